What follows belongs to an exercise in optimizing a design on an open flow for a short achievable clock period and few clock cycles per item; a production flow would make more cautious choices.
RTL that was checked went through simulation tests only; none was proved equivalent to the original.
Order is by start time. A run may have started before the one above it ended, and the first run may already hold edits.
Some runs may be left out. An edit can pass the tests and still lose a function that they never use.
No functional check of the RTL was part of runs 2 to 9.

==> design/flow/design.v <==
typedef enum bit [1:0] {
    pcmux_pc_plus4  = 2'b00
    ,pcmux_alu_out  = 2'b01
    ,pcmux_alu_mod2 = 2'b10
} pcmux_sel_t;
typedef enum bit {
    marmux_pc_out = 1'b0
    ,marmux_alu_out = 1'b1
} marmux_sel_t;
typedef enum bit {
    cmpmux_rs2_out = 1'b0
    ,cmpmux_i_imm = 1'b1
} cmpmux_sel_t;
typedef enum bit {
    alumux_rs1_out = 1'b0
    ,alumux_pc_out = 1'b1
} alumux1_sel_t;
typedef enum bit [2:0] {
    alumux_i_imm    = 3'b000
    ,alumux_u_imm   = 3'b001
    ,alumux_b_imm   = 3'b010
    ,alumux_s_imm   = 3'b011
    ,alumux_j_imm   = 3'b100
    ,alumux_rs2_out = 3'b101
} alumux2_sel_t;
typedef enum bit [3:0] {
    regfilemux_alu_out   = 4'b0000
    ,regfilemux_br_en    = 4'b0001
    ,regfilemux_u_imm    = 4'b0010
    ,regfilemux_lw       = 4'b0011
    ,regfilemux_pc_plus4 = 4'b0100
    ,regfilemux_lb        = 4'b0101
    ,regfilemux_lbu       = 4'b0110   
    ,regfilemux_lh        = 4'b0111
    ,regfilemux_lhu       = 4'b1000   
} regfilemux_sel_t;
typedef logic [31:0] rv32i_word;
typedef logic [4:0] rv32i_reg;
typedef logic [3:0] rv32i_mem_wmask;
typedef enum bit [6:0] {
    op_lui   = 7'b0110111,  
    op_auipc = 7'b0010111,  
    op_jal   = 7'b1101111,  
    op_jalr  = 7'b1100111,  
    op_br    = 7'b1100011,  
    op_load  = 7'b0000011,  
    op_store = 7'b0100011,  
    op_imm   = 7'b0010011,  
    op_reg   = 7'b0110011,  
    op_csr   = 7'b1110011   
} rv32i_opcode;
typedef enum bit [2:0] {
    beq  = 3'b000,
    bne  = 3'b001,
    blt  = 3'b100,
    bge  = 3'b101,
    bltu = 3'b110,
    bgeu = 3'b111
} branch_funct3_t;
typedef enum bit [2:0] {
    lb  = 3'b000,
    lh  = 3'b001,
    lw  = 3'b010,
    lbu = 3'b100,
    lhu = 3'b101
} load_funct3_t;
typedef enum bit [2:0] {
    sb = 3'b000,
    sh = 3'b001,
    sw = 3'b010
} store_funct3_t;
typedef enum bit [2:0] {
    add  = 3'b000,  
    sll  = 3'b001,
    slt  = 3'b010,
    sltu = 3'b011,
    axor = 3'b100,
    sr   = 3'b101,  
    aor  = 3'b110,
    aand = 3'b111
} arith_funct3_t;
typedef enum bit [2:0] {
    alu_add = 3'b000,
    alu_sll = 3'b001,
    alu_sra = 3'b010,
    alu_sub = 3'b011,
    alu_xor = 3'b100,
    alu_srl = 3'b101,
    alu_or  = 3'b110,
    alu_and = 3'b111
} alu_ops;
typedef struct packed {
    rv32i_opcode opcode;
    logic [2:0] funct3;
    logic [6:0] funct7;
    alu_ops aluop;
    branch_funct3_t cmpop;
    logic alumux1_sel;
    logic [2:0] alumux2_sel;
    logic cmpmux_sel;
    logic mem_read;
    logic mem_write;
    logic load_pc;
    logic [1:0] pcmux_sel;
    logic load_regfile;
    logic [3:0] regfilemux_sel;
} rv32i_control_word;
module EX_MEM_buffer(
	input clk, 
	input rst, 
	input load,
	input logic [31:0] pc_i, 
	input rv32i_word alu_out_i,
	input logic br_en_i, 
	input logic [31:0] rs1_out_i, 
	input logic [31:0] rs2_out_i, 
	input logic [31:0] i_imm_i, 
	input logic [31:0] u_imm_i, 
	input logic [31:0] b_imm_i, 
	input logic [31:0] s_imm_i,
	input logic [31:0] j_imm_i,
	input logic [4:0] rd_i, 
	input logic [4:0] rs1_i,
	input logic [4:0] rs2_i,
	input logic [31:0] cmpmux_out_i,
	output logic [31:0] pc_o, 
	output rv32i_word alu_out_o,
	output logic br_en_o,
	output logic [31:0] rs1_out_o, 
	output logic [31:0] rs2_out_o, 
	output logic [31:0] i_imm_o, 
	output logic [31:0] u_imm_o, 
	output logic [31:0] b_imm_o, 
	output logic [31:0] s_imm_o,
	output logic [31:0] j_imm_o,
	output rv32i_reg rd_o,
	output logic [4:0] rs1_o,
	output logic [4:0] rs2_o,
	output logic [31:0] cmpmux_out_o
);
logic [31:0] pc; 
rv32i_word alu_out;
logic br_en;
logic [31:0] rs1_out; 
logic [31:0] rs2_out; 
logic [31:0] i_imm;
logic [31:0] u_imm;
logic [31:0] b_imm;
logic [31:0] s_imm;
logic [31:0] j_imm;
logic [4:0] rd;
logic [4:0] rs1;
logic [4:0] rs2;
logic [31:0] cmpmux_out;
always_ff @(posedge clk) begin 
	if(rst) begin
		pc <= 0; 
		alu_out <= 0; 
		br_en <= 0; 
		rs1_out <= 0;  
		rs2_out <= 0;  
		i_imm <= 0; 
		u_imm <= 0;  
		b_imm <= 0;  
		s_imm <= 0; 
		j_imm <= 0; 
		rd <= 0; 
		rs1 <= 0;
		rs2 <= 0;
		cmpmux_out <= 0;
	end else if(load) begin
		pc <= pc_i; 
		alu_out <= alu_out_i; 
		br_en <= br_en_i;
		rs1_out <= rs1_out_i;  
		rs2_out <= rs2_out_i;  
		i_imm <= i_imm_i; 
		u_imm <= u_imm_i;  
		b_imm <= b_imm_i;  
		s_imm <= s_imm_i; 
		j_imm <= j_imm_i; 
		rd <= rd_i; 
		rs1 <= rs1_i;
		rs2 <= rs2_i;
		cmpmux_out <= cmpmux_out_i;
	end 
end
always_comb begin 
	pc_o = pc; 
	alu_out_o = alu_out; 
	br_en_o = br_en;
	rs1_out_o = rs1_out;  
	rs2_out_o = rs2_out;  
	i_imm_o = i_imm; 
	u_imm_o = u_imm;  
	b_imm_o = b_imm;  
	s_imm_o = s_imm; 
	j_imm_o = j_imm; 
	rd_o = rd;
	rs1_o = rs1;
	rs2_o = rs2;
	cmpmux_out_o = cmpmux_out;
end
endmodule
module ID_EX_buffer(
	input clk, 
	input rst, 
	input logic flush,
	input load,
	input logic [31:0] pc_i, 
	input logic [31:0] old_pc_plus4_i,
	input logic [31:0] rs1_out_i, 
	input logic [31:0] rs2_out_i, 
	input logic [31:0] i_imm_i, 
	input logic [31:0] u_imm_i, 
	input logic [31:0] b_imm_i, 
	input logic [31:0] s_imm_i,
	input logic [31:0] j_imm_i,
	input logic [4:0] rd_i,
	input logic [4:0] rs1_i,
	input logic [4:0] rs2_i,
	output logic [31:0] pc_o, 
	output logic [31:0] old_pc_plus4_o,
	output logic [31:0] rs1_out_o, 
	output logic [31:0] rs2_out_o, 
	output logic [31:0] i_imm_o, 
	output logic [31:0] u_imm_o, 
	output logic [31:0] b_imm_o, 
	output logic [31:0] s_imm_o,
	output logic [31:0] j_imm_o,
	output rv32i_reg rd_o,
	output logic [4:0] rs1_o,
	output logic [4:0] rs2_o
);
logic [31:0] pc;
logic [31:0] rs1_out; 
logic [31:0] rs2_out; 
logic [31:0] i_imm; 
logic [31:0] u_imm; 
logic [31:0] b_imm;
logic [31:0] s_imm;
logic [31:0] j_imm;
logic [4:0] rd;
logic [4:0] rs1;
logic [4:0] rs2;
logic [31:0] old_pc_plus4; 
always_ff @(posedge clk) begin 
	if(rst) begin
		pc_o <= 32'h00000000; 
		rs1_out_o <= 0;  
		rs2_out_o <= 0;  
		i_imm_o <= 0; 
		u_imm_o <= 0;  
		b_imm_o <= 0;  
		s_imm_o <= 0; 
		j_imm_o <= 0; 
		rd_o <= 0; 
		rs1_o <= 0;
		rs2_o <= 0;
		old_pc_plus4_o <= 0; 
	end else if(load) begin
		pc_o <= pc; 
		rs1_out_o <= rs1_out;  
		rs2_out_o <= rs2_out;  
		i_imm_o <= i_imm; 
		u_imm_o <= u_imm;  
		b_imm_o <= b_imm;  
		s_imm_o <= s_imm; 
		j_imm_o <= j_imm; 
		rd_o <= rd; 
		rs1_o <= rs1;
		rs2_o <= rs2;
		old_pc_plus4_o <= old_pc_plus4;
	end 
end
always_comb begin 
	pc = pc_i; 
	rs1_out = rs1_out_i;  
	rs2_out = rs2_out_i;  
	i_imm = i_imm_i; 
	u_imm = u_imm_i;  
	b_imm = b_imm_i;  
	s_imm = s_imm_i; 
	j_imm = j_imm_i; 
	rd = rd_i;
	rs1 = rs1_i;
	rs2 = rs2_i;
	old_pc_plus4 = old_pc_plus4_i;
	if(flush) begin
		pc = 32'h00000000; 
		rs1_out = 0;  
		rs2_out = 0;  
		i_imm = 0; 
		u_imm = 0;  
		b_imm = 0;  
		s_imm = 0; 
		j_imm = 0; 
		rd = 0; 
		rs1 = 0;
		rs2 = 0;
		old_pc_plus4 = 0;
	end
end
endmodule
module IF_ID_buffer(
	input clk, 
	input rst, 
	input logic flush,
	input logic load,
	input logic [31:0] pc_i, 
	input logic [31:0] old_pc_plus4_i, 
	input rv32i_opcode opcode_i, 
	input logic [2:0] funct3_i, 
	input logic [6:0] funct7_i,
	input rv32i_reg rs1_i, 
	input rv32i_reg rs2_i, 
	input logic [31:0] i_imm_i, 
	input logic [31:0] u_imm_i, 
	input logic [31:0] b_imm_i, 
	input logic [31:0] s_imm_i,
	input logic [31:0] j_imm_i,
	input logic [4:0] rd_i, 
	output logic [31:0] pc_o, 
	output logic [31:0] old_pc_plus4_o,
	output rv32i_opcode opcode_o, 
	output logic [2:0] funct3_o, 
	output logic [6:0] funct7_o,
	output rv32i_reg rs1_o, 
	output rv32i_reg rs2_o, 
	output logic [31:0] i_imm_o, 
	output logic [31:0] u_imm_o, 
	output logic [31:0] b_imm_o, 
	output logic [31:0] s_imm_o,
	output logic [31:0] j_imm_o,
	output rv32i_reg rd_o
);
logic [31:0] pc;
rv32i_opcode opcode;
logic [2:0] funct3;
logic [6:0] funct7;
rv32i_reg rs1; 
rv32i_reg rs2;
logic [31:0] i_imm; 
logic [31:0] u_imm;
logic [31:0] b_imm;
logic [31:0] s_imm;
logic [31:0] j_imm;
logic [4:0] rd;
logic [31:0] old_pc_plus4;
always_ff @(posedge clk) begin 
	if(rst) begin
		pc_o <= 32'h00000000;
		opcode_o <= rv32i_opcode'(0);
		funct3_o <= 0;
		funct7_o <= 0;
		rs1_o <= 0;  
		rs2_o <= 0;  
		i_imm_o <= 0; 
		u_imm_o <= 0;  
		b_imm_o <= 0;  
		s_imm_o <= 0; 
		j_imm_o <= 0; 
		rd_o <= 0; 
		old_pc_plus4_o <= 0; 
	end else if(load) begin
		pc_o <= pc; 
		opcode_o <= opcode;
		funct3_o <= funct3;
		funct7_o <= funct7;
		rs1_o <= rs1;  
		rs2_o <= rs2;  
		old_pc_plus4_o <= old_pc_plus4; 
		i_imm_o <= i_imm; 
		u_imm_o <= u_imm;  
		b_imm_o <= b_imm;  
		s_imm_o <= s_imm; 
		j_imm_o <= j_imm; 
		rd_o <= rd; 
	end 
end
always_comb begin 
	pc = pc_i; 
	old_pc_plus4 = old_pc_plus4_i;
	opcode = opcode_i;
	funct3 = funct3_i;
	funct7 = funct7_i;
	rs1 = rs1_i;  
	rs2 = rs2_i;  
	i_imm = i_imm_i; 
	u_imm = u_imm_i;  
	b_imm = b_imm_i;  
	s_imm = s_imm_i; 
	j_imm = j_imm_i; 
	rd = rd_i;
	if(flush) begin
		pc = 32'h00000000;
		opcode = rv32i_opcode'(0);
		funct3 = 0;
		funct7 = 0;
		rs1 = 0;  
		rs2 = 0;  
		i_imm = 0; 
		u_imm = 0;  
		b_imm = 0;  
		s_imm = 0; 
		j_imm = 0; 
		rd = 0;
		old_pc_plus4 = 0;
	end
end
endmodule
module MEM_WB_buffer(
	input clk, 
	input rst, 
	input load,
	input logic [31:0] pc_i, 
	input rv32i_word alu_out_i,
	input logic br_en_i, 
	input logic [31:0] rs1_out_i, 
	input logic [31:0] rs2_out_i, 
	input logic [31:0] i_imm_i, 
	input logic [31:0] u_imm_i, 
	input logic [31:0] b_imm_i, 
	input logic [31:0] s_imm_i,
	input logic [31:0] j_imm_i,
	input logic [4:0] rd_i, 
	input logic [4:0] rs1_i,
	input logic [4:0] rs2_i,
	input rv32i_word read_data_i,
	input logic [31:0] cmpmux_out_i,
	output logic [31:0] pc_o, 
	output rv32i_word alu_out_o,
	output logic br_en_o,
	output logic [31:0] rs1_out_o, 
	output logic [31:0] rs2_out_o, 
	output logic [31:0] i_imm_o, 
	output logic [31:0] u_imm_o, 
	output logic [31:0] b_imm_o, 
	output logic [31:0] s_imm_o,
	output logic [31:0] j_imm_o,
	output rv32i_reg rd_o,
	output rv32i_word read_data_o,
	output logic [4:0] rs1_o,
	output logic [4:0] rs2_o,
	output logic [31:0] cmpmux_out_o
);
logic [31:0] pc; 
rv32i_word alu_out;
logic br_en;
logic [31:0] rs1_out;
logic [31:0] rs2_out;
logic [31:0] i_imm;
logic [31:0] u_imm; 
logic [31:0] b_imm; 
logic [31:0] s_imm;
logic [31:0] j_imm;
logic [4:0] rd;
logic [4:0] rs1;
logic [4:0] rs2;
rv32i_word read_data;
logic [31:0] cmpmux_out;
always_ff @(posedge clk) begin 
	if(rst) begin
		pc <= 0; 
		alu_out <= 0; 
		br_en <= 0; 
		rs1_out <= 0;  
		rs2_out <= 0;  
		i_imm <= 0; 
		u_imm <= 0;  
		b_imm <= 0;  
		s_imm <= 0; 
		j_imm <= 0; 
		rd <= 0; 
		rs1 <= 0;
		rs2 <= 0;
		read_data <= 0;
		cmpmux_out <= 0;
	end else if(load) begin
		pc <= pc_i; 
		alu_out <= alu_out_i; 
		br_en <= br_en_i;
		rs1_out <= rs1_out_i;  
		rs2_out <= rs2_out_i;  
		i_imm <= i_imm_i; 
		u_imm <= u_imm_i;  
		b_imm <= b_imm_i;  
		s_imm <= s_imm_i; 
		j_imm <= j_imm_i; 
		rd <= rd_i; 
		rs1 <= rs1_i;
		rs2 <= rs2_i;
		read_data <= read_data_i;
		cmpmux_out <= cmpmux_out_i;
	end 
end
always_comb begin 
	pc_o = pc; 
	alu_out_o = alu_out; 
	br_en_o = br_en;
	rs1_out_o = rs1_out;  
	rs2_out_o = rs2_out;  
	i_imm_o = i_imm; 
	u_imm_o = u_imm;  
	b_imm_o = b_imm;  
	s_imm_o = s_imm; 
	j_imm_o = j_imm; 
	rd_o = rd;
	rs1_o = rs1;
	rs2_o = rs2;
	read_data_o = read_data;
	cmpmux_out_o = cmpmux_out;
end
endmodule
module alu
(
    input alu_ops aluop,
    input [31:0] a, b,
    output logic [31:0] f
);
always_comb
begin
    unique case (aluop)
        alu_add:  f = a + b;
        alu_sll:  f = a << b[4:0];
        alu_sra:  f = $signed(a) >>> b[4:0];
        alu_sub:  f = a - b;
        alu_xor:  f = a ^ b;
        alu_srl:  f = a >> b[4:0];
        alu_or:   f = a | b;
        alu_and:  f = a & b;
    endcase
end
endmodule
module cmp
(
    input branch_funct3_t cmpop,
    input rv32i_word a, 
	 input rv32i_word b,
    output logic br_en
);
logic [32:0] a_unsigned;
logic [32:0] b_unsigned;
assign a_unsigned = {1'b0,a};
assign b_unsigned = {1'b0,b};
logic signed [31:0] signed_a;
logic signed [31:0] signed_b;
assign signed_a = a;
assign signed_b = b;
always_comb
begin
	 br_en = 1'b0;
    unique case (cmpop)
        beq:  
		  begin
			if(a==b)
				br_en = 1'b1;
		  end
        bne:  
		  begin
			if(a!=b)
				br_en = 1'b1;
		  end
        blt:
		  begin
			if(signed_a < signed_b)
				br_en = 1'b1;
		  end
        bge:
		  begin
			if(signed_a >= signed_b)
				br_en = 1'b1;
		  end
        bltu:  
		  begin
			if(a_unsigned<b_unsigned)
				br_en = 1'b1;
		  end
        bgeu:  
		  begin
			if(a_unsigned>=b_unsigned)
				br_en = 1'b1;
		  end
    endcase
end
endmodule
module control_rom
(
    input rv32i_opcode opcode,
	input logic [6:0] funct7,
    input logic [2:0] funct3,
    output rv32i_control_word ctrl
);
rv32i_opcode opcode_funct7;
arith_funct3_t arith_funct3;
branch_funct3_t branch_funct3;
load_funct3_t load_funct3;
store_funct3_t store_funct3;
alu_ops alu_funct3;
assign opcode_funct7 = rv32i_opcode'(funct7);
assign arith_funct3 = arith_funct3_t'(funct3);
assign branch_funct3 = branch_funct3_t'(funct3);
assign load_funct3 = load_funct3_t'(funct3);
assign store_funct3 = store_funct3_t'(funct3);
assign alu_funct3 = alu_ops'(funct3);
function void loadPC(logic [1:0] sel);
    ctrl.load_pc = 1'b1;
    ctrl.pcmux_sel = sel;
endfunction
function void loadRegfile(logic [3:0] sel);
	ctrl.load_regfile = 1'b1;
	ctrl.regfilemux_sel = sel;
endfunction
function void setALU(logic sel1,
                     logic [2:0] sel2,
                     logic setop, 
                     alu_ops op);
    ctrl.alumux1_sel = sel1;
    ctrl.alumux2_sel = sel2;
    if (setop)
        ctrl.aluop = op;
endfunction
function automatic void setCMP(logic sel, branch_funct3_t op);
	ctrl.cmpmux_sel = sel;
	ctrl.cmpop = op;
endfunction
always_comb
begin
    ctrl.opcode = opcode;
    ctrl.funct3 = funct3;
    ctrl.funct7 = funct7;
    ctrl.aluop = alu_funct3;
    ctrl.cmpop = branch_funct3;
    ctrl.alumux1_sel = alumux_rs1_out;
    ctrl.alumux2_sel = alumux_i_imm;
    ctrl.cmpmux_sel = cmpmux_rs2_out;
    ctrl.mem_read = 1'b0;
    ctrl.mem_write = 1'b0;
    ctrl.load_pc = 1'b0;
    ctrl.pcmux_sel = pcmux_pc_plus4;
    ctrl.load_regfile = 1'b0;
    ctrl.regfilemux_sel = regfilemux_alu_out;
    case(opcode)
        op_auipc: begin
            loadPC(pcmux_pc_plus4);
            setALU(alumux_pc_out, alumux_u_imm, 1'b1, alu_add);
			loadRegfile(regfilemux_alu_out);
        end
        op_lui: begin
            loadPC(pcmux_pc_plus4);
			loadRegfile(regfilemux_u_imm);
        end
        op_br: begin
            loadPC(pcmux_pc_plus4);  
			setALU(alumux_pc_out, alumux_b_imm, 1'b1, alu_add);
        end
        op_imm: begin
            loadPC(pcmux_pc_plus4);
			unique case (arith_funct3)
				add:
				begin
					setALU(alumux_rs1_out, alumux_i_imm, 1'b1, alu_funct3);
					loadRegfile(regfilemux_alu_out);
				end
				sll:
				begin
					setALU(alumux_rs1_out, alumux_i_imm, 1'b1, alu_funct3);
					loadRegfile(regfilemux_alu_out);
				end
				slt:
				begin
					loadRegfile(regfilemux_br_en);
					setCMP(cmpmux_i_imm, blt);
				end
				sltu:
				begin
					loadRegfile(regfilemux_br_en);
					setCMP(cmpmux_i_imm, bltu);
				end
				axor:
				begin
					setALU(alumux_rs1_out, alumux_i_imm, 1'b1, alu_funct3);
					loadRegfile(regfilemux_alu_out);
				end
				sr:
				begin
					loadRegfile(regfilemux_alu_out);
					if(opcode_funct7 == 7'b0)
						setALU(alumux_rs1_out, alumux_i_imm, 1'b1, alu_srl);
					else
						setALU(alumux_rs1_out, alumux_i_imm, 1'b1, alu_sra);
				end
				aor:
				begin
					setALU(alumux_rs1_out, alumux_i_imm, 1'b1, alu_funct3);
					loadRegfile(regfilemux_alu_out);
				end
				aand:
				begin
					setALU(alumux_rs1_out, alumux_i_imm, 1'b1, alu_funct3);
					loadRegfile(regfilemux_alu_out);
				end
			endcase
        end
        op_load: begin
            loadPC(pcmux_pc_plus4);
            setALU(alumux_rs1_out, alumux_i_imm, 1'b1, alu_add);
            ctrl.mem_read = 1'b1;
            unique case (load_funct3)
				lb  : loadRegfile(regfilemux_lb);
				lh  : loadRegfile(regfilemux_lh);
				lw  : loadRegfile(regfilemux_lw);
				lbu : loadRegfile(regfilemux_lbu);
				lhu : loadRegfile(regfilemux_lhu);
			endcase
        end
        op_store: begin
			loadPC(pcmux_pc_plus4);
            setALU(alumux_rs1_out, alumux_s_imm, 1'b1, alu_add);
            ctrl.mem_write = 1'b1;
        end
        op_reg: begin
            loadPC(pcmux_pc_plus4);
			unique case (arith_funct3)
				add:
				begin
					if(opcode_funct7 == 7'b0)
						setALU(alumux_rs1_out, alumux_rs2_out, 1'b1, alu_add);
					else
						setALU(alumux_rs1_out, alumux_rs2_out, 1'b1, alu_sub);
					loadRegfile(regfilemux_alu_out);
				end
				sll:
				begin
					setALU(alumux_rs1_out, alumux_rs2_out, 1'b1, alu_funct3);
					loadRegfile(regfilemux_alu_out);
				end
				slt:
				begin
					loadRegfile(regfilemux_br_en);
					setCMP(cmpmux_rs2_out, blt);
				end
				sltu:
				begin
					loadRegfile(regfilemux_br_en);
					setCMP(cmpmux_rs2_out, bltu);
				end
				axor:
				begin
					setALU(alumux_rs1_out, alumux_rs2_out, 1'b1, alu_funct3);
					loadRegfile(regfilemux_alu_out);
				end
				sr:
				begin
					loadRegfile(regfilemux_alu_out);
					if(opcode_funct7 == 7'b0)
						setALU(alumux_rs1_out, alumux_rs2_out, 1'b1, alu_srl);
					else
						setALU(alumux_rs1_out, alumux_rs2_out, 1'b1, alu_sra);
				end
				aor:
				begin
					setALU(alumux_rs1_out, alumux_rs2_out, 1'b1, alu_funct3);
					loadRegfile(regfilemux_alu_out);
				end
				aand:
				begin
					setALU(alumux_rs1_out, alumux_rs2_out, 1'b1, alu_funct3);
					loadRegfile(regfilemux_alu_out);
				end
			endcase
        end
        op_jal: begin
            loadRegfile(regfilemux_pc_plus4);
			setALU(alumux_pc_out, alumux_j_imm, 1'b1, alu_add);
			loadPC(pcmux_alu_out);
        end
        op_jalr: begin
            loadRegfile(regfilemux_pc_plus4);
			setALU(alumux_rs1_out, alumux_i_imm, 1'b1, alu_add);
			loadPC(pcmux_alu_mod2);
        end
        default: begin
            ctrl = 0;    
        end
    endcase
end
endmodule
module control_word_reg(
    input clk,
    input rst,
    input load,
    input sel,
    input rv32i_control_word in,
    output rv32i_control_word out
);
rv32i_control_word data;
rv32i_control_word data_in;
always_ff @(posedge clk)
begin
    if (rst)
    begin
        data <= 0;
    end
    else if (load)
    begin
        data <= data_in;
    end
    else
    begin
        data <= data;
    end
end
always_comb
begin
    unique case(sel)
        1'b0:   data_in = in;
        1'b1:   data_in = 0;
    endcase
	 out = data;
end
endmodule
module cpu_datapath(
    input clk,
    input rst,
    input [31:0] instruction,
	input i_mem_resp,
	input d_mem_resp,
	input [31:0] d_rdata,
	output rv32i_word pc,
	output logic i_read,
	output logic d_mem_read,
	output logic d_mem_write,
	output rv32i_word d_mem_address,
	output rv32i_word d_wdata,
	output rv32i_mem_wmask d_wmask
);
logic load_IF_ID;
logic flush_IF_ID;
logic [31:0] if_pc;
logic [31:0] if_old_pc_plus4;
logic [2:0] if_funct3;
logic [6:0] if_funct7;
rv32i_opcode if_opcode;
rv32i_reg if_rs1, if_rs2; 
logic [31:0] if_i_imm, if_u_imm, if_b_imm, if_s_imm, if_j_imm;
rv32i_reg if_rd;
logic flush_ID_EX;
logic [31:0] id_pc;
logic [31:0] id_old_pc_plus4;
logic [2:0] id_funct3;
logic [6:0] id_funct7;
rv32i_opcode id_opcode;
rv32i_reg id_rs1, id_rs2; 
logic [31:0] id_i_imm, id_u_imm, id_b_imm, id_s_imm, id_j_imm;
rv32i_reg id_rd;
logic [31:0] id_rs1_out, id_rs2_out;
rv32i_control_word ctrl_word_out;
logic load_ID_EX;
logic [31:0] ex_pc;
logic [31:0] ex_old_pc_plus4;
logic [31:0] ex_i_imm, ex_u_imm, ex_b_imm, ex_s_imm, ex_j_imm;
rv32i_reg ex_rd;
rv32i_word ex_cmpmux_out;
logic[31:0] ex_rs1_out, ex_rs2_out;
rv32i_reg ex_rs1, ex_rs2; 
logic ex_br_en;
rv32i_word ex_alu_out;
rv32i_control_word ex_ctrl_word;
logic ex_ctrl_mux_sel;
logic [1:0] forwardA, forwardB;
logic hazard_load_pc_out;
logic load_EX_ctrl;
logic load_EX_MEM;
rv32i_word forwardA_out;
rv32i_word forwardB_out;
logic [31:0] mem_pc;
logic [31:0] mem_i_imm, mem_u_imm, mem_b_imm, mem_s_imm, mem_j_imm;
rv32i_reg mem_rd;
rv32i_word mem_cmpmux_out;
logic[31:0] mem_rs1_out, mem_rs2_out;
rv32i_reg mem_rs1, mem_rs2; 
logic mem_br_en;
rv32i_word mem_alu_out;
rv32i_word mem_read_data;
rv32i_control_word mem_ctrl_word;
logic mem_ctrl_mux_sel;
logic load_MEM_ctrl;
logic load_MEM_WB;
logic [31:0] wb_pc;
logic [31:0] wb_i_imm, wb_u_imm, wb_b_imm, wb_s_imm, wb_j_imm;
rv32i_reg wb_rd;
rv32i_word wb_cmpmux_out;
logic[31:0] wb_rs1_out, wb_rs2_out;
rv32i_reg wb_rs1, wb_rs2; 
logic wb_br_en;
rv32i_word wb_alu_out;
rv32i_word regfilemux_out;
rv32i_word wb_read_data;
rv32i_control_word wb_ctrl_word;
logic wb_ctrl_mux_sel;
logic load_WB_ctrl;
logic br_out;
rv32i_word pc_target;
assign br_out = 1'b0;
assign pc_target = '0;
assign mem_read_data = d_rdata;  
assign pc = if_pc;
assign i_read = 1'b1;  
IF_ID_buffer IF_ID(
    .*,
	.flush(flush_IF_ID),
	.load(load_IF_ID),
	.pc_i(if_pc), 
	.old_pc_plus4_i(if_old_pc_plus4),
    .opcode_i(if_opcode), 
	.funct3_i(if_funct3), 
	.funct7_i(if_funct7),
    .rs1_i(if_rs1), 
	.rs2_i(if_rs2), 
	.i_imm_i(if_i_imm), 
	.u_imm_i(if_u_imm), 
	.b_imm_i(if_b_imm), 
	.s_imm_i(if_s_imm),
	.j_imm_i(if_j_imm),
	.rd_i(if_rd), 
	.pc_o(id_pc), 
	.old_pc_plus4_o(id_old_pc_plus4),
  	.opcode_o(id_opcode), 
	.funct3_o(id_funct3), 
	.funct7_o(id_funct7),
	.rs1_o(id_rs1), 
	.rs2_o(id_rs2), 
	.i_imm_o(id_i_imm), 
	.u_imm_o(id_u_imm), 
	.b_imm_o(id_b_imm), 
	.s_imm_o(id_s_imm),
	.j_imm_o(id_j_imm),
	.rd_o(id_rd)
);
ID_EX_buffer ID_EX(
    .*,
	.flush(flush_ID_EX),
	.load(load_ID_EX),
    .pc_i(id_pc),
	 .old_pc_plus4_i(id_old_pc_plus4),
	.rs1_out_i(id_rs1_out), 
	.rs2_out_i(id_rs2_out),
	.rs1_i(id_rs1),
	.rs2_i(id_rs2),
	.i_imm_i(id_i_imm), 
	.u_imm_i(id_u_imm), 
	.b_imm_i(id_b_imm), 
	.s_imm_i(id_s_imm),
	.j_imm_i(id_j_imm),
	.rd_i(id_rd),
   .pc_o(ex_pc), 
	.old_pc_plus4_o(ex_old_pc_plus4),	
	.rs1_out_o(ex_rs1_out), 
	.rs2_out_o(ex_rs2_out), 
	.rs1_o(ex_rs1),
	.rs2_o(ex_rs2),
	.i_imm_o(ex_i_imm), 
	.u_imm_o(ex_u_imm), 
	.b_imm_o(ex_b_imm), 
	.s_imm_o(ex_s_imm),
	.j_imm_o(ex_j_imm),
	.rd_o(ex_rd)
);
EX_MEM_buffer EX_MEM(
    .*,
	.load(load_EX_MEM),
    .pc_i(ex_pc), 
	.alu_out_i(ex_alu_out),
    .br_en_i(ex_br_en), 
	.rs1_out_i(forwardA_out), 
	.rs2_out_i(forwardB_out), 
	.rs1_i(ex_rs1),
	.rs2_i(ex_rs2),
	.i_imm_i(ex_i_imm), 
	.u_imm_i(ex_u_imm), 
	.b_imm_i(ex_b_imm), 
	.s_imm_i(ex_s_imm),
	.j_imm_i(ex_j_imm),
	.rd_i(ex_rd), 
	.cmpmux_out_i(ex_cmpmux_out),
    .pc_o(mem_pc), 
	.alu_out_o(mem_alu_out),
	.br_en_o(mem_br_en),
	.rs1_out_o(mem_rs1_out), 
	.rs2_out_o(mem_rs2_out), 
	.rs1_o(mem_rs1),
	.rs2_o(mem_rs2),
	.i_imm_o(mem_i_imm), 
	.u_imm_o(mem_u_imm), 
	.b_imm_o(mem_b_imm), 
	.s_imm_o(mem_s_imm),
	.j_imm_o(mem_j_imm),
	.rd_o(mem_rd),
	.cmpmux_out_o(mem_cmpmux_out)
);
MEM_WB_buffer MEM_WB(
	.*,
	.load(load_MEM_WB),
	.pc_i(mem_pc), 
	.alu_out_i(mem_alu_out),
	.br_en_i(mem_br_en), 
	.rs1_out_i(mem_rs1_out), 
	.rs2_out_i(mem_rs2_out), 
	.rs1_i(mem_rs1),
	.rs2_i(mem_rs2),
	.i_imm_i(mem_i_imm), 
	.u_imm_i(mem_u_imm), 
	.b_imm_i(mem_b_imm), 
	.s_imm_i(mem_s_imm),
	.j_imm_i(mem_j_imm),
	.rd_i(mem_rd),
	.cmpmux_out_i(mem_cmpmux_out),
	.read_data_i(mem_read_data),
	.pc_o(wb_pc), 
	.alu_out_o(wb_alu_out),
	.br_en_o(wb_br_en),
	.rs1_out_o(wb_rs1_out), 
	.rs2_out_o(wb_rs2_out), 
	.rs1_o(wb_rs1),
	.rs2_o(wb_rs2),
	.i_imm_o(wb_i_imm), 
	.u_imm_o(wb_u_imm), 
	.b_imm_o(wb_b_imm), 
	.s_imm_o(wb_s_imm),
	.j_imm_o(wb_j_imm),
	.rd_o(wb_rd),
	.cmpmux_out_o(wb_cmpmux_out),
	.read_data_o(wb_read_data)
);
fetch_stage IF(
    .*,
	.flush(flush_IF_ID),
	.instruction(instruction),
	.alu_out(ex_alu_out),
	.ex_opcode(ex_ctrl_word.opcode),
	.br_en(ex_br_en),
	.ex_old_pc_plus4(ex_old_pc_plus4),
	.br_out(br_out),
	.pcmux_sel(ex_ctrl_word.pcmux_sel), 
	.load_pc(hazard_load_pc_out),
	.pc_i(ex_pc),
	.pc_target(pc_target),
    .pc(if_pc),
	.opcode(if_opcode), 
	.old_pc_plus4(if_old_pc_plus4),
	.funct3(if_funct3), 
	.funct7(if_funct7),
	.rs1(if_rs1),
	.rs2(if_rs2),
	.i_imm(if_i_imm),
	.u_imm(if_u_imm),
	.b_imm(if_b_imm),
	.s_imm(if_s_imm),
	.j_imm(if_j_imm),
	.rd(if_rd)
);
decode_stage ID(
    .*,
    .funct3(id_funct3),
    .funct7(id_funct7),
    .opcode(id_opcode),
    .regfilemux_out(regfilemux_out),
    .load_regfile(wb_ctrl_word.load_regfile),
    .rs1(id_rs1),
    .rs2(id_rs2),
    .rd(wb_rd),
    .rs1_out(id_rs1_out),
    .rs2_out(id_rs2_out),
    .ctrl(ctrl_word_out)
);
execute_stage EX(
	.ex_alu_out(mem_alu_out),
	.regfilemux_out(regfilemux_out),
    .i_imm(ex_i_imm),
    .u_imm(ex_u_imm),
    .b_imm(ex_b_imm),
    .s_imm(ex_s_imm),
    .j_imm(ex_j_imm),
    .rs1_out(ex_rs1_out),
    .rs2_out(ex_rs2_out),
	.mem_rs1_out(mem_rs1_out),
	.wb_rs1_out(wb_rs1_out),
	.mem_cmpmux_out(mem_cmpmux_out),
	.wb_cmpmux_out(wb_cmpmux_out),
    .pc(ex_pc),
    .alumux1_sel(ex_ctrl_word.alumux1_sel),
    .alumux2_sel(ex_ctrl_word.alumux2_sel),
    .cmpmux_sel(ex_ctrl_word.cmpmux_sel),
    .cmpop(ex_ctrl_word.cmpop),
    .aluop(ex_ctrl_word.aluop),
	.forwardA(forwardA),
	.forwardB(forwardB),
    .br_en(ex_br_en),
    .alu_out(ex_alu_out),
	.cmpmux_out(ex_cmpmux_out),
	.forwardA_out,
	.forwardB_out
);
mem_stage MEM(
    .ALU_out(mem_alu_out),
    .rs2_out(mem_rs2_out),
    .mem_read_i(mem_ctrl_word.mem_read),
    .mem_write_i(mem_ctrl_word.mem_write),
    .funct3(mem_ctrl_word.funct3),
    .opcode(mem_ctrl_word.opcode),
    .mem_read(d_mem_read),
    .mem_write(d_mem_write),
    .mem_address(d_mem_address),
    .write_data(d_wdata),
    .mem_byte_enable(d_wmask)
);
wb_stage WB(
    .read_data(wb_read_data),
    .alu_out(wb_alu_out),
    .pc(wb_pc),
    .br_en(wb_br_en),
    .u_imm(wb_u_imm),
    .regfilemux_sel(wb_ctrl_word.regfilemux_sel),
    .regfilemux_out(regfilemux_out)
);
control_word_reg EX_ctrl(
	.*,
	.sel(ex_ctrl_mux_sel),
	.load(load_EX_ctrl),
	.in(ctrl_word_out),
	.out(ex_ctrl_word)
);
control_word_reg MEM_ctrl(
	.*,
	.sel(mem_ctrl_mux_sel),
	.load(load_MEM_ctrl),			 
    .in(ex_ctrl_word),
    .out(mem_ctrl_word)
);
control_word_reg WB_ctrl(
	.*,
	.sel(wb_ctrl_mux_sel),
	.load(load_WB_ctrl),			 
    .in(mem_ctrl_word),
    .out(wb_ctrl_word)
);
hazard hazard(
	.clk(clk),
	.rst(rst),
	.br_en(ex_br_en),
	.br_out(br_out),
	.decode_opcode(ctrl_word_out.opcode),
	.ex_ctrl_opcode(ex_ctrl_word.opcode),
	.ex_ctrl_funct3(ex_ctrl_word.funct3),
	.mem_ctrl_dwrite(mem_ctrl_word.mem_write),
	.mem_ctrl_dread(mem_ctrl_word.mem_read),
	.data_mem_resp(d_mem_resp),
	.inst_mem_resp(i_mem_resp),
	.load_pc_i(1'b1),
	.if_id_rs1(id_rs1),
	.if_id_rs2(id_rs2),
	.id_ex_rd(ex_rd),
	.flush_IF_ID(flush_IF_ID),
	.flush_ID_EX(flush_ID_EX),
	.load_IF_ID(load_IF_ID),
	.load_ID_EX,
	.load_EX_MEM,
	.load_MEM_WB,
	.load_EX_ctrl,
	.load_MEM_ctrl,
	.load_WB_ctrl,
	.load_pc_o(hazard_load_pc_out),
	.ex_ctrl_mux_sel(ex_ctrl_mux_sel),
	.mem_ctrl_mux_sel(mem_ctrl_mux_sel),
	.wb_ctrl_mux_sel(wb_ctrl_mux_sel)
);
forwarding forwarding(
	.clk(clk),
	.rst(rst),
	.ex_mem_rd(mem_rd), 
	.id_ex_rs1(ex_rs1),
	.id_ex_rs2(ex_rs2),
	.mem_wb_rd(wb_rd),
	.id_ex_rd(ex_rd),
	.ex_ctrl_opcode(ex_ctrl_word.opcode),
	.ex_mem_write(mem_ctrl_word.load_regfile),
	.mem_wb_write(wb_ctrl_word.load_regfile),
	.forwardA(forwardA), 
	.forwardB(forwardB)
); 
endmodule
module decode_stage(
    input clk,
    input rst,
    input logic [2:0] funct3,
    input logic [6:0] funct7,
    input rv32i_opcode opcode,
    input [31:0] regfilemux_out,
    input load_regfile,
    input [4:0] rs1,
    input [4:0] rs2,
    input [4:0] rd,
    output rv32i_word rs1_out,
    output rv32i_word rs2_out,
    output rv32i_control_word ctrl
);
logic load_regfile_in;
always_comb begin
    if (rd == 0)
        load_regfile_in = 0;
    else
        load_regfile_in = load_regfile;
	if (rd == 0)
		load_regfile_in = 0;
	else
		load_regfile_in = load_regfile;
end
regfile regile(
    .*,
    .load(load_regfile_in),
    .in(regfilemux_out),
    .src_a(rs1),
    .src_b(rs2),
    .dest(rd),
    .reg_a(rs1_out),
    .reg_b(rs2_out)
);
control_rom control_rom(
    .*
);
endmodule
module execute_stage(
	input rv32i_word ex_alu_out,
	input rv32i_word regfilemux_out,
    input [31:0] i_imm,
    input [31:0] u_imm,
    input [31:0] b_imm,
    input [31:0] s_imm,
    input [31:0] j_imm,
    input [31:0] rs1_out,
    input [31:0] rs2_out,
    input [31:0] pc,
    input logic alumux1_sel,
    input logic [2:0] alumux2_sel,
    input logic cmpmux_sel,
    input branch_funct3_t cmpop,
    input alu_ops aluop,
	input logic [1:0] forwardA,
	input logic [1:0] forwardB,
	 input [31:0] mem_rs1_out,
	 input [31:0] wb_rs1_out,
	 input [31:0] mem_cmpmux_out,
	 input [31:0] wb_cmpmux_out,
    output logic br_en,
    output rv32i_word alu_out,
	 output rv32i_word cmpmux_out,
	 output rv32i_word forwardA_out,
	 output rv32i_word forwardB_out
);
rv32i_word alumux1_out;
rv32i_word alumux2_out;
rv32i_word cmp_forwardA_out;
rv32i_word cmp_forwardB_out;
branch_funct3_t cmpop_in;
always_comb begin
	unique case (cmpop)
		beq: cmpop_in = cmpop;
		bne: cmpop_in = cmpop;
		blt: cmpop_in = cmpop;
		bge: cmpop_in = cmpop;
		bltu: cmpop_in = cmpop;
		bgeu: cmpop_in = cmpop;
		default: cmpop_in = beq;
    endcase
end
alu ALU(
	.aluop,
	.a(alumux1_out),
	.b(alumux2_out),
	.f(alu_out)
);
cmp CMP(
	.cmpop(cmpop_in),
	.a(cmp_forwardA_out),
	.b(cmpmux_out),
	.br_en
);
always_comb begin : MUXES
	unique case(forwardA)
		2'b00: cmp_forwardA_out = rs1_out;
		2'b01: cmp_forwardA_out = regfilemux_out;
		2'b10: cmp_forwardA_out = ex_alu_out;
		default: cmp_forwardA_out = rs1_out;
	endcase
	unique case(forwardA)
		2'b00: forwardA_out = rs1_out;
		2'b01: forwardA_out = regfilemux_out;
		2'b10: forwardA_out = ex_alu_out;
		default: forwardA_out = rs1_out;
	endcase
	unique case(forwardB)
		2'b00: forwardB_out = rs2_out;
		2'b01: forwardB_out = regfilemux_out;
		2'b10: forwardB_out = ex_alu_out;
		default: forwardB_out = rs2_out;
	endcase
    unique case (cmpmux_sel)
		cmpmux_rs2_out: cmpmux_out = forwardB_out;
		cmpmux_i_imm: cmpmux_out = i_imm;
		default: cmpmux_out = forwardB_out;
	endcase
	unique case (alumux1_sel)
		alumux_rs1_out: alumux1_out = forwardA_out;
		alumux_pc_out: alumux1_out = pc;
		default: alumux1_out = forwardA_out;
	endcase
	unique case (alumux2_sel)
		alumux_i_imm: alumux2_out = i_imm;
		alumux_u_imm: alumux2_out = u_imm;
		alumux_b_imm: alumux2_out = b_imm;
		alumux_s_imm: alumux2_out = s_imm;
		alumux_j_imm: alumux2_out = j_imm;
		alumux_rs2_out: alumux2_out = forwardB_out;
		default: alumux2_out = i_imm;
	endcase
end
endmodule
module fetch_stage(
	input clk, 
	input rst,
	input logic flush,
	input rv32i_word instruction,
	input rv32i_word alu_out, 
	input rv32i_opcode ex_opcode,
	input logic br_en,
	input [31:0] pc_i,
	input [31:0] ex_old_pc_plus4,
	input logic br_out,
	input logic [1:0] pcmux_sel, 
	input logic load_pc,
	input rv32i_word pc_target,
	output logic [31:0] pc,
	output logic [31:0] old_pc_plus4,
	output rv32i_opcode opcode, 
	output logic [2:0] funct3, 
	output logic [6:0] funct7,
	output rv32i_reg rs1,
	output rv32i_reg rs2,
	output logic [31:0] i_imm,
	output logic [31:0] u_imm,
	output logic [31:0] b_imm,
	output logic [31:0] s_imm,
	output logic [31:0] j_imm,
	output rv32i_reg rd
); 
logic [31:0] pc_temp;
logic [1:0] branch_mux_out;
logic [31:0] pc_plus4_in;
rv32i_word pcmux_out;
logic [1:0] br_temp; 
assign br_temp = {1'b0, br_en};
assign old_pc_plus4 = pc + 4;
pc_register PC(
	.clk(clk),
	.rst(rst),
	.load(load_pc),
	.in(pcmux_out),
	.out(pc)
); 
always_comb begin: MUXES 
	unique case(ex_opcode == op_br)
		1'b0: branch_mux_out = pcmux_sel; 
		1'b1: branch_mux_out = br_temp; 
		default: branch_mux_out = pcmux_sel; 
	endcase
	unique case(branch_mux_out)
		pcmux_pc_plus4: pcmux_out = pc + 4;
		pcmux_alu_out: pcmux_out = alu_out; 
		pcmux_alu_mod2: pcmux_out = {alu_out[31:1],1'b0};
		default: pcmux_out = pc + 4;  
	endcase 
end
assign opcode = rv32i_opcode'(instruction[6:0]);
assign funct3 = instruction[14:12];
assign funct7 = instruction[31:25];
assign rs1 = instruction[19:15];
assign rs2 = instruction[24:20];
assign i_imm = {{21{instruction[31]}}, instruction[30:20]};
assign u_imm = {instruction[31:12], 12'b000000000000};
assign b_imm = {{20{instruction[31]}}, instruction[7], instruction[30:25], instruction[11:8], 1'b0};
assign s_imm = {{21{instruction[31]}}, instruction[30:25], instruction[11:7]};
assign j_imm = {{12{instruction[31]}}, instruction[19:12], instruction[20], instruction[30:21], 1'b0};
assign rd = instruction[11:7];
endmodule
module forwarding(
	input clk,
	input rst,
	input rv32i_reg ex_mem_rd, 
	input rv32i_reg id_ex_rs1,
	input rv32i_reg id_ex_rs2,
	input rv32i_reg mem_wb_rd,
	input rv32i_reg id_ex_rd,
	input rv32i_opcode ex_ctrl_opcode,
	input logic ex_mem_write,
	input logic mem_wb_write,
	output logic [1:0] forwardA, 
	output logic [1:0] forwardB
); 
logic uses_rs1;
logic uses_rs2;
logic ex_hazard_A;
logic ex_hazard_B;
logic mem_hazard_A;
logic mem_hazard_B;
always_comb begin
	uses_rs1 = (ex_ctrl_opcode != op_lui)&(ex_ctrl_opcode != op_auipc)&(ex_ctrl_opcode != op_jal);
	uses_rs2 = (ex_ctrl_opcode == op_reg)|(ex_ctrl_opcode == op_br)|(ex_ctrl_opcode == op_store);
	ex_hazard_A = ex_mem_write & (ex_mem_rd != 0) & (ex_mem_rd == id_ex_rs1) & uses_rs1;
	mem_hazard_A = mem_wb_write & (mem_wb_rd != 0) & (mem_wb_rd == id_ex_rs1) & uses_rs1;
	ex_hazard_B = ex_mem_write & (ex_mem_rd != 0) & (ex_mem_rd == id_ex_rs2) & uses_rs2;
	mem_hazard_B = mem_wb_write & (mem_wb_rd != 0) & (mem_wb_rd == id_ex_rs2) & uses_rs2;
	if(ex_hazard_A)
		forwardA = 2'b10;
	else if(mem_hazard_A)
		forwardA = 2'b01; 
	else
		forwardA = 2'b00; 
	if(ex_hazard_B)
		forwardB = 2'b10; 
	else if(mem_hazard_B)
		forwardB = 2'b01; 
	else
		forwardB = 2'b00;
end
endmodule
module hazard(
	input clk,
	input rst,
	input br_en,
	input rv32i_opcode decode_opcode,
	input rv32i_opcode ex_ctrl_opcode,
	input [2:0] ex_ctrl_funct3,
	input logic mem_ctrl_dwrite,
	input logic mem_ctrl_dread,
	input logic data_mem_resp, 
	input logic inst_mem_resp,
	input logic load_pc_i,
	input [4:0] if_id_rs1,
   input [4:0] if_id_rs2,
   input [4:0] id_ex_rd,
	input br_out,
	output logic flush_IF_ID,
	output logic flush_ID_EX,
	output logic load_IF_ID,
	output logic load_ID_EX,
	output logic load_EX_MEM,
	output logic load_MEM_WB,
	output logic load_EX_ctrl,
	output logic load_MEM_ctrl,
	output logic load_WB_ctrl,
	output logic load_pc_o,
	output logic ex_ctrl_mux_sel,
	output logic mem_ctrl_mux_sel,
	output logic wb_ctrl_mux_sel
);
logic load_conflict;
logic rs1_conflict;
logic rs2_conflict;
logic all_conflict;
arith_funct3_t arith_funct3;
function void set_defaults ();
	flush_IF_ID = 1'b0;
	flush_ID_EX = 1'b0;
	load_IF_ID = 1'b1;
	load_ID_EX = 1'b1;
	load_EX_MEM = 1'b1;
	load_MEM_WB = 1'b1;
	load_EX_ctrl = 1'b1;
	load_MEM_ctrl = 1'b1;
	load_WB_ctrl = 1'b1;
	load_pc_o = load_pc_i;
	ex_ctrl_mux_sel = 1'b0;
	mem_ctrl_mux_sel = 1'b0;
	wb_ctrl_mux_sel = 1'b0;
endfunction
always_comb begin
	set_defaults();
	arith_funct3 = arith_funct3_t'(ex_ctrl_funct3);
	rs1_conflict = ((if_id_rs1 == id_ex_rd)&(if_id_rs1 != 0)&(decode_opcode != op_lui)&(decode_opcode != op_auipc)&(decode_opcode != op_jal));
	rs2_conflict = ((if_id_rs2 == id_ex_rd)&((decode_opcode == op_reg)|(decode_opcode == op_br)|(decode_opcode == op_store))&(if_id_rs2 != 0));
	load_conflict = ((ex_ctrl_opcode == op_load)|(ex_ctrl_opcode == op_lui)|(arith_funct3 == slt)|(arith_funct3 == sltu))&(rs1_conflict|rs2_conflict);
	if(br_en & (ex_ctrl_opcode == op_br))
	begin 
		flush_IF_ID = 1'b1;
		flush_ID_EX = 1'b1;
		ex_ctrl_mux_sel = 1'b1;
	end
	if((ex_ctrl_opcode == op_jal) | (ex_ctrl_opcode == op_jalr))
	begin
		flush_IF_ID = 1'b1;
		flush_ID_EX = 1'b1;
		ex_ctrl_mux_sel = 1'b1;
	end
	if(load_conflict)
	begin
		if(!flush_IF_ID) begin
			load_IF_ID = 1'b0; 
			load_pc_o = 1'b0; 
		end
		ex_ctrl_mux_sel = 1'b1;
	end
	if((mem_ctrl_dwrite | mem_ctrl_dread) & !data_mem_resp)
	begin
		if(!flush_IF_ID) begin
			load_IF_ID = 1'b0;
			load_pc_o = 1'b0;
		end	
		load_ID_EX = 1'b0;
		load_EX_MEM = 1'b0;
		load_MEM_WB = 1'b0;
		load_EX_ctrl = 1'b0;
		load_MEM_ctrl = 1'b0;
		load_WB_ctrl = 1'b0;
	end
	if(!inst_mem_resp) begin
		if(!flush_IF_ID) begin
			load_IF_ID = 1'b0; 
			load_pc_o = 1'b0; 
		end
		ex_ctrl_mux_sel = 1'b1; 
	end
	all_conflict = (mem_ctrl_dwrite | mem_ctrl_dread) & !data_mem_resp & !inst_mem_resp & flush_IF_ID;
end
endmodule
module mem_stage(
    input [31:0] ALU_out,
    input [31:0] rs2_out,
    input mem_read_i,
    input mem_write_i,
    input [2:0] funct3,
    input rv32i_opcode opcode,
    output logic mem_read,
    output logic mem_write,
    output rv32i_word mem_address,
    output rv32i_word write_data,
    output logic [3:0] mem_byte_enable
);
logic [1:0] address_offset;
store_funct3_t store_funct3;
assign store_funct3 = store_funct3_t'(funct3);
always_comb begin
	 address_offset = ALU_out[1:0];
    mem_address = {ALU_out[31:2], 2'b0};
    mem_read = mem_read_i;
    mem_write = mem_write_i;
    write_data = rs2_out;
    mem_byte_enable = 4'b1111;
    unique case (store_funct3)
        sw: mem_byte_enable = 4'b1111;
        sh: begin
            if(address_offset == 2'b10) begin
                mem_byte_enable = 4'b1100;
                write_data = (rs2_out & 32'h0000FFFF) << 16;
            end
            else begin
                mem_byte_enable = 4'b0011;
                write_data = rs2_out & 32'h0000FFFF;
            end
        end
        sb: begin
            mem_byte_enable = (4'b0001) << address_offset;
            unique case(address_offset)
                2'b00: begin
                    write_data = rs2_out & 32'h000000FF;
                end
                2'b01: begin
                    write_data = (rs2_out & 32'h000000FF) << 8;
                end
                2'b10: begin
                    write_data = (rs2_out & 32'h000000FF) << 16;
                end
                2'b11: begin
                    write_data = (rs2_out & 32'h000000FF) << 24;
                end
					 default: begin
					 end
            endcase
        end 
		  default: begin
		  end
    endcase
end
endmodule
module pc_register #(parameter width = 32)
(
    input clk,
    input rst,
    input load,
    input [width-1:0] in,
    output logic [width-1:0] out
);
logic [width-1:0] data;
always_ff @(posedge clk)
begin
    if (rst)
    begin
        data <= 32'h00000060;
    end
    else if (load)
    begin
        data <= in;
    end
    else
    begin
        data <= data;
    end
end
always_comb
begin
    out = data;
end
endmodule
module regfile
(
    input clk,
    input rst,
    input load,
    input [31:0] in,
    input [4:0] src_a, src_b, dest,
    output logic [31:0] reg_a, reg_b
);
logic [31:0] data [32];
always_ff @(posedge clk)
begin
    if (rst)
    begin
        for (int i=0; i<32; i=i+1) begin
            data[i] <= '0;
        end
    end
    else if (load && dest)
    begin
        data[dest] <= in;
    end
end
always_comb
begin
    reg_a = src_a ? data[src_a] : 0;
    reg_b = src_b ? data[src_b] : 0;
	 if (load && dest) begin
		if(src_a == dest)
			reg_a = in;
		if(src_b == dest)
			reg_b = in;
	 end
end
endmodule
module wb_stage(
    input [31:0] read_data,
    input [31:0] alu_out,
    input [31:0] pc,
    input br_en,
    input [31:0] u_imm,
    input logic [3:0] regfilemux_sel,
    output rv32i_word regfilemux_out
);
logic [1:0] address_offset;
rv32i_word lb_out;
rv32i_word lbu_out;
rv32i_word lh_out;
rv32i_word lhu_out;
always_comb begin
    address_offset = alu_out[1:0];
    if(address_offset == 2'b10) begin
		lhu_out = (read_data & 32'hFFFF0000) >> 16;
		lh_out = {{16{read_data[31]}}, read_data[31:16]};
	end
	else begin
		lhu_out = read_data & 32'h0000FFFF;
		lh_out = {{16{read_data[15]}}, read_data[15:0]};
	end
	unique case(address_offset)
		2'b00: begin
			lbu_out = read_data & 32'h000000FF;
			lb_out = {{24{read_data[7]}}, read_data[7:0]};
		end
		2'b01: begin
			lbu_out = (read_data & 32'h0000FF00) >> 8;
			lb_out = {{24{read_data[15]}}, read_data[15:8]};
		end
		2'b10: begin
			lbu_out = (read_data & 32'h00FF0000) >> 16;
			lb_out = {{24{read_data[23]}}, read_data[23:16]};
		end
		2'b11: begin
			lbu_out = (read_data & 32'hFF000000) >> 24;
			lb_out = {{24{read_data[31]}}, read_data[31:24]};
		end
		default: begin
			lbu_out = '0;
			lb_out = '0;
		end
	endcase
    unique case (regfilemux_sel)
		regfilemux_alu_out: regfilemux_out = alu_out;
		regfilemux_br_en: regfilemux_out = {31'b0, br_en};
		regfilemux_u_imm: regfilemux_out = u_imm;
		regfilemux_lw: regfilemux_out = read_data;
		regfilemux_pc_plus4: regfilemux_out = pc + 4;
		regfilemux_lb: regfilemux_out = lb_out;
		regfilemux_lbu: regfilemux_out = lbu_out;
		regfilemux_lh: regfilemux_out = lh_out;
		regfilemux_lhu: regfilemux_out = lhu_out;
		default: regfilemux_out = alu_out;
	endcase
end
endmodule
==> design/flow/run.sh <==
#!/bin/bash
# synth_recipe.tcl (not shown) runs the flow's synth.tcl, then flattens the netlist and writes it again
# the make line also repeats each setting of config.mk as NAME=value (left out here)
make -C /OpenROAD-flow-scripts/flow DESIGN_CONFIG=/design/flow/config.mk WORK_HOME=/design/flow/orfs CLKGATE_MAP_FILE= SYNTH_SCRIPT=/design/flow/synth_recipe.tcl finish
==> design/flow/constraint.sdc <==
create_clock -name core_clock -period 10.0 [get_ports {clk}]
set_input_delay 2.0000 -clock core_clock [delete_from_list [all_inputs] [get_ports {clk}]]
set_output_delay 2.0000 -clock core_clock [all_outputs]
set_load 0.01 [all_outputs]
==> design/flow/config.mk <==
export PLATFORM = sky130hd
export DESIGN_NAME = cpu_datapath
export DESIGN_NICKNAME = cpu_datapath
export VERILOG_FILES = /design/flow/design.v
export SDC_FILE = /design/flow/constraint.sdc
export NUM_CORES = 4
export LEC_CHECK = 0
export CAP_MARGIN = 20
export CORE_MARGIN = 2
export CORE_UTILIZATION = 40
export PLACE_DENSITY = 0.6
export SLEW_MARGIN = 20
==> results of run 1 <==
layout by cell type (no fill, tap or decap), types with 25 or more instances in the layout:
cell and n:
o211ai_1 38, nor2_1 1329, nand2_2 65, conb_1 35, clkbuf_16 171, a31oi_1 36
a22oi_1 36, a21o_1 34, clkbuf_1 33, mux2i_1 283, xor2_1 30, xnor2_1 74
clkinv_2 25, a22o_1 143, nor3_1 89, o22ai_1 108, a211oi_1 57, o21ai_0 190
a221oi_1 29, nand3_1 79, nor4_1 26, dfxtp_1 505, or3_1 29, nand4_1 38
nand2_1 833, mux4_2 648, ha_1 133, nand2b_1 27, a21oi_1 502, and2_1 26
and3_1 26, nor2b_1 27, edfxtp_1 1024, o21a_1 48, clkinv_1 35, clkdlybuf4s50_1 166
inv_1 127, buf_4 268
worst reg2reg max path, stage by stage, from the launching register on:
cell and delay [ns]:
dfxtp_1 0.96, nor4_2 0.22, nor2_4 0.56, o21ai_0 0.36
a211oi_1 0.90, o21ai_1 0.50, a221oi_4 0.50, buf_12 0.27
ha_1 0.26, and3_1 0.24, inv_1 0.09, o21ai_0 0.23
xnor2_1 0.10, ha_1 0.40, and3_1 0.25, o2111ai_1 0.13
a21oi_1 0.87, o21ai_0 0.22, buf_4 0.18, and2_1 0.15
nand2_1 0.11, xnor2_1 0.13, o221ai_1 0.28, a21oi_1 0.20
o21ai_0 0.36, o21ai_0 0.31, a21oi_1 0.09
layer usage:
metal / global-route usage, % / vias to the layer above
li1: - / 28608
met1: 40.0 / 34320
met2: 55.5 / 4105
met3: 6.66 / 1074
met4: 29.0 / 6
met5: 0 / -
cells by family after synthesis:
logic type,after synthesis
buf+inv,878
fa+ha+maj,134
mux,946
other cells,2
flops,1540
xor+xnor,104
compound gates,1446
simple gates,2692
area by class of cell:
cell class / instances / area (sq um) / area share (%)
tap: 2821 / 3530 / 3.66
antenna: 6 / 15.0 / 0.0156
multi-input combinational: 5357 / 41700 / 43.2
clock inverter: 103 / 1130 / 1.18
inverter: 135 / 507 / 0.526
timing repair buffer: 446 / 3920 / 4.06
sequential: 1540 / 41100 / 42.7
clock buffer: 212 / 4510 / 4.68
metrics by stage:
stage	hold WS [ns]	instance area [sq um]
after floorplan	0.427	85700
after global placement	0.440	90700
after detailed placement	0.443	90700
after CTS	0.447	96400
after global routing	0.461	96400
final	0.444	96400
how the worst max path moves through the flow:
stage / from / to / slack (ns) / depth (start not counted)
6_report: WB_ctrl.data[0] / IF.PC.data[23] / 1.03 / 26
5_1_grt: WB_ctrl.data[0] / IF.PC.data[19] / 0.75 / 25
4_1_cts: WB_ctrl.data[0] / EX_MEM.alu_out[19] / 1.33 / 24
3_5_place_dp: WB_ctrl.data[0] / EX_MEM.alu_out[19] / 1.36 / 24
3_3_place_gp: WB_ctrl.data[0] / IF.PC.data[23] / 1.05 / 27
2_1_floorplan: EX_MEM.rd[1] / IF.PC.data[9] / 3.75 / 29
sequential cells by signal, indices dropped and copies added (netlist names), 10 cells and up, named ones only:
name and cells:
ID.regile.data 1024, EX_MEM.alu_out 32, EX_MEM.pc 32, EX_MEM.rs2_out 32
ID_EX.pc_o 32, ID_EX.rs1_out_o 32, ID_EX.rs2_out_o 32, IF.PC.data 32
IF_ID.pc_o 32, MEM_WB.alu_out 32, MEM_WB.pc 32, MEM_WB.read_data 32
EX_ctrl.data 30, EX_MEM.u_imm 20, MEM_WB.u_imm 20, MEM_ctrl.data 10
==> out/metrics.csv, run 1 <==
stage;metric;value;unit
floorplan;die area;218000;sq um
drt;drt first pass iters;6;
layout;fill count;19663;
setup_path;Buffers & Inverters on Critical Path;3;
drt;met2 wire len;178;mm
drt;max layer used;met5;
setup_path;delay-heaviest family, CP;compound AO/OA/AOI/OAI gates;
timing;Final Max Slew Viols;0;
synthesis;mux contribution to synthesized area;20.6;%
timing;Max Freq;111;MHz
synthesis;Synth top cells by count;nor2_1, edfxtp_1, nand2_1;
synthesis;Syn Area/Cell;11.1;sq um
grt;initial antenna violation count;12;
clock_network;root buf cell;clkbuf_16;
run_status;run status;complete, no violations;
drt;WL met3;34.0;mm
timing;final worst path period need;8.97;ns
timing;Fin. Hold Viols;0;
synthesis;Post-Synthesis Cells;7742;
worst_hold_path;worst min path class;flop to flop;
setup_path;reg2reg path depth;26;
placed_design;Placed Cells;10299;
setup_path;Reg2Reg Setup Slack;1.03;ns
synthesis;largest family of logic cells by synthesized area;multiplexers;
setup_path;Critical Path Source Type;flop;
clock_network;Resized cells post-CTS;0;
worst_hold_path;worst hold path depth;2;
floorplan;row count;169;
run;Max-Cap Viols;0;
clock_network;CTS tree;done;
floorplan;initial core utilization;40.3;%
synthesis;Synth Area in Simple Gates;13.1;%
placed_design;HPWL after detailed placement;259;mm
drt;1st-iter DRT viols;8798;
grt;first-pass GRT wire length;528;mm
setup_path;Critical Path End Type;flop;
drt;antenna-violating nets left;0;
placed_design;Setup WS pre-CTS;1.36;ns
setup_path;Worst EP arrival;9.69;ns
clock_network;post-CTS setup repair buffer count;0;
clock_network;maximum root-to-sink buffer count;3;
floorplan;I/O Pins;171;
setup_path;reg2reg end;IF.PC.data[23];
drt;detailed-route via count;68113;
setup_path;CP most frequent cell;o21ai_0;
worst_hold_path;Hold Crit Start;EX_MEM.pc[31];
clock_network;clock latency on the worst-skew pair;0.88;ns
clock_network;Num CTS Buffers;171;
layout;nets;7853;
drt;total wire length;381;mm
setup_path;kind of critical path;flop to flop;
synthesis;leading area contributor after synthesis;edfxtp_1;
synthesis;Netlist cell types;101;
floorplan;total core area;212000;sq um
timing;Finish-stage setup viols;0;
drt;Via-to-Cell Ratio;6.41;
clock_network;Num Clock Sinks;1540;
layout;Final Util;45.4;%
timing;Least-Margin Pin Slew;1.19;ns
synthesis;ranking of synthesized cells by area;edfxtp_1, mux4_2, dfxtp_1;
synthesis;EDFF count, synth;1024;
synthesis;top-area cell type share of the netlist area;35.9;%
synthesis;adder-cell area share of the yosys netlist;1.97;%
clock_network;H-tree depth;4;
setup_path;Reg-to-Reg Start;WB_ctrl.data[0];
synthesis;Synth Register Bits;1540;
worst_hold_path;hold endpoint;MEM_WB.pc[31];
grt;largest net degree at the start of global routing;189;
setup_path;Slowest cell on crit path;dfxtp_1;
timing;normalized max-slew margin;18.6;%
drt;# DRC;0;
layout;layout cells sized above 1;17.4;%
synthesis;post-synthesis sequential area ratio;48.0;%
timing;RSZ-0062 raised after global routing;false;
timing;Final TNS setup;0;ns
synthesis;Synth Area in XOR/XNOR;1.06;%
timing;Final WS setup;1.03;ns
drt;M1 WL;131;mm
drt;WL per Instance;35.9;um
synthesis;Post-Synthesis Cell Area;85600;sq um
setup_path;delay of the slowest cell on the worst path;0.96;ns
grt;total track usage;34.6;%
floorplan;die width;466;um
timing;final period utilization;89.7;%
clock_network;Clk pin slew, worst setup/hold paths;0.06;ns
placed_design;PortBufs;167;
synthesis;Synth Area in Compound Gates;11.2;%
placed_design;gp weighted congestion;1.05;
setup_path;critical path fanouts, max;27;
synthesis;top_reg_cell synth;edfxtp_1;
grt;GR Overflow Total;0;
layout;area grow syn2layout;12.7;%
layout;Final Non-Filler Cells;10620;
clock_network;hold_buf cts;0;
grt;number of global-route vias before repair;66979;
timing;Final Skew;0.0600;ns
setup_path;CP required;10.72;ns
synthesis;asr flop ratio synth;0;%
synthesis;Synthesis Warnings;17;
floorplan;height of the chip;466;um
synthesis;most frequent cell after synthesis;nor2_1;
Testbench counts, summed over its fixed seeds: cycles 22,901, instrs 13,749.
Power of run 1 is not shown: the default activity estimate is doubtful for this run.
==> inputs of run 2 (changes only) <==
==> design/flow/design.v (replaced) <==
module cpu_datapath(
    input clk,
    input rst,
    input [31:0] instruction,
    input i_mem_resp,
    input d_mem_resp,
    input [31:0] d_rdata,
    output logic [31:0] pc,
    output logic i_read,
    output logic d_mem_read,
    output logic d_mem_write,
    output logic [31:0] d_mem_address,
    output logic [31:0] d_wdata,
    output logic [3:0] d_wmask
);
localparam logic [6:0] OP_LUI   = 7'b0110111;
localparam logic [6:0] OP_AUIPC = 7'b0010111;
localparam logic [6:0] OP_JAL   = 7'b1101111;
localparam logic [6:0] OP_JALR  = 7'b1100111;
localparam logic [6:0] OP_BR    = 7'b1100011;
localparam logic [6:0] OP_LOAD  = 7'b0000011;
localparam logic [6:0] OP_STORE = 7'b0100011;
localparam logic [6:0] OP_IMM   = 7'b0010011;
localparam logic [6:0] OP_REG   = 7'b0110011;
assign i_read = 1'b1;
logic [31:0] f_pc;
logic        d_valid;
logic [31:0] d_instr;
logic [31:0] d_pc;
logic        e_valid;
logic [31:0] e_rs1v, e_rs2v, e_imm, e_pre, e_fix;
logic        e_fa_m, e_fa_w, e_fb_m, e_fb_w;
logic        e_b_imm;
logic        e_op_add, e_op_sub, e_op_sll, e_op_slt, e_op_sltu, e_op_xor;
logic        e_op_sr, e_op_or, e_op_and, e_op_pre, e_sra;
logic        e_br, e_pred, e_jalr, e_load, e_store, e_wen;
logic        e_c_eq, e_c_lts, e_c_ltu, e_c_inv;
logic [2:0]  e_f3;
logic [4:0]  e_rd;
logic        m_read, m_write, m_wen;
logic [31:0] m_res, m_wdata;
logic [3:0]  m_wmask;
logic [2:0]  m_f3;
logic [4:0]  m_rd;
logic        w_wen;
logic [4:0]  w_rd;
logic [31:0] w_res;
logic [31:0] rf [1:31];
assign pc = f_pc;
assign d_mem_read = m_read;
assign d_mem_write = m_write;
assign d_mem_address = {m_res[31:2], 2'b00};
assign d_wdata = m_wdata;
assign d_wmask = m_wmask;
logic [6:0] d_op;
logic [2:0] d_f3;
logic [4:0] d_rs1, d_rs2, d_rd;
logic d_lui, d_auipc, d_jal, d_jalr, d_brn, d_load, d_store, d_opimm, d_opreg;
logic d_use1, d_use2, d_wen;
logic [31:0] i_imm, s_imm, b_imm, u_imm, j_imm, d_imm, d_tadd, d_target, d_pc4;
logic d_pred, d_redirect, stall_d;
logic [31:0] rf1, rf2, d_rs1v, d_rs2v;
assign d_op  = d_instr[6:0];
assign d_f3  = d_instr[14:12];
assign d_rs1 = d_instr[19:15];
assign d_rs2 = d_instr[24:20];
assign d_rd  = d_instr[11:7];
assign d_lui   = d_op == OP_LUI;
assign d_auipc = d_op == OP_AUIPC;
assign d_jal   = d_op == OP_JAL;
assign d_jalr  = d_op == OP_JALR;
assign d_brn   = d_op == OP_BR;
assign d_load  = d_op == OP_LOAD;
assign d_store = d_op == OP_STORE;
assign d_opimm = d_op == OP_IMM;
assign d_opreg = d_op == OP_REG;
assign d_use1 = d_jalr | d_brn | d_load | d_store | d_opimm | d_opreg;
assign d_use2 = d_brn | d_store | d_opreg;
assign d_wen  = (d_lui | d_auipc | d_jal | d_jalr | d_load | d_opimm | d_opreg) & (d_rd != 5'd0);
assign i_imm = {{21{d_instr[31]}}, d_instr[30:20]};
assign s_imm = {{21{d_instr[31]}}, d_instr[30:25], d_instr[11:7]};
assign b_imm = {{20{d_instr[31]}}, d_instr[7], d_instr[30:25], d_instr[11:8], 1'b0};
assign u_imm = {d_instr[31:12], 12'b0};
assign j_imm = {{12{d_instr[31]}}, d_instr[19:12], d_instr[20], d_instr[30:21], 1'b0};
assign d_imm  = d_store ? s_imm : (d_lui | d_auipc) ? u_imm : i_imm;
assign d_tadd = d_jal ? j_imm : d_brn ? b_imm : u_imm;
assign d_target = d_pc + d_tadd;
assign d_pc4 = d_pc + 32'd4;
assign d_pred = d_brn & d_instr[31];
assign d_redirect = d_valid & (d_jal | d_pred);
assign rf1 = (d_rs1 == 5'd0) ? 32'd0 : rf[d_rs1];
assign rf2 = (d_rs2 == 5'd0) ? 32'd0 : rf[d_rs2];
assign d_rs1v = (w_wen && w_rd == d_rs1) ? w_res : rf1;
assign d_rs2v = (w_wen && w_rd == d_rs2) ? w_res : rf2;
assign stall_d = d_valid & e_load & e_wen &
                 ((d_use1 & (e_rd == d_rs1)) | (d_use2 & (e_rd == d_rs2)));
logic [31:0] fa, fb, ab, sum, sll_r, sr_r, res;
logic eq, ltu, lts, taken, e_redirect;
logic [31:0] e_target;
assign fa = e_fa_m ? m_res : e_fa_w ? w_res : e_rs1v;
assign fb = e_fb_m ? m_res : e_fb_w ? w_res : e_rs2v;
assign ab = e_b_imm ? e_imm : fb;
assign sum = e_op_sub ? (fa - ab) : (fa + ab);
assign sll_r = fa << ab[4:0];
assign sr_r = 32'($signed({e_sra & fa[31], fa}) >>> ab[4:0]);
assign eq = fa == ab;
assign ltu = fa < ab;
assign lts = (fa[31] ^ ab[31]) ? fa[31] : ltu;
assign res = ({32{e_op_add | e_op_sub}} & sum)
           | ({32{e_op_sll}} & sll_r)
           | ({32{e_op_sr}} & sr_r)
           | ({32{e_op_slt}} & {31'd0, lts})
           | ({32{e_op_sltu}} & {31'd0, ltu})
           | ({32{e_op_xor}} & (fa ^ ab))
           | ({32{e_op_or}} & (fa | ab))
           | ({32{e_op_and}} & (fa & ab))
           | ({32{e_op_pre}} & e_pre);
assign taken = ((e_c_eq & eq) | (e_c_lts & lts) | (e_c_ltu & ltu)) ^ e_c_inv;
assign e_redirect = (e_br & (taken ^ e_pred)) | e_jalr;
assign e_target = e_jalr ? {sum[31:1], 1'b0} : e_fix;
logic [31:0] st_data;
logic [3:0] st_mask;
always_comb begin
    case (e_f3[1:0])
        2'b00: begin
            st_data = {4{fb[7:0]}};
            st_mask = 4'b0001 << sum[1:0];
        end
        2'b01: begin
            st_data = {2{fb[15:0]}};
            st_mask = sum[1] ? 4'b1100 : 4'b0011;
        end
        default: begin
            st_data = fb;
            st_mask = 4'b1111;
        end
    endcase
end
logic freeze;
assign freeze = (m_read | m_write) & ~d_mem_resp;
logic [7:0] ld_b;
logic [15:0] ld_h;
logic [31:0] ld_v;
always_comb begin
    case (m_res[1:0])
        2'b00: ld_b = d_rdata[7:0];
        2'b01: ld_b = d_rdata[15:8];
        2'b10: ld_b = d_rdata[23:16];
        default: ld_b = d_rdata[31:24];
    endcase
    ld_h = m_res[1] ? d_rdata[31:16] : d_rdata[15:0];
    case (m_f3)
        3'b000: ld_v = {{24{ld_b[7]}}, ld_b};
        3'b001: ld_v = {{16{ld_h[15]}}, ld_h};
        3'b100: ld_v = {24'd0, ld_b};
        3'b101: ld_v = {16'd0, ld_h};
        default: ld_v = d_rdata;
    endcase
end
always_ff @(posedge clk) begin
    if (rst)
        f_pc <= 32'h00000060;
    else if (!freeze) begin
        if (e_redirect)
            f_pc <= e_target;
        else if (!stall_d) begin
            if (d_redirect)
                f_pc <= d_target;
            else if (i_mem_resp)
                f_pc <= f_pc + 32'd4;
        end
    end
end
always_ff @(posedge clk) begin
    if (rst)
        d_valid <= 1'b0;
    else if (!freeze) begin
        if (e_redirect)
            d_valid <= 1'b0;
        else if (!stall_d)
            d_valid <= i_mem_resp & ~d_redirect;
    end
end
always_ff @(posedge clk) begin
    if (!freeze && !stall_d) begin
        d_instr <= instruction;
        d_pc <= f_pc;
    end
end
logic d_go;
assign d_go = d_valid & ~stall_d & ~e_redirect;
always_ff @(posedge clk) begin
    if (rst) begin
        e_valid <= 1'b0;
        e_br <= 1'b0;
        e_jalr <= 1'b0;
        e_load <= 1'b0;
        e_store <= 1'b0;
        e_wen <= 1'b0;
    end else if (!freeze) begin
        e_valid <= d_go;
        e_br <= d_go & d_brn;
        e_jalr <= d_go & d_jalr;
        e_load <= d_go & d_load;
        e_store <= d_go & d_store;
        e_wen <= d_go & d_wen;
    end
end
always_ff @(posedge clk) begin
    if (!freeze) begin
        e_rd <= d_rd;
        e_f3 <= d_f3;
        e_rs1v <= d_rs1v;
        e_rs2v <= d_rs2v;
        e_imm <= d_imm;
        e_pre <= d_lui ? u_imm : d_auipc ? d_target : d_pc4;
        e_fix <= d_pred ? d_pc4 : d_target;
        e_pred <= d_pred;
        e_fa_m <= e_wen & (e_rd == d_rs1);
        e_fa_w <= m_wen & (m_rd == d_rs1);
        e_fb_m <= e_wen & (e_rd == d_rs2);
        e_fb_w <= m_wen & (m_rd == d_rs2);
        e_b_imm <= ~(d_opreg | d_brn);
        e_op_add  <= (d_load | d_store) |
                     ((d_opimm | d_opreg) & d_f3 == 3'b000 & ~(d_opreg & d_instr[30]));
        e_op_sub  <= d_opreg & d_f3 == 3'b000 & d_instr[30];
        e_op_sll  <= (d_opimm | d_opreg) & d_f3 == 3'b001;
        e_op_slt  <= (d_opimm | d_opreg) & d_f3 == 3'b010;
        e_op_sltu <= (d_opimm | d_opreg) & d_f3 == 3'b011;
        e_op_xor  <= (d_opimm | d_opreg) & d_f3 == 3'b100;
        e_op_sr   <= (d_opimm | d_opreg) & d_f3 == 3'b101;
        e_op_or   <= (d_opimm | d_opreg) & d_f3 == 3'b110;
        e_op_and  <= (d_opimm | d_opreg) & d_f3 == 3'b111;
        e_op_pre  <= d_lui | d_auipc | d_jal | d_jalr;
        e_sra     <= d_instr[30];
        e_c_eq  <= d_f3[2:1] == 2'b00;
        e_c_lts <= d_f3[2:1] == 2'b10;
        e_c_ltu <= d_f3[2:1] == 2'b11;
        e_c_inv <= d_f3[0];
    end
end
always_ff @(posedge clk) begin
    if (rst) begin
        m_read <= 1'b0;
        m_write <= 1'b0;
        m_wen <= 1'b0;
    end else if (!freeze) begin
        m_read <= e_load;
        m_write <= e_store;
        m_wen <= e_wen;
    end
end
always_ff @(posedge clk) begin
    if (!freeze) begin
        m_res <= res;
        m_wdata <= st_data;
        m_wmask <= st_mask;
        m_f3 <= e_f3;
        m_rd <= e_rd;
    end
end
always_ff @(posedge clk) begin
    if (rst)
        w_wen <= 1'b0;
    else if (!freeze)
        w_wen <= m_wen;
end
always_ff @(posedge clk) begin
    if (!freeze) begin
        w_rd <= m_rd;
        w_res <= m_read ? ld_v : m_res;
    end
end
always_ff @(posedge clk) begin
    if (w_wen)
        rf[w_rd] <= w_res;
end
endmodule
==> out/metrics.csv, run 2 <==
stage;metric;value;unit
run_status;run status;complete, no violations;
synthesis;Netlist cell types;96;
synthesis;asr flop ratio synth;0;%
synthesis;top_reg_cell synth;edfxtp_1;
grt;initial antenna violation count;10;
drt;drt first pass iters;6;
placed_design;gp weighted congestion;0.983;
run;Max-Cap Viols;0;
timing;normalized max-slew margin;28.0;%
layout;nets;5749;
drt;antenna-violating nets left;0;
layout;layout cells sized above 1;19.1;%
setup_path;worst setup path endpoint;m_res[31];
timing;Fin. Hold Viols;0;
setup_path;critical path fanouts, max;41;
grt;total track usage;27.9;%
setup_path;kind of critical path;flop to flop;
timing;Final TNS setup;0;ns
placed_design;PortBufs;167;
layout;commonest non-fill, non-tap cell in the layout;edfxtp_1;
timing;Least-Margin Pin Slew;1.07;ns
timing;Final Skew;0.0597;ns
clock_network;Resized cells post-CTS;0;
synthesis;Post-Synthesis Cells;5493;
timing;RSZ-0062 raised after global routing;false;
synthesis;top-area cell type share of the netlist area;53.8;%
drt;total wire length;274;mm
layout;largest register by flop count;rf;
floorplan;I/O Pins;171;
drt;detailed-route via count;51828;
clock_network;Num CTS Buffers;157;
grt;largest net degree at the start of global routing;138;
clock_network;CTS tree;done;
setup_path;Critical Path End Type;flop;
clock_network;H-tree depth;4;
synthesis;ranking of synthesized cells by area;edfxtp_1, mux4_2, mux2i_1;
grt;first-pass GRT wire length;382;mm
drt;WL per Instance;33.5;um
timing;Max Freq;152;MHz
setup_path;worst setup path startpoint;e_fb_w;
layout;Largest register FFs;992;
timing;Final Max Slew Viols;0;
drt;# DRC;0;
synthesis;Post-Synthesis Cell Area;75800;sq um
timing;final worst path period need;6.58;ns
synthesis;Synth Register Bits;1409;
clock_network;clock latency on the worst-skew pair;0.84;ns
floorplan;die area;193000;sq um
setup_path;Critical Path Source Type;flop;
clock_network;Num Clock Sinks;1409;
clock_network;maximum root-to-sink buffer count;3;
synthesis;EDFF count, synth;1357;
floorplan;total core area;188000;sq um
timing;Finish-stage setup viols;0;
layout;fill count;16476;
setup_path;Reg2Reg Setup Slack;3.42;ns
drt;Via-to-Cell Ratio;6.33;
synthesis;Synthesis Warnings;1;
setup_path;reg2reg path depth;19;
synthesis;post-synthesis sequential area ratio;55.2;%
worst_hold_path;worst min path class;flop to flop;
grt;GR Overflow Total;0;
floorplan;height of the chip;439;um
synthesis;Synth top cells by count;edfxtp_1, mux4_2, nand2_1;
setup_path;CP required;10.62;ns
floorplan;initial core utilization;40.3;%
layout;Final Util;45.6;%
clock_network;post-CTS setup repair buffer count;0;
layout;area grow syn2layout;13.2;%
synthesis;leading area contributor after synthesis;edfxtp_1;
clock_network;Clk pin slew, worst setup/hold paths;0.06;ns
clock_network;hold_buf cts;0;
setup_path;Worst EP arrival;7.19;ns
grt;number of global-route vias before repair;50231;
layout;most frequent cells in the layout;edfxtp_1, mux4_2, nand2_1;
clock_network;root buf cell;clkbuf_16;
setup_path;Reg-to-Reg Start;e_fb_w;
timing;final period utilization;65.8;%
setup_path;reg2reg end;m_res[31];
drt;1st-iter DRT viols;6814;
placed_design;HPWL after detailed placement;178;mm
floorplan;die width;439;um
synthesis;most frequent cell after synthesis;edfxtp_1;
synthesis;Syn Area/Cell;13.8;sq um
floorplan;row count;159;
## run 2: cell types whose count changed in the layout (fill, tap and decap cells not counted), sizes merged, moves of 127 or more
cell and delta:
a21oi -184, a22o -127, dfxtp -464, edfxtp +333, nand2 -478, nor2 -920
## run 2: stage by stage
step           hold slack [ns]  area (sq um)  setup slack (ns)  std cells
3_3_place_gp             0.404         80300              3.57       7870
6_report                 0.423         85800              3.42       8183
3_5_place_dp             0.411         80300              3.55       7873
2_1_floorplan            0.400         75800              1.78       5494
4_1_cts                  0.425         85600              3.52       8165
5_1_grt                  0.442         85800              3.18       8177
## run 2: worst max-delay path, cell delays in order (launching register included)
cell and delay (ns):
edfxtp_1 0.52, buf_4 0.50, mux2i_1 0.24, nor2_1 0.05, a21oi_1 0.68, o21a_1 0.39
buf_4 0.51, inv_1 0.13, ha_1 0.27, nor2_1 0.15, o211ai_1 0.16, o211ai_1 0.20
nand3_1 0.28, o211ai_1 0.44, nand2_1 0.19, a21o_1 0.23, a2111oi_1 0.87, o41a_1 0.34
o21ai_1 0.09, o311ai_1 0.11
## run 2: cell families (layout without fill, tap and decap cells)
| family | Yosys count | count (layout) | synth area share, % |
|---|---|---|---|
| flops | 1409 | 1409 | 55.2 |
| xor+xnor | 139 | 139 | 1.61 |
| simple gates | 1155 | 1155 | 6.67 |
| compound gates | 1162 | 1162 | 9.86 |
| buf+inv | 590 | 778 | 3.19 |
| other cells | 2 | 9 | 0.00991 |
| fa+ha+maj | 132 | 132 | 2.21 |
| mux | 904 | 904 | 21.3 |
## run 2: cell type report
| type | instances | area, sq um | area share (%) |
|---|---|---|---|
| sequential | 1409 | 41800 | 48.7 |
| multi-input combinational | 3495 | 31800 | 37.1 |
| clock buffer | 194 | 4120 | 4.80 |
| timing repair buffer | 339 | 3150 | 3.67 |
| tap | 2495 | 3120 | 3.64 |
| clock inverter | 98 | 1160 | 1.35 |
| inverter | 147 | 568 | 0.662 |
| antenna | 6 | 15.0 | 0.0175 |
## run 2: how the worst min path moves through the flow
stage	startpoint	to	slack (ns)	cells after the start
after global routing	e_f3[2]	m_f3[2]	0.44	0
after global placement	e_f3[2]	m_f3[2]	0.40	0
after CTS	e_f3[2]	m_f3[2]	0.42	0
after floorplan	e_f3[2]	m_f3[2]	0.40	0
final	e_f3[2]	m_f3[2]	0.42	0
after detailed placement	e_f3[2]	m_f3[2]	0.41	0
## run 2: layer usage
layer	GRT usage (%)	part of all wire (%)	vias to the layer above
met5	0	0.0055	-
met3	5.19	9.0	674
li1	-	-	21748
met2	44.6	47	2814
met1	35.7	37	26590
met4	16.3	6.7	2
Power of run 2 is not shown: the default activity estimate is doubtful for this run.
==> inputs of run 3 (changes only) <==
--- a/design/flow/design.v
+++ b/design/flow/design.v
@@ -27,6 +27,11 @@
 logic        d_valid;
 logic [31:0] d_instr;
 logic [31:0] d_pc;
+logic        d_redir_done;
+logic [1:0]  fb_n;
+logic [31:0] fb_i0, fb_i1, fb_p0, fb_p1;
+logic [2:0]  fb_b0, fb_b1;       
+logic [2:0]  d_bp;
 logic        e_valid;
 logic [31:0] e_rs1v, e_rs2v, e_imm, e_pre, e_fix;
 logic        e_fa_m, e_fa_w, e_fb_m, e_fb_w;
@@ -34,6 +39,9 @@
 logic        e_op_add, e_op_sub, e_op_sll, e_op_slt, e_op_sltu, e_op_xor;
 logic        e_op_sr, e_op_or, e_op_and, e_op_pre, e_sra;
 logic        e_br, e_pred, e_jalr, e_load, e_store, e_wen;
+logic        e_isbr, e_isjal;
+logic [2:0]  e_bp;
+logic [31:0] e_pc, e_btgt;
 logic        e_c_eq, e_c_lts, e_c_ltu, e_c_inv;
 logic [2:0]  e_f3;
 logic [4:0]  e_rd;
@@ -86,8 +94,13 @@
 assign d_tadd = d_jal ? j_imm : d_brn ? b_imm : u_imm;
 assign d_target = d_pc + d_tadd;
 assign d_pc4 = d_pc + 32'd4;
-assign d_pred = d_brn & d_instr[31];
-assign d_redirect = d_valid & (d_jal | d_pred);
+logic d_fpt, d_bad;
+logic [31:0] d_rtarget;
+assign d_fpt = d_bp[2] & d_bp[1];            
+assign d_pred = d_jal | (d_brn & (d_bp[2] ? d_bp[1] : d_instr[31]));
+assign d_bad = d_fpt & ~(d_jal | d_brn);
+assign d_redirect = d_valid & ((d_pred & ~d_fpt) | d_bad);
+assign d_rtarget = d_bad ? d_pc4 : d_target;
 assign rf1 = (d_rs1 == 5'd0) ? 32'd0 : rf[d_rs1];
 assign rf2 = (d_rs2 == 5'd0) ? 32'd0 : rf[d_rs2];
 assign d_rs1v = (w_wen && w_rd == d_rs1) ? w_res : rf1;
@@ -157,34 +170,120 @@
         default: ld_v = d_rdata;
     endcase
 end
+localparam int BB = 2;
+localparam int NB = 1 << BB;
+logic [NB-1:0] btb_v;
+logic [29-BB:0] btb_tag [NB];
+logic [29:0] btb_tgt [NB];
+logic [1:0] btb_ctr [NB];
+logic [BB-1:0] f_idx;
+logic f_hit, f_bpt;
+logic [1:0] f_ctr;
+logic [31:0] f_next;
+assign f_idx = f_pc[BB+1:2];
+assign f_hit = btb_v[f_idx] & (btb_tag[f_idx] == f_pc[31:BB+2]);
+assign f_ctr = btb_ctr[f_idx];
+assign f_bpt = f_hit & f_ctr[1];
+assign f_next = f_bpt ? {btb_tgt[f_idx], 2'b00} : f_pc + 32'd4;
+logic u_we;
+logic [BB-1:0] u_idx;
+logic [29-BB:0] u_tag;
+logic [29:0] u_tgt;
+logic [1:0] u_ctr;
+logic e_tk;
+assign e_tk = e_isjal | taken;
+always_ff @(posedge clk) begin
+    if (rst)
+        u_we <= 1'b0;
+    else
+        u_we <= ~freeze & (e_isjal | (e_isbr & (taken | e_bp[2])));
+    u_idx <= e_pc[BB+1:2];
+    u_tag <= e_pc[31:BB+2];
+    u_tgt <= e_btgt[31:2];
+    if (!e_bp[2])
+        u_ctr <= 2'b10;
+    else if (e_tk)
+        u_ctr <= (e_bp[1:0] == 2'b11) ? 2'b11 : e_bp[1:0] + 2'd1;
+    else
+        u_ctr <= (e_bp[1:0] == 2'b00) ? 2'b00 : e_bp[1:0] - 2'd1;
+end
+always_ff @(posedge clk) begin
+    if (rst)
+        btb_v <= '0;
+    else if (u_we)
+        btb_v[u_idx] <= 1'b1;
+end
+always_ff @(posedge clk) begin
+    if (u_we) begin
+        btb_tag[u_idx] <= u_tag;
+        btb_tgt[u_idx] <= u_tgt;
+        btb_ctr[u_idx] <= u_ctr;
+    end
+end
+logic fetched, d_take, d_redir_go;
+assign fetched = i_mem_resp & ~fb_n[1] & ~e_redirect & ~d_redir_go;
+assign d_take = ~freeze & ~stall_d;
+assign d_redir_go = d_redirect & ~d_redir_done & ~e_redirect;
 always_ff @(posedge clk) begin
     if (rst)
         f_pc <= 32'h00000060;
-    else if (!freeze) begin
-        if (e_redirect)
-            f_pc <= e_target;
-        else if (!stall_d) begin
-            if (d_redirect)
-                f_pc <= d_target;
-            else if (i_mem_resp)
-                f_pc <= f_pc + 32'd4;
+    else if (e_redirect)
+        f_pc <= e_target;
+    else if (d_redir_go)
+        f_pc <= d_rtarget;
+    else if (fetched)
+        f_pc <= f_next;
+end
+always_ff @(posedge clk) begin
+    if (rst || e_redirect || d_redir_go)
+        fb_n <= 2'd0;
+    else if (d_take && fb_n != 2'd0)
+        fb_n <= fb_n - 2'd1 + {1'b0, fetched};
+    else if (fetched && !d_take)
+        fb_n <= fb_n + 2'd1;
+end
+always_ff @(posedge clk) begin
+    if (d_take) begin
+        if (fb_n == 2'd2) begin
+            fb_i0 <= fb_i1;
+            fb_p0 <= fb_p1;
+            fb_b0 <= fb_b1;
+        end
+        if (fb_n == 2'd1) begin
+            fb_i0 <= instruction;
+            fb_p0 <= f_pc;
+            fb_b0 <= {f_hit, f_ctr};
+        end
+    end else begin
+        if (fb_n == 2'd0) begin
+            fb_i0 <= instruction;
+            fb_p0 <= f_pc;
+            fb_b0 <= {f_hit, f_ctr};
+        end
+        if (fb_n == 2'd1) begin
+            fb_i1 <= instruction;
+            fb_p1 <= f_pc;
+            fb_b1 <= {f_hit, f_ctr};
         end
     end
 end
 always_ff @(posedge clk) begin
-    if (rst)
+    if (rst || e_redirect)
         d_valid <= 1'b0;
-    else if (!freeze) begin
-        if (e_redirect)
-            d_valid <= 1'b0;
-        else if (!stall_d)
-            d_valid <= i_mem_resp & ~d_redirect;
-    end
+    else if (d_take)
+        d_valid <= ((fb_n != 2'd0) | fetched) & ~d_redir_go;
+end
+always_ff @(posedge clk) begin
+    if (rst || d_take)
+        d_redir_done <= 1'b0;
+    else if (d_redir_go)
+        d_redir_done <= 1'b1;
 end
 always_ff @(posedge clk) begin
-    if (!freeze && !stall_d) begin
-        d_instr <= instruction;
-        d_pc <= f_pc;
+    if (d_take) begin
+        d_instr <= (fb_n != 2'd0) ? fb_i0 : instruction;
+        d_pc <= (fb_n != 2'd0) ? fb_p0 : f_pc;
+        d_bp <= (fb_n != 2'd0) ? fb_b0 : {f_hit, f_ctr};
     end
 end
 logic d_go;
@@ -192,13 +291,20 @@
 always_ff @(posedge clk) begin
     if (rst) begin
         e_valid <= 1'b0;
+        e_isbr <= 1'b0;
+        e_isjal <= 1'b0;
         e_br <= 1'b0;
         e_jalr <= 1'b0;
         e_load <= 1'b0;
         e_store <= 1'b0;
         e_wen <= 1'b0;
-    end else if (!freeze) begin
+    end else if (freeze) begin
+        e_br <= e_br & ~e_redirect;
+        e_jalr <= e_jalr & ~e_redirect;
+    end else begin
         e_valid <= d_go;
+        e_isbr <= d_go & d_brn;
+        e_isjal <= d_go & d_jal;
         e_br <= d_go & d_brn;
         e_jalr <= d_go & d_jalr;
         e_load <= d_go & d_load;
@@ -216,6 +322,9 @@
         e_pre <= d_lui ? u_imm : d_auipc ? d_target : d_pc4;
         e_fix <= d_pred ? d_pc4 : d_target;
         e_pred <= d_pred;
+        e_bp <= d_bp;
+        e_pc <= d_pc;
+        e_btgt <= d_target;
         e_fa_m <= e_wen & (e_rd == d_rs1);
         e_fa_w <= m_wen & (m_rd == d_rs1);
         e_fb_m <= e_wen & (e_rd == d_rs2);
--- a/design/flow/config.mk
+++ b/design/flow/config.mk
@@ -7,6 +7,7 @@
 export LEC_CHECK = 0
 export CAP_MARGIN = 20
 export CORE_MARGIN = 2
-export CORE_UTILIZATION = 40
-export PLACE_DENSITY = 0.6
+export CORE_UTILIZATION = 55
+export PLACE_DENSITY = 0.65
+export SETUP_SLACK_MARGIN = 5
 export SLEW_MARGIN = 20
==> out/metrics.csv, run 3 <==
stage;metric;value;unit
floorplan;row count;152;
timing;Max Freq;199;MHz
timing;Final WS setup;4.98;ns
floorplan;total core area;172000;sq um
clock_network;maximum root-to-sink buffer count;3;
drt;total wire length;323;mm
synthesis;EDFF count, synth;1797;
timing;Least-Margin Pin Slew;1.17;ns
layout;Largest register FFs;992;
synthesis;Post-Synthesis Cell Area;95000;sq um
floorplan;die width;420;um
synthesis;largest family of logic cells by synthesized area;multiplexers;
placed_design;gp weighted congestion;0.988;
synthesis;leading area contributor after synthesis;edfxtp_1;
placed_design;PortBufs;167;
floorplan;die area;176000;sq um
clock_network;H-tree depth;4;
layout;layout cells sized above 1;21.9;%
timing;final period utilization;50.2;%
synthesis;Synth top cells by count;edfxtp_1, mux4_2, nand2_1;
setup_path;CP required;10.57;ns
drt;# DRC;0;
placed_design;HPWL after detailed placement;212;mm
timing;Finish-stage setup viols;0;
synthesis;Synth Area in Simple Gates;5.64;%
synthesis;adder-cell area share of the yosys netlist;1.84;%
grt;total track usage;36.5;%
drt;detailed-route via count;61755;
drt;antenna-violating nets left;0;
timing;final worst path period need;5.02;ns
floorplan;I/O Pins;171;
timing;normalized max-slew margin;20.4;%
setup_path;Critical Path Source Type;flop;
timing;Final Skew;0.0494;ns
synthesis;top_reg_cell synth;edfxtp_1;
layout;largest register by flop count;rf;
layout;most frequent cells in the layout;edfxtp_1, mux4_2, nand2_1;
setup_path;Reg2Reg Setup Slack;4.98;ns
synthesis;Synth Area in Compound Gates;8.30;%
timing;Final Max Slew Viols;0;
grt;largest net degree at the start of global routing;132;
synthesis;asr flop ratio synth;0;%
clock_network;root buf cell;clkbuf_16;
worst_hold_path;worst min path class;flop to flop;
clock_network;hold_buf cts;0;
timing;Min Hold Slack;0.316;ns
floorplan;initial core utilization;55.4;%
synthesis;Post-Synthesis Cells;6467;
timing;Fin. Hold Viols;0;
clock_network;Num CTS Buffers;192;
clock_network;Clk pin slew, worst setup/hold paths;0.06;ns
layout;area grow syn2layout;12.7;%
synthesis;Synth Area in XOR/XNOR;1.60;%
setup_path;kind of critical path;flop to flop;
placed_design;Setup WS pre-CTS;3.71;ns
grt;number of global-route vias before repair;59567;
clock_network;CTS tree;done;
synthesis;Syn Area/Cell;14.7;sq um
synthesis;mux contribution to synthesized area;20.3;%
synthesis;Netlist cell types;100;
grt;first-pass GRT wire length;451;mm
synthesis;Synthesis Warnings;1;
drt;WL per Instance;35.6;um
synthesis;ranking of synthesized cells by area;edfxtp_1, mux4_2, mux2i_1;
floorplan;height of the chip;420;um
clock_network;clock latency on the worst-skew pair;0.86;ns
setup_path;Worst EP arrival;5.59;ns
layout;commonest non-fill, non-tap cell in the layout;edfxtp_1;
layout;top flop regs;rf (992), btb_tgt (120), btb_tag (112);
synthesis;post-synthesis sequential area ratio;59.5;%
synthesis;top-area cell type share of the netlist area;56.8;%
synthesis;Synth Register Bits;1923;
run;Max-Cap Viols;0;
grt;GR Overflow Total;0;
drt;1st-iter DRT viols;8001;
timing;RSZ-0062 raised after global routing;true;
drt;drt first pass iters;6;
run_status;run status;complete, no violations;
grt;initial antenna violation count;10;
setup_path;Critical Path End Type;flop;
synthesis;most frequent cell after synthesis;edfxtp_1;
clock_network;Num Clock Sinks;1923;
setup_path;critical path fanouts, max;45;
timing;Final TNS setup;0;ns
placed_design;Placed Cells;8620;
layout;Final Non-Filler Cells;9065;
drt;Via-to-Cell Ratio;6.81;
layout;nets;6791;
run 3: cell types whose count changed after synthesis, sizes merged, moves of 21 or more:
| cell | change |
|---|---|
| nand2 | +27 |
| dfxtp | +74 |
| mux4 | +51 |
| mux2 | +130 |
| edfxtp | +440 |
| mux2i | +52 |
| a21oi | -21 |
| xnor2 | +26 |
| clkbuf | +71 |
run 3: per-layer routing:
| metal | wire length, um | track usage (%) | vias to the layer above | part of all wire (%) |
|---|---|---|---|---|
| li1 | - | - | 25777 | - |
| met1 | 120000 | 47.8 | 31734 | 37 |
| met2 | 155000 | 59.2 | 3485 | 48 |
| met3 | 27100 | 6.33 | 753 | 8.4 |
| met4 | 19600 | 18.6 | 6 | 6.1 |
| met5 | 40 | 0 | - | 0.012 |
run 3: repair_timing:
item | CTS | global route
hold endpoints to repair | 0 | 0
endpoints found under the setup margin | 87 | 80
resized for setup | 45 | 52
buffers inserted | 42 | 34
gates cloned | 2 | 0
pin swaps | 9 | 11
run 3: area by class of cell:
| class | instances | area [sq um] |
|---|---|---|
| inverters | 160 | 604 |
| diodes | 5 | 12.5 |
| repair buffers | 432 | 4010 |
| well taps | 2310 | 2890 |
| fillers | 12778 | 64500 |
| clock buffers | 251 | 5230 |
| flip-flops and latches | 1923 | 56500 |
| clock inverters | 106 | 1250 |
| multi-input cells | 3878 | 36500 |
run 3: path summary, 6_finish.rpt:
kind,cells past startpoint,end,startpoint
worst max-delay path,17,m_res[29],e_fb_w
worst min-delay path,0,u_tgt[0],e_btgt[2]
worst max register to register,17,m_res[29],e_fb_w
worst min register to register,0,u_tgt[0],e_btgt[2]
run 3: cells by family after synthesis:
group,count (synthesis)
other,2
flip-flops,1923
adder cells (fa/ha/maj),138
AND/OR/NAND/NOR,1208
buffers and inverters,668
XOR/XNOR,171
AO/OA/AOI/OAI,1220
multiplexers,1137
run 3: through the flow:
stage / cell area [sq um] / util, %
floorplan: 95100 / -
global placement: 99300 / 57.9
detailed placement: 99300 / 57.9
CTS: 106000 / 62.1
global route: 107000 / 62.4
finish: 107000 / 62.4
run 3: worst max-delay path, stage by stage (launching register included):
cell and delay [ns]:
edfxtp_1 0.43, buf_12 0.20, mux2_2 0.39, mux2i_4 0.23, o21a_2 0.23, inv_2 0.05
buf_6 0.22, ha_1 0.30, or2_2 0.27, o211ai_1 0.25, nand4_1 0.22, a41oi_2 0.36
o21ai_2 0.16, a221o_2 0.46, a311oi_2 0.32, o21ai_0 0.13, nor3b_1 0.18, a211o_1 0.26
Power of run 3 is not shown: the default activity estimate is doubtful for this run.
==> inputs of run 4 (changes only) <==
==> design/flow/flow/run.sh (new file) <==
#!/bin/bash
# Standard layout, with repair_timing aiming well past the clock period
# (setup margin 6.5 ns); the clock and constraints are unchanged.
set -euo pipefail
bash standard.sh SETUP_SLACK_MARGIN=6.5 finish > standard_flow.log 2>&1
==> design/flow/standard.sh (new file) <==
#!/bin/bash
# synth_recipe.tcl (not shown) runs the flow's synth.tcl, then flattens the netlist and writes it again
# the make line also repeats each setting of config.mk as NAME=value (left out here)
make -C /OpenROAD-flow-scripts/flow DESIGN_CONFIG=/design/flow/config.mk WORK_HOME=/design/flow/orfs CLKGATE_MAP_FILE= SYNTH_SCRIPT=/design/flow/synth_recipe.tcl "${@:-finish}"
--- a/design/flow/config.mk
+++ b/design/flow/config.mk
@@ -9,5 +9,5 @@
 export CORE_MARGIN = 2
 export CORE_UTILIZATION = 55
 export PLACE_DENSITY = 0.65
-export SETUP_SLACK_MARGIN = 5
 export SLEW_MARGIN = 20
+export TNS_END_PERCENT = 20
removed: design/flow/run.sh
==> out/metrics.csv, run 4 <==
stage;metric;value;unit
drt;drt first pass iters;7;
synthesis;post-synthesis sequential area ratio;59.5;%
floorplan;die width;420;um
clock_network;root buf cell;clkbuf_16;
synthesis;Netlist cell types;100;
synthesis;EDFF count, synth;1797;
drt;antenna-violating nets left;0;
setup_path;Reg-to-Reg Start;e_fb_w;
timing;Final WS setup;5.49;ns
setup_path;Worst EP arrival;5.05;ns
timing;Max Freq;222;MHz
setup_path;Critical Path Source Type;flop;
synthesis;ranking of synthesized cells by area;edfxtp_1, mux4_2, mux2i_1;
worst_hold_path;Hold Crit Start;e_btgt[5];
floorplan;row count;152;
layout;Largest register FFs;992;
timing;Final TNS setup;0;ns
run;Max-Cap Viols;0;
layout;commonest non-fill, non-tap cell in the layout;edfxtp_1;
setup_path;CP cell instances;buf_4 > buf_6 > mux2_4 > mux2i_4 > o21a_4 > buf_12 > inv_16 > ha_4 > or2_4 > o211ai_1 > nand4_1 > a41oi_2 > o21ai_2 > a221o_1 > buf_4 > a211oi_2 > a21oi_2 > xnor2_1 > o221ai_1;
synthesis;Syn Area/Cell;14.7;sq um
clock_network;Clk pin slew, worst setup/hold paths;0.07;ns
clock_network;Num CTS Buffers;194;
timing;normalized max-slew margin;22.5;%
setup_path;Reg2Reg Setup Slack;5.49;ns
timing;Finish-stage setup viols;0;
synthesis;Synthesis Warnings;1;
clock_network;clock latency on the worst-skew pair;0.89;ns
layout;largest register by flop count;rf;
worst_hold_path;hold endpoint;u_tgt[3];
synthesis;top_reg_cell synth;edfxtp_1;
layout;nets;7117;
drt;Via-to-Cell Ratio;6.85;
clock_network;CTS tree;done;
synthesis;Synth Area in Compound Gates;8.30;%
timing;final period utilization;45.1;%
grt;total track usage;36.8;%
placed_design;Setup WS pre-CTS;3.37;ns
drt;total wire length;331;mm
timing;final worst path period need;4.51;ns
placed_design;PortBufs;167;
placed_design;HPWL after detailed placement;199;mm
drt;detailed-route via count;64418;
layout;Final Util;66.3;%
synthesis;largest family of logic cells by synthesized area;multiplexers;
clock_network;hold_buf cts;0;
synthesis;Synth Area in XOR/XNOR;1.60;%
drt;# DRC;0;
placed_design;gp weighted congestion;1.02;
timing;Least-Margin Pin Slew;1.16;ns
setup_path;critical path fanouts, max;4;
synthesis;Post-Synthesis Cell Area;95000;sq um
grt;GR Overflow Total;0;
setup_path;reg2reg path depth;19;
setup_path;kind of critical path;flop to flop;
run_status;run status;complete, no violations;
drt;WL per Instance;35.2;um
setup_path;CP most frequent cell;buf_4;
synthesis;Synth Area in Simple Gates;5.64;%
floorplan;initial core utilization;55.4;%
layout;area grow syn2layout;19.6;%
setup_path;reg2reg end;m_res[25];
synthesis;top-area cell type share of the netlist area;56.8;%
drt;1st-iter DRT viols;9399;
synthesis;Synth Register Bits;1923;
floorplan;die area;176000;sq um
synthesis;mux contribution to synthesized area;20.3;%
setup_path;CP required;10.54;ns
synthesis;Post-Synthesis Cells;6467;
layout;fill count;12104;
setup_path;Critical Path End Type;flop;
clock_network;Num Clock Sinks;1923;
worst_hold_path;worst min path class;flop to flop;
layout;top flop regs;rf (992), btb_tgt (120), btb_tag (112);
timing;Fin. Hold Viols;0;
setup_path;Slowest cell on crit path;edfxtp_1;
synthesis;asr flop ratio synth;0;%
grt;initial antenna violation count;17;
layout;most frequent cells in the layout;edfxtp_1, mux4_2, nand2_1;
timing;Final Skew;0.0607;ns
clock_network;H-tree depth;4;
floorplan;total core area;172000;sq um
setup_path;delay of the slowest cell on the worst path;0.44;ns
synthesis;most frequent cell after synthesis;edfxtp_1;
synthesis;adder-cell area share of the yosys netlist;1.84;%
synthesis;Synth top cells by count;edfxtp_1, mux4_2, nand2_1;
synthesis;leading area contributor after synthesis;edfxtp_1;
grt;largest net degree at the start of global routing;114;
floorplan;height of the chip;420;um
timing;Final Max Slew Viols;0;
grt;first-pass GRT wire length;455;mm
worst_hold_path;worst hold path depth;0;
grt;number of global-route vias before repair;61682;
floorplan;I/O Pins;171;
clock_network;maximum root-to-sink buffer count;3;
layout;layout cells sized above 1;31.9;%
timing;RSZ-0062 raised after global routing;true;
==> run 4: metrics by stage <==
step / area, sq um / hold WS, ns / cells
3_5_place_dp: 99300 / 0.327 / 8617
4_1_cts: 111000 / 0.302 / 9241
3_3_place_gp: 99300 / 0.324 / 8617
5_1_grt: 114000 / 0.331 / 9394
2_1_floorplan: 95000 / 0.323 / 6468
6_report: 114000 / 0.314 / 9400
==> run 4: worst max-delay path by stage <==
stage / from / end / slack, ns / cells after the start
global placement: w_res[1] / flop / 3.57 / 16
global route: e_fb_w / fb_n[1] / 5.43 / 20
CTS: f_pc[21] / pc[21] / 5.61 / 1
floorplan: d_mem_resp / e_b_imm / 1.91 / 3
detailed placement: w_res[1] / f_pc[11] / 3.37 / 16
finish: e_fb_w / m_res[25] / 5.49 / 19
==> run 4: kinds of logic (layout without fill, tap and decap cells) <==
logic type      count (synthesis)  in the layout
flops                        1923           1923
compound gates               1220           1222
simple gates                 1208           1208
mux                          1137           1137
buf+inv                       668           1279
xor+xnor                      171            171
fa+ha+maj                     138            138
other cells                     2             12
==> run 4: cell type report <==
| type | instances | area, sq um | area share (%) |
|---|---|---|---|
| timing repair buffer | 752 | 7730 | 6.80 |
| timing repair inverter | 3 | 26.3 | 0.0231 |
| multi-input combinational | 3879 | 39300 | 34.6 |
| clock inverter | 117 | 1160 | 1.02 |
| tap | 2310 | 2890 | 2.54 |
| clock buffer | 247 | 5270 | 4.64 |
| antenna | 9 | 22.5 | 0.0198 |
| inverter | 160 | 648 | 0.570 |
| sequential | 1923 | 56600 | 49.8 |
==> run 4: what timing repair did <==
action,CTS,global route
pin swaps,192,85
gates resized for setup,711,294
setup endpoints to repair,747,649
setup buffers,233,142
cloned,27,7
==> run 4: worst max-delay path: cells and delay by family, from the launching register on <==
family          cells  cell delay (ns)
compound gates      8             1.81
xor+xnor            1             0.18
fa+ha+maj           1             0.15
buf+inv             5             0.64
flops               1             0.44
mux                 2             0.51
simple gates        2             0.44
==> run 4: per-layer routing <==
| metal | up-vias | wire [um] | GRT usage [%] |
|---|---|---|---|
| li1 | 26428 | - | - |
| met1 | 32941 | 119000 | 47.5 |
| met2 | 4065 | 154000 | 57.1 |
| met3 | 974 | 33600 | 8.09 |
| met4 | 10 | 24600 | 22.7 |
| met5 | - | 66 | 0 |
Power of run 4 is not shown: the default activity estimate is doubtful for this run.
==> inputs of run 5 (changes only) <==
==> design/flow/design.v (replaced) <==
module cpu_datapath(
    input clk,
    input rst,
    input [31:0] instruction,
    input i_mem_resp,
    input d_mem_resp,
    input [31:0] d_rdata,
    output logic [31:0] pc,
    output logic i_read,
    output logic d_mem_read,
    output logic d_mem_write,
    output logic [31:0] d_mem_address,
    output logic [31:0] d_wdata,
    output logic [3:0] d_wmask
);
localparam logic [6:0] OP_LUI   = 7'b0110111;
localparam logic [6:0] OP_AUIPC = 7'b0010111;
localparam logic [6:0] OP_JAL   = 7'b1101111;
localparam logic [6:0] OP_JALR  = 7'b1100111;
localparam logic [6:0] OP_BR    = 7'b1100011;
localparam logic [6:0] OP_LOAD  = 7'b0000011;
localparam logic [6:0] OP_STORE = 7'b0100011;
localparam logic [6:0] OP_IMM   = 7'b0010011;
localparam logic [6:0] OP_REG   = 7'b0110011;
localparam int BB  = 3;            
localparam int NB  = 1 << BB;
localparam int FBN = 2;            
assign i_read = 1'b1;
logic [31:0] f_pc;
logic [2:0]  fb_n;
logic [66:0] fbq [FBN];            
logic        d_valid;
logic [31:0] d_instr;
logic [31:0] d_pc;
logic [2:0]  d_bp;
logic        d_redir_done;
logic        e_valid;
logic [31:0] e_rs1v, e_rs2v, e_imm, e_pre, e_fix, e_pc, e_btgt;
logic        e_fa_m, e_fa_w, e_fb_m, e_fb_w;
logic        e_b_imm, e_sub;
logic        e_op_add, e_op_slt, e_op_sltu, e_op_xor, e_op_or, e_op_and, e_op_pre;
logic        e_sh, e_sra, e_sl;
logic        e_br, e_pred, e_jalr, e_load, e_store, e_wen;
logic        e_isbr, e_isjal;
logic        e_c_eq, e_c_lts, e_c_ltu, e_c_inv;
logic [2:0]  e_bp;
logic [2:0]  e_f3;
logic [4:0]  e_rd;
logic        m_read, m_write, m_wen, m_sh, m_sra, m_sl;
logic [31:0] m_res, m_wdata, m_sa;
logic [4:0]  m_samt;
logic [3:0]  m_wmask;
logic [2:0]  m_f3;
logic [4:0]  m_rd;
logic        x_redir;             
logic [31:0] x_tgt;
logic        w_wen;
logic [4:0]  w_rd;
logic [31:0] w_res;
logic [31:0] rf [1:31];
assign pc = f_pc;
assign d_mem_read = m_read;
assign d_mem_write = m_write;
assign d_mem_address = {m_res[31:2], 2'b00};
assign d_wdata = m_wdata;
assign d_wmask = m_wmask;
logic freeze;
assign freeze = (m_read | m_write) & ~d_mem_resp;
logic [6:0] d_op;
logic [2:0] d_f3;
logic [4:0] d_rs1, d_rs2, d_rd;
logic d_lui, d_auipc, d_jal, d_jalr, d_brn, d_load, d_store, d_opimm, d_opreg, d_alu;
logic d_use1, d_use2, d_wen, d_shift;
logic [31:0] i_imm, s_imm, b_imm, u_imm, j_imm, d_imm, d_tadd, d_target, d_pc4, d_jtgt;
logic d_fpt, d_bad, d_pred, d_jfast, d_redirect, stall_d;
logic [31:0] d_rtarget;
logic [31:0] rf1, rf2, d_rs1v, d_rs2v;
assign d_op  = d_instr[6:0];
assign d_f3  = d_instr[14:12];
assign d_rs1 = d_instr[19:15];
assign d_rs2 = d_instr[24:20];
assign d_rd  = d_instr[11:7];
assign d_lui   = d_op == OP_LUI;
assign d_auipc = d_op == OP_AUIPC;
assign d_jal   = d_op == OP_JAL;
assign d_jalr  = d_op == OP_JALR;
assign d_brn   = d_op == OP_BR;
assign d_load  = d_op == OP_LOAD;
assign d_store = d_op == OP_STORE;
assign d_opimm = d_op == OP_IMM;
assign d_opreg = d_op == OP_REG;
assign d_alu   = d_opimm | d_opreg;
assign d_shift = d_alu & (d_f3[1:0] == 2'b01);
assign d_use1 = d_jalr | d_brn | d_load | d_store | d_opimm | d_opreg;
assign d_use2 = d_brn | d_store | d_opreg;
assign d_wen  = (d_lui | d_auipc | d_jal | d_jalr | d_load | d_opimm | d_opreg) & (d_rd != 5'd0);
assign i_imm = {{21{d_instr[31]}}, d_instr[30:20]};
assign s_imm = {{21{d_instr[31]}}, d_instr[30:25], d_instr[11:7]};
assign b_imm = {{20{d_instr[31]}}, d_instr[7], d_instr[30:25], d_instr[11:8], 1'b0};
assign u_imm = {d_instr[31:12], 12'b0};
assign j_imm = {{12{d_instr[31]}}, d_instr[19:12], d_instr[20], d_instr[30:21], 1'b0};
assign d_imm  = d_store ? s_imm : (d_lui | d_auipc) ? u_imm : i_imm;
assign d_tadd = d_jal ? j_imm : d_brn ? b_imm : u_imm;
assign d_target = d_pc + d_tadd;
assign d_pc4 = d_pc + 32'd4;
assign d_jfast = d_jalr & e_op_pre & e_wen & (e_rd == d_rs1);
assign d_jtgt = e_pre + i_imm;
assign d_fpt = d_bp[2] & d_bp[1];            
assign d_pred = d_jal | (d_brn & (d_bp[2] ? d_bp[1] : d_instr[31]));
assign d_bad = d_fpt & ~(d_jal | d_brn);
assign d_redirect = d_valid & ((d_pred & ~d_fpt) | d_bad | d_jfast);
assign d_rtarget = d_bad ? d_pc4 : d_jfast ? {d_jtgt[31:1], 1'b0} : d_target;
assign rf1 = (d_rs1 == 5'd0) ? 32'd0 : rf[d_rs1];
assign rf2 = (d_rs2 == 5'd0) ? 32'd0 : rf[d_rs2];
assign d_rs1v = (w_wen && w_rd == d_rs1) ? w_res : rf1;
assign d_rs2v = (w_wen && w_rd == d_rs2) ? w_res : rf2;
assign stall_d = d_valid & (e_load | e_sh) & e_wen &
                 ((d_use1 & (e_rd == d_rs1)) | (d_use2 & (e_rd == d_rs2)));
logic [31:0] fa, fb, ab, bx, sum, res;
logic eq, ltu, lts, cout, taken, e_mis;
assign fa = e_fa_m ? m_res : e_fa_w ? w_res : e_rs1v;
assign fb = e_fb_m ? m_res : e_fb_w ? w_res : e_rs2v;
assign ab = e_b_imm ? e_imm : fb;
assign bx = ab ^ {32{e_sub}};
logic [5:0][31:0] kg, kp;
always_comb begin
    kp[0] = fa ^ bx;
    kg[0] = fa & bx;
    kg[0][0] = kg[0][0] | (kp[0][0] & e_sub);
    for (int l = 0; l < 5; l++) begin
        for (int i = 0; i < 32; i++) begin
            if (i >= (1 << l)) begin
                kg[l+1][i] = kg[l][i] | (kp[l][i] & kg[l][i - (1 << l)]);
                kp[l+1][i] = kp[l][i] & kp[l][i - (1 << l)];
            end else begin
                kg[l+1][i] = kg[l][i];
                kp[l+1][i] = kp[l][i];
            end
        end
    end
end
assign sum = kp[0] ^ {kg[5][30:0], e_sub};
assign cout = kg[5][31];
assign eq = fa == ab;
assign ltu = ~cout;
assign lts = (fa[31] ^ ab[31]) ? fa[31] : ltu;
assign res = ({32{e_op_add}} & sum)
           | ({32{e_op_slt}} & {31'd0, lts})
           | ({32{e_op_sltu}} & {31'd0, ltu})
           | ({32{e_op_xor}} & (fa ^ ab))
           | ({32{e_op_or}} & (fa | ab))
           | ({32{e_op_and}} & (fa & ab))
           | ({32{e_op_pre}} & e_pre);
assign taken = ((e_c_eq & eq) | (e_c_lts & lts) | (e_c_ltu & ltu)) ^ e_c_inv;
assign e_mis = ((e_br & (taken ^ e_pred)) | e_jalr) & ~x_redir;
logic [31:0] st_data;
logic [3:0] st_mask;
always_comb begin
    case (e_f3[1:0])
        2'b00: begin
            st_data = {4{fb[7:0]}};
            st_mask = 4'b0001 << sum[1:0];
        end
        2'b01: begin
            st_data = {2{fb[15:0]}};
            st_mask = sum[1] ? 4'b1100 : 4'b0011;
        end
        default: begin
            st_data = fb;
            st_mask = 4'b1111;
        end
    endcase
end
logic [7:0] ld_b;
logic [15:0] ld_h;
logic [31:0] ld_v, sh_v;
always_comb begin
    case (m_res[1:0])
        2'b00: ld_b = d_rdata[7:0];
        2'b01: ld_b = d_rdata[15:8];
        2'b10: ld_b = d_rdata[23:16];
        default: ld_b = d_rdata[31:24];
    endcase
    ld_h = m_res[1] ? d_rdata[31:16] : d_rdata[15:0];
    case (m_f3)
        3'b000: ld_v = {{24{ld_b[7]}}, ld_b};
        3'b001: ld_v = {{16{ld_h[15]}}, ld_h};
        3'b100: ld_v = {24'd0, ld_b};
        3'b101: ld_v = {16'd0, ld_h};
        default: ld_v = d_rdata;
    endcase
end
assign sh_v = m_sl ? (m_sa << m_samt) : 32'($signed({m_sra & m_sa[31], m_sa}) >>> m_samt);
logic [NB-1:0] btb_v;
logic [29-BB:0] btb_tag [NB];
logic [29:0] btb_tgt [NB];
logic [1:0] btb_ctr [NB];
logic [BB-1:0] f_idx;
logic f_hit, f_bpt;
logic [1:0] f_ctr;
logic [31:0] f_next;
assign f_idx = f_pc[BB+1:2];
assign f_hit = btb_v[f_idx] & (btb_tag[f_idx] == f_pc[31:BB+2]);
assign f_ctr = btb_ctr[f_idx];
assign f_bpt = f_hit & f_ctr[1];
assign f_next = f_bpt ? {btb_tgt[f_idx], 2'b00} : f_pc + 32'd4;
logic u_we;
logic [BB-1:0] u_idx;
logic [29-BB:0] u_tag;
logic [29:0] u_tgt;
logic [1:0] u_ctr;
always_ff @(posedge clk) begin
    if (rst)
        u_we <= 1'b0;
    else
        u_we <= ~freeze & ~x_redir & (e_isjal | (e_isbr & (taken | e_bp[2])));
    u_idx <= e_pc[BB+1:2];
    u_tag <= e_pc[31:BB+2];
    u_tgt <= e_btgt[31:2];
    if (!e_bp[2])
        u_ctr <= 2'b10;
    else if (e_isjal | taken)
        u_ctr <= (e_bp[1:0] == 2'b11) ? 2'b11 : e_bp[1:0] + 2'd1;
    else
        u_ctr <= (e_bp[1:0] == 2'b00) ? 2'b00 : e_bp[1:0] - 2'd1;
end
always_ff @(posedge clk) begin
    if (rst)
        btb_v <= '0;
    else if (u_we)
        btb_v[u_idx] <= 1'b1;
end
always_ff @(posedge clk) begin
    if (u_we) begin
        btb_tag[u_idx] <= u_tag;
        btb_tgt[u_idx] <= u_tgt;
        btb_ctr[u_idx] <= u_ctr;
    end
end
logic fetched, d_take, d_redir_go;
logic [66:0] f_ent;
assign d_take = ~freeze & ~stall_d;
assign d_redir_go = d_redirect & ~d_redir_done & ~x_redir;
assign fetched = i_mem_resp & (fb_n != 3'(FBN)) & ~x_redir & ~d_redir_go;
assign f_ent = {f_hit, f_ctr, f_pc, instruction};
always_ff @(posedge clk) begin
    if (rst)
        f_pc <= 32'h00000060;
    else if (x_redir)
        f_pc <= x_tgt;
    else if (d_redir_go)
        f_pc <= d_rtarget;
    else if (fetched)
        f_pc <= f_next;
end
always_ff @(posedge clk) begin
    if (rst || x_redir || d_redir_go)
        fb_n <= 3'd0;
    else if (d_take && fb_n != 3'd0)
        fb_n <= fb_n - 3'd1 + {2'b0, fetched};
    else if (fetched && !d_take)
        fb_n <= fb_n + 3'd1;
end
always_ff @(posedge clk) begin
    for (int i = 0; i < FBN; i++) begin
        if (d_take) begin
            if (i == int'(fb_n) - 1)
                fbq[i] <= f_ent;
            else if (i + 1 < FBN)
                fbq[i] <= fbq[(i + 1) % FBN];
        end else if (i == int'(fb_n))
            fbq[i] <= f_ent;
    end
end
always_ff @(posedge clk) begin
    if (rst || x_redir)
        d_valid <= 1'b0;
    else if (d_take)
        d_valid <= ((fb_n != 3'd0) | fetched) & ~d_redir_go;
end
always_ff @(posedge clk) begin
    if (rst || d_take)
        d_redir_done <= 1'b0;
    else if (d_redir_go)
        d_redir_done <= 1'b1;
end
always_ff @(posedge clk) begin
    if (d_take)
        {d_bp, d_pc, d_instr} <= (fb_n != 3'd0) ? fbq[0] : f_ent;
end
logic d_go;
assign d_go = d_valid & ~stall_d & ~x_redir;
always_ff @(posedge clk) begin
    if (rst) begin
        e_valid <= 1'b0;
        e_isbr <= 1'b0;
        e_isjal <= 1'b0;
        e_br <= 1'b0;
        e_jalr <= 1'b0;
        e_load <= 1'b0;
        e_store <= 1'b0;
        e_wen <= 1'b0;
        e_sh <= 1'b0;
    end else if (x_redir) begin
        e_valid <= 1'b0;
        e_isbr <= 1'b0;
        e_isjal <= 1'b0;
        e_br <= 1'b0;
        e_jalr <= 1'b0;
        e_load <= 1'b0;
        e_store <= 1'b0;
        e_wen <= 1'b0;
        e_sh <= 1'b0;
    end else if (!freeze) begin
        e_valid <= d_go;
        e_isbr <= d_go & d_brn;
        e_isjal <= d_go & d_jal;
        e_br <= d_go & d_brn;
        e_jalr <= d_go & d_jalr & ~d_jfast & ~d_redir_done;
        e_load <= d_go & d_load;
        e_store <= d_go & d_store;
        e_wen <= d_go & d_wen;
        e_sh <= d_go & d_shift;
    end
end
always_ff @(posedge clk) begin
    if (!freeze) begin
        e_rd <= d_rd;
        e_f3 <= d_f3;
        e_rs1v <= d_rs1v;
        e_rs2v <= d_rs2v;
        e_imm <= d_imm;
        e_pre <= d_lui ? u_imm : d_auipc ? d_target : d_pc4;
        e_fix <= d_pred ? d_pc4 : d_target;
        e_pred <= d_pred;
        e_bp <= d_bp;
        e_pc <= d_pc;
        e_btgt <= d_target;
        e_fa_m <= e_wen & (e_rd == d_rs1);
        e_fa_w <= m_wen & (m_rd == d_rs1);
        e_fb_m <= e_wen & (e_rd == d_rs2);
        e_fb_w <= m_wen & (m_rd == d_rs2);
        e_b_imm <= ~(d_opreg | d_brn);
        e_sub <= d_brn | (d_alu & (d_f3[2:1] == 2'b01)) |
                 (d_opreg & d_f3 == 3'b000 & d_instr[30]);
        e_op_add  <= d_load | d_store | (d_alu & d_f3 == 3'b000);
        e_op_slt  <= d_alu & d_f3 == 3'b010;
        e_op_sltu <= d_alu & d_f3 == 3'b011;
        e_op_xor  <= d_alu & d_f3 == 3'b100;
        e_op_or   <= d_alu & d_f3 == 3'b110;
        e_op_and  <= d_alu & d_f3 == 3'b111;
        e_op_pre  <= d_lui | d_auipc | d_jal | d_jalr;
        e_sra     <= d_instr[30];
        e_sl      <= ~d_f3[2];
        e_c_eq  <= d_f3[2:1] == 2'b00;
        e_c_lts <= d_f3[2:1] == 2'b10;
        e_c_ltu <= d_f3[2:1] == 2'b11;
        e_c_inv <= d_f3[0];
    end
end
always_ff @(posedge clk) begin
    if (rst) begin
        x_redir <= 1'b0;
    end else begin
        x_redir <= e_mis & ~freeze;
    end
    x_tgt <= e_jalr ? {sum[31:1], 1'b0} : e_fix;
end
always_ff @(posedge clk) begin
    if (rst) begin
        m_read <= 1'b0;
        m_write <= 1'b0;
        m_wen <= 1'b0;
        m_sh <= 1'b0;
    end else if (!freeze) begin
        m_read <= e_load & ~x_redir;
        m_write <= e_store & ~x_redir;
        m_wen <= e_wen & ~x_redir;
        m_sh <= e_sh;
    end
end
always_ff @(posedge clk) begin
    if (!freeze) begin
        m_res <= res;
        m_wdata <= st_data;
        m_wmask <= st_mask;
        m_f3 <= e_f3;
        m_rd <= e_rd;
        m_sa <= fa;
        m_samt <= ab[4:0];
        m_sra <= e_sra;
        m_sl <= e_sl;
    end
end
always_ff @(posedge clk) begin
    if (rst)
        w_wen <= 1'b0;
    else if (!freeze)
        w_wen <= m_wen;
end
always_ff @(posedge clk) begin
    if (!freeze) begin
        w_rd <= m_rd;
        w_res <= m_read ? ld_v : m_sh ? sh_v : m_res;
    end
end
always_ff @(posedge clk) begin
    if (w_wen)
        rf[w_rd] <= w_res;
end
endmodule
==> out/metrics.csv, run 5 <==
stage;metric;value;unit
timing;RSZ-0062 raised after global routing;true;
clock_network;Num CTS Buffers;222;
floorplan;total core area;194000;sq um
synthesis;ranking of synthesized cells by area;edfxtp_1, mux4_2, mux2i_1;
timing;Final Skew;0.0695;ns
grt;largest net degree at the start of global routing;123;
setup_path;Reg2Reg Setup Slack;5.74;ns
grt;initial antenna violation count;17;
synthesis;Syn Area/Cell;15.2;sq um
setup_path;reg2reg end;e_pre[29];
synthesis;EDFF count, synth;2067;
setup_path;delay of the slowest cell on the worst path;0.44;ns
floorplan;height of the chip;446;um
layout;Final Cell Area;126000;sq um
run;Max-Cap Viols;0;
setup_path;Slowest cell on crit path;edfxtp_1;
setup_path;Worst EP arrival;4.84;ns
setup_path;Buffers & Inverters on Critical Path;5;
setup_path;CP most frequent cell;buf_6;
setup_path;Reg-to-Reg Start;d_instr[6];
layout;Final Util;64.8;%
setup_path;Critical Path Source Type;flop;
clock_network;root buf cell;clkbuf_16;
run_status;run status;complete, no violations;
layout;layout cells sized above 1;29.5;%
clock_network;Clk pin slew, worst setup/hold paths;0.07;ns
timing;Final Max Slew Viols;0;
layout;top flop regs;rf (992), btb_tgt (240), btb_tag (216);
timing;Fin. Hold Viols;0;
floorplan;I/O Pins;171;
synthesis;leading area contributor after synthesis;edfxtp_1;
synthesis;most frequent cell after synthesis;edfxtp_1;
floorplan;die width;446;um
drt;antenna-violating nets left;0;
drt;1st-iter DRT viols;9797;
setup_path;delay-heaviest family, CP;compound AO/OA/AOI/OAI gates;
synthesis;asr flop ratio synth;0;%
timing;Final TNS setup;0;ns
setup_path;reg2reg path depth;20;
layout;nets;7682;
drt;Via-to-Cell Ratio;6.85;
setup_path;CP required;10.58;ns
synthesis;Post-Synthesis Cells;7050;
floorplan;die area;199000;sq um
synthesis;Synth Register Bits;2233;
drt;drt first pass iters;5;
drt;detailed-route via count;69807;
drt;total wire length;361;mm
grt;GR Overflow Total;0;
drt;# DRC;0;
placed_design;gp weighted congestion;1.01;
grt;number of global-route vias before repair;67158;
synthesis;Synth top cells by count;edfxtp_1, mux4_2, nor2_1;
timing;final period utilization;42.6;%
clock_network;clock latency on the worst-skew pair;0.89;ns
timing;Finish-stage setup viols;0;
clock_network;CTS tree;done;
synthesis;Synthesis Warnings;2;
setup_path;critical path fanouts, max;4;
placed_design;HPWL after detailed placement;221;mm
clock_network;H-tree depth;4;
grt;first-pass GRT wire length;502;mm
synthesis;Post-Synthesis Cell Area;107000;sq um
setup_path;kind of critical path;flop to flop;
synthesis;top_reg_cell synth;edfxtp_1;
layout;Largest register FFs;992;
worst_hold_path;worst hold path depth;0;
worst_hold_path;hold endpoint;u_tgt[24];
drt;WL per Instance;35.5;um
layout;largest register by flop count;rf;
synthesis;top-area cell type share of the netlist area;57.8;%
clock_network;Num Clock Sinks;2233;
layout;commonest non-fill, non-tap cell in the layout;edfxtp_1;
grt;total track usage;35.9;%
layout;area grow syn2layout;17.4;%
floorplan;row count;162;
timing;normalized max-slew margin;26.3;%
setup_path;Critical Path End Type;flop;
synthesis;post-synthesis sequential area ratio;60.9;%
layout;most frequent cells in the layout;edfxtp_1, mux4_2, nand2_1;
setup_path;CP cell instances;buf_4 > and4_4 > and3_4 > buf_6 > a22o_4 > ha_4 > fa_2 > a211oi_4 > buf_6 > o21ai_4 > a211oi_4 > buf_6 > nor3_4 > nor2_4 > o21a_1 > o311a_1 > buf_4 > nor2_2 > a211oi_2 > a21oi_1;
placed_design;dpl cell area;112000;sq um
synthesis;Netlist cell types;81;
worst_hold_path;worst min path class;flop to flop;
floorplan;initial core utilization;55.2;%
placed_design;PortBufs;167;
timing;Max Freq;235;MHz
timing;Least-Margin Pin Slew;1.10;ns
clock_network;maximum root-to-sink buffer count;3;
worst_hold_path;Hold Crit Start;e_btgt[26];
timing;final worst path period need;4.26;ns
## run 5: cell count changes after synthesis, moves of 24 or more
cell / delta
edfxtp_1: +270
a21oi_1: +118
mux4_2: +79
dfxtp_1: +40
o21ai_1: -40
mux2_2: +37
ha_1: +35
nand2_1: -35
buf_2: -29
nor2_1: +26
xnor2_1: +25
nor2b_1: +24
## run 5: layout make-up
cell class | count | area (sq um)
fill | 13645 | 68300
sequential | 2233 | 65500
multi-input combinational | 4167 | 42300
timing repair buffer | 672 | 6720
clock buffer | 265 | 5920
tap | 2542 | 3180
clock inverter | 156 | 1880
inverter | 146 | 556
antenna | 10 | 25.0
timing repair inverter | 1 | 5.00
## run 5: cell families (layout without fill, tap and decap cells)
logic type	Yosys count	after routing	synth area share, %
fa+ha+maj	173	173	2.03
simple gates	1227	1229	5.16
other cells	2	13	0.00700
buf+inv	653	1240	2.48
mux	1256	1256	20.0
flops	2233	2233	60.9
compound gates	1293	1293	7.63
xor+xnor	213	213	1.74
## run 5: repair_timing
action                     in CTS  in global routing
buffers inserted              204                114
gates resized for setup       501                294
hold buffers                    0                  0
cloned                         14                  5
pin swaps                     126                107
setup endpoints to repair     982                502
## run 5: how the worst max path moves through the flow
stage,cells past startpoint,slack [ns],startpoint,to
floorplan,2,1.33,d_mem_resp,e_b_imm
global placement,8,4.14,d_mem_resp,fbq[1][29]
detailed placement,8,4.15,d_mem_resp,fbq[1][28]
CTS,1,5.81,m_res[30],d_mem_address[30]
global route,20,5.64,e_fb_w,m_res[29]
finish,20,5.74,d_instr[6],e_pre[29]
## run 5: metrics by stage
stage | hold WS (ns) | instances | setup WS (ns)
after floorplan | 0.323 | 7051 | 1.33
after global placement | 0.326 | 9421 | 4.14
after detailed placement | 0.327 | 9423 | 4.15
after CTS | 0.333 | 10062 | 5.81
after global routing | 0.345 | 10189 | 5.64
final | 0.336 | 10192 | 5.74
## run 5: layer usage
metal / vias to the layer above / wire length [um] / global-route usage (%)
li1: 28762 / - / -
met1: 35844 / 134000 / 48.3
met2: 4288 / 170000 / 56.4
met3: 911 / 34300 / 6.13
met4: 2 / 22900 / 19.0
met5: - / 11 / 0
Power of run 5 is not shown: the default activity estimate is doubtful for this run.
==> inputs of run 6 (changes only) <==
--- a/design/flow/design.v
+++ b/design/flow/design.v
@@ -35,9 +35,9 @@
 logic [2:0]  d_bp;
 logic        d_redir_done;
 logic        e_valid;
-logic [31:0] e_rs1v, e_rs2v, e_imm, e_pre, e_fix, e_pc, e_btgt;
-logic        e_fa_m, e_fa_w, e_fb_m, e_fb_w;
-logic        e_b_imm, e_sub;
+logic [31:0] e_rs1v, e_rs2x, e_sd, e_pre, e_fix, e_pc, e_btgt;
+logic        e_fa_m, e_fb_m, e_sd_m;
+logic        e_sub;
 logic        e_op_add, e_op_slt, e_op_sltu, e_op_xor, e_op_or, e_op_and, e_op_pre;
 logic        e_sh, e_sra, e_sl;
 logic        e_br, e_pred, e_jalr, e_load, e_store, e_wen;
@@ -70,7 +70,7 @@
 logic [2:0] d_f3;
 logic [4:0] d_rs1, d_rs2, d_rd;
 logic d_lui, d_auipc, d_jal, d_jalr, d_brn, d_load, d_store, d_opimm, d_opreg, d_alu;
-logic d_use1, d_use2, d_wen, d_shift;
+logic d_use1, d_use2, d_wen, d_shift, d_sub;
 logic [31:0] i_imm, s_imm, b_imm, u_imm, j_imm, d_imm, d_tadd, d_target, d_pc4, d_jtgt;
 logic d_fpt, d_bad, d_pred, d_jfast, d_redirect, stall_d;
 logic [31:0] d_rtarget;
@@ -91,6 +91,7 @@
 assign d_opreg = d_op == OP_REG;
 assign d_alu   = d_opimm | d_opreg;
 assign d_shift = d_alu & (d_f3[1:0] == 2'b01);
+assign d_sub = d_brn | (d_alu & (d_f3[2:1] == 2'b01)) | (d_opreg & d_f3 == 3'b000 & d_instr[30]);
 assign d_use1 = d_jalr | d_brn | d_load | d_store | d_opimm | d_opreg;
 assign d_use2 = d_brn | d_store | d_opreg;
 assign d_wen  = (d_lui | d_auipc | d_jal | d_jalr | d_load | d_opimm | d_opreg) & (d_rd != 5'd0);
@@ -110,18 +111,18 @@
 assign d_bad = d_fpt & ~(d_jal | d_brn);
 assign d_redirect = d_valid & ((d_pred & ~d_fpt) | d_bad | d_jfast);
 assign d_rtarget = d_bad ? d_pc4 : d_jfast ? {d_jtgt[31:1], 1'b0} : d_target;
+logic [31:0] w_next;
 assign rf1 = (d_rs1 == 5'd0) ? 32'd0 : rf[d_rs1];
 assign rf2 = (d_rs2 == 5'd0) ? 32'd0 : rf[d_rs2];
-assign d_rs1v = (w_wen && w_rd == d_rs1) ? w_res : rf1;
-assign d_rs2v = (w_wen && w_rd == d_rs2) ? w_res : rf2;
+assign d_rs1v = (m_wen && m_rd == d_rs1) ? w_next : (w_wen && w_rd == d_rs1) ? w_res : rf1;
+assign d_rs2v = (m_wen && m_rd == d_rs2) ? w_next : (w_wen && w_rd == d_rs2) ? w_res : rf2;
 assign stall_d = d_valid & (e_load | e_sh) & e_wen &
                  ((d_use1 & (e_rd == d_rs1)) | (d_use2 & (e_rd == d_rs2)));
-logic [31:0] fa, fb, ab, bx, sum, res;
+logic [31:0] fa, bx, sd, sum, res;
 logic eq, ltu, lts, cout, taken, e_mis;
-assign fa = e_fa_m ? m_res : e_fa_w ? w_res : e_rs1v;
-assign fb = e_fb_m ? m_res : e_fb_w ? w_res : e_rs2v;
-assign ab = e_b_imm ? e_imm : fb;
-assign bx = ab ^ {32{e_sub}};
+assign fa = e_fa_m ? m_res : e_rs1v;
+assign bx = e_fb_m ? (m_res ^ {32{e_sub}}) : e_rs2x;
+assign sd = e_sd_m ? m_res : e_sd;
 logic [5:0][31:0] kg, kp;
 always_comb begin
     kp[0] = fa ^ bx;
@@ -141,15 +142,15 @@
 end
 assign sum = kp[0] ^ {kg[5][30:0], e_sub};
 assign cout = kg[5][31];
-assign eq = fa == ab;
+assign eq = &kp[0];
 assign ltu = ~cout;
-assign lts = (fa[31] ^ ab[31]) ? fa[31] : ltu;
+assign lts = (fa[31] ^ bx[31] ^ e_sub) ? fa[31] : ltu;
 assign res = ({32{e_op_add}} & sum)
            | ({32{e_op_slt}} & {31'd0, lts})
            | ({32{e_op_sltu}} & {31'd0, ltu})
-           | ({32{e_op_xor}} & (fa ^ ab))
-           | ({32{e_op_or}} & (fa | ab))
-           | ({32{e_op_and}} & (fa & ab))
+           | ({32{e_op_xor}} & (fa ^ bx))
+           | ({32{e_op_or}} & (fa | bx))
+           | ({32{e_op_and}} & (fa & bx))
            | ({32{e_op_pre}} & e_pre);
 assign taken = ((e_c_eq & eq) | (e_c_lts & lts) | (e_c_ltu & ltu)) ^ e_c_inv;
 assign e_mis = ((e_br & (taken ^ e_pred)) | e_jalr) & ~x_redir;
@@ -158,15 +159,15 @@
 always_comb begin
     case (e_f3[1:0])
         2'b00: begin
-            st_data = {4{fb[7:0]}};
+            st_data = {4{sd[7:0]}};
             st_mask = 4'b0001 << sum[1:0];
         end
         2'b01: begin
-            st_data = {2{fb[15:0]}};
+            st_data = {2{sd[15:0]}};
             st_mask = sum[1] ? 4'b1100 : 4'b0011;
         end
         default: begin
-            st_data = fb;
+            st_data = sd;
             st_mask = 4'b1111;
         end
     endcase
@@ -190,6 +191,7 @@
         default: ld_v = d_rdata;
     endcase
 end
+assign w_next = m_read ? ld_v : m_sh ? sh_v : m_res;
 assign sh_v = m_sl ? (m_sa << m_samt) : 32'($signed({m_sra & m_sa[31], m_sa}) >>> m_samt);
 logic [NB-1:0] btb_v;
 logic [29-BB:0] btb_tag [NB];
@@ -328,8 +330,8 @@
         e_rd <= d_rd;
         e_f3 <= d_f3;
         e_rs1v <= d_rs1v;
-        e_rs2v <= d_rs2v;
-        e_imm <= d_imm;
+        e_rs2x <= ((d_opreg | d_brn) ? d_rs2v : d_imm) ^ {32{d_sub}};
+        e_sd <= d_rs2v;
         e_pre <= d_lui ? u_imm : d_auipc ? d_target : d_pc4;
         e_fix <= d_pred ? d_pc4 : d_target;
         e_pred <= d_pred;
@@ -337,12 +339,9 @@
         e_pc <= d_pc;
         e_btgt <= d_target;
         e_fa_m <= e_wen & (e_rd == d_rs1);
-        e_fa_w <= m_wen & (m_rd == d_rs1);
-        e_fb_m <= e_wen & (e_rd == d_rs2);
-        e_fb_w <= m_wen & (m_rd == d_rs2);
-        e_b_imm <= ~(d_opreg | d_brn);
-        e_sub <= d_brn | (d_alu & (d_f3[2:1] == 2'b01)) |
-                 (d_opreg & d_f3 == 3'b000 & d_instr[30]);
+        e_fb_m <= e_wen & (e_rd == d_rs2) & (d_opreg | d_brn);
+        e_sd_m <= e_wen & (e_rd == d_rs2);
+        e_sub <= d_sub;
         e_op_add  <= d_load | d_store | (d_alu & d_f3 == 3'b000);
         e_op_slt  <= d_alu & d_f3 == 3'b010;
         e_op_sltu <= d_alu & d_f3 == 3'b011;
@@ -387,7 +386,7 @@
         m_f3 <= e_f3;
         m_rd <= e_rd;
         m_sa <= fa;
-        m_samt <= ab[4:0];
+        m_samt <= bx[4:0];
         m_sra <= e_sra;
         m_sl <= e_sl;
     end
@@ -401,7 +400,7 @@
 always_ff @(posedge clk) begin
     if (!freeze) begin
         w_rd <= m_rd;
-        w_res <= m_read ? ld_v : m_sh ? sh_v : m_res;
+        w_res <= w_next;
     end
 end
 always_ff @(posedge clk) begin
==> design/flow/flow/run.sh (replaced) <==
#!/bin/bash
# Standard layout with two changes to how it is made: repair_timing aims well
# past the clock period (setup margin 7 ns), and Yosys maps adders to plain
# gates instead of the library's full-adder cells. The clock, constraints and
# register set are unchanged.
set -euo pipefail
bash standard.sh ADDER_MAP_FILE= SETUP_SLACK_MARGIN=7 finish > standard_flow.log 2>&1
==> out/metrics.csv, run 6 <==
stage;metric;value;unit
run_status;run status;complete, no violations;
synthesis;leading area contributor after synthesis;edfxtp_1;
layout;Final Non-Filler Cells;10917;
synthesis;Synthesis Warnings;2;
setup_path;Critical Path End Type;flop;
setup_path;CP required;10.82;ns
synthesis;Syn Area/Cell;14.9;sq um
timing;final period utilization;40.6;%
grt;first-pass GRT wire length;550;mm
run;Max-Cap Viols;0;
synthesis;top-area cell type share of the netlist area;56.9;%
placed_design;PortBufs;167;
synthesis;EDFF count, synth;2065;
synthesis;asr flop ratio synth;0;%
clock_network;Num Clock Sinks;2231;
floorplan;total core area;197000;sq um
timing;Final Max Slew Viols;0;
floorplan;height of the chip;449;um
placed_design;HPWL after detailed placement;231;mm
layout;area of the multi-input gates;46000;sq um
clock_network;CTS tree;done;
floorplan;die width;449;um
floorplan;initial core utilization;55.3;%
clock_network;clock latency on the worst-skew pair;0.93;ns
timing;Final TNS setup;0;ns
synthesis;ranking of synthesized cells by area;edfxtp_1, mux4_2, dfxtp_1;
floorplan;die area;202000;sq um
setup_path;worst setup path startpoint;e_fa_m;
clock_network;Num CTS Buffers;223;
timing;Max Freq;247;MHz
synthesis;Post-Synthesis Cells;7299;
synthesis;Synth Register Bits;2231;
drt;WL per Instance;36.9;um
setup_path;Critical Path Source Type;flop;
grt;total track usage;38.6;%
synthesis;Synth top cells by count;edfxtp_1, mux4_2, nor2_1;
drt;drt first pass iters;9;
layout;largest register by flop count;rf;
setup_path;kind of critical path;flop to flop;
synthesis;top_reg_cell synth;edfxtp_1;
grt;number of global-route vias before repair;72043;
timing;Least-Margin Pin Slew;1.24;ns
clock_network;root buf cell;clkbuf_16;
setup_path;Worst EP arrival;4.88;ns
layout;Final Util;69.0;%
worst_hold_path;worst min path class;flop to flop;
timing;Finish-stage setup viols;0;
drt;total wire length;403;mm
drt;# DRC;0;
clock_network;maximum root-to-sink buffer count;3;
placed_design;Placed Cells;9685;
synthesis;Post-Synthesis Cell Area;109000;sq um
drt;antenna-violating nets left;0;
grt;initial antenna violation count;19;
synthesis;Netlist cell types;121;
placed_design;gp weighted congestion;1.00;
synthesis;most frequent cell after synthesis;edfxtp_1;
layout;commonest non-fill, non-tap cell in the layout;edfxtp_1;
grt;largest net degree at the start of global routing;79;
timing;Fin. Hold Viols;0;
setup_path;critical path fanouts, max;17;
worst_hold_path;Hold Crit Start;e_pc[13];
layout;fill count;12976;
drt;detailed-route via count;76954;
timing;Final Skew;0.0885;ns
grt;GR Overflow Total;0;
setup_path;Reg-to-Reg Start;e_fa_m;
drt;Via-to-Cell Ratio;7.05;
layout;area grow syn2layout;24.8;%
drt;1st-iter DRT viols;12412;
synthesis;post-synthesis sequential area ratio;59.9;%
layout;layout cells sized above 1;39.1;%
floorplan;row count;163;
layout;top flop regs;rf (992), btb_tgt (240), btb_tag (216);
layout;Largest register FFs;992;
clock_network;hold_buf cts;0;
layout;most frequent cells in the layout;edfxtp_1, mux4_2, buf_4;
timing;RSZ-0062 raised after global routing;true;
clock_network;Clk pin slew, worst setup/hold paths;0.06;ns
clock_network;H-tree depth;4;
layout;register area;65500;sq um
timing;final worst path period need;4.06;ns
floorplan;I/O Pins;171;
timing;normalized max-slew margin;16.8;%
layout;nets;8137;
## run 6: changes by cell type in the layout (fill, tap and decap cells not counted), moves of 78 or more
cell | previous run | this run
xnor2_1 | 99 | 211
nand2_1 | 403 | 325
buf_6 | 79 | 191
buf_4 | 366 | 591
nor2_1 | 368 | 458
mux2i_1 | 351 | 214
ha_1 | 137 | 0
clkdlybuf4s50_1 | 140 | 61
o21ai_0 | 233 | 139
## run 6: cell families after synthesis
family / Yosys count / share of synthesized area [%]
AND/OR/NAND/NOR: 1304 / 5.37
buffers and inverters: 719 / 2.89
XOR/XNOR: 390 / 3.18
AO/OA/AOI/OAI: 1374 / 8.19
adder cells (fa/ha/maj): 39 / 0.368
multiplexers: 1240 / 20.1
flip-flops: 2231 / 59.9
other: 2 / 0.00689
## run 6: worst paths after layout
path / endpoint / slack (ns) / cells after the start
setup / recovery: u_ctr[0] / 5.94 / 17
hold / removal: u_tag[8] / 0.33 / 0
setup reg to reg: u_ctr[0] / 5.94 / 17
hold reg to reg: u_tag[8] / 0.33 / 0
## run 6: final cells by class
class	instances	share of cell area [%]
repair buffers	1129	9.52
clock buffers	273	4.29
clock inverters	145	1.40
repair inverters	5	0.0221
flip-flops and latches	2231	48.1
inverters	121	0.373
diodes	15	0.0276
well taps	2640	2.43
multi-input cells	4358	33.8
## run 6: layer usage
metal | up-vias | track usage, % | wire length (um)
met4 | 12 | 21.5 | 29400
li1 | 30533 | - | -
met2 | 5849 | 59.1 | 183000
met5 | - | 0 | 88
met1 | 39196 | 51.8 | 143000
met3 | 1364 | 8.19 | 47300
## run 6: worst max-delay path: stages (launching register included)
cell and delay, ns:
edfxtp_1 0.43, buf_12 0.18, buf_12 0.13, buf_16 0.17, mux2i_4 0.22, a211oi_4 0.29
maj3_1 0.29, a31oi_1 0.10, o21ai_0 0.48, a31o_2 0.27, nand2_1 0.08, o211a_1 0.17
a311o_2 0.38, xor2_4 0.17, buf_12 0.15, nor2_4 0.05, maj3_2 0.31, nor2b_1 0.12
## run 6: stage by stage
step / cell area [sq um] / setup slack, ns / hold slack [ns]
finish: 136000 / 5.94 / 0.334
global route: 136000 / 5.94 / 0.348
CTS: 131000 / 6.12 / 0.341
detailed placement: 113000 / 4.18 / 0.327
global placement: 113000 / 4.21 / 0.324
floorplan: 109000 / 1.32 / 0.323
## run 6: repair_timing
| item | CTS | global route |
|---|---|---|
| gates resized for setup | 1150 | 825 |
| setup endpoints to repair | 1335 | 1263 |
| buffers inserted | 439 | 238 |
| gates cloned | 85 | 15 |
| pin swaps | 269 | 289 |
Power of run 6 is not shown: the default activity estimate is doubtful for this run.
==> inputs of run 7 (changes only) <==
--- a/design/flow/design.v
+++ b/design/flow/design.v
@@ -28,9 +28,12 @@
 assign i_read = 1'b1;
 logic [31:0] f_pc;
 logic [2:0]  fb_n;
-logic [66:0] fbq [FBN];            
+localparam int FEW = 67 + 9 + 64;
+logic [FEW-1:0] fbq [FBN];         
 logic        d_valid;
 logic [31:0] d_instr;
+logic [8:0]  d_dec;
+logic [31:0] d_timm, d_aimm;
 logic [31:0] d_pc;
 logic [2:0]  d_bp;
 logic        d_redir_done;
@@ -71,7 +74,7 @@
 logic [4:0] d_rs1, d_rs2, d_rd;
 logic d_lui, d_auipc, d_jal, d_jalr, d_brn, d_load, d_store, d_opimm, d_opreg, d_alu;
 logic d_use1, d_use2, d_wen, d_shift, d_sub;
-logic [31:0] i_imm, s_imm, b_imm, u_imm, j_imm, d_imm, d_tadd, d_target, d_pc4, d_jtgt;
+logic [31:0] i_imm, u_imm, d_imm, d_target, d_pc4, d_jtgt;
 logic d_fpt, d_bad, d_pred, d_jfast, d_redirect, stall_d;
 logic [31:0] d_rtarget;
 logic [31:0] rf1, rf2, d_rs1v, d_rs2v;
@@ -80,15 +83,7 @@
 assign d_rs1 = d_instr[19:15];
 assign d_rs2 = d_instr[24:20];
 assign d_rd  = d_instr[11:7];
-assign d_lui   = d_op == OP_LUI;
-assign d_auipc = d_op == OP_AUIPC;
-assign d_jal   = d_op == OP_JAL;
-assign d_jalr  = d_op == OP_JALR;
-assign d_brn   = d_op == OP_BR;
-assign d_load  = d_op == OP_LOAD;
-assign d_store = d_op == OP_STORE;
-assign d_opimm = d_op == OP_IMM;
-assign d_opreg = d_op == OP_REG;
+assign {d_lui, d_auipc, d_jal, d_jalr, d_brn, d_load, d_store, d_opimm, d_opreg} = d_dec;
 assign d_alu   = d_opimm | d_opreg;
 assign d_shift = d_alu & (d_f3[1:0] == 2'b01);
 assign d_sub = d_brn | (d_alu & (d_f3[2:1] == 2'b01)) | (d_opreg & d_f3 == 3'b000 & d_instr[30]);
@@ -96,13 +91,9 @@
 assign d_use2 = d_brn | d_store | d_opreg;
 assign d_wen  = (d_lui | d_auipc | d_jal | d_jalr | d_load | d_opimm | d_opreg) & (d_rd != 5'd0);
 assign i_imm = {{21{d_instr[31]}}, d_instr[30:20]};
-assign s_imm = {{21{d_instr[31]}}, d_instr[30:25], d_instr[11:7]};
-assign b_imm = {{20{d_instr[31]}}, d_instr[7], d_instr[30:25], d_instr[11:8], 1'b0};
 assign u_imm = {d_instr[31:12], 12'b0};
-assign j_imm = {{12{d_instr[31]}}, d_instr[19:12], d_instr[20], d_instr[30:21], 1'b0};
-assign d_imm  = d_store ? s_imm : (d_lui | d_auipc) ? u_imm : i_imm;
-assign d_tadd = d_jal ? j_imm : d_brn ? b_imm : u_imm;
-assign d_target = d_pc + d_tadd;
+assign d_imm  = d_aimm;
+assign d_target = d_pc + d_timm;
 assign d_pc4 = d_pc + 32'd4;
 assign d_jfast = d_jalr & e_op_pre & e_wen & (e_rd == d_rs1);
 assign d_jtgt = e_pre + i_imm;
@@ -240,11 +231,24 @@
     end
 end
 logic fetched, d_take, d_redir_go;
-logic [66:0] f_ent;
+logic [FEW-1:0] f_ent;
+logic [6:0] f_op;
+logic [8:0] f_dec;
+logic [31:0] f_iimm, f_simm, f_bimm, f_uimm, f_jimm, f_timm, f_aimm;
 assign d_take = ~freeze & ~stall_d;
 assign d_redir_go = d_redirect & ~d_redir_done & ~x_redir;
 assign fetched = i_mem_resp & (fb_n != 3'(FBN)) & ~x_redir & ~d_redir_go;
-assign f_ent = {f_hit, f_ctr, f_pc, instruction};
+assign f_op = instruction[6:0];
+assign f_dec = {f_op == OP_LUI, f_op == OP_AUIPC, f_op == OP_JAL, f_op == OP_JALR, f_op == OP_BR,
+                f_op == OP_LOAD, f_op == OP_STORE, f_op == OP_IMM, f_op == OP_REG};
+assign f_iimm = {{21{instruction[31]}}, instruction[30:20]};
+assign f_simm = {{21{instruction[31]}}, instruction[30:25], instruction[11:7]};
+assign f_bimm = {{20{instruction[31]}}, instruction[7], instruction[30:25], instruction[11:8], 1'b0};
+assign f_uimm = {instruction[31:12], 12'b0};
+assign f_jimm = {{12{instruction[31]}}, instruction[19:12], instruction[20], instruction[30:21], 1'b0};
+assign f_timm = f_dec[6] ? f_jimm : f_dec[4] ? f_bimm : f_uimm;
+assign f_aimm = f_dec[2] ? f_simm : (f_dec[8] | f_dec[7]) ? f_uimm : f_iimm;
+assign f_ent = {f_dec, f_timm, f_aimm, f_hit, f_ctr, f_pc, instruction};
 always_ff @(posedge clk) begin
     if (rst)
         f_pc <= 32'h00000060;
@@ -288,7 +292,7 @@
 end
 always_ff @(posedge clk) begin
     if (d_take)
-        {d_bp, d_pc, d_instr} <= (fb_n != 3'd0) ? fbq[0] : f_ent;
+        {d_dec, d_timm, d_aimm, d_bp, d_pc, d_instr} <= (fb_n != 3'd0) ? fbq[0] : f_ent;
 end
 logic d_go;
 assign d_go = d_valid & ~stall_d & ~x_redir;
==> out/metrics.csv, run 7 <==
stage;metric;value;unit
run_status;run status;complete, no violations;
placed_design;HPWL after detailed placement;234;mm
synthesis;Post-Synthesis Cells;7962;
synthesis;asr flop ratio synth;0;%
floorplan;I/O Pins;171;
floorplan;height of the chip;462;um
drt;detailed-route via count;78462;
grt;total track usage;37.1;%
timing;final worst path period need;3.77;ns
layout;Largest register FFs;992;
timing;RSZ-0062 raised after global routing;true;
timing;normalized max-slew margin;18.7;%
setup_path;Buffers & Inverters on Critical Path;3;
layout;top flop regs;rf (992), fbq (260), btb_tgt (240);
synthesis;Netlist cell types;102;
synthesis;Synthesis Warnings;2;
layout;most frequent cells in the layout;edfxtp_1, nand2_1, mux4_2;
setup_path;Slowest cell on crit path;edfxtp_1;
timing;final period utilization;37.7;%
layout;Final Cell Area;140000;sq um
clock_network;H-tree depth;4;
clock_network;Clk pin slew, worst setup/hold paths;0.06;ns
drt;# DRC;0;
synthesis;leading area contributor after synthesis;edfxtp_1;
layout;Final Util;67.4;%
synthesis;most frequent cell after synthesis;edfxtp_1;
setup_path;Critical Path End Type;flop;
synthesis;post-synthesis sequential area ratio;61.7;%
synthesis;top-area cell type share of the netlist area;58.8;%
floorplan;die area;213000;sq um
grt;first-pass GRT wire length;556;mm
timing;Fin. Hold Viols;0;
synthesis;Synth Register Bits;2420;
drt;Via-to-Cell Ratio;6.80;
floorplan;row count;167;
timing;Final TNS setup;0;ns
timing;Max Freq;265;MHz
layout;area grow syn2layout;21.5;%
setup_path;delay of the slowest cell on the worst path;0.45;ns
clock_network;Num Clock Sinks;2420;
synthesis;EDFF count, synth;2254;
setup_path;CP most frequent cell;maj3_2;
clock_network;maximum root-to-sink buffer count;3;
floorplan;die width;462;um
grt;GR Overflow Total;0;
grt;largest net degree at the start of global routing;82;
floorplan;total core area;208000;sq um
layout;nets;8608;
worst_hold_path;worst min path class;flop to flop;
placed_design;gp weighted congestion;0.987;
run;Max-Cap Viols;0;
grt;number of global-route vias before repair;74176;
synthesis;top_reg_cell synth;edfxtp_1;
clock_network;CTS tree;done;
timing;Min Hold Slack;0.336;ns
synthesis;Synth top cells by count;edfxtp_1, nand2_1, mux4_2;
clock_network;root buf cell;clkbuf_16;
placed_design;dpl cell area;119000;sq um
setup_path;Reg2Reg Setup Slack;6.23;ns
clock_network;Num CTS Buffers;240;
timing;Final Max Slew Viols;0;
setup_path;kind of critical path;flop to flop;
layout;largest register by flop count;rf;
layout;commonest non-fill, non-tap cell in the layout;edfxtp_1;
setup_path;CP cell instances;buf_12 > buf_16 > nor2_1 > a211oi_4 > maj3_2 > a32oi_1 > a2bb2oi_2 > nand2b_1 > a21boi_2 > o41ai_4 > xor2_2 > buf_6 > nor2_4 > maj3_2 > nor2b_2;
placed_design;PortBufs;167;
drt;1st-iter DRT viols;11561;
setup_path;critical path fanouts, max;16;
clock_network;hold_buf cts;0;
synthesis;ranking of synthesized cells by area;edfxtp_1, mux4_2, dfxtp_1;
drt;antenna-violating nets left;0;
grt;initial antenna violation count;16;
setup_path;CP required;10.85;ns
timing;Least-Margin Pin Slew;1.22;ns
drt;drt first pass iters;8;
setup_path;Critical Path Source Type;flop;
floorplan;initial core utilization;55.5;%
clock_network;clock latency on the worst-skew pair;0.91;ns
drt;WL per Instance;35.0;um
layout;layout cells sized above 1;32.6;%
synthesis;Syn Area/Cell;14.5;sq um
setup_path;Worst EP arrival;4.62;ns
timing;Final Skew;0.0482;ns
setup_path;delay-heaviest family, CP;compound AO/OA/AOI/OAI gates;
synthesis;Post-Synthesis Cell Area;115000;sq um
layout;fill count;14167;
drt;total wire length;404;mm
timing;Finish-stage setup viols;0;
==> run 7: worst paths after layout <==
kind / from / endpoint / cells after the start
setup / recovery: e_fb_m / u_ctr[0] / 15
setup reg to reg: e_fb_m / u_ctr[0] / 15
hold / removal: e_pc[17] / u_tag[12] / 0
hold reg to reg: e_pc[17] / u_tag[12] / 0
==> run 7: repair_timing <==
action                                  4_1_cts  5_1_grt
hold endpoints to repair                      0        0
setup buffers                               328      227
resized for setup                           964      789
endpoints found under the setup margin     1605     1163
pin swaps                                   147      214
cloned                                       76       14
==> run 7: cell families (layout without fill, tap and decap cells) <==
family / Yosys count / count (layout) / synth area share (%)
flip-flops: 2420 / 2420 / 61.7
AND/OR/NAND/NOR: 1718 / 1730 / 6.30
AO/OA/AOI/OAI: 1443 / 1444 / 7.89
multiplexers: 1136 / 1136 / 17.9
buffers and inverters: 831 / 1597 / 3.08
XOR/XNOR: 375 / 375 / 2.85
adder cells (fa/ha/maj): 37 / 37 / 0.327
other: 2 / 7 / 0.00652
==> run 7: layer usage <==
layer | global-route usage [%] | routed length, um | up-vias
met5 | 0 | 57 | -
met2 | 58.4 | 189000 | 5372
li1 | - | - | 32053
met3 | 7.33 | 42300 | 1247
met1 | 47.7 | 141000 | 39782
met4 | 23.1 | 32300 | 8
==> run 7: metrics by stage <==
| stage | cells | worst slack, ns |
|---|---|---|
| CTS | 11272 | 6.26 |
| floorplan | 7963 | 3.58 |
| finish | 11534 | 6.23 |
| global route | 11532 | 6.15 |
| detailed placement | 10424 | 3.24 |
| global placement | 10422 | 3.25 |
==> run 7: final cells by class <==
type                            count  area (sq um)  area share [%]
Clock inverter                    127          1430            1.02
Timing Repair Buffer              964         11000            7.87
Multi-Input combinational cell   4725         45400            32.5
Tap cell                         2788          3490            2.49
Timing Repair inverter              7          77.6          0.0554
Sequential cell                  2420         71200            50.9
Clock buffer                      317          6500            4.65
Inverter                          182           762           0.545
Antenna cell                        4          10.0         0.00715
==> run 7: worst register-to-register path, stage by stage, from the launching register on <==
cell	delay, ns
edfxtp_1	0.45
buf_12	0.20
buf_16	0.17
nor2_1	0.30
a211oi_4	0.10
maj3_2	0.37
a32oi_1	0.33
a2bb2oi_2	0.26
nand2b_1	0.16
a21boi_2	0.09
o41ai_4	0.44
xor2_2	0.18
buf_6	0.17
nor2_4	0.08
maj3_2	0.31
nor2b_2	0.10
Power of run 7 is not shown: the default activity estimate is doubtful for this run.
==> inputs of run 8 (changes only) <==
--- a/design/flow/design.v
+++ b/design/flow/design.v
@@ -49,12 +49,19 @@
 logic [2:0]  e_bp;
 logic [2:0]  e_f3;
 logic [4:0]  e_rd;
-logic        m_read, m_write, m_wen, m_sh, m_sra, m_sl;
-logic [31:0] m_res, m_wdata, m_sa;
+logic        m_load, m_wen, m_sh, m_sra, m_sl;
+logic [31:0] m_res, m_sa;
+logic        q_read, q_write;
+logic [31:2] q_addr;
+logic [31:0] q_wdata;
+logic [3:0]  q_wmask;
 logic [4:0]  m_samt;
-logic [3:0]  m_wmask;
 logic [2:0]  m_f3;
 logic [4:0]  m_rd;
+logic        m_br, m_isjal, m_jalr;
+logic        m_ceq, m_clts, m_cltu, m_inv, m_pred, m_eq, m_lts, m_ltu;
+logic [2:0]  m_bp;
+logic [31:0] m_pc, m_btgt;
 logic        x_redir;             
 logic [31:0] x_tgt;
 logic        w_wen;
@@ -62,13 +69,13 @@
 logic [31:0] w_res;
 logic [31:0] rf [1:31];
 assign pc = f_pc;
-assign d_mem_read = m_read;
-assign d_mem_write = m_write;
-assign d_mem_address = {m_res[31:2], 2'b00};
-assign d_wdata = m_wdata;
-assign d_wmask = m_wmask;
+assign d_mem_read = q_read;
+assign d_mem_write = q_write;
+assign d_mem_address = {q_addr, 2'b00};
+assign d_wdata = q_wdata;
+assign d_wmask = q_wmask;
 logic freeze;
-assign freeze = (m_read | m_write) & ~d_mem_resp;
+assign freeze = (q_read | q_write) & ~d_mem_resp & (q_read | ((e_load | e_store) & ~x_redir));
 logic [6:0] d_op;
 logic [2:0] d_f3;
 logic [4:0] d_rs1, d_rs2, d_rd;
@@ -110,7 +117,7 @@
 assign stall_d = d_valid & (e_load | e_sh) & e_wen &
                  ((d_use1 & (e_rd == d_rs1)) | (d_use2 & (e_rd == d_rs2)));
 logic [31:0] fa, bx, sd, sum, res;
-logic eq, ltu, lts, cout, taken, e_mis;
+logic eq, ltu, lts, cout;
 assign fa = e_fa_m ? m_res : e_rs1v;
 assign bx = e_fb_m ? (m_res ^ {32{e_sub}}) : e_rs2x;
 assign sd = e_sd_m ? m_res : e_sd;
@@ -143,8 +150,9 @@
            | ({32{e_op_or}} & (fa | bx))
            | ({32{e_op_and}} & (fa & bx))
            | ({32{e_op_pre}} & e_pre);
-assign taken = ((e_c_eq & eq) | (e_c_lts & lts) | (e_c_ltu & ltu)) ^ e_c_inv;
-assign e_mis = ((e_br & (taken ^ e_pred)) | e_jalr) & ~x_redir;
+logic m_taken;
+assign m_taken = ((m_ceq & m_eq) | (m_clts & m_lts) | (m_cltu & m_ltu)) ^ m_inv;
+assign x_redir = (m_br & (m_taken ^ m_pred)) | m_jalr;
 logic [31:0] st_data;
 logic [3:0] st_mask;
 always_comb begin
@@ -182,7 +190,7 @@
         default: ld_v = d_rdata;
     endcase
 end
-assign w_next = m_read ? ld_v : m_sh ? sh_v : m_res;
+assign w_next = m_load ? ld_v : m_sh ? sh_v : m_res;
 assign sh_v = m_sl ? (m_sa << m_samt) : 32'($signed({m_sra & m_sa[31], m_sa}) >>> m_samt);
 logic [NB-1:0] btb_v;
 logic [29-BB:0] btb_tag [NB];
@@ -206,16 +214,16 @@
     if (rst)
         u_we <= 1'b0;
     else
-        u_we <= ~freeze & ~x_redir & (e_isjal | (e_isbr & (taken | e_bp[2])));
-    u_idx <= e_pc[BB+1:2];
-    u_tag <= e_pc[31:BB+2];
-    u_tgt <= e_btgt[31:2];
-    if (!e_bp[2])
+        u_we <= ~freeze & (m_isjal | (m_br & (m_taken | m_bp[2])));
+    u_idx <= m_pc[BB+1:2];
+    u_tag <= m_pc[31:BB+2];
+    u_tgt <= m_btgt[31:2];
+    if (!m_bp[2])
         u_ctr <= 2'b10;
-    else if (e_isjal | taken)
-        u_ctr <= (e_bp[1:0] == 2'b11) ? 2'b11 : e_bp[1:0] + 2'd1;
+    else if (m_isjal | m_taken)
+        u_ctr <= (m_bp[1:0] == 2'b11) ? 2'b11 : m_bp[1:0] + 2'd1;
     else
-        u_ctr <= (e_bp[1:0] == 2'b00) ? 2'b00 : e_bp[1:0] - 2'd1;
+        u_ctr <= (m_bp[1:0] == 2'b00) ? 2'b00 : m_bp[1:0] - 2'd1;
 end
 always_ff @(posedge clk) begin
     if (rst)
@@ -363,21 +371,36 @@
 end
 always_ff @(posedge clk) begin
     if (rst) begin
-        x_redir <= 1'b0;
-    end else begin
-        x_redir <= e_mis & ~freeze;
+        m_br <= 1'b0;
+        m_isjal <= 1'b0;
+        m_jalr <= 1'b0;
+    end else if (!freeze) begin
+        m_br <= e_br & ~x_redir;
+        m_isjal <= e_isjal & ~x_redir;
+        m_jalr <= e_jalr & ~x_redir;
+    end
+    if (!freeze) begin
+        x_tgt <= e_jalr ? {sum[31:1], 1'b0} : e_fix;
+        m_ceq <= e_c_eq;
+        m_clts <= e_c_lts;
+        m_cltu <= e_c_ltu;
+        m_inv <= e_c_inv;
+        m_pred <= e_pred;
+        m_eq <= eq;
+        m_lts <= lts;
+        m_ltu <= ltu;
+        m_bp <= e_bp;
+        m_pc <= e_pc;
+        m_btgt <= e_btgt;
     end
-    x_tgt <= e_jalr ? {sum[31:1], 1'b0} : e_fix;
 end
 always_ff @(posedge clk) begin
     if (rst) begin
-        m_read <= 1'b0;
-        m_write <= 1'b0;
+        m_load <= 1'b0;
         m_wen <= 1'b0;
         m_sh <= 1'b0;
     end else if (!freeze) begin
-        m_read <= e_load & ~x_redir;
-        m_write <= e_store & ~x_redir;
+        m_load <= e_load & ~x_redir;
         m_wen <= e_wen & ~x_redir;
         m_sh <= e_sh;
     end
@@ -385,8 +408,6 @@
 always_ff @(posedge clk) begin
     if (!freeze) begin
         m_res <= res;
-        m_wdata <= st_data;
-        m_wmask <= st_mask;
         m_f3 <= e_f3;
         m_rd <= e_rd;
         m_sa <= fa;
@@ -396,6 +417,22 @@
     end
 end
 always_ff @(posedge clk) begin
+    if (rst) begin
+        q_read <= 1'b0;
+        q_write <= 1'b0;
+    end else if (!(q_read | q_write) || d_mem_resp) begin
+        q_read <= e_load & ~x_redir;
+        q_write <= e_store & ~x_redir;
+    end
+end
+always_ff @(posedge clk) begin
+    if (!(q_read | q_write) || d_mem_resp) begin
+        q_addr <= sum[31:2];
+        q_wdata <= st_data;
+        q_wmask <= st_mask;
+    end
+end
+always_ff @(posedge clk) begin
     if (rst)
         w_wen <= 1'b0;
     else if (!freeze)
==> out/metrics.csv, run 8 <==
stage;metric;value;unit
grt;number of global-route vias before repair;76712;
drt;drt first pass iters;9;
drt;total wire length;420;mm
worst_hold_path;worst min path class;flop to flop;
drt;Via-to-Cell Ratio;6.87;
run;Max-Cap Viols;0;
layout;Final Cell Area;147000;sq um
synthesis;Post-Synthesis Cell Area;118000;sq um
clock_network;Num CTS Buffers;282;
clock_network;maximum root-to-sink buffer count;4;
layout;largest register by flop count;rf;
synthesis;Synth top cells by count;edfxtp_1, nand2_1, mux4_2;
timing;Least-Margin Pin Slew;1.45;ns
setup_path;Critical Path Source Type;flop;
setup_path;critical path fanouts, max;5;
placed_design;PortBufs;167;
layout;fill count;14086;
run_status;run status;complete, no violations;
setup_path;Worst EP arrival;4.84;ns
setup_path;Slowest cell on crit path;edfxtp_1;
timing;final worst path period need;4.12;ns
setup_path;CP cell instances;buf_6 > buf_6 > buf_16 > buf_12 > mux2i_4 > a211oi_2 > maj3_1 > nand3_1 > o2111a_1 > nor2_1 > o31ai_4 > nor3_2 > nand2b_1 > o311ai_4 > maj3_2 > maj3_2 > xor2_1 > mux2_4;
floorplan;row count;170;
synthesis;Netlist cell types;101;
synthesis;Synth Register Bits;2523;
placed_design;gp weighted congestion;1.00;
placed_design;dpl cell area;123000;sq um
timing;Final Max Slew Viols;0;
grt;total track usage;37.2;%
clock_network;Num Clock Sinks;2523;
grt;initial antenna violation count;23;
floorplan;I/O Pins;171;
clock_network;hold_buf cts;0;
synthesis;Post-Synthesis Cells;8075;
setup_path;CP required;10.72;ns
drt;antenna-violating nets left;0;
grt;grt met1 use;48.6;%
synthesis;most frequent cell after synthesis;edfxtp_1;
drt;WL per Instance;35.5;um
layout;nets;8872;
placed_design;Setup WS pre-CTS;3.49;ns
floorplan;initial core utilization;55.2;%
grt;largest net degree at the start of global routing;94;
setup_path;delay of the slowest cell on the worst path;0.44;ns
timing;Fin. Hold Viols;0;
grt;met2 usage;57.7;%
synthesis;asr flop ratio synth;0;%
layout;most frequent cells in the layout;edfxtp_1, nand2_1, mux4_2;
floorplan;height of the chip;467;um
timing;Final WS setup;5.88;ns
drt;detailed-route via count;81454;
layout;commonest non-fill, non-tap cell in the layout;edfxtp_1;
timing;Final Skew;0.0891;ns
synthesis;post-synthesis sequential area ratio;63.0;%
layout;top flop regs;rf (992), fbq (260), btb_tgt (240);
timing;RSZ-0062 raised after global routing;true;
floorplan;die width;467;um
layout;layout cells sized above 1;34.6;%
synthesis;Syn Area/Cell;14.6;sq um
grt;first-pass GRT wire length;574;mm
clock_network;Clk pin slew, worst setup/hold paths;0.06;ns
timing;Finish-stage setup viols;0;
setup_path;Critical Path End Type;flop;
floorplan;total core area;214000;sq um
setup_path;kind of critical path;flop to flop;
synthesis;EDFF count, synth;2386;
synthesis;leading area contributor after synthesis;edfxtp_1;
synthesis;top_reg_cell synth;edfxtp_1;
grt;GRT Max-Usage Layer;met2;
synthesis;Synthesis Warnings;2;
drt;# DRC;0;
clock_network;root buf cell;clkbuf_16;
timing;final period utilization;41.2;%
clock_network;H-tree depth;5;
layout;Largest register FFs;992;
grt;GR Overflow Total;0;
clock_network;clock latency on the worst-skew pair;0.99;ns
timing;Final TNS setup;0;ns
setup_path;Reg2Reg Setup Slack;5.88;ns
placed_design;HPWL after detailed placement;245;mm
synthesis;ranking of synthesized cells by area;edfxtp_1, mux4_2, mux2i_1;
synthesis;top-area cell type share of the netlist area;60.7;%
clock_network;CTS tree;done;
layout;area grow syn2layout;24.1;%
grt;global-route track usage on met3;8.13;%
timing;normalized max-slew margin;2.90;%
drt;1st-iter DRT viols;12576;
timing;Max Freq;243;MHz
timing;Min Hold Slack;0.337;ns
floorplan;die area;219000;sq um
[run 8: cell types whose count changed in the layout (fill, tap and decap cells not counted), moves of 35 or more]
cell       change
nand3_1       +35
nand2_1       -69
edfxtp_1     +132
inv_1         +36
nor2_1        -63
clkbuf_16     +45
mux4_2        -47
a211oi_1      -43
[run 8: worst paths after layout]
path,startpoint,depth (start not counted),endpoint
setup / recovery,e_fa_m,18,x_tgt[30]
hold / removal,m_btgt[22],0,u_tgt[20]
setup reg to reg,e_fa_m,18,x_tgt[30]
hold reg to reg,m_btgt[22],0,u_tgt[20]
[run 8: cells by family (layout without fill, tap and decap cells)]
kind of cell / after synthesis / count (layout) / share of synthesized area (%)
adder cells (fa/ha/maj): 51 / 51 / 0.448
other: 2 / 13 / 0.00636
XOR/XNOR: 357 / 357 / 2.65
flip-flops: 2523 / 2523 / 63.0
multiplexers: 1128 / 1128 / 17.0
buffers and inverters: 835 / 1751 / 2.94
AND/OR/NAND/NOR: 1710 / 1722 / 6.25
AO/OA/AOI/OAI: 1469 / 1469 / 7.77
[run 8: worst max-delay path: cells and delay by family (launching register included)]
family / cells / cell delay (ns)
buf+inv: 4 / 0.55
mux: 2 / 0.53
flops: 1 / 0.44
fa+ha+maj: 3 / 1.04
compound gates: 4 / 0.79
simple gates: 4 / 0.40
xor+xnor: 1 / 0.16
[run 8: what timing repair did]
item,in CTS,in global routing
resized for setup,964,1098
setup endpoints to repair,1745,1546
cloned,106,17
buffers inserted,295,278
pin swaps,181,272
[run 8: stage by stage]
step                cells  utilization, %
floorplan            8076               -
global placement    10646            57.3
detailed placement  10647            57.3
CTS                 11532            65.6
global route        11844            68.5
finish              11852            68.5
[run 8: cell type report]
class	count	area [sq um]	area share (%)
inverters	217	900	0.614
repair inverters	4	31.3	0.0213
clock inverters	121	1160	0.791
clock buffers	363	7630	5.20
diodes	10	25.0	0.0171
repair buffers	1046	12600	8.62
well taps	2838	3550	2.42
multi-input cells	4730	46100	31.5
flip-flops and latches	2523	74500	50.8
[run 8: metal layers]
| metal | wire (um) | vias to the layer above |
|---|---|---|
| li1 | - | 32876 |
| met1 | 147000 | 41343 |
| met2 | 193000 | 5778 |
| met3 | 46900 | 1435 |
| met4 | 32900 | 22 |
| met5 | 124 | - |
Power of run 8 is not shown: the default activity estimate is doubtful for this run.
==> inputs of run 9 (changes only) <==
--- a/design/flow/design.v
+++ b/design/flow/design.v
@@ -75,7 +75,7 @@
 assign d_wdata = q_wdata;
 assign d_wmask = q_wmask;
 logic freeze;
-assign freeze = (q_read | q_write) & ~d_mem_resp & (q_read | ((e_load | e_store) & ~x_redir));
+assign freeze = (q_read | q_write) & ~d_mem_resp & (q_read | e_load | e_store);
 logic [6:0] d_op;
 logic [2:0] d_f3;
 logic [4:0] d_rs1, d_rs2, d_rd;
@@ -105,7 +105,7 @@
 assign d_jfast = d_jalr & e_op_pre & e_wen & (e_rd == d_rs1);
 assign d_jtgt = e_pre + i_imm;
 assign d_fpt = d_bp[2] & d_bp[1];            
-assign d_pred = d_jal | (d_brn & (d_bp[2] ? d_bp[1] : d_instr[31]));
+assign d_pred = d_jal | (d_brn & (d_bp[2] ? d_bp[1] : (d_instr[31] | d_f3 == 3'b001)));
 assign d_bad = d_fpt & ~(d_jal | d_brn);
 assign d_redirect = d_valid & ((d_pred & ~d_fpt) | d_bad | d_jfast);
 assign d_rtarget = d_bad ? d_pc4 : d_jfast ? {d_jtgt[31:1], 1'b0} : d_target;
@@ -114,8 +114,10 @@
 assign rf2 = (d_rs2 == 5'd0) ? 32'd0 : rf[d_rs2];
 assign d_rs1v = (m_wen && m_rd == d_rs1) ? w_next : (w_wen && w_rd == d_rs1) ? w_res : rf1;
 assign d_rs2v = (m_wen && m_rd == d_rs2) ? w_next : (w_wen && w_rd == d_rs2) ? w_res : rf2;
-assign stall_d = d_valid & (e_load | e_sh) & e_wen &
-                 ((d_use1 & (e_rd == d_rs1)) | (d_use2 & (e_rd == d_rs2)));
+assign stall_d = d_valid & (((e_load | e_sh) & e_wen &
+                             ((d_use1 & (e_rd == d_rs1)) | (d_use2 & (e_rd == d_rs2)))) |
+                            (m_sh & m_wen &
+                             ((d_use1 & (m_rd == d_rs1)) | (d_use2 & (m_rd == d_rs2)))));
 logic [31:0] fa, bx, sd, sum, res;
 logic eq, ltu, lts, cout;
 assign fa = e_fa_m ? m_res : e_rs1v;
@@ -190,7 +192,7 @@
         default: ld_v = d_rdata;
     endcase
 end
-assign w_next = m_load ? ld_v : m_sh ? sh_v : m_res;
+assign w_next = m_load ? ld_v : m_res;
 assign sh_v = m_sl ? (m_sa << m_samt) : 32'($signed({m_sra & m_sa[31], m_sa}) >>> m_samt);
 logic [NB-1:0] btb_v;
 logic [29-BB:0] btb_tag [NB];
@@ -441,7 +443,7 @@
 always_ff @(posedge clk) begin
     if (!freeze) begin
         w_rd <= m_rd;
-        w_res <= w_next;
+        w_res <= m_sh ? sh_v : w_next;
     end
 end
 always_ff @(posedge clk) begin
--- a/design/flow/config.mk
+++ b/design/flow/config.mk
@@ -7,7 +7,7 @@
 export LEC_CHECK = 0
 export CAP_MARGIN = 20
 export CORE_MARGIN = 2
-export CORE_UTILIZATION = 55
-export PLACE_DENSITY = 0.65
+export CORE_UTILIZATION = 70
+export PLACE_DENSITY = 0.75
 export SLEW_MARGIN = 20
 export TNS_END_PERCENT = 20
==> out/metrics.csv, run 9 <==
stage;metric;value;unit
run_status;Last stage;global routing (5_1_grt);
floorplan;initial core utilization;70.7;%
floorplan;height of the chip;415;um
synthesis;top_reg_cell synth;edfxtp_1;
clock_network;root buf cell;clkbuf_16;
clock_network;H-tree depth;4;
timing;Worst End Pin Type;register input;
synthesis;asr flop ratio synth;0;%
placed_design;HPWL after detailed placement;233;mm
placed_design;Setup WS pre-CTS;2.91;ns
synthesis;post-synthesis sequential area ratio;62.8;%
synthesis;Post-Synthesis Cell Area;118000;sq um
synthesis;Netlist cell types;99;
run_status;run status;stopped before the end;
clock_network;maximum root-to-sink buffer count;3;
clock_network;hold_buf cts;0;
floorplan;die width;415;um
synthesis;EDFF count, synth;2386;
run_status;Run Error;[ERROR DPL-0033] detailed placement checks failed during check placement.;
synthesis;Synth Register Bits;2523;
timing;worst endpoint from the post-global-route timing repair;f_pc[6]$_SDFFE_PP1N_/D;
clock_network;Num Clock Sinks;2523;
grt;initial antenna violation count;64;
synthesis;Synth top cells by count;edfxtp_1, nand2_1, mux4_2;
placed_design;dpl cell area;122000;sq um
synthesis;most frequent cell after synthesis;edfxtp_1;
clock_network;Num CTS Buffers;237;
synthesis;leading area contributor after synthesis;edfxtp_1;
synthesis;Synthesis Warnings;2;
placed_design;Placed Cells;10071;
synthesis;ranking of synthesized cells by area;edfxtp_1, mux4_2, mux2i_1;
synthesis;Syn Area/Cell;14.5;sq um
synthesis;top-area cell type share of the netlist area;60.5;%
placed_design;PortBufs;167;
floorplan;row count;150;
placed_design;gp weighted congestion;1.07;
grt;largest net degree at the start of global routing;87;
floorplan;I/O Pins;171;
synthesis;Post-Synthesis Cells;8159;
-- run 9: repair_timing --
action / 4_1_cts
pin swaps: 87
buffers inserted: 180
setup endpoints to repair: 1572
gates cloned: 81
gates resized for setup: 642
-- run 9: logic make-up after synthesis --
group	synth area share, %
buffers and inverters	2.86
muxes	17.4
xor gates and xnor gates	2.66
DFF	62.8
other	0.00634
AOI/OAI and AO/OA	7.42
adders and majority gates	0.379
and+or+nand+nor	6.47
-- run 9: metrics by stage --
stage | util [%] | hold slack (ns)
after floorplan | - | 0.323
after global placement | 72.8 | 0.326
after detailed placement | 72.8 | 0.327
after CTS | 81.0 | 0.307
-- run 9: how the worst min path moves through the flow --
| stage | endpoint | slack, ns | cells past startpoint |
|---|---|---|---|
| after floorplan | u_idx[0] | 0.32 | 0 |
| after global placement | u_tgt[17] | 0.33 | 0 |
| after detailed placement | u_tgt[0] | 0.33 | 0 |
| after CTS | u_tgt[4] | 0.31 | 0 |

## port drivers added, routing unchanged
Ports are ideal in the flow. The routed layouts listed here were re-timed in OpenROAD. Step 1, drivers: a clkbuf_16 drives clk and a buf_2 each remaining input, both assumed. Step 2 also shifts input and output timing later by t, the mid clock arrival at the registers, as if the neighbouring blocks saw the same clock. Three values: no drivers, after step 1, after step 2; two values: the first two.
run	shift t [ns]	setup slack, ns	slew at the worst register clock pin (ns)	pins driven straight from the clock port
run 1	0.934	1.031 / 1.031 / 1.031	0.08 / 0.08	1
run 2	0.897	3.425 / 3.425 / 3.425	0.07 / 0.07	1
run 3	0.922	4.981 / 4.981 / 4.511	0.07 / 0.07	1
run 4	0.954	5.494 / 5.494 / 5.127	0.07 / 0.07	1
run 5	0.941	5.737 / 5.737 / 5.123	0.08 / 0.08	1
run 6	0.984	5.945 / 5.945 / 5.647	0.07 / 0.07	1
run 7	0.970	6.227 / 6.227 / 5.460	0.07 / 0.07	1
run 8	1.024	5.880 / 5.880 / 5.376	0.08 / 0.08	1
After both steps setup and hold are still met in every run listed. The setup slack of run 7, which loses most, moves by 0.000 ns with the drivers and by -0.767 ns with both steps.
